Source: an optimization exercise on an open RTL-to-GDS flow (aim: small area, a short achievable clock period and few clock cycles). Production flows keep margins and buffers that such runs may drop.
Where RTL was checked, it was by simulation tests only, not by an equivalence proof against the original.
Order is by start time. A run may have started before the one above it ended, and the first run may already hold edits.
Some runs may be left out. An edit can pass the tests and still lose a function that they never use.
Function not checked in runs 3 to 8, 12, 13, 15, 17, 18 and 21: the RTL went through the layout flow alone.

==> flow/design.v <==
module ysyx_22050612_divider(
	input clk,
	input rst,
	input div_valid,
	input flush,
	input divw,
	input div_signed,
	input [63:0]dividend,
	input [63:0]divisor,
	output div_ready,
	output out_valid,
	output [63:0]quotient,
	output [63:0]remainder
);
reg quotient_signed_amend ; 
reg remainder_signed_amend;
reg divw_reg;
always @(posedge clk) begin
	if(rst || flush || out_valid) begin
		quotient_signed_amend  <= 1'b0;
		remainder_signed_amend <= 1'b0;
		divw_reg               <= 1'b0;
	end
	else if(div_valid && div_ready) begin
		if(divw) begin
			quotient_signed_amend  <= div_signed&&(dividend[31]^divisor[31]) ? 1'b1 : 1'b0;
			remainder_signed_amend <= div_signed&&dividend[31] ? 1'b1 : 1'b0;
		end
		else begin
			quotient_signed_amend  <= div_signed&&(dividend[63]^divisor[63]) ? 1'b1 : 1'b0;
			remainder_signed_amend <= div_signed&&dividend[63] ? 1'b1 : 1'b0;
		end
		divw_reg <= divw;
	end
end
wire [63:0]dividend_amend;
wire [63:0]divisor_amend;
assign dividend_amend = divw ? ((div_signed&&dividend[31]) ? {-dividend[31:0],32'b0} : {dividend[31:0],32'b0}) : ((div_signed&&dividend[63]) ? -dividend : dividend);
assign divisor_amend  = divw ? ((div_signed&& divisor[31]) ? {32'b0,-divisor[31:0]} : {32'b0,divisor[31:0]}) : ((div_signed&& divisor[63]) ? -divisor  : divisor );
reg [127:0] dividend_s;
reg [63:0]  divisor_s;
reg [8:0]   shift_times;
reg divider_working;
reg [63:0] s;
always @(posedge clk) begin
	if(rst || flush || out_valid) begin
		dividend_s   <= 128'b0;
		divisor_s    <= 64'b0;
		shift_times  <= 9'b0 ;
		divider_working <= 1'b0;
		s            <= 64'b0;
	end
	else if(div_valid && div_ready) begin
		dividend_s  <= {64'b0,dividend_amend};
		divisor_s   <= divisor_amend;
		shift_times  <= 9'b0 ;
		divider_working <= 1'b1;
		s            <= 64'b0;
	end
	else if(divider_working) begin
		if(part_sub[64]) begin
			dividend_s[127:1] <= dividend_s[126:0];
			s[63:1]     <= s[62:0];
			s[0]        <= 1'b0;
		end
		else begin
			dividend_s[127:64] <= part_sub[63:0];
			dividend_s[63:1] <= dividend_s[62:0];
			s[63:1]     <= s[62:0];
			s[0]        <= 1'b1;
		end
		shift_times <= shift_times + 1;
	end
end
wire [64:0]part_sub;
assign part_sub = dividend_s[127:63] - {1'b0,divisor_s};
assign div_ready = ~divider_working;
assign out_valid = divw_reg ? (shift_times == 9'd32) : (shift_times == 9'd64);
assign quotient  = out_valid ? (quotient_signed_amend ? -s : s) : 64'b0;
assign remainder = out_valid ? (remainder_signed_amend ? -dividend_s[127:64] : dividend_s[127:64]) : 64'b0;
endmodule
==> flow/run.sh <==
#!/bin/bash
# synth_recipe.tcl (not shown) runs the flow's synth.tcl, then flattens the netlist and writes it again
# the make line also repeats each setting of config.mk as NAME=value (left out here)
make -C /OpenROAD-flow-scripts/flow DESIGN_CONFIG=/design/flow/config.mk WORK_HOME=/design/flow/orfs CLKGATE_MAP_FILE= SYNTH_SCRIPT=/design/flow/synth_recipe.tcl finish
==> flow/config.mk <==
export PLATFORM = sky130hd
export DESIGN_NAME = ysyx_22050612_divider
export DESIGN_NICKNAME = ysyx_22050612_divider
export VERILOG_FILES = /design/flow/design.v
export SDC_FILE = /design/flow/constraint.sdc
export NUM_CORES = 4
export LEC_CHECK = 0
export CAP_MARGIN = 20
export CORE_MARGIN = 2
export CORE_UTILIZATION = 40
export SLEW_MARGIN = 20
==> flow/constraint.sdc <==
create_clock -name core_clock -period 10.0 [get_ports {clk}]
set_input_delay 2.0000 -clock core_clock [delete_from_list [all_inputs] [get_ports {clk}]]
set_output_delay 2.0000 -clock core_clock [all_outputs]
set_load 0.01 [all_outputs]
==> results of run 1 <==
critical path, stage by stage, from the launching register on:
cell and delay, ns:
dfxtp_1 0.38, or4_1 0.62, nor4_1 0.48, nand3_1 0.34, or4_1 0.65, or2_1 0.31
nor4b_2 0.30, nand2_1 0.16, o31ai_1 0.29, xor2_1 0.12, nor2_1 0.10, clkdlybuf4s50_1 0.55
synth_stat cells, drive strengths merged, types with 4 or more instances:
library cell	instances	area share (%)
nor4	28	0.94
inv	105	1.9
dfxtp	269	26
o22ai	43	1.3
a21oi	212	5.1
or3b	4	0.17
xor2	209	8.8
buf	8	0.17
o31ai	52	1.9
o41ai	35	1.5
and4	4	0.17
or2	13	0.39
o21bai	14	0.50
a211oi	44	1.6
and2	18	0.54
nor3b	6	0.22
nand3	42	1.0
a21o	22	0.79
xnor2	128	5.4
nand2b	18	0.54
clkbuf	169	3.0
a32oi	5	0.21
nand2	190	3.4
nand4	29	0.87
mux2i	108	5.2
or3	41	1.3
and3	70	2.1
nor2b	11	0.33
or4	31	1.2
nor2	420	7.6
o211ai	7	0.25
o2111ai	9	0.38
o21a	13	0.47
a2bb2oi	5	0.21
o21ai	168	4.0
nand3b	7	0.25
a21boi	5	0.18
nor3	58	1.4
ha	70	4.2
a31oi	20	0.60
a221oi	62	2.6
routing by layer:
metal,vias up,global-route usage [%],part of all wire (%)
met1,10300,35.4,44
met3,112,2.82,5.9
li1,10400,-,-
met5,-,0,0.033
met2,717,44.3,47
met4,4,8.77,2.9
area by class of cell:
type | count | share of cell area (%)
sequential | 269 | 21.5
inverter | 106 | 1.58
tap | 680 | 3.38
timing repair buffer | 295 | 11.5
clock inverter | 17 | 0.612
multi-input combinational | 2255 | 57.6
antenna | 1 | 0.00995
clock buffer | 45 | 3.83
worst max path at each step:
stage                               from       endpoint  slack [ns]  cells after the start
after floorplan                     s[2]   quotient[61]        4.70                     10
after global placement    dividend_s[76]  remainder[63]        3.84                     11
after detailed placement  dividend_s[76]  remainder[63]        3.74                     11
after CTS                 dividend_s[76]  remainder[63]        3.12                     11
after global routing      dividend_s[66]  remainder[57]        2.88                     10
final                     dividend_s[76]  remainder[63]        3.12                     11
through the flow:
step                cells  hold WS [ns]
floorplan            2807         0.420
global placement     3604         0.444
detailed placement   3604         0.468
CTS                  3666         0.477
global route         3668         0.514
finish               3668         0.473
kinds of logic after synthesis:
kind of cell / after synthesis / share of synthesized area, %
simple gates: 996 / 22.6
xor+xnor: 337 / 14.1
mux: 108 / 5.18
compound gates: 743 / 22.8
buf+inv: 283 / 5.11
fa+ha+maj: 71 / 4.29
flops: 269 / 25.8
==> flow_summary.json, run 1 <==
{
  "outcome": "timing/DRC/antenna clean",
  "post-route-util_pct": 48.9,
  "grt_max_degree": 97,
  "ctsHoldBuffers": 0,
  "drt_wl_total_mm": 73.6,
  "grt_pass1_vias": 20200,
  "path_max_fanout": 8,
  "cts_root_buffer": "clkbuf_16",
  "drt-initial-drc-count": 1616,
  "h-tree-depth": 2,
  "hold_viol_final": 0,
  "fillerInstances": 5156,
  "initial_core_util_pct": 40.6,
  "vias": 21500,
  "rrSetupSlack_ns": 4.29,
  "rows": 83,
  "synth_flop_cell": "dfxtp_1",
  "die_w_um": 232,
  "fin_nets": 3167,
  "r2r-end": "dividend_s[70]",
  "setup_violations": 0,
  "r2r-start": "dividend_s[63]",
  "holdPathStages": 2,
  "viasPerCell": 5.86,
  "place_ws_ns": 3.74,
  "layout_min_cycle_time_ns": 6.88,
  "grt_pass1_wl_mm": 114,
  "finClkSkew_ns": 0.0222,
  "tightest_slew_ns": 1.09,
  "detail-route-antenna-nets": 0,
  "layout_commonest_cell": "nor2_1",
  "ys_types": 77,
  "routabilityCongestion": 1.01,
  "ys_warn_count": 1,
  "clk_pin_slew_worst_paths_ns": 0.06,
  "worst_hold_startpoint": "divisor_s[63]",
  "maxSlewHeadroom_pct": 27.4,
  "die_h_um": 232,
  "path_class": "flip-flop to output pin",
  "grt_usage_pct": 26.5,
  "endpoint_kind": "output pin",
  "syn_inst": 2807,
  "async_flop_share_pct": 0,
  "clock.fmax_mhz": 145,
  "max_cap_violations": 0,
  "clk_latency_ns": 0.56,
  "synth_edf_count": 0,
  "hold_path.class": "flip-flop to flip-flop",
  "postCtsSetupRepairBufs": 0,
  "first_pass_iters": 5,
  "final_cell_area_mm2": 0.0251,
  "syn_area_mm2": 0.0209,
  "synthToLayoutAreaGrowth_pct": 20.5,
  "wl_per_cell_um": 20.1,
  "multi_input_area_mm2": 0.0145,
  "top_register": "dividend_s",
  "slew_violations": 0,
  "finalCritPeriodShare_pct": 68.8,
  "register_area_mm2": 0.00539,
  "ctsResizeCount": 0,
  "fin_ws_ns": 3.12,
  "cts_tree": "built",
  "design.core.area_mm2": 0.0514,
  "synth.net_count": 3012,
  "tns_ns": 0,
  "hpwl_mm": 56.0,
  "drcViolationCount": 0,
  "io_pins": 264,
  "yosysSeqAreaShare_pct": 25.8,
  "drive_gt1_share_pct": 4.39,
  "dpl_cell_area_mm2": 0.0240,
  "placement.io_buffers": 263,
  "rsz0062_at_grt": "false",
  "cp.required_ns": 8.00,
  "r2r.worst_path.cells": 15,
  "antenna_found_initial": 3,
  "largest_reg_flops": 128,
  "top_regs": "dividend_s (128), divisor_s (64), s (64)",
  "layout_common_cells": "nor2_1 (415), dfxtp_1 (266), clkdlybuf4s50_1 (263)",
  "cts_inserted_buffers": 35,
  "clk_path_buf_depth": 3,
  "cts.sinks": 269,
  "cp-start-kind": "flip-flop",
  "hold_path_end": "divisor_s[63]",
  "ys_ff_latch": 269,
  "grt-ovfl-total": 0,
  "avgSynthCellArea_um2": 7.44,
  "cp.arrival_ns": 4.88,
  "die_area_mm2": 0.0540
}
Testbench counts, summed over its fixed seeds: cycles 46,344.
Power of run 1 is not shown: the default activity estimate is doubtful for this run.
==> run 2: changes to the inputs <==
==> flow/design.v (replaced) <==
module ysyx_22050612_divider(
	input clk,
	input rst,
	input div_valid,
	input flush,
	input divw,
	input div_signed,
	input [63:0]dividend,
	input [63:0]divisor,
	output div_ready,
	output out_valid,
	output [63:0]quotient,
	output [63:0]remainder
);
localparam S_IDLE = 2'd0, S_NORM = 2'd1, S_ITER = 2'd2, S_DONE = 2'd3;
reg [1:0]  st;
reg [63:0] rem;      
reg [63:0] dsr;      
reg [63:0] quo;      
reg [5:0]  cnt;      
reg        qneg, rneg, wmode;
assign div_ready = (st == S_IDLE) | (st == S_DONE);
assign out_valid = (st == S_DONE);
wire accept = div_valid & div_ready;
wire sa = div_signed & (divw ? dividend[31] : dividend[63]);
wire sb = div_signed & (divw ? divisor[31]  : divisor[63]);
wire [63:0] a_in = divw ? {32'b0, dividend[31:0]} : dividend;
wire [63:0] b_in = divw ? {32'b0, divisor[31:0]}  : divisor;
wire [63:0] a_neg = -a_in;
wire [63:0] b_neg = -b_in;
wire [63:0] aa = sa ? (divw ? {32'b0, a_neg[31:0]} : a_neg) : a_in;
wire [63:0] bb = sb ? (divw ? {32'b0, b_neg[31:0]} : b_neg) : b_in;
function [6:0] nbits(input [63:0] x);
	integer i;
	begin
		nbits = 7'd0;
		for (i = 0; i < 64; i = i + 1)
			if (x[i]) nbits = i + 1;
	end
endfunction
wire [6:0] la = nbits(rem);
wire [6:0] lb = nbits(dsr);
wire [6:0] sh = la - lb;
wire       bzero = (lb == 7'd0);
wire       qzero = (lb > la);
wire [64:0] diff = {1'b0, rem} - {1'b0, dsr};
wire        qbit = ~diff[64];
always @(posedge clk) begin
	if (rst || flush) begin
		st <= S_IDLE;
	end else begin
		case (st)
			S_IDLE, S_DONE: st <= accept ? S_NORM : S_IDLE;
			S_NORM: st <= (bzero | qzero) ? S_DONE : S_ITER;
			S_ITER: st <= (cnt == 6'd0) ? S_DONE : S_ITER;
		endcase
	end
end
always @(posedge clk) begin
	case (st)
		S_IDLE, S_DONE: if (accept) begin
			rem   <= aa;
			dsr   <= bb;
			qneg  <= div_signed & (divw ? (dividend[31] ^ divisor[31]) : (dividend[63] ^ divisor[63]));
			rneg  <= sa;
			wmode <= divw;
		end
		S_NORM: begin
			quo <= bzero ? (wmode ? 64'h00000000FFFFFFFF : 64'hFFFFFFFFFFFFFFFF) : 64'b0;
			dsr <= dsr << sh[5:0];
			cnt <= sh[5:0];
		end
		S_ITER: begin
			if (qbit) rem <= diff[63:0];
			quo <= {quo[62:0], qbit};
			dsr <= dsr >> 1;
			cnt <= cnt - 6'd1;
		end
	endcase
end
assign quotient  = qneg ? -quo : quo;
assign remainder = rneg ? -rem : rem;
endmodule
==> run 2 against run 1 <==
Against the previous run:
- hold slack improved by 0.12 ns
- largest cell class unchanged
- first-iteration DRC count rose by 34%
- worst setup slack got worse by 0.13 ns
==> flow_summary.json, run 2 <==
{
  "rsz0062_at_grt": "false",
  "io_pins": 264,
  "die_w_um": 244,
  "maxSlewHeadroom_pct": 27.7,
  "placement.io_buffers": 263,
  "yosys-top-cells-count": "nand2_1 (375), a21oi_1 (242), nor2_1 (219), xnor2_1 (218), edfxtp_1 (201)",
  "outcome": "timing/DRC/antenna clean",
  "drt_wl_total_mm": 86.6,
  "h-tree-depth": 1,
  "setup_violations": 0,
  "syn_inst": 2847,
  "layout_commonest_cell": "nand2_1",
  "drive_gt1_share_pct": 6.47,
  "vias": 23400,
  "syn_area_mm2": 0.0231,
  "layout_min_cycle_time_ns": 7.01,
  "rows": 88,
  "finalCritPeriodShare_pct": 70.1,
  "crit_start": "rem[3]",
  "clk_path_buf_depth": 3,
  "synth_compound_area_share_pct": 22.7,
  "yosysSeqAreaShare_pct": 26.3,
  "async_flop_share_pct": 0,
  "hpwl_mm": 65.5,
  "synth_top_cell_by_area": "edfxtp_1",
  "grt_max_degree": 99,
  "viasPerCell": 6.17,
  "synthAdderAreaFrac_pct": 4.84,
  "layout_common_cells": "nand2_1 (375), clkdlybuf4s50_1 (263), a21oi_1 (241)",
  "ctsHoldBuffers": 0,
  "r2r-start": "rem[3]",
  "hold_viol_final": 0,
  "synthXorXnorAreaFrac_pct": 11.8,
  "grt_pass1_wl_mm": 131,
  "cts_root_buffer": "clkbuf_16",
  "synthTopCellsByArea": "edfxtp_1 (26%), xnor2_1 (8.3%), nand2_1 (6.1%)",
  "antenna_found_initial": 0,
  "die_area_mm2": 0.0596,
  "cp.arrival_ns": 7.32,
  "cts_tree": "built",
  "synth_edf_count": 201,
  "synthMuxAreaShare_pct": 9.48,
  "tightest_slew_ns": 1.07,
  "design.core.area_mm2": 0.0574,
  "detail-route-antenna-nets": 0,
  "first_pass_iters": 6,
  "top_regs": "dsr (64), quo (64), rem (64)",
  "cp-start-kind": "flip-flop",
  "ys_types": 88,
  "slew_violations": 0,
  "drt-initial-drc-count": 2158,
  "grt_usage_pct": 27.9,
  "die_h_um": 244,
  "clk_latency_ns": 0.57,
  "routabilityCongestion": 0.968,
  "worst_hold_startpoint": "quo[59]",
  "wl_per_cell_um": 22.8,
  "n_antenna_cell": 0,
  "fillerInstances": 5619,
  "cts.sinks": 203,
  "clk_pin_slew_worst_paths_ns": 0.06,
  "endpoint_kind": "flip-flop",
  "hold_path.class": "flip-flop to flip-flop",
  "post-route-util_pct": 47.6,
  "cts_inserted_buffers": 26,
  "synthToLayoutAreaGrowth_pct": 18.2,
  "path_max_fanout": 38,
  "synth_most_common_cell": "nand2_1",
  "initial_core_util_pct": 40.2,
  "grt-ovfl-total": 0,
  "ys_ff_latch": 203,
  "grt_pass1_vias": 22100,
  "clock.fmax_mhz": 143,
  "synth_top_cell_area_share_pct": 26.2,
  "ctsResizeCount": 0,
  "path_class": "flip-flop to flip-flop",
  "tns_ns": 0,
  "postCtsSetupRepairBufs": 0,
  "rrSetupSlack_ns": 2.99,
  "ys_warn_count": 1,
  "avgSynthCellArea_um2": 8.11,
  "max_cap_violations": 0,
  "yosys.area_share.simple_pct": 20.0,
  "finClkSkew_ns": 0.0152,
  "drcViolationCount": 0,
  "synth.net_count": 3069,
  "synth_flop_cell": "edfxtp_1",
  "fin_nets": 3233,
  "cp.required_ns": 10.31,
  "synth_top_family_by_area": "compound AO/OA/AOI/OAI gates"
}
[run 2: cell count changes after synthesis, moves of 36 or more]
cell / change
a221oi_1: -36
dfxtp_1: -267
xor2_1: -115
and3_1: -56
edfxtp_1: +201
nand2_1: +186
mux4_2: +54
nor2_1: -201
xnor2_1: +90
[run 2: per-stage QoR]
step                      hold WS, ns  setup WS, ns  cells  area [um2]
after floorplan                 0.558          3.55   2847       23100
final                           0.597          2.99   3796       27300
after global placement          0.586          3.13   3747       26400
after global routing            0.636          2.52   3796       27300
after CTS                       0.604          2.96   3796       27300
after detailed placement        0.586          2.96   3748       26400
[run 2: kinds of logic (layout without fill, tap and decap cells)]
family	Yosys count	after routing
compound gates	822	822
simple gates	984	984
xor+xnor	312	312
fa+ha+maj	88	88
flops	203	203
buf+inv	288	472
mux	150	150
[run 2: layout make-up]
cell class / instances / area, um2 / area share [%]
clock buffers: 31 / 669 / 2.45
flip-flops and latches: 203 / 6080 / 22.3
multi-input cells: 2356 / 16000 / 58.8
repair buffers: 298 / 2900 / 10.6
well taps: 765 / 957 / 3.51
clock inverters: 17 / 168 / 0.615
inverters: 126 / 474 / 1.74
[run 2: worst max-delay path: stages, from the launching register on]
cell      delay (ns)
edfxtp_1        0.50
nor2_1          0.15
o21ai_0         0.12
a211oi_1        0.34
o31ai_1         0.14
a211oi_1        0.23
o31ai_1         0.11
a211oi_1        0.36
o31ai_1         0.10
a21boi_0        0.36
o311ai_0        0.42
fa_4            1.36
buf_4           0.65
mux4_2          0.60
mux2i_1         0.24
mux2_2          0.22
nor2_1          0.05
a21oi_1         0.35
a21oi_1         0.13
a221oi_1        0.26
nor2_1          0.06
[run 2: layer usage]
| layer | wire length (um) | share of wire (%) | up-vias | track usage (%) |
|---|---|---|---|---|
| li1 | - | - | 10900 | - |
| met1 | 34600 | 40 | 11200 | 35.1 |
| met2 | 40800 | 47 | 1106 | 46.8 |
| met3 | 6850 | 7.9 | 214 | 4.69 |
| met4 | 4290 | 5.0 | 0 | 12.2 |
| met5 | 0 | 0 | - | 0 |
[run 2: worst paths after layout]
check,end,depth (start not counted)
min,quo[60],2
max,dsr[54],20
min reg2reg,quo[60],2
max reg2reg,dsr[54],20
Testbench counts for the RTL of run 2, summed over its fixed seeds: cycles 7,233.
Power of run 2 is not shown: the default activity estimate is doubtful for this run.
==> run 3: changes to the inputs <==
==> flow/design.v (replaced) <==
module ysyx_22050612_divider(
	input clk,
	input rst,
	input div_valid,
	input flush,
	input divw,
	input div_signed,
	input [63:0]dividend,
	input [63:0]divisor,
	output div_ready,
	output out_valid,
	output [63:0]quotient,
	output [63:0]remainder
);
reg        busy;     
reg        done;     
reg [63:0] rem;      
reg [63:0] dsr;      
reg [63:0] quo;      
reg [5:0]  cnt;      
reg        qneg, rneg;
assign div_ready = ~busy;
assign out_valid = done;
wire accept = div_valid & ~busy;
wire sa = div_signed & (divw ? dividend[31] : dividend[63]);
wire sb = div_signed & (divw ? divisor[31]  : divisor[63]);
wire [63:0] a_in = divw ? {32'b0, dividend[31:0]} : dividend;
wire [63:0] b_in = divw ? {32'b0, divisor[31:0]}  : divisor;
wire [63:0] a_neg = -a_in;
wire [63:0] b_neg = -b_in;
wire [63:0] aa = sa ? (divw ? {32'b0, a_neg[31:0]} : a_neg) : a_in;
wire [63:0] bb = sb ? (divw ? {32'b0, b_neg[31:0]} : b_neg) : b_in;
wire [63:0] xa = divw ? {32'b0, dividend[31:0] ^ {32{sa}}} : (dividend ^ {64{sa}});
wire [63:0] xb = divw ? {32'b0, divisor[31:0]  ^ {32{sb}}} : (divisor  ^ {64{sb}});
wire ma = &(~xa[63:1] | xa[62:0]);
wire mb = &(~xb[63:1] | xb[62:0]);
function [6:0] nbits(input [63:0] x);
	integer i;
	begin
		nbits = 7'd0;
		for (i = 0; i < 64; i = i + 1)
			if (x[i]) nbits = i + 1;
	end
endfunction
wire [6:0] la = nbits(xa) + {6'b0, sa & ma};
wire [6:0] lb = nbits(xb) + {6'b0, sb & mb};
wire [7:0] sh = {1'b0, la} - {1'b0, lb};
wire       bzero = ~|b_in;
wire       qzero = sh[7];    
wire [63:0] dsh  = dsr << cnt;
wire [64:0] diff = {1'b0, rem} - {1'b0, dsh};
wire        qbit = ~diff[64];
always @(posedge clk) begin
	if (rst || flush) begin
		busy <= 1'b0;
		done <= 1'b0;
	end else if (accept) begin
		busy <= ~(bzero | qzero);
		done <= bzero | qzero;
	end else begin
		busy <= busy & (cnt != 6'd0);
		done <= busy & (cnt == 6'd0);
	end
end
always @(posedge clk) begin
	if (accept) begin
		rem  <= aa;
		dsr  <= bb;
		quo  <= bzero ? (divw ? 64'h00000000FFFFFFFF : 64'hFFFFFFFFFFFFFFFF) : 64'b0;
		cnt  <= sh[5:0];
		qneg <= div_signed & (divw ? (dividend[31] ^ divisor[31]) : (dividend[63] ^ divisor[63]));
		rneg <= sa;
	end else if (busy) begin
		if (qbit) rem <= diff[63:0];
		quo <= {quo[62:0], qbit};
		cnt <= cnt - 6'd1;
	end
end
assign quotient  = qneg ? -quo : quo;
assign remainder = rneg ? -rem : rem;
endmodule
==> run 3 against run 2 <==
Against the previous run:
- sequential share of layout area down 2.0 points
- critical path depth up 4
- area after synthesis up 14%
- core utilization down 1.4 points
- flip-flop and latch count down 1
- routed wire length up 14%
==> flow_summary.json, run 3 <==
{
  "avgSynthCellArea_um2": 7.58,
  "setup_violations": 0,
  "grt_pass1_vias": 24000,
  "first_pass_iters": 6,
  "clk_latency_ns": 0.57,
  "syn_inst": 3462,
  "cpPeakStageDelay_ns": 0.90,
  "initial_core_util_pct": 40.6,
  "h-tree-depth": 1,
  "dr_wl_met2_mm": 42.2,
  "grt_max_degree": 88,
  "ys_warn_count": 1,
  "rsz0062_at_grt": "false",
  "drt-initial-drc-count": 3468,
  "die_w_um": 260,
  "dp_cells": 4320,
  "fin_ws_ns": 2.23,
  "top_layer_used": "met4",
  "drcViolationCount": 0,
  "tightest_slew_ns": 0.960,
  "placement.io_buffers": 263,
  "vias": 27100,
  "detail-route-antenna-nets": 0,
  "routabilityCongestion": 0.970,
  "ys_ff_latch": 202,
  "fin_cells": 4363,
  "grt_usage_pct": 27.9,
  "n_antenna_cell": 0,
  "wl_met3_mm": 8.02,
  "grt-ovfl-total": 0,
  "die_area_mm2": 0.0677,
  "hpwl_mm": 76.3,
  "hold_path.class": "flip-flop to flip-flop",
  "m1WireLength_mm": 45.6,
  "layout_min_cycle_time_ns": 7.77,
  "worst-path-buf-inv": 3,
  "path_class": "input port to flip-flop",
  "max_cap_violations": 0,
  "yosysSeqAreaShare_pct": 23.0,
  "ys_types": 93,
  "synth_most_common_cell": "nand2_1",
  "synth.net_count": 3679,
  "place_ws_ns": 1.85,
  "hold_viol_final": 0,
  "cts_root_buffer": "clkbuf_16",
  "wl_per_cell_um": 22.6,
  "postCtsSetupRepairBufs": 0,
  "clk_pin_slew_worst_paths_ns": 0.06,
  "fin_nets": 3708,
  "synth_edf_count": 200,
  "design.core.area_mm2": 0.0647,
  "synth_top_cell_by_area": "edfxtp_1",
  "cp-start-kind": "input port",
  "cts.sinks": 202,
  "slew_violations": 0,
  "ctsHoldBuffers": 0,
  "async_flop_share_pct": 0,
  "antenna_found_initial": 1,
  "cts_tree": "built",
  "clk_path_buf_depth": 3,
  "hold-worst-slack_ns": 0.597,
  "synth_flop_cell": "edfxtp_1",
  "finalCritPeriodShare_pct": 77.7,
  "drt_wl_total_mm": 98.5,
  "crit_chain": "clkdlybuf4s50_1 > mux2_2 > nand2_1 > inv_2 > buf_4 > nand3_1 > a32oi_1 > o211ai_1 > a21oi_1 > o21ai_1 > a211oi_1 > a2111oi_0 > a31o_1 > ha_1 > ha_1 > ha_1 > a21o_1 > a21o_1 > a21o_1 > nand2_1 > a21boi_0 > o21a_1 > o211ai_1 > a2111oi_0",
  "ctsResizeCount": 0,
  "layout_common_cells": "nand2_1 (414), nor2_1 (312), o21ai_0 (273)",
  "layout_commonest_cell": "nand2_1",
  "path_max_fanout": 69,
  "cp.arrival_ns": 8.21,
  "rows": 93,
  "synth_top_cell_area_share_pct": 22.9,
  "die_h_um": 260,
  "synthToLayoutAreaGrowth_pct": 13.8,
  "outcome": "timing/DRC/antenna clean",
  "top_regs": "dsr (64), quo (64), rem (64)",
  "cp.required_ns": 10.44,
  "grt_pass1_wl_mm": 148,
  "clock.fmax_mhz": 129,
  "io_pins": 264,
  "cts_inserted_buffers": 23,
  "yosys-top-cells-count": "nand2_1 (415), nor2_1 (314), o21ai_0 (273), clkbuf_1 (251), xnor2_1 (239)",
  "drive_gt1_share_pct": 5.05,
  "maxSlewHeadroom_pct": 36.0,
  "viasPerCell": 6.22,
  "tns_ns": 0,
  "endpoint_kind": "flip-flop",
  "syn_area_mm2": 0.0262,
  "finClkSkew_ns": 0.0196,
  "cp_top_family": "compound AO/OA/AOI/OAI gates",
  "crit_path_top_delay_cell": "clkdlybuf4s50_1",
  "synthTopCellsByArea": "edfxtp_1 (23%), xnor2_1 (8.0%), nand2_1 (5.9%)"
}
==> run 3: cell types whose count changed after synthesis, sizes merged, moves of 30 or more <==
cell    change
a21o       +77
clkbuf    +114
inv        -30
nand2      +40
nor2       +95
o21ai     +114
xor2       -37
==> run 3: cells by family (layout without fill, tap and decap cells) <==
group / after synthesis / after routing / share of synthesized area [%]
flip-flops: 202 / 202 / 23.0
buffers and inverters: 388 / 434 / 5.62
adder cells (fa/ha/maj): 83 / 83 / 4.01
multiplexers: 133 / 133 / 7.46
XOR/XNOR: 296 / 296 / 9.88
AO/OA/AOI/OAI: 1105 / 1105 / 27.3
AND/OR/NAND/NOR: 1255 / 1255 / 22.7
==> run 3: path summary, 6_finish.rpt <==
path / cells after the start / slack (ns) / start / end
hold / removal: 1 / 0.60 / quo[14] / quo[15]
setup / recovery: 24 / 2.23 / dividend[63] / busy
setup reg to reg: 20 / 3.37 / cnt[0] / rem[10]
hold reg to reg: 1 / 0.60 / quo[14] / quo[15]
==> run 3: worst register-to-register path, cell delays in order (launching register included) <==
cell	delay, ns
edfxtp_1	0.32
buf_4	0.33
buf_4	0.61
mux4_2	0.65
nand2_1	0.09
nand2_1	0.09
o21ai_0	0.43
o21ai_0	0.26
nand2b_1	0.25
ha_1	0.19
nand2_1	0.09
or3_1	0.44
o2111a_1	0.26
a21oi_1	0.12
buf_4	0.17
a31o_1	0.23
a221o_1	0.34
a21boi_1	0.15
or2_1	0.29
a31oi_4	0.16
buf_4	0.70
==> run 3: per-layer routing <==
layer / GRT usage, % / vias up
li1: - / 12900
met1: 42.6 / 12800
met2: 41.5 / 1265
met3: 2.81 / 130
met4: 7.14 / 0
met5: 0 / -
==> run 3: cell type report <==
type                       instances  area (um2)
timing repair buffer             298        2900
clock inverter                    12         106
clock buffer                      30         632
inverter                          94         355
sequential                       202        6050
multi-input combinational       2872       18800
fill                            6569       34800
tap                              855        1070
==> run 3: per-stage QoR <==
stage / util [%] / area (um2)
after floorplan: - / 26200
after global placement: 45.0 / 29100
after detailed placement: 45.0 / 29100
after CTS: 46.1 / 29800
after global routing: 46.2 / 29900
final: 46.2 / 29900
Power of run 3 is not shown: the default activity estimate is doubtful for this run.
==> run 4: changes to the inputs <==
--- a/flow/config.mk
+++ b/flow/config.mk
@@ -6,6 +6,8 @@
 export NUM_CORES = 4
 export LEC_CHECK = 0
+export ABC_CLOCK_PERIOD_IN_PS = 3000
 export CAP_MARGIN = 20
 export CORE_MARGIN = 2
 export CORE_UTILIZATION = 40
+export SETUP_SLACK_MARGIN = 5
 export SLEW_MARGIN = 20
==> run 4 against run 3 <==
Against the previous run:
- still clean on timing, DRC and antenna
- core utilization rose by 7.0 points
- sequential share of layout area is 2.7 points lower
- clock skew decreased by 0.0018 ns
- flip-flop and latch count did not move
- final area up 15%
- routed wire length is 8.9% higher
- hold slack got worse by 0.0035 ns
- clock-buffer cell count grew 4
- fmax is 25% higher
==> flow_summary.json, run 4 <==
{
  "die_h_um": 260,
  "synthXorXnorAreaFrac_pct": 9.88,
  "top_regs": "dsr (64), quo (64), rem (64)",
  "synth.net_count": 3679,
  "detail-route-antenna-nets": 0,
  "design.core.area_mm2": 0.0647,
  "grt_max_degree": 122,
  "finalCritPeriodShare_pct": 62.0,
  "drt_wl_total_mm": 107,
  "layout_common_cells": "nand2_1 (389), nor2_1 (291), xnor2_1 (201)",
  "rsz0062_at_grt": "true",
  "r2r-start": "cnt[1]",
  "grt_pass1_vias": 25600,
  "syn_area_mm2": 0.0262,
  "layout_min_cycle_time_ns": 6.20,
  "synthTopCellsByArea": "edfxtp_1 (23%), xnor2_1 (8.0%), nand2_1 (5.9%)",
  "cts.sinks": 202,
  "synth_most_common_cell": "nand2_1",
  "cp.required_ns": 8.00,
  "io_pins": 264,
  "clk_path_buf_depth": 3,
  "placement.io_buffers": 263,
  "ys_types": 93,
  "die_area_mm2": 0.0677,
  "synthToLayoutAreaGrowth_pct": 31.1,
  "slew_violations": 0,
  "tns_ns": 0,
  "max_cap_violations": 0,
  "die_w_um": 260,
  "cp.arrival_ns": 4.20,
  "grt-ovfl-total": 0,
  "endpoint_kind": "output pin",
  "ys_ff_latch": 202,
  "yosys.area_share.simple_pct": 22.7,
  "synth_top_cell_by_area": "edfxtp_1",
  "drcViolationCount": 0,
  "yosys-top-cells-count": "nand2_1 (415), nor2_1 (314), o21ai_0 (273), clkbuf_1 (251), xnor2_1 (239)",
  "synthAdderAreaFrac_pct": 4.01,
  "synth_compound_area_share_pct": 27.3,
  "synth_flop_cell": "edfxtp_1",
  "tightest_slew_ns": 1.14,
  "wl_per_cell_um": 23.5,
  "vias": 28700,
  "maxSlewHeadroom_pct": 24.0,
  "path_class": "flip-flop to output pin",
  "clk_latency_ns": 0.57,
  "h-tree-depth": 1,
  "hold_path.class": "flip-flop to flip-flop",
  "layout_commonest_cell": "nand2_1",
  "cts_tree": "built",
  "async_flop_share_pct": 0,
  "antenna_found_initial": 3,
  "path_max_fanout": 5,
  "synth_top_family_by_area": "compound AO/OA/AOI/OAI gates",
  "grt_usage_pct": 29.7,
  "clk_pin_slew_worst_paths_ns": 0.07,
  "finClkSkew_ns": 0.0178,
  "cts_inserted_buffers": 23,
  "ys_warn_count": 1,
  "outcome": "timing/DRC/antenna clean",
  "synth_top_cell_area_share_pct": 22.9,
  "synthMuxAreaShare_pct": 7.46,
  "avgSynthCellArea_um2": 7.58,
  "hold_viol_final": 0,
  "routabilityCongestion": 0.982,
  "worst_hold_startpoint": "quo[9]",
  "synth_edf_count": 200,
  "cts_root_buffer": "clkbuf_16",
  "drt-initial-drc-count": 3647,
  "rows": 93,
  "grt_pass1_wl_mm": 158,
  "initial_core_util_pct": 40.6,
  "drive_gt1_share_pct": 24.5,
  "viasPerCell": 6.31,
  "first_pass_iters": 9,
  "yosysSeqAreaShare_pct": 23.0,
  "syn_inst": 3462,
  "fin_nets": 3899,
  "crit_start": "rem[6]",
  "clock.fmax_mhz": 161,
  "hpwl_mm": 76.3,
  "setup_violations": 0,
  "cp-start-kind": "flip-flop"
}
[run 4: cell types whose count changed in the layout (fill, tap and decap cells not counted), moves of 46 or more]
cell | previous run | this run
buf_2 | 1 | 88
buf_4 | 35 | 152
clkdlybuf4s50_1 | 261 | 39
dlygate4sd2_1 | 0 | 53
o21ai_0 | 273 | 186
o21ai_2 | 0 | 46
[run 4: kinds of logic (layout without fill, tap and decap cells)]
| group | Yosys count | after routing |
|---|---|---|
| xor+xnor | 296 | 296 |
| compound gates | 1105 | 1105 |
| flops | 202 | 202 |
| fa+ha+maj | 83 | 83 |
| simple gates | 1255 | 1259 |
| mux | 133 | 133 |
| buf+inv | 388 | 621 |
| other cells | 0 | 1 |
[run 4: path summary, 6_finish.rpt]
path,slack [ns],cells past startpoint,to
max,3.80,12,remainder[59]
min,0.59,1,quo[10]
max reg2reg,4.67,22,rem[17]
min reg2reg,0.59,1,quo[10]
[run 4: through the flow]
| stage | worst slack [ns] | hold WS [ns] | cell area, um2 | utilization (%) | instances |
|---|---|---|---|---|---|
| global route | 3.71 | 0.610 | 34400 | 53.2 | 4555 |
| global placement | 2.06 | 0.581 | 29400 | 45.5 | 4315 |
| floorplan | 4.00 | 0.558 | 26800 | - | 3462 |
| CTS | 3.63 | 0.596 | 32700 | 50.5 | 4471 |
| finish | 3.80 | 0.594 | 34400 | 53.2 | 4555 |
| detailed placement | 1.76 | 0.581 | 29400 | 45.5 | 4315 |
[run 4: final cells by class]
type / instances / area, um2
diodes: 1 / 2.50
inverters: 94 / 379
repair buffers: 483 / 4480
flip-flops and latches: 202 / 6050
clock buffers: 34 / 637
well taps: 855 / 1070
clock inverters: 8 / 81.3
multi-input cells: 2876 / 21700
repair inverters: 2 / 17.5
fillers: 6193 / 30300
[run 4: timing repair]
action,in CTS,in global routing
resized for setup,948,340
pin swaps,121,133
endpoints found under the setup margin,298,266
buffers inserted,99,77
gates cloned,15,6
hold buffers,0,0
[run 4: metal layers]
layer | wire, um | share of wire [%] | track usage (%)
met1 | 46800 | 44 | 44.1
met2 | 46900 | 44 | 44.5
met3 | 9340 | 8.7 | 3.12
met4 | 4130 | 3.9 | 10.6
met5 | 0 | 0 | 0
[run 4: worst max-delay path, stage by stage, from the launching register on]
cell,delay (ns)
edfxtp_1,0.42
or4_1,0.53
or2_1,0.25
or3_4,0.37
nor4_4,0.23
nand3_4,0.13
or3_4,0.36
or3_4,0.34
or3_4,0.39
buf_4,0.16
o31ai_4,0.17
xnor2_1,0.13
buf_2,0.15
Power of run 4 is not shown: the default activity estimate is doubtful for this run.
==> run 5: changes to the inputs <==
--- a/flow/design.v
+++ b/flow/design.v
@@ -18,5 +18,5 @@
 reg [63:0] dsr;      
 reg [63:0] quo;      
-reg [5:0]  cnt;      
+reg [4:0]  cnt;      
 reg        qneg, rneg;
 assign div_ready = ~busy;
@@ -48,7 +48,18 @@
 wire       bzero = ~|b_in;
 wire       qzero = sh[7];    
-wire [63:0] dsh  = dsr << cnt;
-wire [64:0] diff = {1'b0, rem} - {1'b0, dsh};
-wire        qbit = ~diff[64];
+wire [63:0] d1 = dsr << {cnt, 1'b0};
+wire [64:0] s1 = {1'b0, rem} - {1'b0, d1};
+wire [65:0] s2 = {2'b0, rem} - {1'b0, d1, 1'b0};
+wire [66:0] ta = {3'b0, rem};
+wire [66:0] tb = ~{3'b0, d1};
+wire [66:0] tc = ~{2'b0, d1, 1'b0};
+wire [66:0] cs = ta ^ tb ^ tc;
+wire [66:0] cc = (ta & tb) | (ta & tc) | (tb & tc);
+wire [66:0] s3 = cs - ~{cc[65:0], 1'b1};
+wire ge1 = ~s1[64];
+wire ge2 = ~s2[65];
+wire ge3 = ~s3[66];
+wire [1:0] qd = ge3 ? 2'd3 : ge2 ? 2'd2 : ge1 ? 2'd1 : 2'd0;
+wire [63:0] rnext = ge3 ? s3[63:0] : ge2 ? s2[63:0] : ge1 ? s1[63:0] : rem;
 always @(posedge clk) begin
 	if (rst || flush) begin
@@ -59,6 +70,6 @@
 		done <= bzero | qzero;
 	end else begin
-		busy <= busy & (cnt != 6'd0);
-		done <= busy & (cnt == 6'd0);
+		busy <= busy & (cnt != 5'd0);
+		done <= busy & (cnt == 5'd0);
 	end
 end
@@ -68,11 +79,11 @@
 		dsr  <= bb;
 		quo  <= bzero ? (divw ? 64'h00000000FFFFFFFF : 64'hFFFFFFFFFFFFFFFF) : 64'b0;
-		cnt  <= sh[5:0];
+		cnt  <= sh[5:1];
 		qneg <= div_signed & (divw ? (dividend[31] ^ divisor[31]) : (dividend[63] ^ divisor[63]));
 		rneg <= sa;
 	end else if (busy) begin
-		if (qbit) rem <= diff[63:0];
-		quo <= {quo[62:0], qbit};
-		cnt <= cnt - 6'd1;
+		rem <= rnext;
+		quo <= {quo[61:0], qd};
+		cnt <= cnt - 5'd1;
 	end
 end
--- a/flow/config.mk
+++ b/flow/config.mk
@@ -6,8 +6,6 @@
 export NUM_CORES = 4
 export LEC_CHECK = 0
-export ABC_CLOCK_PERIOD_IN_PS = 3000
 export CAP_MARGIN = 20
 export CORE_MARGIN = 2
 export CORE_UTILIZATION = 40
-export SETUP_SLACK_MARGIN = 5
 export SLEW_MARGIN = 20
==> run 5 against run 4 <==
Against the previous run:
- still clean on timing, DRC and antenna
- global-route usage rose by 0.88 points
- critical path depth did not move
- routed wire length rose by 28%
- largest cell class unchanged
- highest routed layer is now met5
==> flow_summary.json, run 5 <==
{
  "outcome": "timing/DRC/antenna clean",
  "dr_wl_met2_mm": 60.4,
  "synth_flop_cell": "edfxtp_1",
  "drt_wl_total_mm": 137,
  "synth_top_family_by_area": "compound AO/OA/AOI/OAI gates",
  "async_flop_share_pct": 0,
  "synth_top_cell_area_share_pct": 17.8,
  "rsz0062_at_grt": "false",
  "syn_area_mm2": 0.0336,
  "io_pins": 264,
  "ctsHoldBuffers": 0,
  "synthToLayoutAreaGrowth_pct": 12.2,
  "routabilityCongestion": 1.03,
  "cts_tree": "built",
  "first_pass_iters": 5,
  "avgSynthCellArea_um2": 7.62,
  "cp.required_ns": 8.00,
  "finalCritPeriodShare_pct": 83.6,
  "drcViolationCount": 0,
  "drive_gt1_share_pct": 4.70,
  "maxSlewHeadroom_pct": 19.1,
  "tightest_slew_ns": 1.18,
  "hpwl_mm": 109,
  "ys_warn_count": 1,
  "drt-initial-drc-count": 3901,
  "ys_types": 88,
  "endpoint_kind": "output pin",
  "finClkSkew_ns": 0.0241,
  "cts_inserted_buffers": 24,
  "clk_path_buf_depth": 3,
  "layout_min_cycle_time_ns": 8.36,
  "top_regs": "dsr (64), quo (64), rem (64)",
  "design.core.area_mm2": 0.0834,
  "syn_inst": 4410,
  "slew_violations": 0,
  "detail-route-antenna-nets": 0,
  "yosys.area_share.simple_pct": 20.5,
  "grt_pass1_wl_mm": 206,
  "viasPerCell": 6.42,
  "vias": 35600,
  "clk_latency_ns": 0.59,
  "hold_viol_final": 0,
  "synthMuxAreaShare_pct": 5.15,
  "fin_nets": 4858,
  "wl_per_cell_um": 24.7,
  "max_cap_violations": 0,
  "ys_ff_latch": 201,
  "grt-ovfl-total": 0,
  "cp.arrival_ns": 6.36,
  "die_area_mm2": 0.0863,
  "postCtsSetupRepairBufs": 0,
  "setup_violations": 0,
  "hold_path.class": "flip-flop to flip-flop",
  "synthTopCellsByArea": "edfxtp_1 (18%), ha_1 (7.7%), xnor2_1 (7.3%)",
  "m1WireLength_mm": 59.8,
  "clock.fmax_mhz": 120,
  "synth_edf_count": 199,
  "grt_max_degree": 81,
  "layout_common_cells": "nand2_1 (410), nor2_1 (392), a21oi_1 (379)",
  "wl_met3_mm": 12.6,
  "top_layer_used": "met5",
  "path_class": "flip-flop to output pin",
  "tns_ns": 0,
  "placement.io_buffers": 263,
  "h-tree-depth": 1,
  "die_h_um": 294,
  "grt_pass1_vias": 32600,
  "synthXorXnorAreaFrac_pct": 10.6,
  "die_w_um": 294,
  "cp-start-kind": "flip-flop",
  "synthAdderAreaFrac_pct": 11.7,
  "yosys-top-cells-count": "nand2_1 (412), nor2_1 (394), a21oi_1 (379), o21ai_0 (341), xnor2_1 (281)",
  "synth.net_count": 4817,
  "initial_core_util_pct": 40.3,
  "antenna_found_initial": 10,
  "path_max_fanout": 8,
  "rows": 106,
  "cts.sinks": 201,
  "synth_top_cell_by_area": "edfxtp_1",
  "grt_usage_pct": 30.6,
  "ctsResizeCount": 0,
  "clk_pin_slew_worst_paths_ns": 0.06,
  "cts_root_buffer": "clkbuf_16",
  "synth_compound_area_share_pct": 29.2,
  "yosysSeqAreaShare_pct": 17.9,
  "layout_commonest_cell": "nand2_1",
  "synth_most_common_cell": "nand2_1"
}
-- run 5: changes by cell type after synthesis, moves of 45 or more --
cell / before / now
inv_1: 90 / 137
ha_1: 81 / 206
fa_1: 2 / 67
nand3_1: 81 / 126
a21oi_1: 219 / 379
nor2_1: 314 / 394
a21o_1: 101 / 161
o21ai_0: 273 / 341
xor2_1: 57 / 124
-- run 5: path summary, 6_finish.rpt --
check / from / end / slack [ns] / depth (start not counted)
min: quo[18] / quo[20] / 0.60 / 1
min reg2reg: quo[18] / quo[20] / 0.60 / 1
max reg2reg: cnt[1] / rem[18] / 2.00 / 20
max: rem[6] / remainder[62] / 1.64 / 12
-- run 5: through the flow --
step / util, % / cells / area (um2) / hold WS (ns) / setup slack (ns)
5_1_grt: 45.2 / 5551 / 37700 / 0.625 / 1.42
2_1_floorplan: - / 4410 / 33600 / 0.483 / 1.96
3_5_place_dp: 44.2 / 5504 / 36900 / 0.587 / 1.70
3_3_place_gp: 44.2 / 5503 / 36900 / 0.583 / 1.77
4_1_cts: 45.2 / 5548 / 37700 / 0.608 / 1.62
6_report: 45.2 / 5552 / 37700 / 0.605 / 1.64
-- run 5: worst max-delay path: stages, from the launching register on --
cell and delay [ns]:
edfxtp_1 0.54, or4_1 0.62, or3_1 0.41, or4_1 0.45
or4_1 0.48, or4_1 0.44, or4_1 0.47, or4_1 0.68
o31ai_2 0.53, a21boi_2 0.28, o21ai_1 0.12, xnor2_1 0.16
clkdlybuf4s50_1 0.61
-- run 5: cell type report --
class / instances / area [um2]
Antenna cell: 3 / 7.51
Tap cell: 1080 / 1350
Clock buffer: 25 / 604
Timing Repair Buffer: 315 / 3050
Inverter: 142 / 536
Sequential cell: 201 / 6020
Fill cell: 8497 / 45700
Multi-Input combinational cell: 3767 / 26000
Clock inverter: 19 / 191
-- run 5: logic make-up (layout without fill, tap and decap cells) --
family	Yosys count	after routing
AND/OR/NAND/NOR	1451	1451
multiplexers	119	119
XOR/XNOR	405	405
AO/OA/AOI/OAI	1519	1519
other	0	3
adder cells (fa/ha/maj)	273	273
flip-flops	201	201
buffers and inverters	442	501
-- run 5: per-layer routing --
metal / vias to the layer above / GRT usage [%]
met5: - / 0
met4: 10 / 8.97
li1: 16500 / -
met2: 1696 / 47.4
met3: 233 / 4.96
met1: 17200 / 43.6
Power of run 5 is not shown: the default activity estimate is doubtful for this run.
==> run 6: changes to the inputs <==
==> flow/design.v (replaced) <==
module ysyx_22050612_divider(
	input clk,
	input rst,
	input div_valid,
	input flush,
	input divw,
	input div_signed,
	input [63:0]dividend,
	input [63:0]divisor,
	output div_ready,
	output out_valid,
	output [63:0]quotient,
	output [63:0]remainder
);
reg        v1;
reg [63:0] xa1, xb1;    
reg        sa1, sb1;    
reg        w1, z1;      
reg        busy;        
reg        done;        
reg [63:0] rem;         
reg [63:0] dsr;         
reg [63:0] quo;         
reg [4:0]  cnt;         
reg        qneg, rneg;
wire go = v1 & ~busy;   
assign div_ready = ~v1 | go;
assign out_valid = done;
wire accept = div_valid & div_ready;
wire sa = div_signed & (divw ? dividend[31] : dividend[63]);
wire sb = div_signed & (divw ? divisor[31]  : divisor[63]);
wire [63:0] xa = divw ? {32'b0, dividend[31:0] ^ {32{sa}}} : (dividend ^ {64{sa}});
wire [63:0] xb = divw ? {32'b0, divisor[31:0]  ^ {32{sb}}} : (divisor  ^ {64{sb}});
wire        bz = divw ? ~|divisor[31:0] : ~|divisor;
always @(posedge clk) begin
	if (rst || flush) v1 <= 1'b0;
	else              v1 <= accept | (v1 & ~go);
end
always @(posedge clk) begin
	if (accept) begin
		xa1 <= xa;
		xb1 <= xb;
		sa1 <= sa;
		sb1 <= sb;
		w1  <= divw;
		z1  <= bz;
	end
end
function [6:0] nbits(input [63:0] x);
	integer i;
	begin
		nbits = 7'd0;
		for (i = 0; i < 64; i = i + 1)
			if (x[i]) nbits = i + 1;
	end
endfunction
wire ma = &(~xa1[63:1] | xa1[62:0]);
wire mb = &(~xb1[63:1] | xb1[62:0]);
wire [6:0] la = nbits(xa1) + {6'b0, sa1 & ma};
wire [6:0] lb = nbits(xb1) + {6'b0, sb1 & mb};
wire [7:0] sh = {1'b0, la} - {1'b0, lb};
wire       qzero = sh[7];    
wire [63:0] aa = xa1 + {63'b0, sa1};
wire [63:0] bb = xb1 + {63'b0, sb1};
wire [64:0] s1 = {1'b0, rem} - {1'b0, dsr};
wire [65:0] s2 = {2'b0, rem} - {1'b0, dsr, 1'b0};
wire [66:0] ta = {3'b0, rem};
wire [66:0] tb = ~{3'b0, dsr};
wire [66:0] tc = ~{2'b0, dsr, 1'b0};
wire [66:0] cs = ta ^ tb ^ tc;
wire [66:0] cc = (ta & tb) | (ta & tc) | (tb & tc);
wire [66:0] s3 = cs - ~{cc[65:0], 1'b1};
wire ge1 = ~s1[64];
wire ge2 = ~s2[65];
wire ge3 = ~s3[66];
wire [1:0] qd = ge3 ? 2'd3 : ge2 ? 2'd2 : ge1 ? 2'd1 : 2'd0;
wire [63:0] rnext = ge3 ? s3[63:0] : ge2 ? s2[63:0] : ge1 ? s1[63:0] : rem;
always @(posedge clk) begin
	if (rst || flush) begin
		busy <= 1'b0;
		done <= 1'b0;
	end else if (go) begin
		busy <= ~(z1 | qzero);
		done <= z1 | qzero;
	end else begin
		busy <= busy & (cnt != 5'd0);
		done <= busy & (cnt == 5'd0);
	end
end
always @(posedge clk) begin
	if (go) begin
		rem  <= aa;
		dsr  <= bb << {sh[5:1], 1'b0};
		quo  <= z1 ? (w1 ? 64'h00000000FFFFFFFF : 64'hFFFFFFFFFFFFFFFF) : 64'b0;
		cnt  <= sh[5:1];
		qneg <= sa1 ^ sb1;
		rneg <= sa1;
	end else if (busy) begin
		rem <= rnext;
		dsr <= dsr >> 2;
		quo <= {quo[61:0], qd};
		cnt <= cnt - 5'd1;
	end
end
assign quotient  = qneg ? -quo : quo;
assign remainder = rneg ? -rem : rem;
endmodule
==> run 6 against run 5 <==
Against the previous run:
- still clean
- area after synthesis is 11% higher
- synthesized cell count rose by 4.6%
- flip-flop and latch count rose by 133
- hold slack got worse by 0.0054 ns
- first-iteration DRC count shrank 2.4%
- die area grew 11%
- sequential share of layout area increased by 7.7 points
- register-to-register slack improved by 1.0 ns
- critical path depth fell by 1
- final area is 12% higher
- via count increased by 0.88%
==> flow_summary.json, run 6 <==
{
  "fin_cells": 5952,
  "fillerInstances": 9388,
  "syn_area_mm2": 0.0374,
  "maxSlewHeadroom_pct": 32.0,
  "dp_cells": 5883,
  "grt-ovfl-total": 0,
  "rsz0062_at_grt": "false",
  "synth_most_common_cell": "nand2_1",
  "rows": 112,
  "clk_latency_ns": 0.58,
  "design.core.area_mm2": 0.0930,
  "avgSynthCellArea_um2": 8.11,
  "synth_flop_cell": "edfxtp_1",
  "wl_per_cell_um": 22.6,
  "synthMuxAreaShare_pct": 3.28,
  "max_cap_violations": 0,
  "clock.fmax_mhz": 131,
  "rrSetupSlack_ns": 3.04,
  "h-tree-depth": 2,
  "tns_ns": 0,
  "finClkSkew_ns": 0.0184,
  "hpwl_mm": 107,
  "hold_path_end": "done",
  "first_pass_iters": 6,
  "ys_warn_count": 1,
  "antenna_found_initial": 2,
  "cts_inserted_buffers": 40,
  "setup_violations": 0,
  "crit_start": "rem[8]",
  "drcViolationCount": 0,
  "synth_edf_count": 331,
  "post-route-util_pct": 45.4,
  "ys_ff_latch": 334,
  "grt_pass1_vias": 32800,
  "cp.required_ns": 8.00,
  "grt_usage_pct": 27.2,
  "multi_input_area_mm2": 0.0259,
  "synth_compound_area_share_pct": 23.8,
  "drt_wl_total_mm": 135,
  "synthXorXnorAreaFrac_pct": 11.3,
  "drive_gt1_share_pct": 4.09,
  "cp-start-kind": "flip-flop",
  "layout_min_cycle_time_ns": 7.64,
  "synth.net_count": 5020,
  "ctsHoldBuffers": 0,
  "placement.io_buffers": 263,
  "hold_viol_final": 0,
  "layout_commonest_cell": "nand2_1",
  "finalCritPeriodShare_pct": 76.4,
  "viasPerCell": 6.04,
  "holdPathStages": 2,
  "ys_types": 88,
  "r2r-start": "xb1[2]",
  "routabilityCongestion": 0.986,
  "ctsResizeCount": 0,
  "synthToLayoutAreaGrowth_pct": 12.9,
  "fin_nets": 5080,
  "yosys-top-cells-count": "nand2_1 (509), nor2_1 (405), a21oi_1 (366), xnor2_1 (334), edfxtp_1 (331)",
  "n_antenna_cell": 0,
  "cts.sinks": 334,
  "synthTopCellsByArea": "edfxtp_1 (27%), xnor2_1 (7.8%), ha_1 (7.0%)",
  "yosys.area_share.simple_pct": 19.8,
  "path_max_fanout": 6,
  "hold-worst-slack_ns": 0.600,
  "r2r-end": "dsr[61]",
  "layout_common_cells": "nand2_1 (506), nor2_1 (404), a21oi_1 (364)",
  "worst_hold_startpoint": "busy",
  "postCtsSetupRepairBufs": 0,
  "grt_max_degree": 118,
  "synth_top_family_by_area": "compound AO/OA/AOI/OAI gates",
  "cts_tree": "built",
  "yosysSeqAreaShare_pct": 26.7,
  "cts_root_buffer": "clkbuf_16",
  "path_class": "flip-flop to output pin",
  "clk_path_buf_depth": 3,
  "cp.arrival_ns": 5.64,
  "outcome": "timing/DRC/antenna clean",
  "initial_core_util_pct": 40.2,
  "endpoint_kind": "output pin",
  "io_pins": 264,
  "syn_inst": 4611,
  "drt-initial-drc-count": 3807,
  "register_area_mm2": 0.0100,
  "die_area_mm2": 0.0960,
  "grt_pass1_wl_mm": 202,
  "die_w_um": 310,
  "async_flop_share_pct": 0,
  "detail-route-antenna-nets": 0,
  "slew_violations": 0,
  "tightest_slew_ns": 1.02,
  "hold_path.class": "flip-flop to flip-flop",
  "die_h_um": 310,
  "synthAdderAreaFrac_pct": 10.5,
  "synth_top_cell_by_area": "edfxtp_1",
  "synth_top_cell_area_share_pct": 26.6,
  "vias": 36000,
  "r2r.worst_path.cells": 21,
  "clk_pin_slew_worst_paths_ns": 0.06
}
-- run 6: cell count changes in the layout (fill, tap and decap cells not counted), sizes merged, moves of 29 or more --
cell / delta
edfxtp: +132
nand2: +97
a31oi: -29
nand4: +56
mux4: -41
a21o: -45
xnor2: +53
-- run 6: worst max path at each step --
stage / endpoint / slack [ns] / cells after the start
6_report: remainder[62] / 2.36 / 11
5_1_grt: remainder[62] / 2.17 / 11
4_1_cts: remainder[62] / 2.41 / 11
3_5_place_dp: remainder[62] / 3.04 / 11
3_3_place_gp: remainder[62] / 3.01 / 11
2_1_floorplan: rem[10] / 3.15 / 15
-- run 6: per-stage QoR --
step | cell area (um2) | setup slack (ns)
after detailed placement | 40900 | 3.04
after global placement | 40900 | 3.01
after CTS | 42200 | 2.41
final | 42200 | 2.36
after floorplan | 37400 | 3.15
after global routing | 42200 | 2.17
-- run 6: routing by layer --
layer / wire (um) / GRT usage, % / share of wire [%]
met1: 60300 / 38.8 / 45
met2: 58800 / 41.7 / 44
met3: 10800 / 4.41 / 8.0
met4: 4710 / 8.99 / 3.5
met5: 31 / 0 / 0.023
-- run 6: worst max-delay path, stage by stage (launching register included) --
cell and delay, ns:
edfxtp_1 0.51, or4_4 0.60, nor3_1 0.31, nand4_1 0.29, or4_1 0.61, nand2b_1 0.23
nor3_1 0.72, nand3_1 0.22, or4_1 0.51, o41ai_1 0.33, xnor2_1 0.16, clkdlybuf4s50_1 0.56
-- run 6: layout make-up --
cell class	count	area share, %
clock buffers	45	2.41
clock inverters	24	0.634
flip-flops and latches	334	23.7
inverters	165	1.48
well taps	1254	3.72
multi-input cells	3836	61.3
repair buffers	294	6.80
-- run 6: cell families (layout without fill, tap and decap cells) --
kind of cell               Yosys count  count (layout)
AOI/OAI and AO/OA                 1396            1396
xor gates and xnor gates           484             484
adders and majority gates          275             275
buffers and inverters              441             528
DFF                                334             334
muxes                              117             117
and+or+nand+nor                   1564            1564
Power of run 6 is not shown: the default activity estimate is doubtful for this run.
==> run 7: changes to the inputs <==
--- a/flow/design.v
+++ b/flow/design.v
@@ -22,10 +22,11 @@
 reg [63:0] dsr;         
 reg [63:0] quo;         
+reg [63:0] quom;        
 reg [4:0]  cnt;         
 reg        qneg, rneg;
 wire go = v1 & ~busy;   
-assign div_ready = ~v1 | go;
+wire load1 = ~v1 | go;  
+assign div_ready = load1;
 assign out_valid = done;
-wire accept = div_valid & div_ready;
 wire sa = div_signed & (divw ? dividend[31] : dividend[63]);
 wire sb = div_signed & (divw ? divisor[31]  : divisor[63]);
@@ -35,8 +36,8 @@
 always @(posedge clk) begin
 	if (rst || flush) v1 <= 1'b0;
-	else              v1 <= accept | (v1 & ~go);
+	else              v1 <= (div_valid & load1) | (v1 & ~go);
 end
 always @(posedge clk) begin
-	if (accept) begin
+	if (load1) begin
 		xa1 <= xa;
 		xb1 <= xb;
@@ -61,17 +62,22 @@
 wire [7:0] sh = {1'b0, la} - {1'b0, lb};
 wire       qzero = sh[7];    
-wire [63:0] aa = xa1 + {63'b0, sa1};
 wire [63:0] bb = xb1 + {63'b0, sb1};
-wire [64:0] s1 = {1'b0, rem} - {1'b0, dsr};
-wire [65:0] s2 = {2'b0, rem} - {1'b0, dsr, 1'b0};
-wire [66:0] ta = {3'b0, rem};
-wire [66:0] tb = ~{3'b0, dsr};
-wire [66:0] tc = ~{2'b0, dsr, 1'b0};
-wire [66:0] cs = ta ^ tb ^ tc;
-wire [66:0] cc = (ta & tb) | (ta & tc) | (tb & tc);
-wire [66:0] s3 = cs - ~{cc[65:0], 1'b1};
-wire ge1 = ~s1[64];
-wire ge2 = ~s2[65];
-wire ge3 = ~s3[66];
+wire [63:0] qz = w1 ? 64'h00000000FFFFFFFF : 64'hFFFFFFFFFFFFFFFF;
+function is_m1(input [66:0] a, input [66:0] b);
+	begin
+		is_m1 = ~(a[0] ^ b[0]) & (&((a[66:1] ^ b[66:1]) ^ (a[65:0] & b[65:0])));
+	end
+endfunction
+wire [66:0] ta = {{3{rneg & rem[63]}}, rem};
+wire [66:0] t1 = ~{3'b0, dsr};
+wire [66:0] t2 = ~{2'b0, dsr, 1'b0};
+wire [66:0] s1 = ta - {3'b0, dsr};
+wire [66:0] s2 = ta - {2'b0, dsr, 1'b0};
+wire [66:0] cs = ta ^ t1 ^ t2;
+wire [66:0] cc = {(ta[65:0] & t1[65:0]) | (ta[65:0] & t2[65:0]) | (t1[65:0] & t2[65:0]), 1'b1};
+wire [66:0] s3 = cs - ~cc;
+wire ge1 = ~s1[66] | (rneg & is_m1(ta, t1));
+wire ge2 = ~s2[66] | (rneg & is_m1(ta, t2));
+wire ge3 = ~s3[66] | (rneg & is_m1(cs, cc));
 wire [1:0] qd = ge3 ? 2'd3 : ge2 ? 2'd2 : ge1 ? 2'd1 : 2'd0;
 wire [63:0] rnext = ge3 ? s3[63:0] : ge2 ? s2[63:0] : ge1 ? s1[63:0] : rem;
@@ -90,18 +96,20 @@
 always @(posedge clk) begin
 	if (go) begin
-		rem  <= aa;
+		rem  <= xa1;
 		dsr  <= bb << {sh[5:1], 1'b0};
-		quo  <= z1 ? (w1 ? 64'h00000000FFFFFFFF : 64'hFFFFFFFFFFFFFFFF) : 64'b0;
+		quo  <= z1 ? qz : 64'b0;
+		quom <= z1 ? {qz[63:1], 1'b0} : 64'hFFFFFFFFFFFFFFFF;
 		cnt  <= sh[5:1];
 		qneg <= sa1 ^ sb1;
 		rneg <= sa1;
 	end else if (busy) begin
-		rem <= rnext;
-		dsr <= dsr >> 2;
-		quo <= {quo[61:0], qd};
-		cnt <= cnt - 5'd1;
+		rem  <= rnext;
+		dsr  <= dsr >> 2;
+		quo  <= {quo[61:0], qd};
+		quom <= (qd != 2'd0) ? {quo[61:0], qd - 2'd1} : {quom[61:0], 2'b11};
+		cnt  <= cnt - 5'd1;
 	end
 end
-assign quotient  = qneg ? -quo : quo;
-assign remainder = rneg ? -rem : rem;
+assign quotient  = qneg ? ~quom : quo;
+assign remainder = rneg ? ~rem : rem;
 endmodule
==> run 7 against run 6 <==
Against the previous run:
- clock skew increased by 0.012 ns
- flip-flop and latch count increased by 64
- hold slack got worse by 0.025 ns
- non-clock buffer count grew 7
- synthesized cell count shrank 0.52%
- final area grew 9.7%
- core utilization up 0.28 points
- via count rose by 1.1%
- first-iteration DRC count rose by 10%
- critical endpoint is now dsr[58]
- largest cell class unchanged
==> flow_summary.json, run 7 <==
{
  "outcome": "timing/DRC/antenna clean",
  "cts.sinks": 398,
  "rows": 117,
  "design.core.area_mm2": 0.101,
  "hold_path.class": "flip-flop to flip-flop",
  "vias": 36300,
  "io_pins": 264,
  "worst_hold_startpoint": "quo[6]",
  "async_flop_share_pct": 0,
  "hold_viol_final": 0,
  "cp.arrival_ns": 8.18,
  "die_area_mm2": 0.105,
  "cts_root_buffer": "clkbuf_16",
  "drt_wl_total_mm": 159,
  "setup_violations": 0,
  "h-tree-depth": 2,
  "slew_violations": 0,
  "clk_pin_slew_worst_paths_ns": 0.06,
  "cpPeakStageDelay_ns": 1.16,
  "yosysSeqAreaShare_pct": 29.2,
  "clock.fmax_mhz": 128,
  "antenna_found_initial": 9,
  "grt-ovfl-total": 0,
  "finClkSkew_ns": 0.0300,
  "cp.required_ns": 10.35,
  "synth_top_cell_by_area": "edfxtp_1",
  "synth_flop_cell": "edfxtp_1",
  "multi_input_area_mm2": 0.0268,
  "grt_pass1_vias": 35000,
  "path_class": "flip-flop to flip-flop",
  "maxSlewHeadroom_pct": 15.5,
  "wl_per_cell_um": 25.9,
  "synthToLayoutAreaGrowth_pct": 13.4,
  "cts_inserted_buffers": 50,
  "post-route-util_pct": 45.7,
  "clk_path_buf_depth": 3,
  "cts_tree": "built",
  "r2r-start": "xa1[2]",
  "layout_common_cells": "nand2_1 (527), nor2_1 (425), edfxtp_1 (395)",
  "fin_nets": 5314,
  "rrSetupSlack_ns": 2.17,
  "drcViolationCount": 0,
  "worst-path-buf-inv": 2,
  "detail-route-antenna-nets": 0,
  "syn_area_mm2": 0.0408,
  "clk_latency_ns": 0.66,
  "die_w_um": 324,
  "cp_top_family": "compound AO/OA/AOI/OAI gates",
  "r2r.worst_path.cells": 21,
  "holdPathStages": 2,
  "cp.depth": 21,
  "endpoint_kind": "flip-flop",
  "cp-start-kind": "flip-flop",
  "hpwl_mm": 127,
  "register_area_mm2": 0.0119,
  "avgSynthCellArea_um2": 8.90,
  "synth_top_cell_area_share_pct": 29.0,
  "syn_inst": 4587,
  "crit_chain": "or2_2 > a21boi_0 > o31ai_1 > a21boi_0 > o31ai_1 > a21boi_0 > nor3b_1 > o41ai_1 > nor2_1 > ha_1 > inv_1 > fa_4 > clkinv_1 > a21oi_1 > o21ai_0 > o21ai_1 > nor2_1 > a21oi_1 > nor2_1 > a211oi_1 > o21ai_0",
  "fillerInstances": 9965,
  "placement.io_buffers": 263,
  "synth.net_count": 5189,
  "crit_path_top_delay_cell": "fa_4",
  "die_h_um": 324,
  "max_cap_violations": 0,
  "tns_ns": 0,
  "layout_min_cycle_time_ns": 7.83,
  "grt_pass1_wl_mm": 231,
  "r2r-end": "dsr[58]",
  "hold_path_end": "quo[8]",
  "synth_most_common_cell": "nand2_1",
  "synth_edf_count": 395,
  "ys_warn_count": 1,
  "rsz0062_at_grt": "false",
  "ys_ff_latch": 398,
  "grt_usage_pct": 29.9,
  "viasPerCell": 5.94,
  "yosys-top-cells-count": "nand2_1 (531), nor2_1 (427), edfxtp_1 (395), inv_1 (352), a21oi_1 (304)",
  "synthTopCellsByArea": "edfxtp_1 (29%), fa_1 (12%), ha_1 (6.6%)",
  "path_max_fanout": 44,
  "finalCritPeriodShare_pct": 78.3,
  "ys_types": 93,
  "routabilityCongestion": 1.02,
  "layout_commonest_cell": "nand2_1",
  "ctsHoldBuffers": 0,
  "tightest_slew_ns": 1.27,
  "drt-initial-drc-count": 4197,
  "ctsResizeCount": 0,
  "initial_core_util_pct": 40.3,
  "drive_gt1_share_pct": 4.23,
  "first_pass_iters": 6,
  "grt_max_degree": 138,
  "postCtsSetupRepairBufs": 0
}
run 7: cell type report:
class                      count  share of cell area, %
multi-input combinational   3608                   57.8
sequential                   398                   25.7
tap                         1368                   3.69
timing repair buffer         301                   6.36
inverter                     353                   2.88
clock inverter                29                  0.651
antenna                        6                 0.0324
clock buffer                  59                   2.82
run 7: worst register-to-register path, stage by stage, from the launching register on:
cell and delay (ns):
edfxtp_1 0.42, or2_2 0.33, a21boi_0 0.24, o31ai_1 0.11, a21boi_0 0.19, o31ai_1 0.08
a21boi_0 0.26, nor3b_1 0.11, o41ai_1 0.68, nor2_1 0.09, ha_1 0.35, inv_1 0.08
fa_4 1.16, clkinv_1 0.51, a21oi_1 1.13, o21ai_0 0.17, o21ai_1 0.62, nor2_1 0.07
a21oi_1 0.58, nor2_1 0.08, a211oi_1 0.17, o21ai_0 0.11
run 7: layer usage:
layer,global-route usage (%),share of wire (%),vias to the layer above
met3,8.42,9.7,275
met5,0,0.021,-
met1,40.5,42,17800
li1,-,-,16700
met4,11.6,4.1,4
met2,45.0,44,1570
run 7: cells by family (layout without fill, tap and decap cells):
family / Yosys count / after routing / share of synthesized area, %
AND/OR/NAND/NOR: 1449 / 1449 / 16.3
AO/OA/AOI/OAI: 1114 / 1114 / 17.0
buffers and inverters: 581 / 742 / 5.54
adder cells (fa/ha/maj): 468 / 468 / 19.0
XOR/XNOR: 410 / 410 / 8.79
flip-flops: 398 / 398 / 29.2
multiplexers: 167 / 167 / 4.17
other: 0 / 6 / 0
run 7: stage by stage:
stage | hold WS (ns) | std cells | cell area [um2] | worst slack, ns
3_3_place_gp | 0.557 | 6026 | 44700 | 1.66
2_1_floorplan | 0.471 | 4587 | 40800 | 3.22
6_report | 0.575 | 6122 | 46300 | 2.17
5_1_grt | 0.589 | 6116 | 46300 | 1.56
3_5_place_dp | 0.557 | 6027 | 44700 | 1.69
4_1_cts | 0.569 | 6115 | 46300 | 1.65
run 7: worst max path at each step:
stage	to	slack, ns	start
floorplan	rem[10]	3.22	dsr[20]
global placement	dsr[58]	1.66	xa1[2]
detailed placement	dsr[58]	1.69	xa1[2]
CTS	dsr[58]	1.65	xa1[2]
global route	dsr[48]	1.56	xb1[3]
finish	dsr[58]	2.17	xa1[2]
Power of run 7 is not shown: the default activity estimate is doubtful for this run.
==> run 8: changes to the inputs <==
--- a/flow/design.v
+++ b/flow/design.v
@@ -49,9 +49,34 @@
 end
 function [6:0] nbits(input [63:0] x);
+	reg [31:0] v1; reg [4:0] p1 [0:31];
+	reg [15:0] v2; reg [4:0] p2 [0:15];
+	reg [7:0]  v3; reg [4:0] p3 [0:7];
+	reg [3:0]  v4; reg [4:0] p4 [0:3];
+	reg [1:0]  v5; reg [4:0] p5 [0:1];
+	reg [5:0]  p;
 	integer i;
 	begin
-		nbits = 7'd0;
-		for (i = 0; i < 64; i = i + 1)
-			if (x[i]) nbits = i + 1;
+		for (i = 0; i < 32; i = i + 1) begin
+			v1[i] = x[2*i+1] | x[2*i];
+			p1[i] = {4'b0, x[2*i+1]};
+		end
+		for (i = 0; i < 16; i = i + 1) begin
+			v2[i] = v1[2*i+1] | v1[2*i];
+			p2[i] = v1[2*i+1] ? {3'b0, 1'b1, p1[2*i+1][0]} : {3'b0, 1'b0, p1[2*i][0]};
+		end
+		for (i = 0; i < 8; i = i + 1) begin
+			v3[i] = v2[2*i+1] | v2[2*i];
+			p3[i] = v2[2*i+1] ? {2'b0, 1'b1, p2[2*i+1][1:0]} : {2'b0, 1'b0, p2[2*i][1:0]};
+		end
+		for (i = 0; i < 4; i = i + 1) begin
+			v4[i] = v3[2*i+1] | v3[2*i];
+			p4[i] = v3[2*i+1] ? {1'b0, 1'b1, p3[2*i+1][2:0]} : {1'b0, 1'b0, p3[2*i][2:0]};
+		end
+		for (i = 0; i < 2; i = i + 1) begin
+			v5[i] = v4[2*i+1] | v4[2*i];
+			p5[i] = v4[2*i+1] ? {1'b1, p4[2*i+1][3:0]} : {1'b0, p4[2*i][3:0]};
+		end
+		p = v5[1] ? {1'b1, p5[1]} : {1'b0, p5[0]};
+		nbits = (v5[1] | v5[0]) ? {1'b0, p} + 7'd1 : 7'd0;
 	end
 endfunction
--- a/flow/config.mk
+++ b/flow/config.mk
@@ -9,3 +9,4 @@
 export CORE_MARGIN = 2
 export CORE_UTILIZATION = 40
+export SETUP_SLACK_MARGIN = 5
 export SLEW_MARGIN = 20
==> run 8 against run 7 <==
Against the previous run:
- flip-flop and latch count did not move
- global-route usage rose by 2.9 points
- still clean on timing, DRC and antenna
- highest routed layer unchanged
- area after synthesis rose by 2.0%
- sequential share of layout area fell by 3.9 points
- worst setup slack improved by 2.3 ns
- largest cell class unchanged
- critical path type unchanged
- routed wire length rose by 15%
- die area rose by 2.0%
- final area rose by 18%
==> flow_summary.json, run 8 <==
{
  "detail-route-antenna-nets": 0,
  "cp.arrival_ns": 5.92,
  "grt_pass1_wl_mm": 259,
  "rsz0062_at_grt": "true",
  "design.core.area_mm2": 0.103,
  "clock.fmax_mhz": 181,
  "yosysSeqAreaShare_pct": 28.6,
  "post-route-util_pct": 52.8,
  "synth_top_cell_by_area": "edfxtp_1",
  "drive_gt1_share_pct": 19.6,
  "io_pins": 264,
  "finalCritPeriodShare_pct": 55.2,
  "synthAdderAreaFrac_pct": 18.6,
  "first_pass_iters": 7,
  "outcome": "timing/DRC/antenna clean",
  "layout_common_cells": "nand2_1 (493), inv_1 (421), nor2_1 (405)",
  "synth_most_common_cell": "nand2_1",
  "grt_max_degree": 117,
  "clk_latency_ns": 0.67,
  "drt-initial-drc-count": 4764,
  "path_max_fanout": 7,
  "grt_usage_pct": 32.8,
  "tightest_slew_ns": 1.14,
  "async_flop_share_pct": 0,
  "synth_flop_cell": "edfxtp_1",
  "ctsHoldBuffers": 0,
  "cts_tree": "built",
  "placement.io_buffers": 263,
  "max_cap_violations": 0,
  "synth_edf_count": 395,
  "synthToLayoutAreaGrowth_pct": 31.0,
  "synthMuxAreaShare_pct": 4.00,
  "initial_core_util_pct": 40.3,
  "synth.net_count": 5374,
  "crit_path_top_delay_cell": "fa_4",
  "rows": 118,
  "yosys.area_share.simple_pct": 16.1,
  "ys_warn_count": 11,
  "yosys-top-cells-count": "nand2_1 (520), inv_1 (480), nor2_1 (445), edfxtp_1 (395), a21oi_1 (314)",
  "clk_pin_slew_worst_paths_ns": 0.07,
  "register_area_mm2": 0.0119,
  "drcViolationCount": 0,
  "synthXorXnorAreaFrac_pct": 9.48,
  "dpl_cell_area_mm2": 0.0456,
  "layout_commonest_cell": "nand2_1",
  "die_area_mm2": 0.107,
  "h-tree-depth": 2,
  "hpwl_mm": 135,
  "grt_pass1_vias": 38200,
  "path_class": "flip-flop to flip-flop",
  "synth_top_family_by_area": "adder cells",
  "cts.sinks": 398,
  "cp-start-kind": "flip-flop",
  "antenna_found_initial": 18,
  "synth_top_cell_area_share_pct": 28.5,
  "wl_per_cell_um": 27.1,
  "multi_input_area_mm2": 0.0298,
  "routabilityCongestion": 1.03,
  "ys_types": 92,
  "cts_inserted_buffers": 49,
  "layout_min_cycle_time_ns": 5.52,
  "final_cell_area_mm2": 0.0546,
  "cpPeakStageDelay_ns": 0.86,
  "finClkSkew_ns": 0.0433,
  "viasPerCell": 5.97,
  "hold_path.class": "flip-flop to flip-flop",
  "synth_compound_area_share_pct": 16.5,
  "fin_nets": 5906,
  "hold_viol_final": 0,
  "synthTopCellsByArea": "edfxtp_1 (28%), fa_1 (12%), ha_1 (6.6%)",
  "cts_root_buffer": "clkbuf_16",
  "slew_violations": 0,
  "avgSynthCellArea_um2": 8.73,
  "cp.required_ns": 10.39,
  "endpoint_kind": "flip-flop",
  "drt_wl_total_mm": 182,
  "setup_violations": 0,
  "maxSlewHeadroom_pct": 24.0,
  "syn_area_mm2": 0.0417,
  "syn_inst": 4770,
  "ys_ff_latch": 398,
  "clk_path_buf_depth": 3,
  "tns_ns": 0,
  "vias": 40100,
  "die_h_um": 327,
  "crit_chain": "nor4_4 > nand4b_1 > buf_4 > a21oi_2 > o32ai_4 > a2111o_1 > ha_4 > nor2b_4 > ha_4 > inv_2 > fa_4 > buf_12 > mux2_4 > o21ai_4 > nor2_2 > a31oi_4 > mux2i_4 > mux2i_4 > o22ai_1 > a221oi_1 > o21ai_1",
  "fillerInstances": 9565,
  "die_w_um": 327,
  "grt-ovfl-total": 0
}
-- run 8: layout make-up --
cell class                      instances  share of cell area, %
Clock buffer                           56                   2.33
Timing Repair Buffer                  718                   13.7
Sequential cell                       398                   21.8
Clock inverter                         32                  0.702
Tap cell                             1380                   3.16
Antenna cell                            3                 0.0138
Timing Repair inverter                  2                 0.0504
Multi-Input combinational cell       3651                   54.6
Inverter                              482                   3.60
-- run 8: stage by stage --
stage	hold slack, ns	instances	setup WS, ns
global placement	0.547	6208	2.57
floorplan	0.464	4770	5.01
global route	0.596	6721	4.31
detailed placement	0.559	6209	2.59
finish	0.570	6722	4.48
CTS	0.575	6579	4.50
-- run 8: routing by layer --
metal	global-route usage (%)	part of all wire [%]
met3	7.41	9.9
met2	50.8	44
met5	0	0.065
met4	16.5	6.2
met1	42.9	40
-- run 8: critical path: cells and delay by family (launching register included) --
| family | cells | cell delay (ns) |
|---|---|---|
| AND/OR/NAND/NOR | 4 | 0.73 |
| buffers and inverters | 3 | 0.40 |
| multiplexers | 3 | 0.64 |
| AO/OA/AOI/OAI | 8 | 1.67 |
| flip-flops | 1 | 0.43 |
| adder cells (fa/ha/maj) | 3 | 1.40 |
-- run 8: kinds of logic (layout without fill, tap and decap cells) --
family                   count (synthesis)  in the layout
multiplexers                           156            156
flip-flops                             398            398
buffers and inverters                  721           1290
XOR/XNOR                               451            451
adder cells (fa/ha/maj)                470            470
AND/OR/NAND/NOR                       1462           1462
other                                    0              3
AO/OA/AOI/OAI                         1112           1112
-- run 8: what timing repair did --
item                                   CTS  global route
cloned                                  22            12
resized for setup                      479           320
endpoints found under the hold margin    0             0
setup endpoints to repair              280           254
setup buffers                          260           127
pin swaps                              114           156
-- run 8: worst paths after layout --
| path | start | endpoint | slack [ns] | cells past startpoint |
|---|---|---|---|---|
| worst max register to register | xa1[27] | dsr[61] | 4.48 | 21 |
| worst max-delay path | xa1[27] | dsr[61] | 4.48 | 21 |
| worst min register to register | quo[12] | quo[14] | 0.57 | 2 |
| worst min-delay path | quo[12] | quo[14] | 0.57 | 2 |
Power of run 8 is not shown: the default activity estimate is doubtful for this run.
==> run 9: changes to the inputs <==
--- a/flow/design.v
+++ b/flow/design.v
@@ -17,4 +17,5 @@
 reg        sa1, sb1;    
 reg        w1, z1;      
+reg [6:0]  la1, lb1;    
 reg        busy;        
 reg        done;        
@@ -34,18 +35,4 @@
 wire [63:0] xb = divw ? {32'b0, divisor[31:0]  ^ {32{sb}}} : (divisor  ^ {64{sb}});
 wire        bz = divw ? ~|divisor[31:0] : ~|divisor;
-always @(posedge clk) begin
-	if (rst || flush) v1 <= 1'b0;
-	else              v1 <= (div_valid & load1) | (v1 & ~go);
-end
-always @(posedge clk) begin
-	if (load1) begin
-		xa1 <= xa;
-		xb1 <= xb;
-		sa1 <= sa;
-		sb1 <= sb;
-		w1  <= divw;
-		z1  <= bz;
-	end
-end
 function [6:0] nbits(input [63:0] x);
 	reg [31:0] v1; reg [4:0] p1 [0:31];
@@ -81,9 +68,25 @@
 	end
 endfunction
-wire ma = &(~xa1[63:1] | xa1[62:0]);
-wire mb = &(~xb1[63:1] | xb1[62:0]);
-wire [6:0] la = nbits(xa1) + {6'b0, sa1 & ma};
-wire [6:0] lb = nbits(xb1) + {6'b0, sb1 & mb};
-wire [7:0] sh = {1'b0, la} - {1'b0, lb};
+wire ma = &(~xa[63:1] | xa[62:0]);
+wire mb = &(~xb[63:1] | xb[62:0]);
+wire [6:0] la = nbits(xa) + {6'b0, sa & ma};
+wire [6:0] lb = nbits(xb) + {6'b0, sb & mb};
+always @(posedge clk) begin
+	if (rst || flush) v1 <= 1'b0;
+	else              v1 <= (div_valid & load1) | (v1 & ~go);
+end
+always @(posedge clk) begin
+	if (load1) begin
+		xa1 <= xa;
+		xb1 <= xb;
+		sa1 <= sa;
+		sb1 <= sb;
+		w1  <= divw;
+		z1  <= bz;
+		la1 <= la;
+		lb1 <= lb;
+	end
+end
+wire [7:0] sh = {1'b0, la1} - {1'b0, lb1};
 wire       qzero = sh[7];    
 wire [63:0] bb = xb1 + {63'b0, sb1};
--- a/flow/config.mk
+++ b/flow/config.mk
@@ -6,4 +6,5 @@
 export NUM_CORES = 4
 export LEC_CHECK = 0
+export ABC_AREA = 1
 export CAP_MARGIN = 20
 export CORE_MARGIN = 2
==> run 9 against run 8 <==
Against the previous run:
- still clean on timing, DRC and antenna
- area after synthesis increased by 13%
- final area increased by 2.8%
- die area increased by 13%
- worst setup slack improved by 0.50 ns
- core utilization decreased by 4.7 points
- via count increased by 24%
- global-route usage increased by 3.2 points
- routed wire length increased by 22%
- highest routed layer unchanged
==> flow_summary.json, run 9 <==
{
  "outcome": "timing/DRC/antenna clean",
  "crit_chain": "clkinvlp_4 > fa_2 > ha_4 > nand2_1 > nor2_2 > inv_1 > nor3_4 > nand4_1 > nor2_1 > nand2_1 > nand3b_1 > nor2_1 > nor2_4 > buf_8 > o211ai_1 > nand3_1 > nand2_1",
  "synth_flop_cell": "edfxtp_1",
  "synth_top_cell_area_share_pct": 26.1,
  "cp-start-kind": "flip-flop",
  "fin_nets": 7679,
  "endpoint_kind": "flip-flop",
  "synthTopCellsByArea": "edfxtp_1 (26%), nand2_1 (15%), fa_1 (11%)",
  "cts.sinks": 412,
  "tns_ns": 0,
  "finalCritPeriodShare_pct": 50.2,
  "hold_viol_final": 0,
  "layout_common_cells": "nand2_1 (1826), inv_1 (951), nand3_1 (578)",
  "drive_gt1_share_pct": 8.84,
  "syn_area_mm2": 0.0471,
  "maxSlewHeadroom_pct": 21.4,
  "slew_violations": 0,
  "grt_pass1_vias": 47000,
  "clk_path_buf_depth": 3,
  "max_cap_violations": 0,
  "cpPeakStageDelay_ns": 0.57,
  "detail-route-antenna-nets": 0,
  "routabilityCongestion": 1.09,
  "design.core.area_mm2": 0.117,
  "vias": 49600,
  "synth.net_count": 7339,
  "hpwl_mm": 179,
  "antenna_found_initial": 7,
  "clk_latency_ns": 0.66,
  "synth_top_cell_by_area": "edfxtp_1",
  "cts_root_buffer": "clkbuf_16",
  "top_layer_used": "met5",
  "syn_inst": 6735,
  "avgSynthCellArea_um2": 7.00,
  "dr_wl_met2_mm": 93.6,
  "cts_tree": "built",
  "wl_met3_mm": 26.1,
  "crit_top_cell": "nand2_1",
  "drt_wl_total_mm": 223,
  "finClkSkew_ns": 0.0507,
  "crit_path_top_delay_cell": "o211ai_1",
  "layout_commonest_cell": "nand2_1",
  "ys_types": 63,
  "cp.required_ns": 10.41,
  "cp.arrival_ns": 5.44,
  "die_area_mm2": 0.121,
  "grt-ovfl-total": 0,
  "hold_path.class": "flip-flop to flip-flop",
  "initial_core_util_pct": 40.4,
  "yosysSeqAreaShare_pct": 26.2,
  "ys_warn_count": 11,
  "m1WireLength_mm": 94.7,
  "path_class": "flip-flop to flip-flop",
  "ys_ff_latch": 412,
  "first_pass_iters": 6,
  "drcViolationCount": 0,
  "rsz0062_at_grt": "true",
  "io_pins": 264,
  "grt_max_degree": 174,
  "synth_most_common_cell": "nand2_1",
  "die_w_um": 347,
  "yosys-top-cells-count": "nand2_1 (1861), inv_1 (1003), nand3_1 (602), o21ai_0 (533), nor2_1 (531)",
  "wl_per_cell_um": 25.8,
  "cts_inserted_buffers": 51,
  "synth_edf_count": 409,
  "placement.io_buffers": 263,
  "clk_pin_slew_worst_paths_ns": 0.06,
  "viasPerCell": 5.73,
  "path_max_fanout": 66,
  "clock.fmax_mhz": 199,
  "grt_usage_pct": 36.0,
  "cp_top_family": "simple AND/OR/NAND/NOR gates",
  "worst-path-buf-inv": 3,
  "die_h_um": 347,
  "rows": 125,
  "tightest_slew_ns": 1.17,
  "layout_min_cycle_time_ns": 5.02,
  "async_flop_share_pct": 0,
  "drt-initial-drc-count": 5826,
  "synthToLayoutAreaGrowth_pct": 19.0,
  "h-tree-depth": 2,
  "grt_pass1_wl_mm": 319,
  "setup_violations": 0
}
run 9: cell types whose count changed after synthesis, moves of 121 or more:
| cell | delta |
|---|---|
| nand2_1 | +1341 |
| inv_1 | +523 |
| nand3_1 | +503 |
| o21ai_0 | +252 |
| xnor2_1 | -147 |
| mux2i_1 | -121 |
run 9: timing repair:
action	in CTS	in global routing
pin swaps	20	45
cloned	17	8
gates resized for setup	181	163
buffers inserted	115	62
hold buffers	0	0
endpoints found under the setup margin	237	153
run 9: layer usage:
metal  up-vias  track usage [%]
met3       326             10.7
met5         -            0.160
met1     23900             50.1
li1      22800                -
met2      2586             53.1
met4         2             11.7
run 9: logic make-up (layout without fill, tap and decap cells):
group                    Yosys count  after routing  synth area share (%)
other                              0              5                     0
flip-flops                       412            412                  26.2
multiplexers                       6              6                 0.127
AND/OR/NAND/NOR                 3279           3286                  29.4
buffers and inverters           1235           1611                  10.2
AO/OA/AOI/OAI                   1065           1065                  12.7
adder cells (fa/ha/maj)          470            470                  16.5
XOR/XNOR                         268            268                  4.98
run 9: layout make-up:
class | instances | area, um2
flip-flops and latches | 412 | 12300
repair buffers | 499 | 5140
repair inverters | 1 | 11.3
clock inverters | 35 | 398
clock buffers | 61 | 1360
fillers | 11800 | 60400
well taps | 1524 | 1910
multi-input cells | 5095 | 30900
diodes | 5 | 12.5
inverters | 1015 | 3980
run 9: worst reg2reg max path: cells and delay by family (launching register included):
kind | cells | cell delay, ns
and+or+nand+nor | 11 | 2.00
adders and majority gates | 2 | 0.86
buffers and inverters | 3 | 0.75
AOI/OAI and AO/OA | 1 | 0.70
DFF | 1 | 0.43
run 9: path summary, 6_finish.rpt:
kind / cells after the start / end / slack [ns] / from
hold reg to reg: 2 / rem[13] / 0.51 / xa1[13]
setup reg to reg: 17 / rem[16] / 4.98 / dsr[17]
setup / recovery: 17 / rem[16] / 4.98 / dsr[17]
hold / removal: 2 / rem[13] / 0.51 / xa1[13]
run 9: stage by stage:
stage                     hold slack [ns]  cells  setup WS (ns)  instance area, um2  utilization (%)
after floorplan                     0.448   6735           5.12               47100                -
after CTS                           0.515   8572           4.99               54900             47.1
after global routing                0.531   8642           4.94               56100             48.1
after detailed placement            0.503   8344           3.03               51100             43.8
after global placement              0.503   8342           2.98               51100             43.8
final                               0.513   8647           4.98               56100             48.1
Testbench counts for the RTL of run 9, summed over its fixed seeds: cycles 3,811.
Power of run 9 is not shown: the default activity estimate is doubtful for this run.
==> run 10: changes to the inputs <==
==> flow/flow/run.sh (new file) <==
#!/bin/bash
set -euo pipefail
export SETUP_SLACK_MARGIN=6.5
bash standard.sh > standard.log 2>&1
==> flow/standard.sh (new file) <==
#!/bin/bash
# synth_recipe.tcl (not shown) runs the flow's synth.tcl, then flattens the netlist and writes it again
# the make line also repeats each setting of config.mk as NAME=value (left out here)
make -C /OpenROAD-flow-scripts/flow DESIGN_CONFIG=/design/flow/config.mk WORK_HOME=/design/flow/orfs CLKGATE_MAP_FILE= SYNTH_SCRIPT=/design/flow/synth_recipe.tcl "${@:-finish}"
--- a/flow/config.mk
+++ b/flow/config.mk
@@ -6,8 +6,6 @@
 export NUM_CORES = 4
 export LEC_CHECK = 0
-export ABC_AREA = 1
 export CAP_MARGIN = 20
 export CORE_MARGIN = 2
 export CORE_UTILIZATION = 40
-export SETUP_SLACK_MARGIN = 5
 export SLEW_MARGIN = 20
removed: flow/run.sh
==> run 10 against run 9 <==
Against the previous run:
- core utilization increased by 6.8 points
- final area is 6.5% higher
- final cell count decreased by 18%
- non-clock buffer count is 325 higher
- flip-flop and latch count unchanged
- critical path depth grew 1
- sequential share of layout area decreased by 1.3 points
- routed wire length decreased by 12%
- fmax shrank 1.3%
- critical endpoint is now quom[27]
==> flow_summary.json, run 10 <==
{
  "outcome": "timing/DRC/antenna clean",
  "antenna_found_initial": 15,
  "slew_violations": 0,
  "path_max_fanout": 8,
  "r2r-end": "quom[27]",
  "r2r.worst_path.cells": 18,
  "worst_hold_startpoint": "xa1[53]",
  "layout_min_cycle_time_ns": 5.09,
  "rsz0062_at_grt": "true",
  "setup_violations": 0,
  "viasPerCell": 6.18,
  "fin_nets": 6215,
  "max_cap_violations": 0,
  "die_w_um": 335,
  "synth.net_count": 5574,
  "h-tree-depth": 2,
  "cp_top_family": "simple AND/OR/NAND/NOR gates",
  "clk_path_buf_depth": 3,
  "synth_edf_count": 409,
  "finClkSkew_ns": 0.0286,
  "cts_root_buffer": "clkbuf_16",
  "drt-initial-drc-count": 5718,
  "holdPathStages": 2,
  "clock.fmax_mhz": 196,
  "ys_types": 102,
  "crit_path_top_delay_cell": "fa_1",
  "drt_wl_total_mm": 196,
  "ys_ff_latch": 412,
  "tns_ns": 0,
  "hpwl_mm": 134,
  "synth_most_common_cell": "nand2_1",
  "hold_path_end": "rem[53]",
  "grt_pass1_vias": 41700,
  "use_met3_pct": 6.66,
  "rrSetupSlack_ns": 4.91,
  "synth_top_cell_by_area": "edfxtp_1",
  "initial_core_util_pct": 40.3,
  "met1_usage_pct": 45.4,
  "grt_usage_pct": 33.5,
  "cp-start-kind": "flip-flop",
  "grt-ovfl-total": 0,
  "crit_chain": "fa_1 > ha_1 > inv_1 > fa_1 > nor4_2 > nand4_1 > nor4_2 > nand4_1 > nand3_1 > nand2_2 > nor2_4 > buf_12 > nor2_4 > ha_4 > buf_12 > buf_16 > mux2i_1 > nand2_1",
  "layout_commonest_cell": "nand2_1",
  "detail-route-antenna-nets": 0,
  "hold_viol_final": 0,
  "maxSlewHeadroom_pct": 17.9,
  "syn_area_mm2": 0.0438,
  "clk_latency_ns": 0.64,
  "synth_flop_cell": "edfxtp_1",
  "synth_top_cell_area_share_pct": 28.1,
  "rows": 121,
  "grt_util_met2_pct": 51.7,
  "die_h_um": 335,
  "register_area_mm2": 0.0123,
  "hold_path.class": "flip-flop to flip-flop",
  "vias": 43700,
  "multi_input_area_mm2": 0.0332,
  "avgSynthCellArea_um2": 8.81,
  "wl_per_cell_um": 27.7,
  "drive_gt1_share_pct": 28.3,
  "path_class": "flip-flop to flip-flop",
  "grt_max_degree": 99,
  "design.core.area_mm2": 0.109,
  "clk_pin_slew_worst_paths_ns": 0.06,
  "synthTopCellsByArea": "edfxtp_1 (28%), fa_1 (11%), ha_1 (6.3%)",
  "cpPeakStageDelay_ns": 0.68,
  "layout_common_cells": "nand2_1 (474), edfxtp_1 (409), inv_1 (386)",
  "placement.io_buffers": 263,
  "cp.required_ns": 10.33,
  "endpoint_kind": "flip-flop",
  "synthToLayoutAreaGrowth_pct": 36.5,
  "yosysSeqAreaShare_pct": 28.2,
  "cts_inserted_buffers": 51,
  "cts.sinks": 412,
  "finalCritPeriodShare_pct": 50.9,
  "async_flop_share_pct": 0,
  "first_pass_iters": 8,
  "yosys-top-cells-count": "nand2_1 (498), nor2_1 (467), inv_1 (449), edfxtp_1 (409), xnor2_1 (283)",
  "cp.arrival_ns": 5.42,
  "top_usage_layer": "met2",
  "ys_warn_count": 11,
  "syn_inst": 4970,
  "grt_pass1_wl_mm": 281,
  "routabilityCongestion": 1.01,
  "io_pins": 264,
  "tightest_slew_ns": 1.22,
  "die_area_mm2": 0.112,
  "worst-path-buf-inv": 4,
  "r2r-start": "rem[59]",
  "cts_tree": "built",
  "fillerInstances": 9664,
  "drcViolationCount": 0
}
run 10: worst max path at each step:
stage,end,startpoint,slack (ns),cells past startpoint
after CTS,quom[33],dsr[47],5.30,18
after global routing,quom[27],dsr[55],4.84,19
after global placement,lb1[6],divisor[63],3.01,13
after floorplan,lb1[4],divw,5.09,19
final,quom[27],rem[59],4.91,18
after detailed placement,la1[6],dividend[63],2.95,15
run 10: per-stage QoR:
| stage | hold WS [ns] | setup WS [ns] | cells | utilization (%) | cell area, um2 |
|---|---|---|---|---|---|
| CTS | 0.570 | 5.30 | 6934 | 52.6 | 57100 |
| floorplan | 0.448 | 5.09 | 4970 | - | 44500 |
| detailed placement | 0.550 | 2.95 | 6433 | 44.1 | 48000 |
| finish | 0.575 | 4.91 | 7073 | 55.0 | 59800 |
| global placement | 0.557 | 3.01 | 6433 | 44.1 | 47900 |
| global route | 0.616 | 4.84 | 7069 | 55.0 | 59700 |
run 10: logic make-up (layout without fill, tap and decap cells):
kind of cell,count (synthesis),after routing,share of synthesized area [%]
other,0,7,0
adder cells (fa/ha/maj),470,470,17.7
multiplexers,172,172,4.05
buffers and inverters,703,1377,6.21
AND/OR/NAND/NOR,1627,1635,17.7
flip-flops,412,412,28.2
XOR/XNOR,443,443,8.86
AO/OA/AOI/OAI,1143,1143,17.2
run 10: cell type report:
class	instances	area share [%]
clock buffer	57	2.21
timing repair buffer	824	14.7
clock inverter	37	0.731
multi-input combinational	3863	55.5
tap	1414	2.96
timing repair inverter	8	0.159
inverter	451	3.03
antenna	7	0.0293
sequential	412	20.7
run 10: layer usage:
layer  routed length (um)  vias to the layer above
li1                     -                    19200
met4                11300                       16
met1                78100                    21500
met5                  145                        -
met3                20200                      520
met2                86100                     2519
run 10: what timing repair did:
item                                     CTS  global route
pin swaps                                184           137
gates resized for setup                 1598           389
endpoints found under the setup margin   508           373
buffers inserted                         342           123
gates cloned                              65             8
hold buffers                               0             0
run 10: worst register-to-register path, delay by kind of cell, from the launching register on:
| family | cells | cell delay (ns) |
|---|---|---|
| fa+ha+maj | 4 | 1.54 |
| flops | 1 | 0.65 |
| mux | 1 | 0.15 |
| simple gates | 9 | 1.92 |
| buf+inv | 4 | 0.52 |
Power of run 10 is not shown: the default activity estimate is doubtful for this run.
==> run 11: changes to the inputs <==
==> flow/run.sh (new file) <==
#!/bin/bash
# synth_recipe.tcl (not shown) runs the flow's synth.tcl, then flattens the netlist and writes it again
# the make line also repeats each setting of config.mk as NAME=value (left out here)
make -C /OpenROAD-flow-scripts/flow DESIGN_CONFIG=/design/flow/config.mk WORK_HOME=/design/flow/orfs CLKGATE_MAP_FILE= SYNTH_SCRIPT=/design/flow/synth_recipe.tcl finish
--- a/flow/config.mk
+++ b/flow/config.mk
@@ -9,3 +9,4 @@
 export CORE_MARGIN = 2
 export CORE_UTILIZATION = 40
+export SETUP_SLACK_MARGIN = 5
 export SLEW_MARGIN = 20
removed: flow/flow/run.sh
removed: flow/standard.sh
==> run 11 against run 10 <==
Against the previous run:
- still clean
- area after synthesis did not move
- global-route usage is 4.0 points lower
- clock-buffer cell count is 6 lower
- final area shrank 14%
- routed wire length fell by 13%
- highest routed layer unchanged
==> flow_summary.json, run 11 <==
{
  "outcome": "timing/DRC/antenna clean",
  "slew_violations": 0,
  "setup_violations": 0,
  "cp.arrival_ns": 5.43,
  "syn_inst": 4970,
  "async_flop_share_pct": 0,
  "tightest_slew_ns": 1.28,
  "first_pass_iters": 6,
  "routabilityCongestion": 1.00,
  "viasPerCell": 6.01,
  "hold_path.class": "flip-flop to flip-flop",
  "maxSlewHeadroom_pct": 14.3,
  "fin_nets": 5806,
  "cp.required_ns": 10.36,
  "wl_per_cell_um": 25.7,
  "vias": 40000,
  "clock.fmax_mhz": 197,
  "clk_pin_slew_worst_paths_ns": 0.07,
  "ctsHoldBuffers": 0,
  "yosys-top-cells-count": "nand2_1 (498), nor2_1 (467), inv_1 (449), edfxtp_1 (409), xnor2_1 (283)",
  "finalCritPeriodShare_pct": 50.7,
  "drt-initial-drc-count": 4560,
  "grt_pass1_wl_mm": 249,
  "ys_warn_count": 11,
  "grt_usage_pct": 29.4,
  "syn_area_mm2": 0.0438,
  "synth_edf_count": 409,
  "drt_wl_total_mm": 171,
  "cts_root_buffer": "clkbuf_16",
  "synth_top_cell_by_area": "edfxtp_1",
  "cts_inserted_buffers": 51,
  "io_pins": 264,
  "initial_core_util_pct": 40.3,
  "hold_viol_final": 0,
  "rows": 121,
  "cts_tree": "built",
  "die_h_um": 335,
  "die_area_mm2": 0.112,
  "detail-route-antenna-nets": 0,
  "hold-worst-slack_ns": 0.539,
  "drcViolationCount": 0,
  "synth_most_common_cell": "nand2_1",
  "layout_min_cycle_time_ns": 5.07,
  "clk_latency_ns": 0.67,
  "ys_ff_latch": 412,
  "hpwl_mm": 132,
  "endpoint_kind": "flip-flop",
  "cts.sinks": 412,
  "rsz0062_at_grt": "true",
  "grt_pass1_vias": 37400,
  "layout_common_cells": "nand2_1 (490), nor2_1 (459), edfxtp_1 (409)",
  "yosysSeqAreaShare_pct": 28.2,
  "grt-ovfl-total": 0,
  "design.core.area_mm2": 0.109,
  "avgSynthCellArea_um2": 8.81,
  "synth_flop_cell": "edfxtp_1",
  "placement.io_buffers": 263,
  "antenna_found_initial": 10,
  "synthToLayoutAreaGrowth_pct": 18.0,
  "synthTopCellsByArea": "edfxtp_1 (28%), fa_1 (11%), ha_1 (6.3%)",
  "finClkSkew_ns": 0.0411,
  "post-route-util_pct": 47.5,
  "grt_max_degree": 127,
  "ys_types": 102,
  "tns_ns": 0,
  "synth_top_cell_area_share_pct": 28.1,
  "max_cap_violations": 0,
  "cp-start-kind": "flip-flop",
  "drive_gt1_share_pct": 9.86,
  "layout_commonest_cell": "nand2_1",
  "path_class": "flip-flop to flip-flop",
  "die_w_um": 335,
  "path_max_fanout": 6,
  "synth.net_count": 5574,
  "clk_path_buf_depth": 3,
  "h-tree-depth": 2
}
## run 11: metal layers
layer / up-vias / wire length, um / track usage (%)
met5: - / 73 / 0
met4: 12 / 6690 / 9.28
met3: 278 / 14800 / 5.56
met2: 1719 / 75700 / 45.3
met1: 19700 / 74100 / 41.7
li1: 18300 / - / -
## run 11: timing repair
item / 4_1_cts / 5_1_grt
resized for setup: 122 / 152
pin swaps: 13 / 26
setup endpoints to repair: 270 / 231
cloned: 8 / 11
setup buffers: 27 / 84
## run 11: worst paths after layout
kind,startpoint,endpoint,slack (ns),cells past startpoint
max,dsr[36],quom[23],4.93,19
min,xa1[47],rem[47],0.54,2
max reg2reg,dsr[36],quom[23],4.93,19
min reg2reg,xa1[47],rem[47],0.54,2
## run 11: through the flow
step / cell area (um2) / worst slack [ns] / std cells
2_1_floorplan: 43900 / 5.00 / 4970
3_3_place_gp: 47600 / 2.91 / 6432
3_5_place_dp: 47600 / 2.85 / 6432
4_1_cts: 50300 / 4.99 / 6560
5_1_grt: 51700 / 4.87 / 6656
6_report: 51700 / 4.93 / 6659
## run 11: critical path, cell delays in order (launching register included)
cell	delay [ns]
edfxtp_1	0.52
clkinvlp_4	0.30
fa_1	0.57
ha_2	0.18
inv_2	0.03
fa_2	0.46
nor4b_2	0.26
nand4_1	0.30
nor4_2	0.39
nand4_1	0.28
nand3_2	0.21
mux2i_4	0.10
nor2_4	0.24
buf_6	0.14
nor2_4	0.04
ha_4	0.20
buf_12	0.15
clkbuf_16	0.17
mux2i_1	0.14
nand2_1	0.07
## run 11: logic make-up after synthesis
logic type / count (synthesis) / synth area share [%]
adders and majority gates: 470 / 17.7
DFF: 412 / 28.2
muxes: 172 / 4.05
AOI/OAI and AO/OA: 1143 / 17.2
xor gates and xnor gates: 443 / 8.86
buffers and inverters: 703 / 6.21
and+or+nand+nor: 1627 / 17.7
## run 11: area by class of cell
type                    instances  area [um2]
repair inverters                3        26.3
diodes                          3        7.51
clock buffers                  51        1280
repair buffers                425        4330
clock inverters                42         531
flip-flops and latches        412       12300
inverters                     451        1840
multi-input cells            3858       29500
well taps                    1414        1770
fillers                     10600       57000
Power of run 11 is not shown: the default activity estimate is doubtful for this run.
==> run 12: changes to the inputs <==
==> flow/design.v (replaced) <==
module ysyx_22050612_divider(
	input clk,
	input rst,
	input div_valid,
	input flush,
	input divw,
	input div_signed,
	input [63:0]dividend,
	input [63:0]divisor,
	output div_ready,
	output out_valid,
	output [63:0]quotient,
	output [63:0]remainder
);
reg        v1;
reg [63:0] xa1, xb1;    
reg        sa1, sb1;    
reg        w1, z1;      
reg [7:0]  la1, lb1;    
reg        busy;        
reg        done;        
reg        fixr;        
reg [63:0] rem;         
reg [63:0] dsr;         
reg [63:0] quo;         
reg [63:0] qal;         
reg [4:0]  cnt;         
reg        qneg, rneg;
wire go = v1 & ~busy;   
wire load1 = ~v1 | go;  
assign div_ready = load1;
assign out_valid = done;
wire sa = div_signed & (divw ? dividend[31] : dividend[63]);
wire sb = div_signed & (divw ? divisor[31]  : divisor[63]);
wire [63:0] xa = divw ? {32'b0, dividend[31:0] ^ {32{sa}}} : (dividend ^ {64{sa}});
wire [63:0] xb = divw ? {32'b0, divisor[31:0]  ^ {32{sb}}} : (divisor  ^ {64{sb}});
wire        bz = divw ? ~|divisor[31:0] : ~|divisor;
function [5:0] lead(input [31:0] x);
	reg [15:0] v1; reg [3:0] p1 [0:15];
	reg [7:0]  v2; reg [3:0] p2 [0:7];
	reg [3:0]  v3; reg [3:0] p3 [0:3];
	reg [1:0]  v4; reg [3:0] p4 [0:1];
	integer i;
	begin
		for (i = 0; i < 16; i = i + 1) begin
			v1[i] = x[2*i+1] | x[2*i];
			p1[i] = {3'b0, x[2*i+1]};
		end
		for (i = 0; i < 8; i = i + 1) begin
			v2[i] = v1[2*i+1] | v1[2*i];
			p2[i] = v1[2*i+1] ? {2'b0, 1'b1, p1[2*i+1][0]} : {2'b0, 1'b0, p1[2*i][0]};
		end
		for (i = 0; i < 4; i = i + 1) begin
			v3[i] = v2[2*i+1] | v2[2*i];
			p3[i] = v2[2*i+1] ? {1'b0, 1'b1, p2[2*i+1][1:0]} : {1'b0, 1'b0, p2[2*i][1:0]};
		end
		for (i = 0; i < 2; i = i + 1) begin
			v4[i] = v3[2*i+1] | v3[2*i];
			p4[i] = v3[2*i+1] ? {1'b1, p3[2*i+1][2:0]} : {1'b0, p3[2*i][2:0]};
		end
		lead = {v4[1] | v4[0], v4[1] ? {1'b1, p4[1]} : {1'b0, p4[0]}};
	end
endfunction
function [7:0] maglead(input [63:0] x, input s, input w);
	reg [5:0] ph, pl, nh, nl;
	reg [6:0] lp, ln;
	reg       m32, m64;
	begin
		ph = lead(x[63:32]);
		pl = lead(x[31:0]);
		nh = lead(~x[63:32]);
		nl = lead(~x[31:0]);
		lp = (!w && ph[5]) ? {1'b1, 1'b1, ph[4:0]} : {pl[5], 1'b0, pl[4:0]};
		ln = (!w && nh[5]) ? {1'b1, 1'b1, nh[4:0]} : {nl[5], 1'b0, nl[4:0]};
		m32 = &(x[31:1] | ~x[30:0]);
		m64 = m32 & (&(x[63:32] | ~x[62:31]));
		maglead = s ? {ln, w ? m32 : m64} : {lp, 1'b0};
	end
endfunction
wire [7:0] la = maglead(dividend, sa, divw);
wire [7:0] lb = maglead(divisor,  sb, divw);
always @(posedge clk) begin
	if (rst || flush) v1 <= 1'b0;
	else              v1 <= (div_valid & load1) | (v1 & ~go);
end
always @(posedge clk) begin
	if (load1) begin
		xa1 <= xa;
		xb1 <= xb;
		sa1 <= sa;
		sb1 <= sb;
		w1  <= divw;
		z1  <= bz;
		la1 <= la;
		lb1 <= lb;
	end
end
wire [7:0]  sh = {2'b0, la1[6:1]} - {2'b0, lb1[6:1]}
               + {7'b0, la1[0] & la1[7]} - {7'b0, lb1[0] & lb1[7]};
wire        qzero = ~(la1[7] | sa1) | sh[7];
wire [63:0] bb = xb1 + {63'b0, sb1};
wire [63:0] qz = w1 ? 64'h00000000FFFFFFFF : 64'hFFFFFFFFFFFFFFFF;
wire [66:0] ta = {3'b0, rem};
wire [66:0] t1 = ~{3'b0, dsr};
wire [66:0] t2 = ~{2'b0, dsr, 1'b0};
wire [66:0] s1 = ta - {3'b0, dsr};
wire [66:0] s2 = ta - {2'b0, dsr, 1'b0};
wire [66:0] cs = ta ^ t1 ^ t2;
wire [66:0] cc = {(ta[65:0] & t1[65:0]) | (ta[65:0] & t2[65:0]) | (t1[65:0] & t2[65:0]), 1'b1};
wire [66:0] s3 = cs - ~cc;
wire ge1 = ~s1[66];
wire ge2 = ~s2[66];
wire ge3 = ~s3[66];
wire [1:0] qd  = {ge2, ge3 | (ge1 & ~ge2)};
wire [1:0] qdm = {ge3, ge2 & ~ge3};           
wire [1:0] qdp = {ge1, ~ge1 | (ge2 & ~ge3)};  
wire [63:0] rnext = ge3 ? s3[63:0] : ge2 ? s2[63:0] : ge1 ? s1[63:0] : rem;
wire last = (cnt == 5'd0);
always @(posedge clk) begin
	if (rst || flush) begin
		busy <= 1'b0;
		done <= 1'b0;
	end else if (go) begin
		busy <= ~(z1 | qzero);
		done <= z1 | qzero;
	end else begin
		busy <= busy & ~last;
		done <= busy & last;
	end
end
always @(posedge clk) begin
	if (go) begin
		rem  <= xa1;
		dsr  <= bb << {sh[5:1], 1'b0};
		quo  <= z1 ? qz : 64'b0;
		qal  <= (sa1 ^ sb1) ? (z1 ? {qz[63:1], 1'b0} : 64'hFFFFFFFFFFFFFFFF) : 64'd1;
		cnt  <= sh[5:1];
		qneg <= sa1 ^ sb1;
		rneg <= sa1;
		fixr <= 1'b0;
	end else if (busy) begin
		fixr <= rneg & exact;
		rem  <= rnext;
		dsr  <= dsr >> 2;
		quo  <= {quo[61:0], qd};
		if (qneg) qal <= ge1 ? {quo[61:0], qdm} : {qal[61:0], 2'b11};
		else      qal <= ge3 ? {qal[61:0], 2'b00} : {quo[61:0], qdp};
		cnt  <= cnt - 5'd1;
	end
end
wire [63:0] ep = rem ^ ~{dsr[61:0], 2'b00};
wire [63:0] eg = rem & ~{dsr[61:0], 2'b00};
wire e4 = ~ep[0] & (&(ep[63:1] ^ eg[62:0])) & ~|dsr[63:62];
wire exact = (&s1) | (&s2) | (&s3) | e4;
wire fix = fixr;
assign quotient  = qneg ? ~(fix ? quo : qal) : (fix ? qal : quo);
assign remainder = rneg ? (fix ? 64'b0 : ~rem) : rem;
endmodule
==> run 12 against run 11 <==
Against the previous run:
- still clean on timing, DRC and antenna
- area after synthesis increased by 5.6%
- fmax increased by 0.20%
- register-to-register slack about the same
- routed wire length increased by 21%
- clock-buffer cell count increased by 9
- first-iteration DRC count increased by 21%
- critical path type unchanged
- critical endpoint is now fixr
- largest cell class unchanged
==> flow_summary.json, run 12 <==
{
  "layout_commonest_cell": "nand2_1",
  "slew_violations": 0,
  "antenna_found_initial": 8,
  "yosys.area_share.simple_pct": 19.7,
  "yosysSeqAreaShare_pct": 26.9,
  "cts_inserted_buffers": 52,
  "layout_min_cycle_time_ns": 5.06,
  "synthToLayoutAreaGrowth_pct": 16.7,
  "path_max_fanout": 6,
  "io_pins": 264,
  "first_pass_iters": 6,
  "r2r.worst_path.cells": 15,
  "layout_common_cells": "nand2_1 (606), a21oi_1 (496), nor2_1 (492)",
  "hold_path_end": "v1",
  "clk_path_buf_depth": 3,
  "ys_warn_count": 33,
  "holdPathStages": 2,
  "drt_wl_total_mm": 208,
  "vias": 47200,
  "drcViolationCount": 0,
  "synth_top_cell_by_area": "edfxtp_1",
  "syn_area_mm2": 0.0462,
  "synth_compound_area_share_pct": 24.0,
  "viasPerCell": 6.41,
  "cp.arrival_ns": 5.61,
  "synth_top_cell_area_share_pct": 26.7,
  "synth_top_family_by_area": "compound AO/OA/AOI/OAI gates",
  "clk_latency_ns": 0.66,
  "cts_tree": "built",
  "detail-route-antenna-nets": 0,
  "clk_pin_slew_worst_paths_ns": 0.06,
  "rows": 124,
  "finalCritPeriodShare_pct": 50.6,
  "clock.fmax_mhz": 198,
  "cp-start-kind": "flip-flop",
  "grt_pass1_vias": 43200,
  "initial_core_util_pct": 40.4,
  "syn_inst": 5700,
  "max_cap_violations": 0,
  "synthMuxAreaShare_pct": 7.47,
  "hold-worst-slack_ns": 0.526,
  "synthXorXnorAreaFrac_pct": 6.75,
  "synth_edf_count": 411,
  "cp.required_ns": 10.55,
  "tightest_slew_ns": 1.11,
  "drt-initial-drc-count": 5524,
  "r2r-end": "fixr",
  "crit_start": "dsr[58]",
  "die_area_mm2": 0.118,
  "cts.sinks": 415,
  "design.core.area_mm2": 0.115,
  "placement.io_buffers": 263,
  "endpoint_kind": "flip-flop",
  "die_w_um": 344,
  "cts_root_buffer": "clkbuf_16",
  "tns_ns": 0,
  "grt-ovfl-total": 0,
  "hold_viol_final": 0,
  "maxSlewHeadroom_pct": 25.8,
  "synthTopCellsByArea": "edfxtp_1 (27%), ha_1 (7.4%), a21oi_1 (5.5%)",
  "wl_per_cell_um": 28.2,
  "async_flop_share_pct": 0,
  "drive_gt1_share_pct": 10.0,
  "finClkSkew_ns": 0.0349,
  "rsz0062_at_grt": "true",
  "h-tree-depth": 2,
  "outcome": "timing/DRC/antenna clean",
  "setup_violations": 0,
  "r2r-start": "dsr[58]",
  "yosys-top-cells-count": "nand2_1 (611), a21oi_1 (507), nor2_1 (495), edfxtp_1 (411), o21ai_0 (410)",
  "synth.net_count": 6174,
  "synth_most_common_cell": "nand2_1",
  "grt_max_degree": 135,
  "routabilityCongestion": 1.08,
  "path_class": "flip-flop to flip-flop",
  "fin_nets": 6276,
  "die_h_um": 344,
  "ys_types": 91,
  "grt_usage_pct": 33.5,
  "rrSetupSlack_ns": 4.94,
  "ys_ff_latch": 415,
  "synthAdderAreaFrac_pct": 10.3,
  "hpwl_mm": 161,
  "grt_pass1_wl_mm": 295,
  "hold_path.class": "flip-flop to flip-flop",
  "synth_flop_cell": "edfxtp_1",
  "avgSynthCellArea_um2": 8.11,
  "worst_hold_startpoint": "v1"
}
[run 12: critical path: stages (launching register included)]
cell	delay (ns)
edfxtp_1	0.42
inv_1	0.46
fa_1	0.54
ha_1	0.37
a21o_1	0.19
a21oi_1	0.16
o21bai_1	0.16
a21o_1	0.23
a21oi_2	0.56
o2111a_1	0.31
nand4_1	0.17
nor4_4	0.42
nand4_1	0.38
nor4_4	0.34
a32oi_1	0.08
a22oi_1	0.18
[run 12: through the flow]
step	worst slack, ns	instance area (um2)	std cells	util [%]
floorplan	4.91	46300	5700	-
global placement	3.44	49800	7139	43.5
detailed placement	3.54	49900	7140	43.6
CTS	5.00	52700	7282	46.0
global route	4.98	53900	7357	47.1
finish	4.94	54000	7362	47.1
[run 12: metal layers]
layer	track usage (%)	wire length [um]	up-vias	share of wire (%)
met5	0	48	-	0.023
li1	-	-	21400	-
met2	51.5	91300	2460	44
met1	46.5	87100	22900	42
met4	14.6	10400	8	5.0
met3	5.42	18700	409	9.0
[run 12: cells by family (layout without fill, tap and decap cells)]
kind of cell	count (synthesis)	count (layout)
flops	415	415
compound gates	1751	1752
other cells	0	5
fa+ha+maj	340	340
buf+inv	589	733
mux	328	328
xor+xnor	356	356
simple gates	1921	1921
[run 12: area by class of cell]
class	instances	area [um2]
Fill cell	11300	60500
Multi-Input combinational cell	4697	32700
Sequential cell	415	12400
Timing Repair Buffer	432	4380
Tap cell	1512	1890
Clock buffer	60	1350
Inverter	203	876
Clock inverter	37	309
Antenna cell	5	12.5
Timing Repair inverter	1	7.51
[run 12: timing repair]
| item | in CTS | in global routing |
|---|---|---|
| gates resized for setup | 147 | 113 |
| gates cloned | 4 | 6 |
| hold endpoints to repair | 0 | 0 |
| setup buffers | 41 | 69 |
| setup endpoints to repair | 379 | 185 |
| pin swaps | 15 | 30 |
| hold buffers | 0 | 0 |
[run 12: worst max-delay path by stage]
stage,endpoint,slack [ns],cells past startpoint
2_1_floorplan,cnt[0],4.91,3
3_3_place_gp,dsr[45],3.44,15
3_5_place_dp,dsr[45],3.54,15
4_1_cts,rem[25],5.00,17
5_1_grt,fixr,4.98,14
6_report,fixr,4.94,15
Power of run 12 is not shown: the default activity estimate is doubtful for this run.
==> run 13: changes to the inputs <==
--- a/flow/design.v
+++ b/flow/design.v
@@ -136,9 +136,6 @@
 		qal  <= (sa1 ^ sb1) ? (z1 ? {qz[63:1], 1'b0} : 64'hFFFFFFFFFFFFFFFF) : 64'd1;
 		cnt  <= sh[5:1];
-		qneg <= sa1 ^ sb1;
-		rneg <= sa1;
 		fixr <= 1'b0;
-	end else if (busy) begin
-		fixr <= rneg & exact;
+	end else begin
 		rem  <= rnext;
 		dsr  <= dsr >> 2;
@@ -147,4 +144,11 @@
 		else      qal <= ge3 ? {qal[61:0], 2'b00} : {quo[61:0], qdp};
 		cnt  <= cnt - 5'd1;
+		fixr <= rneg & exact;
+	end
+end
+always @(posedge clk) begin
+	if (go) begin
+		qneg <= sa1 ^ sb1;
+		rneg <= sa1;
 	end
 end
==> run 13 against run 12 <==
Against the previous run:
- sequential share of layout area is 2.6 points lower
- register-to-register slack got worse by 0.48 ns
- hold slack lost 0.052 ns
- critical path type unchanged
- core utilization shrank 0.14 points
- largest cell class unchanged
- critical path depth decreased by 2
==> flow_summary.json, run 13 <==
{
  "syn_area_mm2": 0.0439,
  "maxSlewHeadroom_pct": 26.1,
  "path_class": "flip-flop to flip-flop",
  "avgSynthCellArea_um2": 7.78,
  "synthAdderAreaFrac_pct": 10.9,
  "cp-start-kind": "flip-flop",
  "dpl_cell_area_mm2": 0.0474,
  "hold_path.class": "flip-flop to flip-flop",
  "die_h_um": 335,
  "synth_compound_area_share_pct": 25.0,
  "drive_gt1_share_pct": 9.89,
  "routabilityCongestion": 1.08,
  "grt_pass1_vias": 42200,
  "dr_wl_met2_mm": 86.1,
  "ys_warn_count": 33,
  "clk_pin_slew_worst_paths_ns": 0.07,
  "syn_inst": 5643,
  "hpwl_mm": 162,
  "m1WireLength_mm": 85.7,
  "drcViolationCount": 0,
  "synthTopCellsByArea": "edfxtp_1 (15%), dfxtp_1 (9.2%), ha_1 (7.8%)",
  "synthToLayoutAreaGrowth_pct": 16.5,
  "ys_ff_latch": 415,
  "antenna_found_initial": 15,
  "cp.arrival_ns": 6.12,
  "grt-ovfl-total": 0,
  "top_layer_used": "met5",
  "r2r-start": "rem[33]",
  "h-tree-depth": 2,
  "holdPathStages": 2,
  "cts_tree": "built",
  "cts.sinks": 415,
  "clk_path_buf_depth": 3,
  "final_cell_area_mm2": 0.0511,
  "synth_top_family_by_area": "compound AO/OA/AOI/OAI gates",
  "yosysSeqAreaShare_pct": 23.8,
  "drt_wl_total_mm": 204,
  "cp.required_ns": 10.58,
  "clock.fmax_mhz": 181,
  "rsz0062_at_grt": "true",
  "grt_max_degree": 132,
  "finalCritPeriodShare_pct": 55.4,
  "die_area_mm2": 0.112,
  "finClkSkew_ns": 0.0218,
  "ctsHoldBuffers": 0,
  "r2r.worst_path.cells": 13,
  "synthMuxAreaShare_pct": 7.21,
  "synth_top_cell_area_share_pct": 14.6,
  "vias": 46000,
  "synth_top_cell_by_area": "edfxtp_1",
  "post-route-util_pct": 47.0,
  "drt-initial-drc-count": 5262,
  "max_cap_violations": 0,
  "worst_hold_startpoint": "quo[19]",
  "viasPerCell": 6.39,
  "grt_usage_pct": 34.6,
  "cts_inserted_buffers": 52,
  "layout_min_cycle_time_ns": 5.54,
  "first_pass_iters": 6,
  "grt_pass1_wl_mm": 289,
  "path_max_fanout": 11,
  "wl_per_cell_um": 28.4,
  "fin_nets": 6216,
  "detail-route-antenna-nets": 0,
  "synth_most_common_cell": "nand2_1",
  "wl_met3_mm": 22.0,
  "r2r-end": "fixr",
  "design.core.area_mm2": 0.109,
  "hold_viol_final": 0,
  "slew_violations": 0,
  "endpoint_kind": "flip-flop",
  "layout_commonest_cell": "nand2_1",
  "synth_flop_cell": "edfxtp_1",
  "outcome": "timing/DRC/antenna clean",
  "layout_common_cells": "nand2_1 (659), a21oi_1 (499), nor2_1 (460)",
  "clk_latency_ns": 0.65,
  "cts_root_buffer": "clkbuf_16",
  "ys_types": 102,
  "rows": 121,
  "fin_cells": 7201,
  "tns_ns": 0,
  "setup_violations": 0,
  "hold_path_end": "quo[21]",
  "tightest_slew_ns": 1.10,
  "fillerInstances": 10800,
  "die_w_um": 335,
  "synthXorXnorAreaFrac_pct": 7.52,
  "dp_cells": 6992,
  "synth.net_count": 6117,
  "yosys.area_share.simple_pct": 20.5,
  "rrSetupSlack_ns": 4.46,
  "initial_core_util_pct": 40.3,
  "yosys-top-cells-count": "nand2_1 (663), a21oi_1 (509), nor2_1 (468), o21ai_0 (384), clkbuf_1 (298)",
  "async_flop_share_pct": 0,
  "placement.io_buffers": 263,
  "synth_edf_count": 214,
  "io_pins": 264
}
run 13: cell count changes after synthesis, sizes merged, moves of 19 or more:
cell and change:
clkbuf -23, dfxtp +197, edfxtp -197, mux2i -22, nand2 +52, nand3 -19, nor2 -25, xnor2 +31
run 13: per-stage QoR:
stage          worst slack (ns)  hold WS [ns]
2_1_floorplan              3.94         0.433
3_3_place_gp               3.28         0.461
3_5_place_dp               3.73         0.466
4_1_cts                    4.68         0.474
5_1_grt                    4.62         0.497
6_report                   4.46         0.474
run 13: logic make-up after synthesis:
family                   Yosys count
flip-flops                       415
adder cells (fa/ha/maj)          340
AND/OR/NAND/NOR                 1907
multiplexers                     300
AO/OA/AOI/OAI                   1731
XOR/XNOR                         377
buffers and inverters            573
run 13: area by class of cell:
| class | instances | area, um2 | area share, % |
|---|---|---|---|
| multi-input combinational | 4657 | 32300 | 63.1 |
| timing repair buffer | 418 | 4100 | 8.02 |
| clock inverter | 27 | 292 | 0.570 |
| inverter | 198 | 778 | 1.52 |
| sequential | 415 | 10500 | 20.4 |
| antenna | 3 | 7.51 | 0.0147 |
| clock buffer | 69 | 1460 | 2.85 |
| tap | 1414 | 1770 | 3.46 |
run 13: worst max-delay path by stage:
stage / start / end / slack [ns]
2_1_floorplan: rem[39] / rem[10] / 3.94
3_3_place_gp: rem[1] / fixr / 3.28
3_5_place_dp: rem[1] / fixr / 3.73
4_1_cts: rem[33] / fixr / 4.68
5_1_grt: rem[1] / fixr / 4.62
6_report: rem[33] / fixr / 4.46
run 13: critical path, stage by stage, from the launching register on:
cell,delay [ns]
edfxtp_1,0.52
ha_1,0.59
a21oi_1,0.41
o21ai_0,0.26
a22o_1,0.34
o21ai_0,0.36
a21oi_1,0.15
o21ai_0,0.61
nand4b_1,0.28
nor4_2,0.53
nand4_1,0.36
nor4_2,0.52
a41oi_1,0.34
a31oi_1,0.20
run 13: what timing repair did:
item / CTS / global route
buffers inserted: 13 / 92
pin swaps: 5 / 41
endpoints found under the hold margin: 0 / 0
gates cloned: 1 / 4
gates resized for setup: 79 / 160
setup endpoints to repair: 309 / 201
run 13: routing by layer:
metal  vias up  global-route usage (%)
met4        18                    15.2
met5         -                       0
met2      2477                    51.1
li1      20900                       -
met1     22200                    47.2
met3       404                    8.93
Power of run 13 is not shown: default switching activity piles up to over one toggle a cycle in this logic, so the estimate is an artifact.
==> run 14: changes to the inputs <==
--- a/flow/design.v
+++ b/flow/design.v
@@ -20,4 +20,5 @@
 reg        busy;        
 reg        done;        
+reg        fx;          
 reg        fixr;        
 reg [63:0] rem;         
@@ -121,10 +122,17 @@
 		busy <= 1'b0;
 		done <= 1'b0;
+		fx   <= 1'b0;
 	end else if (go) begin
 		busy <= ~(z1 | qzero);
 		done <= z1 | qzero;
+		fx   <= 1'b0;
+	end else if (fx) begin
+		busy <= 1'b0;
+		done <= 1'b1;
+		fx   <= 1'b0;
 	end else begin
-		busy <= busy & ~last;
-		done <= busy & last;
+		busy <= busy & ~(last & ~rneg);
+		done <= busy & last & ~rneg;
+		fx   <= busy & last & rneg;
 	end
 end
@@ -136,25 +144,21 @@
 		qal  <= (sa1 ^ sb1) ? (z1 ? {qz[63:1], 1'b0} : 64'hFFFFFFFFFFFFFFFF) : 64'd1;
 		cnt  <= sh[5:1];
+		qneg <= sa1 ^ sb1;
+		rneg <= sa1;
 		fixr <= 1'b0;
-	end else begin
+	end else if (fx) begin
+		fixr <= exact;
+	end else if (busy) begin
 		rem  <= rnext;
-		dsr  <= dsr >> 2;
+		if (!last) dsr <= dsr >> 2;
 		quo  <= {quo[61:0], qd};
 		if (qneg) qal <= ge1 ? {quo[61:0], qdm} : {qal[61:0], 2'b11};
 		else      qal <= ge3 ? {qal[61:0], 2'b00} : {quo[61:0], qdp};
 		cnt  <= cnt - 5'd1;
-		fixr <= rneg & exact;
 	end
 end
-always @(posedge clk) begin
-	if (go) begin
-		qneg <= sa1 ^ sb1;
-		rneg <= sa1;
-	end
-end
-wire [63:0] ep = rem ^ ~{dsr[61:0], 2'b00};
-wire [63:0] eg = rem & ~{dsr[61:0], 2'b00};
-wire e4 = ~ep[0] & (&(ep[63:1] ^ eg[62:0])) & ~|dsr[63:62];
-wire exact = (&s1) | (&s2) | (&s3) | e4;
+wire [63:0] ep = rem ^ ~dsr;
+wire [63:0] eg = rem & ~dsr;
+wire exact = ~ep[0] & (&(ep[63:1] ^ eg[62:0]));
 wire fix = fixr;
 assign quotient  = qneg ? ~(fix ? quo : qal) : (fix ? qal : quo);
==> run 14 against run 13 <==
Against the previous run:
- non-clock buffer count shrank 105
- routed wire length is 18% lower
- final cell count down 9.3%
- critical path type unchanged
- largest cell class unchanged
==> flow_summary.json, run 14 <==
{
  "slew_violations": 0,
  "ys_warn_count": 33,
  "path_class": "flip-flop to flip-flop",
  "drt-initial-drc-count": 4472,
  "grt_max_degree": 129,
  "yosysSeqAreaShare_pct": 29.1,
  "yosys-top-cells-count": "nand2_1 (668), nor2_1 (421), edfxtp_1 (411), a21oi_1 (371), o21ai_0 (309)",
  "hpwl_mm": 129,
  "wl_per_cell_um": 25.7,
  "rows": 119,
  "initial_core_util_pct": 40.5,
  "clock.fmax_mhz": 204,
  "hold_path.class": "flip-flop to flip-flop",
  "worst-path-buf-inv": 0,
  "first_pass_iters": 8,
  "finalCritPeriodShare_pct": 49.1,
  "register_area_mm2": 0.0124,
  "finClkSkew_ns": 0.0233,
  "synth.net_count": 5534,
  "clk_latency_ns": 0.63,
  "avgSynthCellArea_um2": 8.44,
  "viasPerCell": 6.18,
  "die_h_um": 331,
  "max_cap_violations": 0,
  "drive_gt1_share_pct": 6.25,
  "fin_nets": 5569,
  "cts.sinks": 416,
  "clk_pin_slew_worst_paths_ns": 0.06,
  "design.core.area_mm2": 0.106,
  "placement.io_buffers": 263,
  "vias": 40400,
  "antenna_found_initial": 5,
  "clk_path_buf_depth": 3,
  "cp-start-kind": "flip-flop",
  "cts_root_buffer": "clkbuf_16",
  "grt_pass1_vias": 37900,
  "drt_wl_total_mm": 168,
  "io_pins": 264,
  "async_flop_share_pct": 0,
  "synth_most_common_cell": "nand2_1",
  "cp.required_ns": 10.33,
  "drcViolationCount": 0,
  "fillerInstances": 10300,
  "synth_flop_cell": "edfxtp_1",
  "layout_common_cells": "nand2_1 (664), nor2_1 (416), edfxtp_1 (411)",
  "grt-ovfl-total": 0,
  "ys_types": 96,
  "synthToLayoutAreaGrowth_pct": 13.0,
  "synth_top_cell_by_area": "edfxtp_1",
  "syn_inst": 5062,
  "maxSlewHeadroom_pct": 22.5,
  "cp.arrival_ns": 5.25,
  "detail-route-antenna-nets": 0,
  "crit_top_cell": "o21ai_0",
  "endpoint_kind": "flip-flop",
  "cts_tree": "built",
  "ys_ff_latch": 416,
  "synth_edf_count": 411,
  "setup_violations": 0,
  "die_w_um": 331,
  "h-tree-depth": 2,
  "cp_top_family": "compound AO/OA/AOI/OAI gates",
  "synth_top_cell_area_share_pct": 28.9,
  "crit_path_top_delay_cell": "fa_4",
  "routabilityCongestion": 1.05,
  "grt_pass1_wl_mm": 247,
  "path_max_fanout": 19,
  "cts_inserted_buffers": 51,
  "layout_min_cycle_time_ns": 4.91,
  "cpPeakStageDelay_ns": 1.07,
  "die_area_mm2": 0.109,
  "outcome": "timing/DRC/antenna clean",
  "rsz0062_at_grt": "true",
  "multi_input_area_mm2": 0.0286,
  "synthTopCellsByArea": "edfxtp_1 (29%), fa_1 (6.1%), ha_1 (6.1%)",
  "tightest_slew_ns": 1.16,
  "syn_area_mm2": 0.0427,
  "layout_commonest_cell": "nand2_1",
  "grt_usage_pct": 29.8,
  "crit_chain": "and2_1 > ha_1 > or2_2 > fa_4 > mux2_2 > o21ai_0 > mux2i_1 > o21ai_0 > nor2_1 > a31oi_1 > o22ai_1",
  "tns_ns": 0,
  "hold_viol_final": 0
}
run 14: changes by cell type after synthesis, moves of 36 or more:
| cell | change |
|---|---|
| mux2i_1 | -36 |
| fa_1 | +62 |
| dfxtp_1 | -196 |
| nand4_1 | -37 |
| nor2_1 | -47 |
| clkbuf_1 | -42 |
| o21ai_0 | -75 |
| a21oi_1 | -138 |
| a31oi_1 | +86 |
| a21o_1 | -58 |
| edfxtp_1 | +197 |
| ha_1 | -64 |
run 14: kinds of logic after synthesis:
logic type	after synthesis	synth area share [%]
muxes	249	6.17
AOI/OAI and AO/OA	1451	21.6
adders and majority gates	338	12.2
xor gates and xnor gates	359	7.36
DFF	416	29.1
and+or+nand+nor	1726	18.7
buffers and inverters	523	4.79
run 14: layout make-up:
cell class	instances	share of cell area, %
diodes	4	0.0207
clock buffers	57	2.69
clock inverters	36	0.712
inverters	191	1.49
multi-input cells	4124	59.1
flip-flops and latches	416	25.8
well taps	1391	3.60
repair buffers	313	6.57
run 14: final timing paths:
kind,from,to,slack [ns],cells after the start
hold reg to reg,xa1[8],rem[8],0.56,2
setup reg to reg,lb1[7],dsr[20],5.09,11
setup / recovery,lb1[7],dsr[20],5.09,11
hold / removal,xa1[8],rem[8],0.56,2
run 14: worst min-delay path: stages (launching register included):
cell and delay, ns:
edfxtp_1 0.32, nand2_1 0.06, o21ai_0 0.07
run 14: per-layer routing:
metal	vias up	GRT usage, %	part of all wire, %
li1	18700	-	-
met1	19500	42.1	43
met2	1869	45.1	44
met3	312	5.85	9.2
met4	2	10.8	3.9
met5	-	0	0.0078
run 14: what timing repair did:
item                                    in CTS  in global routing
buffers inserted                             4                  5
pin swaps                                    2                  2
endpoints found under the setup margin     347                150
endpoints found under the hold margin        0                  0
hold buffers                                 0                  0
gates resized for setup                     36                 30
cloned                                       1                  1
run 14: stage by stage:
| step | instances | hold WS, ns | setup slack (ns) | cell area, um2 | util (%) |
|---|---|---|---|---|---|
| floorplan | 5062 | 0.472 | 4.96 | 42700 | - |
| global placement | 6424 | 0.562 | 3.65 | 46200 | 43.8 |
| detailed placement | 6424 | 0.566 | 3.71 | 46200 | 43.8 |
| CTS | 6522 | 0.581 | 5.01 | 48100 | 45.6 |
| global route | 6528 | 0.611 | 4.91 | 48300 | 45.7 |
| finish | 6532 | 0.562 | 5.09 | 48300 | 45.8 |
Testbench counts for the RTL of run 14, summed over its fixed seeds: cycles 3,930.
Power of run 14 is not shown: the default activity estimate is doubtful for this run.
==> run 15: changes to the inputs <==
--- a/flow/design.v
+++ b/flow/design.v
@@ -20,6 +20,5 @@
 reg        busy;        
 reg        done;        
-reg        fx;          
-reg        fixr;        
+reg        itr;         
 reg [63:0] rem;         
 reg [63:0] dsr;         
@@ -122,17 +121,10 @@
 		busy <= 1'b0;
 		done <= 1'b0;
-		fx   <= 1'b0;
 	end else if (go) begin
 		busy <= ~(z1 | qzero);
 		done <= z1 | qzero;
-		fx   <= 1'b0;
-	end else if (fx) begin
-		busy <= 1'b0;
-		done <= 1'b1;
-		fx   <= 1'b0;
 	end else begin
-		busy <= busy & ~(last & ~rneg);
-		done <= busy & last & ~rneg;
-		fx   <= busy & last & rneg;
+		busy <= busy & ~last;
+		done <= busy & last;
 	end
 end
@@ -144,10 +136,6 @@
 		qal  <= (sa1 ^ sb1) ? (z1 ? {qz[63:1], 1'b0} : 64'hFFFFFFFFFFFFFFFF) : 64'd1;
 		cnt  <= sh[5:1];
-		qneg <= sa1 ^ sb1;
-		rneg <= sa1;
-		fixr <= 1'b0;
-	end else if (fx) begin
-		fixr <= exact;
-	end else if (busy) begin
+		itr  <= ~(z1 | qzero);
+	end else begin
 		rem  <= rnext;
 		if (!last) dsr <= dsr >> 2;
@@ -158,8 +146,14 @@
 	end
 end
+always @(posedge clk) begin
+	if (go) begin
+		qneg <= sa1 ^ sb1;
+		rneg <= sa1;
+	end
+end
 wire [63:0] ep = rem ^ ~dsr;
 wire [63:0] eg = rem & ~dsr;
 wire exact = ~ep[0] & (&(ep[63:1] ^ eg[62:0]));
-wire fix = fixr;
+wire fix = rneg & itr & exact;
 assign quotient  = qneg ? ~(fix ? quo : qal) : (fix ? qal : quo);
 assign remainder = rneg ? (fix ? 64'b0 : ~rem) : rem;
==> run 15 against run 14 <==
Against the previous run:
- critical endpoint is now remainder[14]
- worst setup slack worse by 1.2 ns
- largest cell class unchanged
- critical path type is now flip-flop to output pin
- hold slack lost 0.048 ns
- core utilization is 2.0 points higher
- final cell count up 4.0%
==> flow_summary.json, run 15 <==
{
  "drt-initial-drc-count": 4430,
  "syn_inst": 5194,
  "synth_top_cell_by_area": "edfxtp_1",
  "synth_flop_cell": "edfxtp_1",
  "ys_types": 106,
  "max_cap_violations": 0,
  "cts_tree": "built",
  "ys_ff_latch": 415,
  "drive_gt1_share_pct": 14.1,
  "slew_violations": 0,
  "path_max_fanout": 7,
  "fillerInstances": 10200,
  "synth.net_count": 5666,
  "synth_top_cell_area_share_pct": 19.7,
  "rsz0062_at_grt": "true",
  "outcome": "timing/DRC/antenna clean",
  "rows": 119,
  "clk_path_buf_depth": 3,
  "grt_usage_pct": 30.2,
  "synth_edf_count": 279,
  "grt-ovfl-total": 0,
  "initial_core_util_pct": 40.3,
  "crit_path_top_delay_cell": "fa_1",
  "vias": 42000,
  "antenna_found_initial": 7,
  "path_class": "flip-flop to output pin",
  "cpPeakStageDelay_ns": 0.50,
  "die_h_um": 330,
  "h-tree-depth": 2,
  "finClkSkew_ns": 0.0448,
  "endpoint_kind": "output pin",
  "crit_chain": "clkinvlp_4 > ha_4 > fa_1 > nand4_1 > nor4_4 > nand2_2 > buf_6 > nor3_4 > buf_6 > buf_12 > clkbuf_16 > buf_4 > nor2_2 > mux2_4 > buf_6",
  "cts_inserted_buffers": 51,
  "viasPerCell": 6.18,
  "hold_viol_final": 0,
  "register_area_mm2": 0.0111,
  "cp-start-kind": "flip-flop",
  "routabilityCongestion": 1.03,
  "cts_root_buffer": "clkbuf_16",
  "die_area_mm2": 0.109,
  "ctsHoldBuffers": 0,
  "grt_pass1_vias": 37900,
  "cp.arrival_ns": 4.07,
  "clk_latency_ns": 0.66,
  "synthTopCellsByArea": "edfxtp_1 (20%), dfxtp_1 (6.4%), fa_1 (6.1%)",
  "crit_top_cell": "buf_6",
  "cts.sinks": 415,
  "tightest_slew_ns": 1.36,
  "placement.io_buffers": 263,
  "grt_pass1_wl_mm": 250,
  "ys_warn_count": 33,
  "io_pins": 264,
  "maxSlewHeadroom_pct": 9.56,
  "layout_min_cycle_time_ns": 6.07,
  "clock.fmax_mhz": 165,
  "tns_ns": 0,
  "synth_most_common_cell": "nand2_1",
  "first_pass_iters": 8,
  "wl_per_cell_um": 25.2,
  "yosys-top-cells-count": "nand2_1 (592), nor2_1 (467), a21oi_1 (411), o21ai_0 (346), clkbuf_1 (286)",
  "hold-worst-slack_ns": 0.513,
  "cp.required_ns": 8.00,
  "drcViolationCount": 0,
  "syn_area_mm2": 0.0424,
  "layout_commonest_cell": "nand2_1",
  "yosysSeqAreaShare_pct": 26.2,
  "multi_input_area_mm2": 0.0304,
  "clk_pin_slew_worst_paths_ns": 0.07,
  "setup_violations": 0,
  "async_flop_share_pct": 0,
  "finalCritPeriodShare_pct": 60.7,
  "grt_max_degree": 130,
  "drt_wl_total_mm": 171,
  "hpwl_mm": 126,
  "design.core.area_mm2": 0.105,
  "detail-route-antenna-nets": 0,
  "fin_nets": 5834,
  "layout_common_cells": "nand2_1 (582), nor2_1 (441), a21oi_1 (397)",
  "die_w_um": 330,
  "avgSynthCellArea_um2": 8.17,
  "hold_path.class": "flip-flop to flip-flop",
  "synthToLayoutAreaGrowth_pct": 18.4
}
-- run 15: changes by cell type after synthesis, sizes merged, moves of 40 or more --
| cell | before | now |
|---|---|---|
| nor2 | 423 | 468 |
| nand2 | 672 | 593 |
| a21o | 71 | 112 |
| a21oi | 371 | 411 |
| o21ai | 324 | 385 |
| dfxtp | 5 | 136 |
| a31oi | 142 | 95 |
| edfxtp | 411 | 279 |
-- run 15: worst max-delay path: cells and delay by family, from the launching register on --
family	cells	cell delay (ns)
mux	1	0.26
simple gates	5	0.94
flops	1	0.38
fa+ha+maj	2	0.74
buf+inv	7	1.08
-- run 15: area by class of cell --
type | instances | area share [%]
Inverter | 181 | 1.42
Antenna cell | 2 | 0.00996
Tap cell | 1391 | 3.46
Timing Repair Buffer | 472 | 8.97
Multi-Input combinational cell | 4241 | 60.4
Sequential cell | 415 | 22.1
Clock inverter | 36 | 0.976
Clock buffer | 58 | 2.65
-- run 15: logic make-up (layout without fill, tap and decap cells) --
kind of cell    count (synthesis)  in the layout  synth area share (%)
xor+xnor                      366            366                  7.57
buf+inv                       543            747                  5.16
simple gates                 1714           1718                  18.9
compound gates               1555           1556                  23.3
flops                         415            415                  26.2
mux                           263            263                  6.58
other cells                     0              2                     0
fa+ha+maj                     338            338                  12.3
-- run 15: stage by stage --
stage	instance area, um2	setup slack (ns)	std cells	utilization (%)
5_1_grt	50200	3.86	6795	47.7
3_3_place_gp	45800	3.11	6531	43.5
6_report	50200	3.93	6796	47.7
2_1_floorplan	42500	5.00	5194	-
3_5_place_dp	45800	3.46	6531	43.5
4_1_cts	48900	3.96	6719	46.5
-- run 15: path summary, 6_finish.rpt --
path,from,end,slack [ns],depth (start not counted)
worst max-delay path,dsr[21],remainder[14],3.93,15
worst min-delay path,quo[29],quo[31],0.51,2
worst max register to register,dsr[20],qal[55],4.73,16
worst min register to register,quo[29],quo[31],0.51,2
-- run 15: routing by layer --
metal	part of all wire [%]	up-vias	GRT usage, %
li1	-	19300	-
met1	44	20400	43.1
met2	43	1979	45.4
met3	9.4	280	6.44
met4	3.5	8	9.04
met5	0.046	-	0
-- run 15: what timing repair did --
item                                    CTS  global route
endpoints found under the setup margin  336           289
pin swaps                                21            78
cloned                                   15             8
setup buffers                            79            67
gates resized for setup                 501           398
Power of run 15 is left out: the tool's default activity adds up to more than one toggle a clock period on the data nets, which glitch-free logic cannot reach.
==> run 16: changes to the inputs <==
--- a/flow/design.v
+++ b/flow/design.v
@@ -20,5 +20,6 @@
 reg        busy;        
 reg        done;        
-reg        itr;         
+reg        fx;          
+reg        fixr;        
 reg [63:0] rem;         
 reg [63:0] dsr;         
@@ -121,10 +122,17 @@
 		busy <= 1'b0;
 		done <= 1'b0;
+		fx   <= 1'b0;
 	end else if (go) begin
 		busy <= ~(z1 | qzero);
 		done <= z1 | qzero;
+		fx   <= 1'b0;
+	end else if (fx) begin
+		busy <= 1'b0;
+		done <= 1'b1;
+		fx   <= 1'b0;
 	end else begin
-		busy <= busy & ~last;
-		done <= busy & last;
+		busy <= busy & ~(last & ~rneg);
+		done <= busy & last & ~rneg;
+		fx   <= busy & last & rneg;
 	end
 end
@@ -136,6 +144,10 @@
 		qal  <= (sa1 ^ sb1) ? (z1 ? {qz[63:1], 1'b0} : 64'hFFFFFFFFFFFFFFFF) : 64'd1;
 		cnt  <= sh[5:1];
-		itr  <= ~(z1 | qzero);
-	end else begin
+		qneg <= sa1 ^ sb1;
+		rneg <= sa1;
+		fixr <= 1'b0;
+	end else if (fx) begin
+		fixr <= exact;
+	end else if (busy) begin
 		rem  <= rnext;
 		if (!last) dsr <= dsr >> 2;
@@ -146,14 +158,8 @@
 	end
 end
-always @(posedge clk) begin
-	if (go) begin
-		qneg <= sa1 ^ sb1;
-		rneg <= sa1;
-	end
-end
 wire [63:0] ep = rem ^ ~dsr;
 wire [63:0] eg = rem & ~dsr;
 wire exact = ~ep[0] & (&(ep[63:1] ^ eg[62:0]));
-wire fix = rneg & itr & exact;
+wire fix = fixr;
 assign quotient  = qneg ? ~(fix ? quo : qal) : (fix ? qal : quo);
 assign remainder = rneg ? (fix ? 64'b0 : ~rem) : rem;
--- a/flow/config.mk
+++ b/flow/config.mk
@@ -8,5 +8,5 @@
 export CAP_MARGIN = 20
 export CORE_MARGIN = 2
-export CORE_UTILIZATION = 40
+export CORE_UTILIZATION = 60
 export SETUP_SLACK_MARGIN = 5
 export SLEW_MARGIN = 20
==> run 16 against run 15 <==
Against the previous run:
- still clean
- flip-flop and latch count increased by 1
- first-iteration DRC count is 20% higher
- fmax is 22% higher
- via count fell by 2.2%
- die area is 33% lower
- clock skew down 0.0084 ns
- routed wire length is 11% lower
- final cell count is 11% lower
- sequential share of layout area grew 4.0 points
- critical path depth shrank 11
- worst setup slack improved by 1.1 ns
==> flow_summary.json, run 16 <==
{
  "crit_chain": "nand2b_2 > buf_6 > mux2i_1 > clkdlybuf4s50_1",
  "rsz0062_at_grt": "true",
  "ys_types": 96,
  "synthToLayoutAreaGrowth_pct": 11.4,
  "place_ws_ns": 3.71,
  "die_w_um": 271,
  "synth.net_count": 5534,
  "tns_ns": 0,
  "routabilityCongestion": 1.08,
  "drt_wl_total_mm": 152,
  "cts_inserted_buffers": 48,
  "hold_path.class": "flip-flop to flip-flop",
  "dp_cells": 5972,
  "setup_violations": 0,
  "path_class": "flip-flop to output pin",
  "clk_pin_slew_worst_paths_ns": 0.06,
  "top_usage_layer": "met2",
  "ys_warn_count": 33,
  "synth_most_common_cell": "nand2_1",
  "avgSynthCellArea_um2": 8.44,
  "grt_util_met2_pct": 60.7,
  "cpPeakStageDelay_ns": 0.62,
  "finalCritPeriodShare_pct": 49.9,
  "drt-initial-drc-count": 5319,
  "design.core.area_mm2": 0.0703,
  "synth_top_cell_area_share_pct": 28.9,
  "cp.arrival_ns": 2.99,
  "grt-ovfl-total": 0,
  "wl_per_cell_um": 25.0,
  "layout_common_cells": "nand2_1 (665), nor2_1 (416), edfxtp_1 (411)",
  "clk_latency_ns": 0.64,
  "syn_area_mm2": 0.0427,
  "io_pins": 264,
  "ctsHoldBuffers": 0,
  "clk_path_buf_depth": 3,
  "initial_core_util_pct": 60.8,
  "endpoint_kind": "output pin",
  "viasPerCell": 6.76,
  "grt_max_degree": 132,
  "async_flop_share_pct": 0,
  "yosys-top-cells-count": "nand2_1 (668), nor2_1 (421), edfxtp_1 (411), a21oi_1 (371), o21ai_0 (309)",
  "placement.io_buffers": 263,
  "slew_violations": 0,
  "rows": 97,
  "tightest_slew_ns": 1.09,
  "ys_ff_latch": 416,
  "worst-path-buf-inv": 2,
  "path_max_fanout": 64,
  "crit_path_top_delay_cell": "dfxtp_4",
  "maxSlewHeadroom_pct": 27.5,
  "fin_nets": 5559,
  "hpwl_mm": 115,
  "die_h_um": 271,
  "drive_gt1_share_pct": 6.09,
  "first_pass_iters": 6,
  "use_met3_pct": 10.4,
  "outcome": "timing/DRC/antenna clean",
  "syn_inst": 5062,
  "grt_pass1_wl_mm": 230,
  "cp_top_family": "buffers and inverters",
  "cts_root_buffer": "clkbuf_16",
  "layout_commonest_cell": "nand2_1",
  "fin_cells": 6074,
  "synth_top_cell_by_area": "edfxtp_1",
  "synthTopCellsByArea": "edfxtp_1 (29%), fa_1 (6.1%), ha_1 (6.1%)",
  "clock.fmax_mhz": 201,
  "cp-start-kind": "flip-flop",
  "cts_tree": "built",
  "cts.sinks": 416,
  "grt_usage_pct": 40.3,
  "yosysSeqAreaShare_pct": 29.1,
  "layout_min_cycle_time_ns": 4.99,
  "drcViolationCount": 0,
  "met1_usage_pct": 54.0,
  "detail-route-antenna-nets": 0,
  "finClkSkew_ns": 0.0364,
  "vias": 41000,
  "synth_edf_count": 411,
  "antenna_found_initial": 10,
  "fin_ws_ns": 5.01,
  "max_cap_violations": 0,
  "die_area_mm2": 0.0734,
  "cp.required_ns": 8.00,
  "h-tree-depth": 2,
  "hold_viol_final": 0,
  "grt_pass1_vias": 38300,
  "synth_flop_cell": "edfxtp_1"
}
-- run 16: cell count changes after synthesis, moves of 18 or more --
cell	previous run	this run
clkbuf_1	286	256
o21ai_1	38	12
a211oi_1	111	129
o21a_1	56	35
edfxtp_1	279	411
o21ai_0	346	309
o221ai_1	51	14
nor2_1	467	421
a21o_1	111	71
mux2i_1	182	162
dfxtp_1	136	5
nand2_1	592	668
a31oi_1	92	140
a21oi_1	411	371
-- run 16: final timing paths --
check            endpoint  slack (ns)  startpoint  cells past startpoint
max reg2reg       rem[50]        5.04     dsr[45]                     13
max          remainder[5]        5.01        fixr                      4
min                rem[8]        0.57      xa1[8]                      2
min reg2reg        rem[8]        0.57      xa1[8]                      2
-- run 16: worst register-to-register path: cells and delay by family (launching register included) --
kind	cells	cell delay, ns
AO/OA/AOI/OAI	9	2.80
adder cells (fa/ha/maj)	1	0.37
buffers and inverters	2	0.80
flip-flops	1	0.49
AND/OR/NAND/NOR	1	0.21
-- run 16: final cells by class --
class                      count  area, um2
inverter                     191        722
fill                        5753      22700
timing repair buffer         306       3100
clock inverter                35        382
clock buffer                  54       1250
sequential                   416      12400
multi-input combinational   4124      28500
antenna                        8       20.0
tap                          940       1180
-- run 16: stage by stage --
stage	cell area (um2)	utilization (%)	hold WS [ns]
floorplan	42700	-	0.472
global placement	45600	65.0	0.550
detailed placement	45700	65.0	0.559
CTS	47500	67.6	0.571
global route	47600	67.7	0.591
finish	47600	67.8	0.574
-- run 16: kinds of logic (layout without fill, tap and decap cells) --
group	Yosys count	count (layout)	synth area share (%)
flops	416	416	29.1
compound gates	1451	1452	21.6
mux	249	249	6.17
buf+inv	523	586	4.79
fa+ha+maj	338	338	12.2
simple gates	1726	1726	18.7
other cells	0	8	0
xor+xnor	359	359	7.36
-- run 16: routing by layer --
metal,vias up,share of wire (%)
met1,19400,39
met4,4,5.6
met5,-,0.015
li1,18600,-
met2,2533,43
met3,457,12
-- run 16: timing repair --
item / 4_1_cts / 5_1_grt
pin swaps: 3 / 4
cloned: 2 / 0
resized for setup: 29 / 28
buffers inserted: 3 / 0
setup endpoints to repair: 194 / 155
Testbench counts for the RTL of run 16, summed over its fixed seeds: cycles 3,930.
Power of run 16 is not shown: the default activity estimate is doubtful for this run.
==> run 17: changes to the inputs <==
--- a/flow/design.v
+++ b/flow/design.v
@@ -20,6 +20,8 @@
 reg        busy;        
 reg        done;        
-reg        fx;          
+reg        itr;         
+reg        fxd;         
 reg        fixr;        
+reg        mayr;        
 reg [63:0] rem;         
 reg [63:0] dsr;         
@@ -28,8 +30,9 @@
 reg [4:0]  cnt;         
 reg        qneg, rneg;
-wire go = v1 & ~busy;   
+wire need;              
+wire go = v1 & ~busy & ~need;   
 wire load1 = ~v1 | go;  
 assign div_ready = load1;
-assign out_valid = done;
+assign out_valid = done & ~need;
 wire sa = div_signed & (divw ? dividend[31] : dividend[63]);
 wire sb = div_signed & (divw ? divisor[31]  : divisor[63]);
@@ -118,21 +121,33 @@
 wire [63:0] rnext = ge3 ? s3[63:0] : ge2 ? s2[63:0] : ge1 ? s1[63:0] : rem;
 wire last = (cnt == 5'd0);
+function low_m1(input [7:0] x, input [7:0] d);
+	reg [7:0] p, g;
+	begin
+		p = x ^ ~d;
+		g = x & ~d;
+		low_m1 = ~p[0] & (&(p[7:1] ^ g[6:0]));
+	end
+endfunction
+wire m0 = low_m1(rem[7:0], dsr[7:0]);
+wire m1 = low_m1(s1[7:0], dsr[7:0]);
+wire m2 = low_m1(s2[7:0], dsr[7:0]);
+wire m3 = low_m1(s3[7:0], dsr[7:0]);
+wire mnext = ge3 ? m3 : ge2 ? m2 : ge1 ? m1 : m0;
 always @(posedge clk) begin
 	if (rst || flush) begin
 		busy <= 1'b0;
 		done <= 1'b0;
-		fx   <= 1'b0;
+		fxd  <= 1'b0;
 	end else if (go) begin
 		busy <= ~(z1 | qzero);
 		done <= z1 | qzero;
-		fx   <= 1'b0;
-	end else if (fx) begin
-		busy <= 1'b0;
+		fxd  <= 1'b0;
+	end else if (need) begin
 		done <= 1'b1;
-		fx   <= 1'b0;
+		fxd  <= 1'b1;
 	end else begin
-		busy <= busy & ~(last & ~rneg);
-		done <= busy & last & ~rneg;
-		fx   <= busy & last & rneg;
+		busy <= busy & ~last;
+		done <= busy & last;
+		fxd  <= 1'b0;
 	end
 end
@@ -146,6 +161,7 @@
 		qneg <= sa1 ^ sb1;
 		rneg <= sa1;
+		itr  <= ~(z1 | qzero);
 		fixr <= 1'b0;
-	end else if (fx) begin
+	end else if (need) begin
 		fixr <= exact;
 	end else if (busy) begin
@@ -156,4 +172,5 @@
 		else      qal <= ge3 ? {qal[61:0], 2'b00} : {quo[61:0], qdp};
 		cnt  <= cnt - 5'd1;
+		mayr <= mnext;
 	end
 end
@@ -161,4 +178,5 @@
 wire [63:0] eg = rem & ~dsr;
 wire exact = ~ep[0] & (&(ep[63:1] ^ eg[62:0]));
+assign need = done & ~fxd & rneg & itr & mayr;
 wire fix = fixr;
 assign quotient  = qneg ? ~(fix ? quo : qal) : (fix ? qal : quo);
--- a/flow/config.mk
+++ b/flow/config.mk
@@ -8,5 +8,5 @@
 export CAP_MARGIN = 20
 export CORE_MARGIN = 2
-export CORE_UTILIZATION = 60
+export CORE_UTILIZATION = 40
 export SETUP_SLACK_MARGIN = 5
 export SLEW_MARGIN = 20
==> run 17 against run 16 <==
Against the previous run:
- core utilization decreased by 22 points
- final area increased by 3.3%
- area after synthesis increased by 1.2%
- synthesized cell count decreased by 0.45%
- register-to-register slack about the same
- largest cell class unchanged
==> flow_summary.json, run 17 <==
{
  "outcome": "timing/DRC/antenna clean",
  "cts_root_buffer": "clkbuf_16",
  "drive_gt1_share_pct": 7.78,
  "worst_hold_startpoint": "xa1[4]",
  "clk_pin_slew_worst_paths_ns": 0.06,
  "clk_path_buf_depth": 3,
  "fin_nets": 5579,
  "path_max_fanout": 6,
  "synth_most_common_cell": "nand2_1",
  "grt_max_degree": 129,
  "holdPathStages": 1,
  "ys_warn_count": 33,
  "synth_flop_cell": "edfxtp_1",
  "multi_input_area_mm2": 0.0289,
  "clock.fmax_mhz": 201,
  "r2r-end": "rem[0]",
  "cts_inserted_buffers": 50,
  "avgSynthCellArea_um2": 8.58,
  "syn_inst": 5039,
  "synth_top_cell_area_share_pct": 28.7,
  "detail-route-antenna-nets": 0,
  "crit_path_top_delay_cell": "or4_1",
  "place_ws_ns": 4.21,
  "synth_top_cell_by_area": "edfxtp_1",
  "drt_wl_total_mm": 167,
  "maxSlewHeadroom_pct": 27.8,
  "tightest_slew_ns": 1.08,
  "cts_tree": "built",
  "hold_path.class": "flip-flop to flip-flop",
  "cp.required_ns": 10.35,
  "die_w_um": 333,
  "rsz0062_at_grt": "true",
  "ys_types": 89,
  "hold-worst-slack_ns": 0.520,
  "cp-start-kind": "flip-flop",
  "placement.io_buffers": 263,
  "post-route-util_pct": 45.9,
  "rrSetupSlack_ns": 5.04,
  "syn_area_mm2": 0.0432,
  "yosysSeqAreaShare_pct": 28.9,
  "layout_commonest_cell": "nand2_1",
  "grt_pass1_wl_mm": 246,
  "r2r-start": "rem[0]",
  "vias": 40400,
  "drcViolationCount": 0,
  "clk_latency_ns": 0.65,
  "finalCritPeriodShare_pct": 49.6,
  "design.core.area_mm2": 0.107,
  "endpoint_kind": "flip-flop",
  "first_pass_iters": 6,
  "synth_edf_count": 413,
  "cpPeakStageDelay_ns": 0.62,
  "layout_common_cells": "nand2_1 (578), edfxtp_1 (413), nor2_1 (402)",
  "async_flop_share_pct": 0,
  "finClkSkew_ns": 0.0376,
  "wl_per_cell_um": 25.5,
  "routabilityCongestion": 1.03,
  "grt-ovfl-total": 0,
  "tns_ns": 0,
  "rows": 120,
  "cp.arrival_ns": 5.31,
  "grt_usage_pct": 28.9,
  "fillerInstances": 10500,
  "antenna_found_initial": 15,
  "synth.net_count": 5529,
  "drt-initial-drc-count": 4818,
  "hold_path_end": "rem[4]",
  "fin_ws_ns": 5.04,
  "synthTopCellsByArea": "edfxtp_1 (29%), ha_1 (6.5%), fa_1 (6.0%)",
  "crit_start": "rem[0]",
  "synthToLayoutAreaGrowth_pct": 13.8,
  "io_pins": 264,
  "path_class": "flip-flop to flip-flop",
  "layout_min_cycle_time_ns": 4.96,
  "viasPerCell": 6.18,
  "h-tree-depth": 2,
  "max_cap_violations": 0,
  "register_area_mm2": 0.0125,
  "ys_ff_latch": 418,
  "die_h_um": 333,
  "grt_pass1_vias": 37700,
  "initial_core_util_pct": 40.3,
  "r2r.worst_path.cells": 15,
  "yosys-top-cells-count": "nand2_1 (582), edfxtp_1 (413), nor2_1 (403), a21oi_1 (398), clkbuf_1 (284)",
  "setup_violations": 0,
  "hpwl_mm": 126,
  "slew_violations": 0,
  "crit_chain": "inv_1 > ha_1 > inv_1 > fa_1 > a31oi_1 > o21ba_1 > or4_1 > a21oi_4 > a21oi_2 > a2bb2oi_4 > a41oi_1 > o31a_2 > o21ai_0 > nand2_1 > nand2_1",
  "die_area_mm2": 0.111,
  "hold_viol_final": 0,
  "cts.sinks": 418
}
[run 17: timing repair]
action                     in CTS  in global routing
pin swaps                       5                 10
gates resized for setup        36                 29
gates cloned                    6                  2
setup buffers                   7                 19
setup endpoints to repair     298                171
hold endpoints to repair        0                  0
hold buffers                    0                  0
[run 17: area by class of cell]
class                      count  share of cell area (%)
multi-input combinational   4079                    58.8
clock inverter                33                   0.877
antenna                        9                  0.0458
inverter                     193                    1.49
sequential                   418                    25.4
timing repair buffer         347                    7.19
tap                         1403                    3.57
clock buffer                  56                    2.63
[run 17: worst max-delay path by stage]
stage               slack [ns]        end  cells past startpoint
global placement          4.29    qal[37]                     15
CTS                       4.90  div_ready                      7
finish                    5.04     rem[0]                     15
global route              4.98    qal[25]                     17
floorplan                 5.14    rem[10]                     12
detailed placement        4.21    qal[40]                     15
[run 17: critical path: cells and delay by family (launching register included)]
family / cells / cell delay [ns]
AND/OR/NAND/NOR: 3 / 1.11
flip-flops: 1 / 0.44
AO/OA/AOI/OAI: 8 / 2.36
buffers and inverters: 2 / 0.25
adder cells (fa/ha/maj): 2 / 0.50
[run 17: per-stage QoR]
step           cell area, um2  cells
3_3_place_gp            46800   6406
3_5_place_dp            46800   6406
4_1_cts                 48900   6508
5_1_grt                 49200   6536
2_1_floorplan           43300   5039
6_report                49200   6538
[run 17: logic make-up after synthesis]
group | after synthesis | share of synthesized area, %
AND/OR/NAND/NOR | 1671 | 17.9
multiplexers | 239 | 6.06
AO/OA/AOI/OAI | 1426 | 21.9
XOR/XNOR | 385 | 7.80
buffers and inverters | 544 | 4.90
adder cells (fa/ha/maj) | 356 | 12.6
flip-flops | 418 | 28.9
[run 17: per-layer routing]
layer / vias to the layer above / track usage [%] / wire [um]
met5: - / 0 / 60
li1: 18700 / - / -
met2: 1698 / 44.6 / 74300
met4: 10 / 10.2 / 6090
met1: 19700 / 41.4 / 73900
met3: 270 / 3.83 / 12400
Power of run 17 is not shown: the default activity estimate is doubtful for this run.
==> run 18: changes to the inputs <==
--- a/flow/design.v
+++ b/flow/design.v
@@ -108,9 +108,27 @@
 wire [66:0] t1 = ~{3'b0, dsr};
 wire [66:0] t2 = ~{2'b0, dsr, 1'b0};
-wire [66:0] s1 = ta - {3'b0, dsr};
-wire [66:0] s2 = ta - {2'b0, dsr, 1'b0};
+function [66:0] add1(input [66:0] a, input [66:0] b);
+	reg [66:0] g, p, gg, pp;
+	integer i, k, j;
+	begin
+		g = a & b;
+		p = a ^ b;
+		gg = {g[66:1], g[0] | p[0]};
+		pp = p;
+		for (k = 1; k < 67; k = k * 2)
+			for (i = 66; i >= 0; i = i - 1)
+				if (i & k) begin
+					j = (i & ~(k - 1)) - 1;
+					gg[i] = gg[i] | (pp[i] & gg[j]);
+					pp[i] = pp[i] & pp[j];
+				end
+		add1 = p ^ {gg[65:0], 1'b1};
+	end
+endfunction
+wire [66:0] s1 = add1(ta, t1);
+wire [66:0] s2 = add1(ta, t2);
 wire [66:0] cs = ta ^ t1 ^ t2;
 wire [66:0] cc = {(ta[65:0] & t1[65:0]) | (ta[65:0] & t2[65:0]) | (t1[65:0] & t2[65:0]), 1'b1};
-wire [66:0] s3 = cs - ~cc;
+wire [66:0] s3 = add1(cs, cc);
 wire ge1 = ~s1[66];
 wire ge2 = ~s2[66];
==> run 18 against run 17 <==
Against the previous run:
- hold slack better by 0.0017 ns
- fmax increased by 1.1%
- register-to-register slack improved by 0.05 ns
- largest cell class unchanged
==> flow_summary.json, run 18 <==
{
  "r2r-end": "dsr[61]",
  "rows": 117,
  "synth_top_cell_area_share_pct": 30.2,
  "layout_common_cells": "nand2_1 (704), edfxtp_1 (413), nor2_1 (367)",
  "hold_path_end": "rem[39]",
  "drt-initial-drc-count": 4250,
  "slew_violations": 0,
  "die_w_um": 324,
  "ys_warn_count": 33,
  "setup_violations": 0,
  "die_h_um": 324,
  "detail-route-antenna-nets": 0,
  "rrSetupSlack_ns": 5.09,
  "synth_edf_count": 413,
  "synth_flop_cell": "edfxtp_1",
  "final_cell_area_mm2": 0.0470,
  "grt_usage_pct": 27.3,
  "vias": 37100,
  "syn_inst": 4792,
  "path_class": "flip-flop to output pin",
  "cp-start-kind": "flip-flop",
  "initial_core_util_pct": 40.3,
  "yosys-top-cells-count": "nand2_1 (708), edfxtp_1 (413), nor2_1 (369), inv_1 (326), o21ai_0 (316)",
  "grt_pass1_vias": 34500,
  "hold_viol_final": 0,
  "rsz0062_at_grt": "true",
  "viasPerCell": 5.89,
  "syn_area_mm2": 0.0410,
  "h-tree-depth": 2,
  "antenna_found_initial": 5,
  "synth_most_common_cell": "nand2_1",
  "clock.fmax_mhz": 204,
  "path_max_fanout": 87,
  "cts_root_buffer": "clkbuf_16",
  "cp.required_ns": 8.00,
  "tns_ns": 0,
  "routabilityCongestion": 0.996,
  "synth_top_cell_by_area": "edfxtp_1",
  "finClkSkew_ns": 0.0440,
  "grt-ovfl-total": 0,
  "ctsHoldBuffers": 0,
  "avgSynthCellArea_um2": 8.56,
  "maxSlewHeadroom_pct": 18.4,
  "grt_pass1_wl_mm": 219,
  "design.core.area_mm2": 0.102,
  "finalCritPeriodShare_pct": 49.1,
  "placement.io_buffers": 263,
  "drcViolationCount": 0,
  "dpl_cell_area_mm2": 0.0446,
  "wl_per_cell_um": 23.5,
  "layout_min_cycle_time_ns": 4.91,
  "clk_pin_slew_worst_paths_ns": 0.06,
  "hpwl_mm": 110,
  "tightest_slew_ns": 1.22,
  "cp.arrival_ns": 2.91,
  "synthTopCellsByArea": "edfxtp_1 (30%), ha_1 (6.9%), nand2_1 (6.5%)",
  "async_flop_share_pct": 0,
  "endpoint_kind": "output pin",
  "worst_hold_startpoint": "xa1[39]",
  "clk_path_buf_depth": 3,
  "io_pins": 264,
  "hold_path.class": "flip-flop to flip-flop",
  "max_cap_violations": 0,
  "fin_nets": 5353,
  "drive_gt1_share_pct": 6.72,
  "multi_input_area_mm2": 0.0263,
  "clk_latency_ns": 0.65,
  "cts_inserted_buffers": 52,
  "synthToLayoutAreaGrowth_pct": 14.5,
  "die_area_mm2": 0.105,
  "synth.net_count": 5264,
  "r2r-start": "la1[1]",
  "grt_max_degree": 175,
  "ys_types": 101,
  "drt_wl_total_mm": 148,
  "holdPathStages": 2,
  "fillerInstances": 9797,
  "first_pass_iters": 6,
  "layout_commonest_cell": "nand2_1",
  "cts.sinks": 418,
  "r2r.worst_path.cells": 14,
  "outcome": "timing/DRC/antenna clean",
  "register_area_mm2": 0.0125,
  "cts_tree": "built",
  "ys_ff_latch": 418,
  "yosysSeqAreaShare_pct": 30.5
}
[run 18: what timing repair did]
| action | in CTS | in global routing |
|---|---|---|
| setup endpoints to repair | 345 | 232 |
| buffers inserted | 13 | 7 |
| pin swaps | 2 | 3 |
| hold endpoints to repair | 0 | 0 |
| gates cloned | 4 | 2 |
| resized for setup | 31 | 19 |
[run 18: layer usage]
metal	global-route usage [%]	vias up	wire length [um]
met4	10.2	2	6060
met3	4.76	254	12600
met5	0	-	13
met1	38.9	17900	65300
met2	41.2	1569	64200
li1	-	17400	-
[run 18: area by class of cell]
type	count	area share [%]
Inverter	328	2.63
Tap cell	1368	3.65
Clock buffer	58	2.82
Timing Repair Buffer	329	7.01
Clock inverter	38	1.15
Antenna cell	4	0.0213
Sequential cell	418	26.6
Multi-Input combinational cell	3752	56.1
[run 18: worst max path at each step]
stage | from | endpoint | slack [ns] | depth (start not counted)
6_report | qneg | quotient[1] | 5.09 | 4
5_1_grt | rem[15] | rem[36] | 4.98 | 18
4_1_cts | rneg | div_ready | 4.83 | 6
3_5_place_dp | dsr[1] | rem[41] | 3.97 | 16
3_3_place_gp | dsr[8] | rem[41] | 4.17 | 16
2_1_floorplan | rem[15] | rem[10] | 5.14 | 16
[run 18: worst max-delay path, stage by stage, from the launching register on]
cell and delay, ns:
edfxtp_1 0.53, buf_6 0.60, o21ai_0 0.13, o21ai_0 0.36
clkdlybuf4s50_1 0.62
[run 18: kinds of logic after synthesis]
| group | Yosys count | synth area share [%] |
|---|---|---|
| xor gates and xnor gates | 386 | 8.25 |
| buffers and inverters | 627 | 6.02 |
| adders and majority gates | 338 | 12.4 |
| DFF | 418 | 30.5 |
| and+or+nand+nor | 1611 | 18.2 |
| muxes | 230 | 5.89 |
| AOI/OAI and AO/OA | 1182 | 18.8 |
[run 18: stage by stage]
stage          util, %  setup slack [ns]  instances  hold WS [ns]
2_1_floorplan        -              5.14       4792         0.472
3_3_place_gp      43.8              4.17       6168         0.513
3_5_place_dp      43.9              3.97       6169         0.511
4_1_cts           46.0              4.83       6282         0.525
5_1_grt           46.1              4.98       6293         0.564
6_report          46.2              5.09       6295         0.522
Power of run 18 is not shown: the default activity estimate is doubtful for this run.
==> run 19: changes to the inputs <==
--- a/flow/design.v
+++ b/flow/design.v
@@ -103,5 +103,19 @@
                + {7'b0, la1[0] & la1[7]} - {7'b0, lb1[0] & lb1[7]};
 wire        qzero = ~(la1[7] | sa1) | sh[7];
-wire [63:0] bb = xb1 + {63'b0, sb1};
+function [63:0] inc(input [63:0] x, input c);
+	reg [63:0] t;
+	integer i, k, j;
+	begin
+		t = x;
+		for (k = 1; k < 64; k = k * 2)
+			for (i = 63; i >= 0; i = i - 1)
+				if (i & k) begin
+					j = (i & ~(k - 1)) - 1;
+					t[i] = t[i] & t[j];
+				end
+		inc = x ^ ({t[62:0], 1'b1} & {64{c}});
+	end
+endfunction
+wire [63:0] bb = inc(xb1, sb1);
 wire [63:0] qz = w1 ? 64'h00000000FFFFFFFF : 64'hFFFFFFFFFFFFFFFF;
 wire [66:0] ta = {3'b0, rem};
==> run 19 against run 18 <==
Against the previous run:
- area after synthesis shrank 1.3%
- first-iteration DRC count shrank 6.3%
- non-clock buffer count shrank 13
- worst setup slack lost 0.027 ns
- clock skew shrank 0.0025 ns
- hold slack gained 0.019 ns
- global-route usage shrank 1.0 points
- flip-flop and latch count is the same
- critical path depth grew 1
- routed wire length shrank 4.3%
- final cell count shrank 3.3%
- final area shrank 2.1%
==> flow_summary.json, run 19 <==
{
  "finClkSkew_ns": 0.0414,
  "rows": 116,
  "max_cap_violations": 0,
  "synthToLayoutAreaGrowth_pct": 13.5,
  "outcome": "timing/DRC/antenna clean",
  "routabilityCongestion": 0.971,
  "clk_pin_slew_worst_paths_ns": 0.06,
  "clk_path_buf_depth": 3,
  "drive_gt1_share_pct": 5.11,
  "path_class": "flip-flop to output pin",
  "layout_min_cycle_time_ns": 4.94,
  "io_pins": 264,
  "synth_top_cell_area_share_pct": 30.6,
  "met1_usage_pct": 37.4,
  "n_antenna_cell": 0,
  "syn_area_mm2": 0.0405,
  "r2r-end": "dsr[4]",
  "antenna_found_initial": 6,
  "cts_root_buffer": "clkbuf_16",
  "clock.fmax_mhz": 203,
  "avgSynthCellArea_um2": 8.61,
  "viasPerCell": 5.99,
  "cp.arrival_ns": 2.94,
  "initial_core_util_pct": 40.4,
  "grt_max_degree": 197,
  "hold_path.class": "flip-flop to flip-flop",
  "layout_commonest_cell": "nand2_1",
  "drcViolationCount": 0,
  "yosys-top-cells-count": "nand2_1 (538), edfxtp_1 (413), nor2_1 (395), o21ai_0 (378), a21oi_1 (317)",
  "ys_ff_latch": 418,
  "ys_warn_count": 33,
  "cts.sinks": 418,
  "wl_per_cell_um": 23.3,
  "endpoint": "remainder[38]",
  "synth_most_common_cell": "nand2_1",
  "cp-start-kind": "flip-flop",
  "cp.required_ns": 8.00,
  "syn_inst": 4701,
  "finalCritPeriodShare_pct": 49.4,
  "drt_wl_total_mm": 142,
  "endpoint_kind": "output pin",
  "grt_usage_pct": 26.3,
  "layout_common_cells": "nand2_1 (534), edfxtp_1 (413), nor2_1 (390)",
  "design.core.area_mm2": 0.100,
  "hold_viol_final": 0,
  "grt_pass1_vias": 33900,
  "rsz0062_at_grt": "true",
  "cts_tree": "built",
  "fin_nets": 5225,
  "r2r-start": "la1[1]",
  "crit_start": "rneg",
  "grt_pass1_wl_mm": 211,
  "synth_flop_cell": "edfxtp_1",
  "top_usage_layer": "met2",
  "die_w_um": 322,
  "synth_top_cell_by_area": "edfxtp_1",
  "detail-route-antenna-nets": 0,
  "setup_violations": 0,
  "placement.io_buffers": 263,
  "die_area_mm2": 0.104,
  "synth.net_count": 5173,
  "use_met3_pct": 3.62,
  "die_h_um": 322,
  "clk_latency_ns": 0.64,
  "yosysSeqAreaShare_pct": 30.9,
  "cts_inserted_buffers": 50,
  "rrSetupSlack_ns": 5.09,
  "tightest_slew_ns": 1.08,
  "synth_edf_count": 413,
  "ys_types": 101,
  "first_pass_iters": 6,
  "async_flop_share_pct": 0,
  "grt_util_met2_pct": 41.1,
  "r2r.worst_path.cells": 17,
  "h-tree-depth": 2,
  "path_max_fanout": 65,
  "slew_violations": 0,
  "grt-ovfl-total": 0,
  "tns_ns": 0,
  "synthTopCellsByArea": "edfxtp_1 (31%), ha_1 (7.0%), mux2i_1 (5.8%)",
  "hpwl_mm": 107,
  "maxSlewHeadroom_pct": 27.3,
  "drt-initial-drc-count": 3984,
  "vias": 36500
}
==> run 19: per-stage QoR <==
step	setup slack (ns)	util [%]	instances	hold slack, ns	area, um2
finish	5.06	45.9	6090	0.541	46000
global route	4.91	45.9	6090	0.593	46000
CTS	4.98	45.7	6083	0.536	45800
detailed placement	4.07	43.9	5988	0.523	44000
global placement	4.12	43.9	5988	0.525	43900
floorplan	5.04	-	4701	0.472	40500
==> run 19: worst max-delay path, stage by stage, from the launching register on <==
cell	delay, ns
edfxtp_1	0.41
buf_12	0.32
nand2b_2	0.10
buf_6	0.23
mux2i_1	0.46
clkdlybuf4s50_1	0.65
==> run 19: metal layers <==
metal	vias up	part of all wire [%]
met1	17500	44
met4	2	3.5
met3	247	8.0
li1	17100	-
met5	-	0.0078
met2	1592	45
==> run 19: cell families (layout without fill, tap and decap cells) <==
kind of cell | Yosys count | in the layout | synth area share [%]
multiplexers | 262 | 262 | 6.62
XOR/XNOR | 376 | 376 | 8.15
buffers and inverters | 605 | 695 | 5.87
flip-flops | 418 | 418 | 30.9
AND/OR/NAND/NOR | 1393 | 1394 | 15.7
AO/OA/AOI/OAI | 1309 | 1309 | 20.3
adder cells (fa/ha/maj) | 338 | 338 | 12.5
==> run 19: layout make-up <==
| type | count | area [um2] |
|---|---|---|
| fill | 9703 | 54200 |
| multi-input combinational | 3679 | 25900 |
| sequential | 418 | 12500 |
| timing repair buffer | 316 | 3150 |
| tap | 1298 | 1620 |
| clock buffer | 57 | 1280 |
| inverter | 288 | 1090 |
| clock inverter | 34 | 382 |
==> run 19: what timing repair did <==
| action | in CTS | in global routing |
|---|---|---|
| endpoints found under the hold margin | 0 | 0 |
| setup buffers | 2 | 6 |
| gates resized for setup | 35 | 23 |
| hold buffers | 0 | 0 |
| pin swaps | 3 | 3 |
| setup endpoints to repair | 292 | 184 |
| gates cloned | 2 | 1 |
==> run 19: worst min-delay path by stage <==
stage,depth (start not counted),end,slack [ns],start
floorplan,0,rneg,0.47,sa1
global placement,2,fixr,0.53,fixr
detailed placement,2,fixr,0.52,fixr
CTS,2,fixr,0.54,fixr
global route,2,fixr,0.59,fixr
finish,2,fixr,0.54,fixr
Testbench counts for the RTL of run 19, summed over its fixed seeds: cycles 3,812.
Power of run 19 is not shown: the default activity estimate is doubtful for this run.
==> run 20: changes to the inputs <==
--- a/flow/config.mk
+++ b/flow/config.mk
@@ -9,4 +9,5 @@
 export CORE_MARGIN = 2
 export CORE_UTILIZATION = 40
+export PLACE_DENSITY = 0.8
 export SETUP_SLACK_MARGIN = 5
 export SLEW_MARGIN = 20
==> run 20 against run 19 <==
Against the previous run:
- clock-buffer cell count is 2 lower
- worst setup slack worse by 0.13 ns
- die area stayed put
- critical path type is now flip-flop to flip-flop
- routed wire length is 0.53% higher
- largest cell class unchanged
- clock skew is 0.022 ns lower
- critical path depth is 9 higher
- via count is 1.5% higher
- area after synthesis stayed put
==> flow_summary.json, run 20 <==
{
  "ctsHoldBuffers": 0,
  "rsz0062_at_grt": "true",
  "yosysSeqAreaShare_pct": 30.9,
  "synth_top_cell_by_area": "edfxtp_1",
  "avgSynthCellArea_um2": 8.61,
  "cp.required_ns": 10.23,
  "clock.fmax_mhz": 197,
  "ys_warn_count": 33,
  "drcViolationCount": 0,
  "cp-start-kind": "flip-flop",
  "ys_ff_latch": 418,
  "tns_ns": 0,
  "async_flop_share_pct": 0,
  "slew_violations": 0,
  "drive_gt1_share_pct": 5.40,
  "worst-path-buf-inv": 2,
  "clk_pin_slew_worst_paths_ns": 0.07,
  "die_h_um": 322,
  "hold_viol_final": 0,
  "yosys-top-cells-count": "nand2_1 (538), edfxtp_1 (413), nor2_1 (395), o21ai_0 (378), a21oi_1 (317)",
  "cts_tree": "built",
  "drt_wl_total_mm": 142,
  "grt_pass1_vias": 34600,
  "crit_chain": "and2_1 > ha_1 > or2_2 > fa_4 > clkinvlp_4 > clkbuf_8 > mux2_2 > o221ai_1 > nand2_1 > o21ai_0 > mux2_2 > mux2i_1 > nand2_1 > o21ai_0",
  "initial_core_util_pct": 40.4,
  "layout_min_cycle_time_ns": 5.07,
  "rows": 116,
  "hold_path.class": "flip-flop to flip-flop",
  "finalCritPeriodShare_pct": 50.7,
  "antenna_found_initial": 11,
  "final_cell_area_mm2": 0.0461,
  "cts.sinks": 418,
  "routabilityCongestion": 1.03,
  "cp.arrival_ns": 5.30,
  "fillerInstances": 9516,
  "r2r-start": "lb1[0]",
  "layout_commonest_cell": "nand2_1",
  "synth_top_cell_area_share_pct": 30.6,
  "die_area_mm2": 0.104,
  "ys_types": 101,
  "grt_pass1_wl_mm": 213,
  "detail-route-antenna-nets": 0,
  "placement.io_buffers": 263,
  "clk_latency_ns": 0.62,
  "first_pass_iters": 8,
  "io_pins": 264,
  "cts_inserted_buffers": 48,
  "wl_per_cell_um": 23.3,
  "rrSetupSlack_ns": 4.93,
  "maxSlewHeadroom_pct": 22.9,
  "hold_path_end": "fixr",
  "crit_start": "lb1[0]",
  "die_w_um": 322,
  "grt-ovfl-total": 0,
  "synth_most_common_cell": "nand2_1",
  "h-tree-depth": 2,
  "synth_flop_cell": "edfxtp_1",
  "drt-initial-drc-count": 4762,
  "synth.net_count": 5173,
  "r2r-end": "dsr[28]",
  "vias": 37100,
  "dpl_cell_area_mm2": 0.0439,
  "tightest_slew_ns": 1.14,
  "viasPerCell": 6.07,
  "max_cap_violations": 0,
  "design.core.area_mm2": 0.100,
  "cts_root_buffer": "clkbuf_16",
  "clk_path_buf_depth": 3,
  "grt_max_degree": 128,
  "synthTopCellsByArea": "edfxtp_1 (31%), ha_1 (7.0%), mux2i_1 (5.8%)",
  "synth_edf_count": 413,
  "syn_area_mm2": 0.0405,
  "hpwl_mm": 106,
  "endpoint_kind": "flip-flop",
  "r2r.worst_path.cells": 14,
  "synthToLayoutAreaGrowth_pct": 13.9,
  "syn_inst": 4701,
  "grt_usage_pct": 26.5,
  "worst_hold_startpoint": "fixr",
  "path_class": "flip-flop to flip-flop",
  "cpPeakStageDelay_ns": 1.00,
  "cp_top_family": "adder cells",
  "crit_path_top_delay_cell": "fa_4",
  "outcome": "timing/DRC/antenna clean",
  "path_max_fanout": 46,
  "layout_common_cells": "nand2_1 (534), edfxtp_1 (413), nor2_1 (388)",
  "fin_nets": 5231,
  "finClkSkew_ns": 0.0198,
  "holdPathStages": 2,
  "setup_violations": 0
}
-- run 20: changes by cell type in the layout (fill, tap and decap cells not counted), moves of 2 or more --
cell,delta
clkinv_16,-2
diode_2,+8
mux2i_1,-3
inv_16,+2
nor2_1,-2
buf_4,+5
bufinv_16,+4
inv_1,+4
mux2i_2,+3
inv_2,-3
clkinv_1,-8
nor2_2,+2
clkbuf_8,+2
-- run 20: area by class of cell --
cell class                 count  area, um2  share of cell area (%)
antenna                        8       20.0                  0.0434
clock buffer                  55       1250                    2.71
clock inverter                33        465                    1.01
inverter                     288       1090                    2.37
multi-input combinational   3680      25900                    56.2
sequential                   418      12500                    27.1
tap                         1298       1620                    3.52
timing repair buffer         323       3220                    6.99
-- run 20: logic make-up after synthesis --
kind of cell	Yosys count	synth area share, %
simple gates	1393	15.7
compound gates	1309	20.3
buf+inv	605	5.87
flops	418	30.9
xor+xnor	376	8.15
fa+ha+maj	338	12.5
mux	262	6.62
-- run 20: worst max path at each step --
stage | endpoint | cells past startpoint
2_1_floorplan | div_ready | 10
3_3_place_gp | rem[24] | 14
3_5_place_dp | rem[43] | 14
5_1_grt | dsr[28] | 15
6_report | dsr[28] | 14
4_1_cts | dsr[63] | 14
-- run 20: worst register-to-register path: stages (launching register included) --
cell and delay (ns):
edfxtp_1 0.36, and2_1 0.17, ha_1 0.30, or2_2 0.30, fa_4 1.00, clkinvlp_4 0.22
clkbuf_8 0.29, mux2_2 0.32, o221ai_1 0.44, nand2_1 0.09, o21ai_0 0.24, mux2_2 0.30
mux2i_1 0.12, nand2_1 0.17, o21ai_0 0.34
-- run 20: metrics by stage --
stage | setup slack [ns] | hold WS (ns) | instances | utilization, %
CTS | 5.01 | 0.540 | 6083 | 45.8
floorplan | 5.04 | 0.472 | 4701 | -
global placement | 4.00 | 0.513 | 5987 | 43.9
finish | 4.93 | 0.550 | 6103 | 46.1
global route | 4.91 | 0.571 | 6101 | 46.0
detailed placement | 3.88 | 0.525 | 5987 | 43.9
-- run 20: what timing repair did --
item,4_1_cts,5_1_grt
setup endpoints to repair,314,178
cloned,2,2
buffers inserted,6,10
resized for setup,37,28
pin swaps,4,1
-- run 20: routing by layer --
layer / GRT usage (%) / part of all wire [%]
met1: 35.6 / 40
met2: 40.9 / 44
met3: 4.81 / 9.9
met4: 13.1 / 5.4
met5: 0 / 0.018
Power of run 20 is not shown: the default activity estimate is doubtful for this run.
==> run 21: changes to the inputs <==
--- a/flow/design.v
+++ b/flow/design.v
@@ -17,5 +17,5 @@
 reg        sa1, sb1;    
 reg        w1, z1;      
-reg [7:0]  la1, lb1;    
+reg [6:0]  la1, lb1;    
 reg        busy;        
 reg        done;        
@@ -40,34 +40,41 @@
 wire [63:0] xb = divw ? {32'b0, divisor[31:0]  ^ {32{sb}}} : (divisor  ^ {64{sb}});
 wire        bz = divw ? ~|divisor[31:0] : ~|divisor;
-function [5:0] lead(input [31:0] x);
-	reg [15:0] v1; reg [3:0] p1 [0:15];
-	reg [7:0]  v2; reg [3:0] p2 [0:7];
-	reg [3:0]  v3; reg [3:0] p3 [0:3];
-	reg [1:0]  v4; reg [3:0] p4 [0:1];
+function [11:0] lead(input [31:0] x);
+	reg [15:0] v1; reg [0:0] p1 [0:15]; reg [1:0] q1 [0:15];
+	reg [7:0]  v2; reg [1:0] p2 [0:7];  reg [2:0] q2 [0:7];
+	reg [3:0]  v3; reg [2:0] p3 [0:3];  reg [3:0] q3 [0:3];
+	reg [1:0]  v4; reg [3:0] p4 [0:1];  reg [4:0] q4 [0:1];
+	reg [4:0]  p;  reg [5:0] q;
 	integer i;
 	begin
 		for (i = 0; i < 16; i = i + 1) begin
 			v1[i] = x[2*i+1] | x[2*i];
-			p1[i] = {3'b0, x[2*i+1]};
+			p1[i] = x[2*i+1];
+			q1[i] = {x[2*i+1], ~x[2*i+1]};
 		end
 		for (i = 0; i < 8; i = i + 1) begin
 			v2[i] = v1[2*i+1] | v1[2*i];
-			p2[i] = v1[2*i+1] ? {2'b0, 1'b1, p1[2*i+1][0]} : {2'b0, 1'b0, p1[2*i][0]};
+			p2[i] = v1[2*i+1] ? {1'b1, p1[2*i+1]} : {1'b0, p1[2*i]};
+			q2[i] = v1[2*i+1] ? (q1[2*i+1][1] ? 3'b100 : {2'b01, q1[2*i+1][0]}) : {1'b0, q1[2*i]};
 		end
 		for (i = 0; i < 4; i = i + 1) begin
 			v3[i] = v2[2*i+1] | v2[2*i];
-			p3[i] = v2[2*i+1] ? {1'b0, 1'b1, p2[2*i+1][1:0]} : {1'b0, 1'b0, p2[2*i][1:0]};
+			p3[i] = v2[2*i+1] ? {1'b1, p2[2*i+1]} : {1'b0, p2[2*i]};
+			q3[i] = v2[2*i+1] ? (q2[2*i+1][2] ? 4'b1000 : {2'b01, q2[2*i+1][1:0]}) : {1'b0, q2[2*i]};
 		end
 		for (i = 0; i < 2; i = i + 1) begin
 			v4[i] = v3[2*i+1] | v3[2*i];
-			p4[i] = v3[2*i+1] ? {1'b1, p3[2*i+1][2:0]} : {1'b0, p3[2*i][2:0]};
-		end
-		lead = {v4[1] | v4[0], v4[1] ? {1'b1, p4[1]} : {1'b0, p4[0]}};
-	end
-endfunction
-function [7:0] maglead(input [63:0] x, input s, input w);
-	reg [5:0] ph, pl, nh, nl;
-	reg [6:0] lp, ln;
-	reg       m32, m64;
+			p4[i] = v3[2*i+1] ? {1'b1, p3[2*i+1]} : {1'b0, p3[2*i]};
+			q4[i] = v3[2*i+1] ? (q3[2*i+1][3] ? 5'b10000 : {2'b01, q3[2*i+1][2:0]}) : {1'b0, q3[2*i]};
+		end
+		p = v4[1] ? {1'b1, p4[1]} : {1'b0, p4[0]};
+		q = v4[1] ? (q4[1][4] ? 6'b100000 : {2'b01, q4[1][3:0]}) : {1'b0, q4[0]};
+		lead = {v4[1] | v4[0], q, p};
+	end
+endfunction
+function [6:0] maglead(input [63:0] x, input s, input w);
+	reg [11:0] ph, pl, nh, nl;
+	reg       m32, m64, hi;
+	reg [5:0] lp, ln, lq;
 	begin
 		ph = lead(x[63:32]);
@@ -75,13 +82,20 @@
 		nh = lead(~x[63:32]);
 		nl = lead(~x[31:0]);
-		lp = (!w && ph[5]) ? {1'b1, 1'b1, ph[4:0]} : {pl[5], 1'b0, pl[4:0]};
-		ln = (!w && nh[5]) ? {1'b1, 1'b1, nh[4:0]} : {nl[5], 1'b0, nl[4:0]};
 		m32 = &(x[31:1] | ~x[30:0]);
 		m64 = m32 & (&(x[63:32] | ~x[62:31]));
-		maglead = s ? {ln, w ? m32 : m64} : {lp, 1'b0};
-	end
-endfunction
-wire [7:0] la = maglead(dividend, sa, divw);
-wire [7:0] lb = maglead(divisor,  sb, divw);
+		lp = (!w && ph[11]) ? {1'b1, ph[4:0]} : {1'b0, pl[4:0]};
+		hi = !w && nh[11];
+		ln = hi ? {1'b1, nh[4:0]} : {1'b0, nl[4:0]};
+		lq = hi ? {1'b1, nh[9:5]} : nl[10:5];
+		if (!s)
+			maglead = {ph[11] & !w | pl[11], lp};
+		else if (!(hi | nl[11]))
+			maglead = 7'b1000000;
+		else
+			maglead = {1'b1, (w ? m32 : m64) ? lq : ln};
+	end
+endfunction
+wire [6:0] la = maglead(dividend, sa, divw);
+wire [6:0] lb = maglead(divisor,  sb, divw);
 always @(posedge clk) begin
 	if (rst || flush) v1 <= 1'b0;
@@ -100,7 +114,6 @@
 	end
 end
-wire [7:0]  sh = {2'b0, la1[6:1]} - {2'b0, lb1[6:1]}
-               + {7'b0, la1[0] & la1[7]} - {7'b0, lb1[0] & lb1[7]};
-wire        qzero = ~(la1[7] | sa1) | sh[7];
+wire [7:0]  sh = {2'b0, la1[5:0]} - {2'b0, lb1[5:0]};
+wire        qzero = ~la1[6] | sh[7];
 function [63:0] inc(input [63:0] x, input c);
 	reg [63:0] t;
--- a/flow/config.mk
+++ b/flow/config.mk
@@ -9,5 +9,4 @@
 export CORE_MARGIN = 2
 export CORE_UTILIZATION = 40
-export PLACE_DENSITY = 0.8
 export SETUP_SLACK_MARGIN = 5
 export SLEW_MARGIN = 20
==> run 21 against run 20 <==
Against the previous run:
- critical endpoint is now rem[18]
- still clean on timing, DRC and antenna
- die area rose by 0.84%
- core utilization decreased by 0.24 points
- first-iteration DRC count down 12%
- non-clock buffer count is 5 lower
- worst setup slack better by 0.10 ns
- fmax grew 2.1%
- hold slack gained 0.027 ns
- final cell count hardly changed
- clock skew increased by 0.024 ns
- flip-flop and latch count is 3 lower
==> flow_summary.json, run 21 <==
{
  "drive_gt1_share_pct": 6.50,
  "die_w_um": 323,
  "cp-start-kind": "flip-flop",
  "register_area_mm2": 0.0124,
  "finalCritPeriodShare_pct": 49.7,
  "setup_violations": 0,
  "ys_ff_latch": 415,
  "synth.net_count": 5104,
  "wl_per_cell_um": 24.1,
  "fin_nets": 5159,
  "syn_area_mm2": 0.0408,
  "drt-initial-drc-count": 4210,
  "grt_pass1_wl_mm": 218,
  "routabilityCongestion": 0.980,
  "path_class": "flip-flop to flip-flop",
  "h-tree-depth": 2,
  "layout_common_cells": "nand2_1 (453), nor2_1 (415), edfxtp_1 (410)",
  "synth_flop_cell": "edfxtp_1",
  "cp.arrival_ns": 5.27,
  "holdPathStages": 2,
  "synthTopCellsByArea": "edfxtp_1 (30%), ha_1 (6.7%), mux2i_1 (6.6%)",
  "yosysSeqAreaShare_pct": 30.4,
  "finClkSkew_ns": 0.0436,
  "first_pass_iters": 7,
  "synth_most_common_cell": "nand2_1",
  "path_max_fanout": 29,
  "io_pins": 264,
  "vias": 36700,
  "rsz0062_at_grt": "true",
  "avgSynthCellArea_um2": 8.79,
  "grt_usage_pct": 27.2,
  "maxSlewHeadroom_pct": 27.0,
  "endpoint_kind": "flip-flop",
  "die_h_um": 323,
  "cts_inserted_buffers": 52,
  "layout_min_cycle_time_ns": 4.97,
  "clk_path_buf_depth": 3,
  "grt_pass1_vias": 34000,
  "rows": 117,
  "r2r-end": "rem[18]",
  "outcome": "timing/DRC/antenna clean",
  "hold_path_end": "rem[14]",
  "initial_core_util_pct": 40.2,
  "place_ws_ns": 4.21,
  "async_flop_share_pct": 0,
  "yosys-top-cells-count": "nand2_1 (457), nor2_1 (417), edfxtp_1 (410), a21oi_1 (398), xnor2_1 (283)",
  "tightest_slew_ns": 1.09,
  "hold_path.class": "flip-flop to flip-flop",
  "hold-worst-slack_ns": 0.577,
  "layout_commonest_cell": "nand2_1",
  "dpl_cell_area_mm2": 0.0443,
  "multi_input_area_mm2": 0.0266,
  "design.core.area_mm2": 0.101,
  "grt_max_degree": 178,
  "ys_warn_count": 65,
  "antenna_found_initial": 5,
  "clock.fmax_mhz": 201,
  "slew_violations": 0,
  "clk_latency_ns": 0.65,
  "ys_types": 110,
  "fillerInstances": 9850,
  "rrSetupSlack_ns": 5.03,
  "worst_hold_startpoint": "xa1[14]",
  "drcViolationCount": 0,
  "clk_pin_slew_worst_paths_ns": 0.07,
  "hpwl_mm": 109,
  "cts.sinks": 415,
  "hold_viol_final": 0,
  "tns_ns": 0,
  "grt-ovfl-total": 0,
  "fin_ws_ns": 5.03,
  "synth_edf_count": 410,
  "synth_top_cell_by_area": "edfxtp_1",
  "syn_inst": 4642,
  "placement.io_buffers": 263,
  "cp.required_ns": 10.30,
  "viasPerCell": 6.00,
  "synth_top_cell_area_share_pct": 30.2,
  "synthToLayoutAreaGrowth_pct": 13.9,
  "ctsHoldBuffers": 0,
  "max_cap_violations": 0,
  "final_cell_area_mm2": 0.0465,
  "die_area_mm2": 0.105,
  "r2r-start": "dsr[38]",
  "r2r.worst_path.cells": 14,
  "drt_wl_total_mm": 147,
  "cts_root_buffer": "clkbuf_16",
  "cts_tree": "built",
  "detail-route-antenna-nets": 0
}
[run 21: timing repair]
item / CTS / global route
resized for setup: 35 / 31
gates cloned: 4 / 2
hold endpoints to repair: 0 / 0
setup endpoints to repair: 310 / 178
setup buffers: 5 / 3
pin swaps: 4 / 5
[run 21: worst max path at each step]
stage / endpoint / slack, ns / startpoint
after floorplan: rem[10] / 5.36 / dsr[31]
after global placement: qal[60] / 4.28 / rem[0]
after detailed placement: qal[60] / 4.21 / rem[0]
after CTS: rem[20] / 4.91 / dsr[21]
after global routing: rem[30] / 4.97 / dsr[31]
final: rem[18] / 5.03 / dsr[38]
[run 21: layout make-up]
type                            instances  area share [%]
Multi-Input combinational cell       3698            57.2
Sequential cell                       415            26.7
Timing Repair Buffer                  318            7.02
Tap cell                             1368            3.68
Clock buffer                           59            2.86
Inverter                              212            1.78
Clock inverter                         33           0.748
Antenna cell                            4          0.0215
[run 21: kinds of logic after synthesis]
kind of cell / after synthesis / synth area share, %
simple gates: 1500 / 17.7
compound gates: 1182 / 18.8
buf+inv: 532 / 5.22
flops: 415 / 30.4
xor+xnor: 392 / 8.41
fa+ha+maj: 328 / 12.1
mux: 293 / 7.38
[run 21: routing by layer]
layer  vias to the layer above  GRT usage, %  wire, um
met4                         0          8.22      4790
met5                         -             0         0
li1                      17200             -         -
met1                     17800          38.8     65000
met2                      1469          42.2     65400
met3                       238          4.51     11800
[run 21: through the flow]
step | instances | utilization [%]
2_1_floorplan | 4642 | -
4_1_cts | 6098 | 45.6
5_1_grt | 6106 | 45.8
3_3_place_gp | 5997 | 43.7
3_5_place_dp | 5997 | 43.7
6_report | 6107 | 45.8
[run 21: worst max-delay path, stage by stage (launching register included)]
cell and delay (ns):
edfxtp_1 0.36, inv_1 0.38, fa_1 0.53, ha_1 0.38
and4_1 0.28, nand2_1 0.16, or2_2 0.30, o221ai_1 0.22
a311oi_2 0.16, nand2_2 0.25, a22oi_4 0.12, o31ai_4 0.45
nor2_4 0.18, a21oi_4 0.36, bufbuf_16 0.45
Power of run 21 is not shown: the default activity estimate is doubtful for this run.
==> run 22: changes to the inputs <==
==> flow/design.v: back to that of run 19 <==
==> flow/flow/run.sh (new file) <==
#!/bin/bash
set -euo pipefail
export SETUP_SLACK_MARGIN=6.2
bash standard.sh > standard.log 2>&1
==> flow/standard.sh (new file) <==
#!/bin/bash
# synth_recipe.tcl (not shown) runs the flow's synth.tcl, then flattens the netlist and writes it again
# the make line also repeats each setting of config.mk as NAME=value (left out here)
make -C /OpenROAD-flow-scripts/flow DESIGN_CONFIG=/design/flow/config.mk WORK_HOME=/design/flow/orfs CLKGATE_MAP_FILE= SYNTH_SCRIPT=/design/flow/synth_recipe.tcl "${@:-finish}"
--- a/flow/config.mk
+++ b/flow/config.mk
@@ -9,4 +9,3 @@
 export CORE_MARGIN = 2
 export CORE_UTILIZATION = 40
-export SETUP_SLACK_MARGIN = 5
 export SLEW_MARGIN = 20
removed: flow/run.sh
==> run 22 against run 21 <==
Against the previous run:
- first-iteration DRC count rose by 13%
- worst setup slack better by 0.63 ns
- final area up 21%
- area after synthesis shrank 0.85%
- core utilization rose by 10 points
- final cell count increased by 8.1%
- synthesized cell count is 1.3% higher
- register-to-register slack improved by 0.63 ns
- fmax grew 14%
- largest cell class unchanged
==> flow_summary.json, run 22 <==
{
  "outcome": "timing/DRC/antenna clean",
  "maxSlewHeadroom_pct": 33.3,
  "yosysSeqAreaShare_pct": 30.9,
  "syn_inst": 4701,
  "die_w_um": 322,
  "rows": 116,
  "synth_top_cell_area_share_pct": 30.6,
  "cpPeakStageDelay_ns": 0.48,
  "clk_latency_ns": 0.67,
  "layout_min_cycle_time_ns": 4.34,
  "syn_area_mm2": 0.0405,
  "drive_gt1_share_pct": 28.3,
  "avgSynthCellArea_um2": 8.61,
  "grt-ovfl-total": 0,
  "setup_violations": 0,
  "initial_core_util_pct": 40.4,
  "tightest_slew_ns": 0.998,
  "hpwl_mm": 108,
  "grt_pass1_wl_mm": 244,
  "hold_path.class": "flip-flop to flip-flop",
  "async_flop_share_pct": 0,
  "fin_ws_ns": 5.66,
  "synth_flop_cell": "edfxtp_1",
  "die_h_um": 322,
  "n_antenna_cell": 0,
  "wl_met3_mm": 18.5,
  "tns_ns": 0,
  "ctsHoldBuffers": 0,
  "crit_path_top_delay_cell": "fa_1",
  "rsz0062_at_grt": "true",
  "drcViolationCount": 0,
  "finalCritPeriodShare_pct": 43.4,
  "hold_viol_final": 0,
  "dr_wl_met2_mm": 76.2,
  "ys_ff_latch": 418,
  "first_pass_iters": 8,
  "slew_violations": 0,
  "crit_top_cell": "o21ai_2",
  "path_max_fanout": 9,
  "grt_usage_pct": 31.1,
  "worst-path-buf-inv": 4,
  "cp.required_ns": 10.35,
  "cts_tree": "built",
  "synth_most_common_cell": "nand2_1",
  "ys_warn_count": 33,
  "io_pins": 264,
  "clk_pin_slew_worst_paths_ns": 0.06,
  "cts_root_buffer": "clkbuf_16",
  "place_ws_ns": 4.39,
  "yosys-top-cells-count": "nand2_1 (538), edfxtp_1 (413), nor2_1 (395), o21ai_0 (378), a21oi_1 (317)",
  "routabilityCongestion": 0.981,
  "clock.fmax_mhz": 230,
  "die_area_mm2": 0.104,
  "layout_commonest_cell": "nand2_1",
  "clk_path_buf_depth": 3,
  "synthToLayoutAreaGrowth_pct": 38.4,
  "synthTopCellsByArea": "edfxtp_1 (31%), ha_1 (7.0%), mux2i_1 (5.8%)",
  "cp_top_family": "compound AO/OA/AOI/OAI gates",
  "ys_types": 101,
  "endpoint_kind": "flip-flop",
  "detail-route-antenna-nets": 0,
  "drt_wl_total_mm": 174,
  "layout_common_cells": "nand2_1 (476), edfxtp_1 (413), nor2_1 (352)",
  "cts.sinks": 418,
  "m1WireLength_mm": 68.7,
  "wl_per_cell_um": 26.4,
  "viasPerCell": 6.17,
  "synth_top_cell_by_area": "edfxtp_1",
  "max_cap_violations": 0,
  "cts_inserted_buffers": 51,
  "cp-start-kind": "flip-flop",
  "drt-initial-drc-count": 4768,
  "vias": 40700,
  "path_class": "flip-flop to flip-flop",
  "grt_max_degree": 130,
  "grt_pass1_vias": 37500,
  "finClkSkew_ns": 0.0616,
  "cp.arrival_ns": 4.69,
  "synth_edf_count": 413,
  "synth.net_count": 5173,
  "top_layer_used": "met4",
  "design.core.area_mm2": 0.100,
  "crit_chain": "inv_2 > fa_1 > ha_4 > a21oi_2 > o21ai_2 > a221oi_2 > o21ai_2 > a221o_1 > a21oi_4 > o21a_2 > buf_6 > nor2_4 > buf_4 > buf_12 > a222oi_1 > a21oi_1",
  "placement.io_buffers": 263,
  "h-tree-depth": 2,
  "antenna_found_initial": 4,
  "fin_nets": 5732
}
[run 22: changes by cell type in the layout (fill, tap and decap cells not counted), moves of 55 or more]
cell | before | now
buf_2 | 1 | 115
buf_4 | 36 | 288
buf_16 | 1 | 66
buf_12 | 9 | 67
o21ai_2 | 2 | 71
nor2_1 | 415 | 352
o21ai_1 | 9 | 121
clkdlybuf4s50_1 | 261 | 29
a21o_1 | 43 | 98
buf_6 | 5 | 120
a21oi_1 | 395 | 244
mux2i_1 | 267 | 180
[run 22: per-stage QoR]
stage / utilization (%) / cells / hold WS [ns] / instance area [um2]
after global placement: 44.0 / 5983 / 0.553 / 44100
after CTS: 52.5 / 6419 / 0.580 / 52600
after floorplan: - / 4701 / 0.472 / 40900
after detailed placement: 44.0 / 5984 / 0.572 / 44100
after global routing: 55.9 / 6601 / 0.605 / 56000
final: 55.9 / 6601 / 0.575 / 56000
[run 22: final timing paths]
| check | from | to | slack [ns] | cells after the start |
|---|---|---|---|---|
| min | xa1[27] | rem[27] | 0.57 | 2 |
| min reg2reg | xa1[27] | rem[27] | 0.57 | 2 |
| max reg2reg | dsr[32] | rem[25] | 5.66 | 16 |
| max | dsr[32] | rem[25] | 5.66 | 16 |
[run 22: logic make-up (layout without fill, tap and decap cells)]
family	count (synthesis)	in the layout	synth area share (%)
and+or+nand+nor	1393	1398	15.7
AOI/OAI and AO/OA	1309	1310	20.3
buffers and inverters	605	1201	5.87
DFF	418	418	30.9
xor gates and xnor gates	376	376	8.15
adders and majority gates	338	338	12.5
muxes	262	262	6.62
[run 22: what timing repair did]
item | CTS | global route
buffers inserted | 270 | 165
gates cloned | 69 | 17
resized for setup | 1398 | 582
pin swaps | 217 | 200
endpoints found under the setup margin | 521 | 433
[run 22: cell type report]
class / instances / area [um2]
flip-flops and latches: 418 / 12500
well taps: 1298 / 1620
fillers: 8703 / 44100
clock inverters: 42 / 412
clock buffers: 54 / 1290
inverters: 288 / 1170
multi-input cells: 3684 / 29900
repair buffers: 817 / 9120
[run 22: layer usage]
layer | vias up | GRT usage (%)
met1 | 19600 | 42.0
met5 | - | 0
met3 | 557 | 6.21
met2 | 2327 | 47.8
li1 | 18200 | -
met4 | 0 | 14.8
[run 22: worst reg2reg max path, cell delays in order, from the launching register on]
cell and delay [ns]:
edfxtp_1 0.46, inv_2 0.15, fa_1 0.48, ha_4 0.29
a21oi_2 0.15, o21ai_2 0.09, a221oi_2 0.40, o21ai_2 0.14
a221o_1 0.37, a21oi_4 0.24, o21a_2 0.25, buf_6 0.12
nor2_4 0.08, buf_4 0.18, buf_12 0.16, a222oi_1 0.36
a21oi_1 0.13
Testbench counts for the RTL of run 22, summed over its fixed seeds: cycles 3,812.
Power of run 22 is not shown: the default activity estimate is doubtful for this run.
==> run 23: changes to the inputs <==
==> flow/flow/run.sh (replaced) <==
#!/bin/bash
set -euo pipefail
export SETUP_SLACK_MARGIN=5.95
bash standard.sh > standard.log 2>&1
==> run 23 against run 22 <==
Against the previous run:
- final area shrank 2.5%
- non-clock buffer count shrank 73
- critical path type unchanged
- area after synthesis is the same
- die area is the same
- largest cell class unchanged
- synthesized cell count is the same
- clock-buffer cell count grew 2
- via count shrank 1.0%
- first-iteration DRC count grew 0.76%
- register-to-register slack lost 0.03 ns
- clock skew shrank 0.028 ns
- flip-flop and latch count is the same
==> flow_summary.json, run 23 <==
{
  "cts_root_buffer": "clkbuf_16",
  "hpwl_mm": 105,
  "ctsHoldBuffers": 0,
  "rsz0062_at_grt": "true",
  "synthToLayoutAreaGrowth_pct": 35.0,
  "cpPeakStageDelay_ns": 0.54,
  "rrSetupSlack_ns": 5.63,
  "synthTopCellsByArea": "edfxtp_1 (31%), ha_1 (7.0%), mux2i_1 (5.8%)",
  "grt-ovfl-total": 0,
  "path_max_fanout": 8,
  "die_area_mm2": 0.104,
  "clk_path_buf_depth": 3,
  "crit_path_top_delay_cell": "fa_1",
  "holdPathStages": 2,
  "final_cell_area_mm2": 0.0546,
  "fin_ws_ns": 5.63,
  "drt-initial-drc-count": 4804,
  "avgSynthCellArea_um2": 8.61,
  "layout_min_cycle_time_ns": 4.37,
  "die_h_um": 322,
  "vias": 40300,
  "viasPerCell": 6.18,
  "antenna_found_initial": 6,
  "ys_ff_latch": 418,
  "drive_gt1_share_pct": 24.7,
  "yosysSeqAreaShare_pct": 30.9,
  "post-route-util_pct": 54.5,
  "h-tree-depth": 2,
  "placement.io_buffers": 263,
  "max_cap_violations": 0,
  "io_pins": 264,
  "synth_flop_cell": "edfxtp_1",
  "detail-route-antenna-nets": 0,
  "first_pass_iters": 10,
  "r2r-end": "rem[40]",
  "crit_chain": "inv_2 > fa_1 > ha_4 > a2111oi_4 > o21ai_2 > a31oi_4 > o21ai_2 > a221o_1 > a21oi_4 > o21ai_4 > a21boi_4 > a31oi_4 > buf_12 > buf_12 > buf_16",
  "grt_pass1_vias": 36800,
  "register_area_mm2": 0.0125,
  "clk_pin_slew_worst_paths_ns": 0.06,
  "synth_most_common_cell": "nand2_1",
  "setup_violations": 0,
  "finClkSkew_ns": 0.0337,
  "drt_wl_total_mm": 169,
  "slew_violations": 0,
  "drcViolationCount": 0,
  "cts_tree": "built",
  "ys_types": 101,
  "clk_latency_ns": 0.64,
  "yosys-top-cells-count": "nand2_1 (538), edfxtp_1 (413), nor2_1 (395), o21ai_0 (378), a21oi_1 (317)",
  "clock.fmax_mhz": 229,
  "ys_warn_count": 33,
  "outcome": "timing/DRC/antenna clean",
  "synth_top_cell_by_area": "edfxtp_1",
  "layout_commonest_cell": "nand2_1",
  "endpoint_kind": "flip-flop",
  "grt_usage_pct": 30.3,
  "layout_common_cells": "nand2_1 (493), edfxtp_1 (413), nor2_1 (367)",
  "fillerInstances": 8774,
  "hold_path_end": "rem[29]",
  "synth_edf_count": 413,
  "grt_max_degree": 144,
  "rows": 116,
  "place_ws_ns": 4.25,
  "r2r.worst_path.cells": 15,
  "hold_path.class": "flip-flop to flip-flop",
  "r2r-start": "dsr[28]",
  "syn_inst": 4701,
  "synth_top_cell_area_share_pct": 30.6,
  "cts_inserted_buffers": 49,
  "worst_hold_startpoint": "xa1[29]",
  "cp.arrival_ns": 4.75,
  "routabilityCongestion": 0.997,
  "tns_ns": 0,
  "syn_area_mm2": 0.0405,
  "cts.sinks": 418,
  "design.core.area_mm2": 0.100,
  "path_class": "flip-flop to flip-flop",
  "initial_core_util_pct": 40.4,
  "multi_input_area_mm2": 0.0291,
  "maxSlewHeadroom_pct": 24.6,
  "hold_viol_final": 0,
  "grt_pass1_wl_mm": 238,
  "cp.required_ns": 10.38,
  "cp-start-kind": "flip-flop",
  "async_flop_share_pct": 0,
  "tightest_slew_ns": 1.13,
  "finalCritPeriodShare_pct": 43.7,
  "wl_per_cell_um": 25.9,
  "synth.net_count": 5173,
  "die_w_um": 322,
  "fin_nets": 5656,
  "dpl_cell_area_mm2": 0.0440
}
==> run 23: cell count changes in the layout (fill, tap and decap cells not counted), sizes merged, moves of 2 or more <==
cell / change
clkbuf: +4
clkdlybuf4s15: -8
dlygate4sd2: -33
dlymetal6s2s: +9
bufbuf: +2
clkdlybuf4s50: +47
inv: +2
clkinv: -7
clkinvlp: -10
diode: +3
buf: -91
==> run 23: layer usage <==
layer,wire (um),part of all wire (%),track usage (%)
met5,11,0.0065,0
met4,10100,6.0,14.6
met3,18100,11,6.44
met2,74600,44,46.7
met1,66000,39,40.6
==> run 23: kinds of logic after synthesis <==
group                      after synthesis  share of synthesized area (%)
and+or+nand+nor                       1393                           15.7
adders and majority gates              338                           12.5
buffers and inverters                  605                           5.87
AOI/OAI and AO/OA                     1309                           20.3
muxes                                  262                           6.62
DFF                                    418                           30.9
xor gates and xnor gates               376                           8.15
==> run 23: repair_timing <==
item | 4_1_cts | 5_1_grt
gates cloned | 73 | 20
endpoints found under the hold margin | 0 | 0
endpoints found under the setup margin | 438 | 452
pin swaps | 151 | 222
resized for setup | 1126 | 566
setup buffers | 206 | 148
==> run 23: area by class of cell <==
cell class                      instances  area share, %
Inverter                              288           2.08
Clock buffer                           56           2.33
Clock inverter                         28          0.554
Multi-Input combinational cell       3683           53.3
Antenna cell                            3         0.0137
Tap cell                             1298           2.97
Sequential cell                       418           22.9
Timing Repair Buffer                  744           15.9
==> run 23: worst max path at each step <==
stage,from,end,cells past startpoint
final,dsr[28],rem[40],15
after global routing,dsr[36],rem[9],16
after CTS,dsr[3],rem[53],17
after detailed placement,dsr[27],qal[39],15
after global placement,dsr[27],qal[13],15
after floorplan,dsr[7],rem[10],13
==> run 23: metrics by stage <==
stage | hold WS [ns] | instances
after floorplan | 0.472 | 4701
after global placement | 0.552 | 5984
after detailed placement | 0.572 | 5984
after CTS | 0.585 | 6347
after global routing | 0.595 | 6515
final | 0.572 | 6518
==> run 23: worst max-delay path, delay by kind of cell (launching register included) <==
family	cells	cell delay [ns]
fa+ha+maj	2	0.74
flops	1	0.47
buf+inv	4	0.60
compound gates	9	2.28
Power of run 23 is not shown: the default activity estimate is doubtful for this run.
==> run 24: changes to the inputs <==
==> flow/flow/run.sh (replaced) <==
#!/bin/bash
set -euo pipefail
export SETUP_SLACK_MARGIN=5.7
bash standard.sh > standard.log 2>&1
==> run 24 against run 23 <==
Against the previous run:
- die area stayed put
- clock skew rose by 0.0097 ns
- fmax decreased by 1.4%
- synthesized cell count is the same
- highest routed layer unchanged
- core utilization decreased by 4.6 points
==> flow_summary.json, run 24 <==
{
  "outcome": "timing/DRC/antenna clean",
  "wl_per_cell_um": 24.8,
  "crit_top_cell": "a21oi_4",
  "detail-route-antenna-nets": 0,
  "r2r-end": "qal[49]",
  "ys_warn_count": 33,
  "cp.depth": 18,
  "design.core.area_mm2": 0.100,
  "endpoint_kind": "flip-flop",
  "synth_edf_count": 413,
  "rows": 116,
  "layout_commonest_cell": "nand2_1",
  "synth.net_count": 5173,
  "drcViolationCount": 0,
  "rsz0062_at_grt": "true",
  "grt_usage_pct": 28.6,
  "synth_most_common_cell": "nand2_1",
  "synth_top_cell_by_area": "edfxtp_1",
  "yosys-top-cells-count": "nand2_1 (538), edfxtp_1 (413), nor2_1 (395), o21ai_0 (378), a21oi_1 (317)",
  "dpl_cell_area_mm2": 0.0440,
  "maxSlewHeadroom_pct": 24.8,
  "h-tree-depth": 2,
  "ys_types": 101,
  "crit_path_top_delay_cell": "fa_1",
  "antenna_found_initial": 6,
  "synthToLayoutAreaGrowth_pct": 23.7,
  "drt-initial-drc-count": 4169,
  "hpwl_mm": 106,
  "async_flop_share_pct": 0,
  "hold_path.class": "flip-flop to flip-flop",
  "r2r.worst_path.cells": 18,
  "fillerInstances": 9456,
  "first_pass_iters": 8,
  "viasPerCell": 6.05,
  "routabilityCongestion": 1.01,
  "clk_path_buf_depth": 3,
  "layout_common_cells": "nand2_1 (528), edfxtp_1 (413), nor2_1 (382)",
  "crit_start": "rem[3]",
  "cts_inserted_buffers": 51,
  "cts.sinks": 418,
  "ctsHoldBuffers": 0,
  "synth_top_cell_area_share_pct": 30.6,
  "synthTopCellsByArea": "edfxtp_1 (31%), ha_1 (7.0%), mux2i_1 (5.8%)",
  "die_h_um": 322,
  "layout_min_cycle_time_ns": 4.43,
  "cts_root_buffer": "clkbuf_16",
  "die_area_mm2": 0.104,
  "r2r-start": "rem[3]",
  "io_pins": 264,
  "cts_tree": "built",
  "yosysSeqAreaShare_pct": 30.9,
  "max_cap_violations": 0,
  "placement.io_buffers": 263,
  "drt_wl_total_mm": 157,
  "clk_pin_slew_worst_paths_ns": 0.06,
  "final_cell_area_mm2": 0.0501,
  "clock.fmax_mhz": 226,
  "initial_core_util_pct": 40.4,
  "setup_violations": 0,
  "tightest_slew_ns": 1.13,
  "die_w_um": 322,
  "vias": 38300,
  "ys_ff_latch": 418,
  "finalCritPeriodShare_pct": 44.3,
  "worst-path-buf-inv": 5,
  "slew_violations": 0,
  "cp.arrival_ns": 4.78,
  "crit_chain": "fa_1 > ha_4 > o211ai_1 > a21oi_4 > o41ai_4 > o211a_1 > buf_12 > o41ai_4 > buf_6 > a21oi_4 > buf_6 > o21a_4 > nor3_4 > a21oi_4 > buf_12 > clkbuf_16 > mux2i_1 > o21ai_0",
  "grt_pass1_vias": 35400,
  "syn_area_mm2": 0.0405,
  "drive_gt1_share_pct": 14.2,
  "syn_inst": 4701,
  "grt_pass1_wl_mm": 227,
  "rrSetupSlack_ns": 5.57,
  "cp-start-kind": "flip-flop",
  "path_class": "flip-flop to flip-flop",
  "grt-ovfl-total": 0,
  "avgSynthCellArea_um2": 8.61,
  "tns_ns": 0,
  "synth_flop_cell": "edfxtp_1",
  "cp_top_family": "compound AO/OA/AOI/OAI gates",
  "grt_max_degree": 129,
  "fin_nets": 5460,
  "cp.required_ns": 10.35,
  "clk_latency_ns": 0.64,
  "hold_viol_final": 0,
  "endpoint": "qal[49]",
  "finClkSkew_ns": 0.0434,
  "cpPeakStageDelay_ns": 0.61,
  "path_max_fanout": 6
}
-- run 24: cell types whose count changed in the layout (fill, tap and decap cells not counted), moves of 43 or more --
cell             before  now
buf_16               72   28
buf_6                72   29
buf_4               251  177
dlygate4sd2_1        12   79
buf_2               108    4
o21ai_0             206  306
clkdlybuf4s50_1      76  119
o21ai_2              65   20
o21ai_1             107   63
-- run 24: kinds of logic after synthesis --
family                   share of synthesized area [%]
AO/OA/AOI/OAI                                     20.3
XOR/XNOR                                          8.15
adder cells (fa/ha/maj)                           12.5
buffers and inverters                             5.87
flip-flops                                        30.9
multiplexers                                      6.62
AND/OR/NAND/NOR                                   15.7
-- run 24: final cells by class --
| cell class | count | area, um2 | share of cell area, % |
|---|---|---|---|
| repair buffers | 545 | 6010 | 12.0 |
| multi-input cells | 3684 | 27100 | 54.2 |
| inverters | 288 | 1120 | 2.23 |
| diodes | 2 | 5.00 | 0.0100 |
| clock inverters | 30 | 335 | 0.670 |
| flip-flops and latches | 418 | 12500 | 25.0 |
| clock buffers | 63 | 1320 | 2.64 |
| well taps | 1298 | 1620 | 3.24 |
-- run 24: per-stage QoR --
step                hold WS [ns]  cells  worst slack, ns  utilization, %
floorplan                  0.472   4701             5.57               -
global placement           0.516   5988             4.27            43.9
detailed placement         0.518   5988             4.20            43.9
CTS                        0.549   6199             5.45            48.0
global route               0.582   6326             5.50            50.0
finish                     0.561   6328             5.57            50.0
-- run 24: repair_timing --
item                                    4_1_cts  5_1_grt
buffers inserted                             85      112
cloned                                       33       15
endpoints found under the setup margin      429      367
pin swaps                                    29       96
gates resized for setup                     446      266
-- run 24: worst min path at each step --
stage | from | to | slack (ns) | cells past startpoint
final | fixr | fixr | 0.56 | 2
after global routing | fixr | fixr | 0.58 | 2
after CTS | fixr | fixr | 0.55 | 2
after detailed placement | fixr | fixr | 0.52 | 2
after global placement | fixr | fixr | 0.52 | 2
after floorplan | sa1 | rneg | 0.47 | 0
-- run 24: worst register-to-register path, stage by stage, from the launching register on --
cell	delay, ns
edfxtp_1	0.43
fa_1	0.61
ha_4	0.23
o211ai_1	0.27
a21oi_4	0.08
o41ai_4	0.40
o211a_1	0.28
buf_12	0.13
o41ai_4	0.05
buf_6	0.15
a21oi_4	0.24
buf_6	0.14
o21a_4	0.15
nor3_4	0.06
a21oi_4	0.23
buf_12	0.20
clkbuf_16	0.20
mux2i_1	0.19
o21ai_0	0.10
-- run 24: metal layers --
metal  track usage (%)  vias to the layer above  wire, um  part of all wire [%]
met5                 0                        -        35                 0.022
met4              10.9                        4      7090                   4.5
met3              5.12                      353     14400                   9.2
met2              44.5                     1897     69700                    44
met1              39.7                    18400     65900                    42
li1                  -                    17600         -                     -
Power of run 24 is not shown: the default activity estimate is doubtful for this run.
==> run 25: changes to the inputs <==
==> flow/flow/run.sh (replaced) <==
#!/bin/bash
set -euo pipefail
export SETUP_SLACK_MARGIN=5.5
bash standard.sh > standard.log 2>&1
==> run 25 against run 24 <==
Against the previous run:
- still clean
- area after synthesis did not move
- clock-buffer cell count fell by 2
- critical path depth fell by 5
- largest cell class unchanged
==> flow_summary.json, run 25 <==
{
  "synthToLayoutAreaGrowth_pct": 18.9,
  "synthAdderAreaFrac_pct": 12.5,
  "cts_root_buffer": "clkbuf_16",
  "first_pass_iters": 8,
  "cts.sinks": 418,
  "yosys.area_share.simple_pct": 15.7,
  "die_h_um": 322,
  "yosys-top-cells-count": "nand2_1 (538), edfxtp_1 (413), nor2_1 (395), o21ai_0 (378), a21oi_1 (317)",
  "register_area_mm2": 0.0125,
  "synth_top_cell_by_area": "edfxtp_1",
  "detail-route-antenna-nets": 0,
  "grt_usage_pct": 27.7,
  "fin_nets": 5344,
  "fin_cells": 6214,
  "dp_cells": 5989,
  "slew_violations": 0,
  "tns_ns": 0,
  "syn_inst": 4701,
  "hold_viol_final": 0,
  "hpwl_mm": 107,
  "synth_flop_cell": "edfxtp_1",
  "synth_compound_area_share_pct": 20.3,
  "synthMuxAreaShare_pct": 6.62,
  "synthTopCellsByArea": "edfxtp_1 (31%), ha_1 (7.0%), mux2i_1 (5.8%)",
  "grt_pass1_wl_mm": 220,
  "synthXorXnorAreaFrac_pct": 8.15,
  "synth_top_cell_area_share_pct": 30.6,
  "async_flop_share_pct": 0,
  "path_max_fanout": 24,
  "hold_path_end": "dsr[36]",
  "outcome": "timing/DRC/antenna clean",
  "layout_commonest_cell": "nand2_1",
  "antenna_found_initial": 6,
  "ctsHoldBuffers": 0,
  "cp-start-kind": "flip-flop",
  "grt-ovfl-total": 0,
  "yosysSeqAreaShare_pct": 30.9,
  "clk_latency_ns": 0.64,
  "placement.io_buffers": 263,
  "cts_tree": "built",
  "cts_inserted_buffers": 50,
  "grt_max_degree": 152,
  "endpoint_kind": "flip-flop",
  "h-tree-depth": 2,
  "drt-initial-drc-count": 4265,
  "avgSynthCellArea_um2": 8.61,
  "viasPerCell": 6.00,
  "die_w_um": 322,
  "maxSlewHeadroom_pct": 32.0,
  "rrSetupSlack_ns": 5.54,
  "tightest_slew_ns": 1.02,
  "ys_types": 101,
  "path_class": "flip-flop to flip-flop",
  "layout_min_cycle_time_ns": 4.46,
  "synth.net_count": 5173,
  "place_ws_ns": 4.43,
  "drcViolationCount": 0,
  "finClkSkew_ns": 0.0423,
  "max_cap_violations": 0,
  "grt_pass1_vias": 34600,
  "synth_edf_count": 413,
  "rows": 116,
  "rsz0062_at_grt": "true",
  "r2r-end": "dsr[48]",
  "ys_warn_count": 33,
  "finalCritPeriodShare_pct": 44.6,
  "cp.arrival_ns": 4.80,
  "design.core.area_mm2": 0.100,
  "syn_area_mm2": 0.0405,
  "clock.fmax_mhz": 224,
  "drive_gt1_share_pct": 9.71,
  "die_area_mm2": 0.104,
  "worst_hold_startpoint": "dsr[38]",
  "routabilityCongestion": 0.992,
  "fin_ws_ns": 5.54,
  "clk_path_buf_depth": 3,
  "r2r-start": "lb1[1]",
  "cp.required_ns": 10.34,
  "fillerInstances": 9637,
  "r2r.worst_path.cells": 13,
  "io_pins": 264,
  "holdPathStages": 2,
  "clk_pin_slew_worst_paths_ns": 0.07,
  "layout_common_cells": "nand2_1 (531), edfxtp_1 (413), nor2_1 (385)",
  "setup_violations": 0,
  "synth_top_family_by_area": "compound AO/OA/AOI/OAI gates",
  "vias": 37300,
  "drt_wl_total_mm": 152,
  "wl_per_cell_um": 24.4,
  "ys_ff_latch": 418,
  "initial_core_util_pct": 40.4,
  "synth_most_common_cell": "nand2_1",
  "hold_path.class": "flip-flop to flip-flop",
  "multi_input_area_mm2": 0.0266
}
run 25: logic make-up (layout without fill, tap and decap cells):
logic type                 Yosys count  in the layout
and+or+nand+nor                   1393           1398
AOI/OAI and AO/OA                 1309           1309
buffers and inverters              605            813
DFF                                418            418
xor gates and xnor gates           376            376
adders and majority gates          338            338
muxes                              262            262
other                                0              2
run 25: critical path, stage by stage (launching register included):
cell and delay, ns:
edfxtp_1 0.48, ha_1 0.22, inv_1 0.10, fa_2 0.47
fa_4 0.92, buf_6 0.16, buf_16 0.17, mux2_2 0.34
o21ai_0 0.38, mux2i_1 0.19, nor2_1 0.13, a21oi_1 0.12
a22oi_1 0.31, o221ai_1 0.17
run 25: routing by layer:
| layer | vias to the layer above | wire (um) | track usage [%] |
|---|---|---|---|
| li1 | 17400 | - | - |
| met1 | 18000 | 66100 | 39.2 |
| met2 | 1618 | 68000 | 43.4 |
| met3 | 259 | 12000 | 3.97 |
| met4 | 4 | 5580 | 9.27 |
| met5 | - | 27 | 0 |
run 25: timing repair:
| item | CTS | global route |
|---|---|---|
| gates resized for setup | 245 | 151 |
| cloned | 15 | 12 |
| setup endpoints to repair | 391 | 319 |
| pin swaps | 16 | 24 |
| buffers inserted | 56 | 46 |
run 25: worst max path at each step:
stage,from,to,slack (ns),cells past startpoint
detailed placement,dsr[26],qal[18],4.43,15
CTS,rneg,quo[62],5.33,13
global placement,dsr[32],qal[18],4.46,15
global route,lb1[1],dsr[61],5.43,13
finish,lb1[1],dsr[48],5.54,13
floorplan,dsr[7],rem[10],5.50,13
run 25: final cells by class:
cell class              instances  share of cell area (%)
diodes                          2                  0.0104
clock buffers                  61                    2.73
clock inverters                33                   0.572
inverters                     288                    2.32
multi-input cells            3683                    55.3
flip-flops and latches        418                    26.0
well taps                    1298                    3.38
repair buffers                431                    9.68
run 25: metrics by stage:
| stage | hold slack, ns | area (um2) | utilization [%] |
|---|---|---|---|
| 2_1_floorplan | 0.472 | 40600 | - |
| 3_3_place_gp | 0.559 | 44000 | 43.9 |
| 3_5_place_dp | 0.566 | 44000 | 43.9 |
| 4_1_cts | 0.580 | 47000 | 46.9 |
| 5_1_grt | 0.604 | 48100 | 48.0 |
| 6_report | 0.575 | 48100 | 48.0 |
Power of run 25 is not shown: the default activity estimate is doubtful for this run.

what the ideal ports hide:
The results above use ideal ports. As a check the final layouts listed here were re-extracted and re-timed, cells and wires unchanged.
Step 1, drivers: a clkbuf_16 drives clk and a buf_2 each remaining input, both assumed.
Step 2 adds t to the input delays and takes it off the output delays; t is the mean of the earliest and latest rising clock arrival at the registers after step 1. Input paths then give back, and output paths get back, about the clock's delay inside the block.
Slacks: ideal / step 1 / step 2; pairs: ideal / step 1.
| run | t, ns | slack for setup (ns) | worst slew at a driven data input, ns |
|---|---|---|---|
| run 1 | 0.611 | 3.117 / 3.055 / 3.666 | 0.09 |
| run 2 | 0.621 | 2.990 / 2.990 / 2.990 | 0.07 |
| run 3 | 0.613 | 2.235 / 2.270 / 1.657 | 0.09 |
| run 4 | 0.614 | 3.804 / 3.746 / 3.293 | 0.18 |
| run 5 | 0.642 | 1.642 / 1.581 / 1.639 | 0.10 |
| run 6 | 0.638 | 2.360 / 2.294 / 2.932 | 0.07 |
| run 7 | 0.716 | 2.166 / 2.166 / 2.166 | 0.07 |
| run 8 | 0.722 | 4.477 / 4.477 / 4.477 | 0.07 |
| run 9 | 0.718 | 4.975 / 4.975 / 4.264 | 0.09 |
| run 10 | 0.699 | 4.910 / 4.910 / 4.637 | 0.19 |
| run 11 | 0.724 | 4.929 / 4.929 / 4.421 | 0.11 |
| run 12 | 0.720 | 4.940 / 4.940 / 4.509 | 0.09 |
| run 13 | 0.718 | 4.460 / 4.460 / 4.460 | 0.09 |
| run 14 | 0.687 | 5.086 / 5.044 / 4.625 | 0.09 |
| run 15 | 0.699 | 3.927 / 3.861 / 4.560 | 0.11 |
| run 16 | 0.690 | 5.013 / 4.942 / 4.681 | 0.08 |
| run 17 | 0.707 | 5.035 / 5.028 / 4.595 | 0.10 |
| run 18 | 0.700 | 5.089 / 5.018 / 4.775 | 0.10 |
| run 19 | 0.695 | 5.062 / 4.988 / 4.683 | 0.08 |
| run 20 | 0.680 | 4.928 / 4.928 / 4.605 | 0.12 |
| run 21 | 0.696 | 5.031 / 5.031 / 4.458 | 0.10 |
| run 22 | 0.709 | 5.659 / 5.659 / 5.584 | 0.10 |
| run 23 | 0.691 | 5.630 / 5.630 / 5.388 | 0.09 |
| run 24 | 0.699 | 5.569 / 5.569 / 5.162 | 0.07 |
| run 25 | 0.694 | 5.540 / 5.490 / 4.917 | 0.10 |
After both steps every run listed still meets setup and hold. The setup slack of run 9, which loses most, moves by 0.000 ns with the drivers and by -0.711 ns with both steps.
